From an optimization exercise on the open Yosys and OpenROAD flow, aimed at small area and few clock cycles; shortcuts taken in it are not production practice.
Where RTL was checked, it was by simulation tests only, not by an equivalence proof against the original.
The runs stand in the order in which they began. Some may have run side by side, so a run need not build on the results above it, and the first need not be the original design.
Some runs may be left out. An edit can pass the tests and still lose a function that they never use.
Only the layout flow was run in runs 12, 13 and 16; the RTL was not checked for function there.
The clock cells of runs 9, 10, 12 and 14 to 19 come from the design's own scripts or RTL, not from TritonCTS.
The clock input has no modelled driver; a real chip could not lean on it and would need a root buffer or a full tree.
Power is estimated from default activity; no workload was simulated.

File: flow/run.sh
#!/bin/bash
# synth_recipe.tcl (not shown) runs the flow's synth.tcl, then flattens the netlist and writes it again
# the make line also repeats each setting of config.mk as NAME=value (left out here)
make -C /OpenROAD-flow-scripts/flow DESIGN_CONFIG=/design/flow/config.mk WORK_HOME=/design/flow/orfs CLKGATE_MAP_FILE= SYNTH_SCRIPT=/design/flow/synth_recipe.tcl finish
File: flow/config.mk
export PLATFORM = sky130hd
export DESIGN_NAME = data_pipe_1ton
export DESIGN_NICKNAME = data_pipe_1ton
export VERILOG_FILES = /design/flow/design.v
export SDC_FILE = /design/flow/constraint.sdc
export NUM_CORES = 4
export LEC_CHECK = 0
export CAP_MARGIN = 20
export CORE_MARGIN = 2
export CORE_UTILIZATION = 40
export PLACE_DENSITY = 0.6
export SLEW_MARGIN = 20
File: flow/constraint.sdc
create_clock -name core_clock -period 5.0 [get_ports {clock}]
set_input_delay 1.0000 -clock core_clock [delete_from_list [all_inputs] [get_ports {clock}]]
set_output_delay 1.0000 -clock core_clock [all_outputs]
set_load 0.01 [all_outputs]
File: flow/design.v
`timescale 1ns/1ps
module data_pipe_1ton #(
    parameter   DSIZE   = 8,
    parameter   NSIZE   = 8
)(
    input                           clock,
    input                           rst_n,
    input [DSIZE-1:0]               wr_data,
    input                           wr_vld,
    output logic                    wr_ready,
    input                           wr_align_last,
    output logic[DSIZE*NSIZE-1:0]   rd_data,
    output logic                    rd_vld,
    input                           rd_ready
);
localparam CW = (NSIZE <= 2) ? 1 : (NSIZE <= 4) ? 2 : (NSIZE <= 8) ? 3 : (NSIZE <= 16) ? 4 : (NSIZE <= 32) ? 5 : (NSIZE <= 64) ? 6 : (NSIZE <= 128) ? 7 : 8;
logic [CW-1:0]  cnt;
logic           word_vld;
logic           accept;
logic           last;
assign wr_ready = !word_vld || rd_ready;
assign accept   = wr_vld && wr_ready;
assign last     = (cnt == NSIZE-1);
assign rd_vld   = word_vld;
always @(posedge clock, negedge rst_n) begin
    if (!rst_n) begin
        cnt      <= '0;
        word_vld <= 1'b0;
    end else begin
        if (accept) begin
            if (last || wr_align_last) cnt <= '0;
            else                       cnt <= cnt + 1'b1;
        end
        if (accept && last)  word_vld <= 1'b1;
        else if (rd_ready)   word_vld <= 1'b0;
    end
end
genvar i;
generate
for (i = 0; i < NSIZE; i = i + 1) begin : g_lane
    always @(posedge clock) begin
        if (accept && cnt == i)
            rd_data[DSIZE*(NSIZE-i)-1 -: DSIZE] <= wr_data;
    end
end
endgenerate
endmodule
==> flow_summary.yaml, run 1 <==
power:
  peakVddDrop_v: 0.000236
  switching_share_pct: 19.8
  seq_power_share_pct: 54.2
  p_int_uw: 973
  total_power_mw: 1.21
  power.density_mw_per_mm2: 366
  cellLeakagePower_nw: 1.18
  power_frac_comb_pct: 7.2
  p_switching_uw: 240
  pwr-share-clk_pct: 38.6
global_routing:
  grt_max_degree: 12
  overflow: 0
  antenna_found_initial: 0
  grt_usage_pct: 14.9
  grt_pass1_wl_mm: 6.50
  grt_pass1_vias: 1192
setup_path:
  cp_max_fo: 8
  critPathArrivalTime_ps: 2140
  setup.worst_path.class: "in2out"
  worst_setup_path_start_kind: "primary input"
  critical_path.endpoint_type: "output port"
  crit_start: "rd_ready"
  required_ps: 4000
  rr_worst_depth: 3
  r2r_start: "word_vld"
detailed_routing:
  drt_wl_total_mm: 4.58
  routedWlPerCell_um: 17.5
  via_per_inst: 4.57
  vias: 1198
  drt-initial-drc-count: 48
  first_pass_iters: 4
  ant_nets: 0
  drc: 0
outcome:
  status: "no timing/DRC/antenna violations"
floorplan:
  die_w_um: 79.1
  die_y_um: 79.1
  initial_utilization_pct: 41.2
  core_area_mm2: 0.00547
  boundaryPins: 79
  fp.dieArea_mm2: 0.00625
  rows: 27
finish:
  layout_commonest_cell: "clkdlybuf4s50_1"
  drive_gt1_share_pct: 8.95
  diodes: 0
  area_growth_pct: 46.9
  utilization_pct: 60.5
  final_nets: 204
  final_cell_mix: "78 x clkdlybuf4s50_1, 64 x edfxtp_1, 9 x clkbuf_8, 6 x and3_1, 6 x ha_1"
timing:
  holdWs_ps: 570
  fin_crit_sh_pct: 62.9
  max_clock_freq_mhz: 318
  fin_crit_ps: 3140
  setup_violations: 0
  hold_viol: 0
  maxSlewViolCount: 0
  finClkSkew_ps: 5.69
  tns_ps: 0
  worst_pin_slew_ps: 497
  relSlewSlack_pct: 66.8
  rsz0062_at_grt: "no"
place:
  dp_hpwl_mm: 3.20
  place.port_buffers: 78
  gp_congestion: 0.792
min_path:
  min_from: "word_vld"
  hp-class: "reg2reg"
  hold_path_depth: 2
cts:
  cts_root_buf: "clkbuf_8"
  cts.clk_slew.worst_paths_ps: 60
  cts_tree: "built"
  cts.hold.buffers_added: 0
  clk_path_buf_depth: 2
  cts_inserted_buffers: 9
  post_cts_resized: 0
  h-tree-depth: 3
  post_cts_buffers: 0
  clk_latency_ps: 330
  cts.sinks: 68
logic_synthesis:
  synth_cells: 98
  synth_top_area_share_pct: 85.3
  yosysSeqAreaShare_pct: 89.7
  yosysWarnings: 1
  synthTopCellsByArea: "edfxtp_1 85%, dfrtp_1 4.4%, ha_1 3.3%"
  syn_nets: 117
  postSynthAreaPerCell_um2: 23.0
  netlist_area_mm2: 0.00225
  ys_ff_latch: 68
  yosysTopAreaCell: "edfxtp_1"
  synth_cell_types: 14
flow_run:
  cap_violations: 0
cell type report:
cell class | instances | area [um^2]
clock inverter | 4 | 73.8
inverter | 3 | 11.3
clock buffer | 12 | 135
tap | 72 | 90.1
multi-input combinational | 25 | 198
sequential | 68 | 2020
fill | 407 | 2160
timing repair buffer | 78 | 781
cells by family after synthesis:
logic type	Yosys count	synth area share, %
AO/OA/AOI/OAI	3	0.666
adder cells (fa/ha/maj)	6	3.33
buffers and inverters	5	1.50
flip-flops	68	89.7
AND/OR/NAND/NOR	16	4.77
routing by layer:
layer | share of wire (%) | up-vias | track usage (%)
li1 | - | 559 | -
met1 | 41 | 577 | 17.3
met2 | 53 | 54 | 25.6
met3 | 4.6 | 8 | 3.30
met4 | 1.7 | 0 | 8.62
met5 | 0 | - | 0
final timing paths:
kind                                to  slack [ps]
setup / recovery              wr_ready        1860
hold / removal                word_vld         570
setup reg to reg           rd_data[50]        3450
hold reg to reg               word_vld         570
max in group asynchronous       cnt[0]        3940
min in group asynchronous       cnt[1]         880
state kept, by name, indices dropped and copies added, names as in the netlist:
register  cells
rd_data      64
cnt           3
word_vld      1
power groups by stage:
stage	Combinational (mW)	Clock (mW)	Sequential (mW)
6_report	0.0873	0.468	0.658
3_5_place_dp	0.0885	0	0.670
4_1_cts	0.0887	0.477	0.658
2_1_floorplan	0.0217	0	0.678
5_1_grt	0.0940	0.500	0.659
3_3_place_gp	0.0857	0	0.669
through the flow:
step	std cells	instance area, um^2	worst slack, ps
after floorplan	98	2250	2760
after global placement	246	3100	1850
after detailed placement	246	3100	1860
after CTS	262	3310	1860
after global routing	262	3310	1830
final	262	3310	1860
synth_stat cells:
cell type / number
nor2_1: 1
and3_1: 6
nand4b_1: 1
ha_1: 6
nand2b_4: 1
nand2_1: 2
nand4_1: 2
buf_6: 2
and2_4: 1
o21ai_0: 3
dfrtp_1: 4
edfxtp_1: 64
inv_1: 3
and3_2: 2
critical path, cell delays in order:
cell and delay (ps):
clkdlybuf4s50_1 450, nand2b_4 150, clkdlybuf4s50_1 540
Testbench counts, summed over its fixed seeds: cycles 25,608.
==> run 2: changes to the inputs <==
==> flow/design.v (replaced) <==
`timescale 1ns/1ps
module data_pipe_1ton #(
    parameter   DSIZE   = 8,
    parameter   NSIZE   = 8
)(
    input                           clock,
    input                           rst_n,
    input [DSIZE-1:0]               wr_data,
    input                           wr_vld,
    output logic                    wr_ready,
    input                           wr_align_last,
    output logic[DSIZE*NSIZE-1:0]   rd_data,
    output logic                    rd_vld,
    input                           rd_ready
);
localparam CW = (NSIZE <= 2) ? 1 : (NSIZE <= 4) ? 2 : (NSIZE <= 8) ? 3 : (NSIZE <= 16) ? 4 : (NSIZE <= 32) ? 5 : (NSIZE <= 64) ? 6 : (NSIZE <= 128) ? 7 : 8;
logic [CW-1:0]                  cnt;
logic [DSIZE*(NSIZE-1)-1:0]     sr;
logic                           accept;
logic                           last;
assign last     = (cnt == NSIZE-1);
assign wr_ready = !last || rd_ready;
assign accept   = wr_vld && wr_ready;
assign rd_vld   = wr_vld && rd_ready && last;
assign rd_data  = {sr, wr_data};
always @(posedge clock, negedge rst_n) begin
    if (!rst_n)
        cnt <= '0;
    else if (accept) begin
        if (last || wr_align_last) cnt <= '0;
        else                       cnt <= cnt + 1'b1;
    end
end
always @(posedge clock) begin
    if (accept)
        sr <= {sr[DSIZE*(NSIZE-2)-1:0], wr_data};
end
endmodule
==> flow_summary.yaml, run 2 <==
outcome:
  status: "no timing/DRC/antenna violations"
logic_synthesis:
  yosysWarnings: 1
  synth_ff_type: "edfxtp_1"
  async_reset_ff_share_pct: 5.08
  yosysSeqAreaShare_pct: 91.8
  synth_cell_types: 11
  ys_ff_latch: 59
  synth_cells: 77
  yosysMostFrequentCell: "edfxtp_1"
  synthTopCellsByArea: "edfxtp_1 88%, dfrtp_1 3.9%, buf_4 3.1%"
  synth_top_area_share_pct: 87.9
  syn_nets: 92
  netlist_area_mm2: 0.00191
  synth_edf_count: 56
  yosysTopAreaCell: "edfxtp_1"
  synth_common_cells: "56 x edfxtp_1, 8 x buf_4, 3 x dfrtp_1"
  postSynthAreaPerCell_um2: 24.8
setup_path:
  critPathArrivalTime_ps: 2220
  setup.worst_path.class: "in2out"
  cp_max_fo: 3
  required_ps: 4000
  critical_path.endpoint_type: "output port"
  worst_setup_path_start_kind: "primary input"
  reg2reg_slack_ps: 2820
finish:
  largest_reg_flops: 56
  top_register: "sr"
  final_cell_mix: "78 x clkdlybuf4s50_1, 56 x edfxtp_1, 9 x clkbuf_8"
  layout_commonest_cell: "clkdlybuf4s50_1"
  drive_gt1_share_pct: 10.4
  final_nets: 173
  reg_top3: "sr (56), cnt (3)"
  nFillCells: 330
  final_cells: 217
  final_area_mm2: 0.00286
  diodes: 0
  area_growth_pct: 49.2
  utilization_pct: 61.3
timing:
  relSlewSlack_pct: 41.0
  fin_crit_sh_pct: 64.3
  worst_pin_slew_ps: 884
  setup_violations: 0
  maxSlewViolCount: 0
  holdWs_ps: 448
  rsz0062_at_grt: "no"
  finClkSkew_ps: 4.72
  tns_ps: 0
  hold_viol: 0
  fin_crit_ps: 3220
  max_clock_freq_mhz: 311
power:
  p_switching_uw: 217
  pwr-share-clk_pct: 32.5
  switching_share_pct: 21.0
  seq_power_share_pct: 57.5
  p_int_uw: 816
  power.density_mw_per_mm2: 362
  cellLeakagePower_nw: 1.03
  peakVddDrop_v: 0.000203
  power_frac_comb_pct: 10.0
detailed_routing:
  drt-initial-drc-count: 63
  first_pass_iters: 4
  via_per_inst: 4.59
  drc: 0
  routedWlPerCell_um: 14.6
  drt_wl_total_mm: 3.17
  vias: 995
  ant_nets: 0
global_routing:
  overflow: 0
  grt_pass1_vias: 1030
  grt_max_degree: 57
  grt_pass1_wl_mm: 4.86
  antenna_found_initial: 0
  grt_usage_pct: 13.1
floorplan:
  initial_utilization_pct: 41.0
  die_w_um: 73.2
  core_area_mm2: 0.00466
  fp.dieArea_mm2: 0.00535
  die_y_um: 73.2
  boundaryPins: 79
  rows: 25
place:
  dpl-instance-area_mm2: 0.00270
  dp_cells: 201
  dp_hpwl_mm: 2.17
  place.port_buffers: 78
  gp_congestion: 0.643
cts:
  cts.clk_slew.worst_paths_ps: 60
  cts_inserted_buffers: 9
  cts.sinks: 59
  cts_root_buf: "clkbuf_8"
  cts_tree: "built"
  post_cts_buffers: 0
  clk_path_buf_depth: 2
  post_cts_resized: 0
  clk_latency_ps: 320
  h-tree-depth: 3
  cts.hold.buffers_added: 0
min_path:
  hp-class: "reg2reg"
flow_run:
  cap_violations: 0
-- run 2: cell type report --
type / count / area [um^2] / area share, %
Clock buffer: 12 / 135 / 4.73
Sequential cell: 59 / 1760 / 61.5
Clock inverter: 4 / 17.5 / 0.613
Tap cell: 54 / 67.6 / 2.37
Inverter: 1 / 5.00 / 0.175
Multi-Input combinational cell: 9 / 92.6 / 3.24
Timing Repair Buffer: 78 / 781 / 27.3
-- run 2: final timing paths --
path | from | end | depth (start not counted)
max | wr_vld | rd_vld | 3
min | sr[25] | sr[33] | 0
max reg2reg | cnt[0] | sr[44] | 5
min reg2reg | sr[25] | sr[33] | 0
max in group asynchronous | rst_n | cnt[1] | 1
min in group asynchronous | rst_n | cnt[0] | 1
-- run 2: critical path, stage by stage --
cell and delay, ps:
clkdlybuf4s50_1 500, and3_2 180, clkdlybuf4s50_1 530
-- run 2: stage by stage --
stage | total power [mW] | setup WS [ps]
detailed placement | 0.708 | 1780
floorplan | 0.635 | 2270
finish | 1.03 | 1780
CTS | 1.05 | 1780
global route | 1.08 | 1740
global placement | 0.705 | 1810
-- run 2: cell families (layout without fill, tap and decap cells) --
group	after synthesis	count (layout)	share of synthesized area, %
buffers and inverters	9	95	3.34
flip-flops	59	59	91.8
AO/OA/AOI/OAI	2	2	0.916
AND/OR/NAND/NOR	4	4	1.83
adder cells (fa/ha/maj)	2	2	1.31
multiplexers	1	1	0.785
-- run 2: metal layers --
metal / wire length, um / part of all wire, % / vias to the layer above / GRT usage, %
li1: - / - / 461 / -
met1: 1250 / 39 / 462 / 14.4
met2: 1490 / 47 / 63 / 19.1
met3: 337 / 11 / 9 / 6.49
met4: 95 / 3.0 / 0 / 10.5
met5: 0 / 0 / - / 0
-- run 2: power groups by stage --
stage,registers [mW],logic [mW],clock network [mW]
after detailed placement,0.604,0.104,0
after global routing,0.598,0.109,0.372
after global placement,0.602,0.103,0
after CTS,0.594,0.105,0.349
final,0.594,0.103,0.336
after floorplan,0.616,0.0191,0
Testbench counts for the RTL of run 2, summed over its fixed seeds: cycles 25,600.
==> run 3: changes to the inputs <==
==> flow/flow/run.sh (new file) <==
#!/bin/bash
# Standard ORFS layout, with smaller port buffers and a lighter clock tree.
cp standard.sh standard_sh_copy.log 2>/dev/null
export BUFFER_PORTS_ARGS="-buffer_cell sky130_fd_sc_hd__buf_1"
export CTS_ARGS="-sink_clustering_enable -repair_clock_nets -dont_use_dummy_load -buf_list sky130_fd_sc_hd__clkbuf_4 -root_buf sky130_fd_sc_hd__clkbuf_4 -sink_clustering_size 20"
bash standard.sh finish > standard.log 2>&1
==> flow/standard.sh (new file) <==
#!/bin/bash
# synth_recipe.tcl (not shown) runs the flow's synth.tcl, then flattens the netlist and writes it again
# the make line also repeats each setting of config.mk as NAME=value (left out here)
make -C /OpenROAD-flow-scripts/flow DESIGN_CONFIG=/design/flow/config.mk WORK_HOME=/design/flow/orfs CLKGATE_MAP_FILE= SYNTH_SCRIPT=/design/flow/synth_recipe.tcl "${@:-finish}"
--- a/flow/config.mk
+++ b/flow/config.mk
@@ -7,6 +7,6 @@
 export LEC_CHECK = 0
 export CAP_MARGIN = 20
 export CORE_MARGIN = 2
-export CORE_UTILIZATION = 40
-export PLACE_DENSITY = 0.6
+export CORE_UTILIZATION = 70
+export PLACE_DENSITY = 0.8
 export SLEW_MARGIN = 20
removed: flow/run.sh
==> flow_summary.yaml, run 3 <==
timing:
  setup_violations: 0
  rsz0062_at_grt: "no"
  max_clock_freq_mhz: 392
  relSlewSlack_pct: 42.1
  worst_pin_slew_ps: 868
  hold_viol: 0
  fin_crit_ps: 2550
  maxSlewViolCount: 0
  finClkSkew_ps: 22.0
  fin_crit_sh_pct: 51.1
  tns_ps: 0
  holdWs_ps: 445
logic_synthesis:
  synth_edf_count: 56
  syn_nets: 92
  yosysTopAreaCell: "edfxtp_1"
  ys_ff_latch: 59
  synth_common_cells: "56 x edfxtp_1, 8 x buf_4, 3 x dfrtp_1"
  synth_ff_type: "edfxtp_1"
  yosysWarnings: 1
  postSynthAreaPerCell_um2: 24.8
  yosysMostFrequentCell: "edfxtp_1"
  synthTopCellsByArea: "edfxtp_1 88%, dfrtp_1 3.9%, buf_4 3.1%"
  netlist_area_mm2: 0.00191
  yosysSeqAreaShare_pct: 91.8
  synth_cell_types: 11
  async_reset_ff_share_pct: 5.08
  synth_top_area_share_pct: 87.9
  synth_cells: 77
cts:
  cts_inserted_buffers: 9
  cts_tree: "built"
  cts.hold.buffers_added: 0
  h-tree-depth: 3
  clk_path_buf_depth: 2
  cts.sinks: 59
  cts.clk_slew.worst_paths_ps: 70
  post_cts_buffers: 0
  cts_root_buf: "clkbuf_4"
  post_cts_resized: 0
  clk_latency_ps: 370
finish:
  final_nets: 173
  area_growth_pct: 17.7
  register_area_mm2: 0.00176
  final_cell_mix: "78 x buf_1, 56 x edfxtp_1, 9 x clkbuf_4, 3 x dfrtp_1"
  diodes: 0
  utilization_pct: 89.3
  top_register: "sr"
  largest_reg_flops: 56
  drive_gt1_share_pct: 9.62
  multi_input_area_um2: 92.6
  layout_commonest_cell: "buf_1"
  nFillCells: 86
  reg_top3: "sr (56), cnt (3)"
setup_path:
  required_ps: 4000
  critPathArrivalTime_ps: 1550
  setup.worst_path.class: "reg2out"
  r2r_start: "cnt[0]"
  critical_path.endpoint_type: "output port"
  max_stage_delay_ps: 410
  path_cells: "ha_1 -> ha_1 -> and3_2 -> buf_1"
  worst_setup_path_start_kind: "flop"
  cp_top_family: "adder cells"
  path_buf_inv: 1
  cpMaxStageDelayCell: "dfrtp_1"
  r2r-end: "sr[36]"
  rr_worst_depth: 5
  crit_path_frequent_cell: "ha_1"
  reg2reg_slack_ps: 2800
  cp_max_fo: 3
detailed_routing:
  drt-initial-drc-count: 37
  routedWlPerCell_um: 19.5
  drc: 0
  first_pass_iters: 4
  drt_wl_total_mm: 3.63
  vias: 1047
  via_per_inst: 5.63
  ant_nets: 0
floorplan:
  die_w_um: 56.3
  die_y_um: 56.3
  fp.dieArea_mm2: 0.00317
  rows: 18
  core_area_mm2: 0.00252
  boundaryPins: 79
  initial_utilization_pct: 75.8
power:
  cellLeakagePower_nw: 0.775
  peakVddDrop_v: 0.000304
  power.density_mw_per_mm2: 388
global_routing:
  grt_pass1_wl_mm: 5.42
  antenna_found_initial: 0
  overflow: 0
  grt_pass1_vias: 1048
  grt_usage_pct: 24.9
  grt_max_degree: 57
flow_run:
  cap_violations: 0
outcome:
  status: "no timing/DRC/antenna violations"
min_path:
  hp-class: "in2async"
place:
  place.port_buffers: 78
  dp_hpwl_mm: 2.09
  gp_congestion: 0.647
## run 3: per-stage QoR
step / worst slack, ps / cells / cell area [um^2] / power [mW]
after floorplan: 2270 / 77 / 1910 / 0.635
after global placement: 2570 / 177 / 2180 / 0.658
after detailed placement: 2500 / 177 / 2180 / 0.664
after CTS: 2420 / 186 / 2250 / 0.880
after global routing: 2370 / 186 / 2250 / 0.909
final: 2450 / 186 / 2250 / 0.874
## run 3: routing by layer
layer	track usage (%)	vias to the layer above	wire length, um
met5	0	-	0
met4	16.0	0	116
met3	7.83	12	376
met2	40.5	86	1830
met1	28.7	497	1300
li1	-	452	-
## run 3: how the worst max path moves through the flow
stage                   from      to  slack [ps]  cells past startpoint
floorplan           rd_ready   sr[0]        2270                      3
global placement    rd_ready   sr[3]        2570                      4
detailed placement  rd_ready   sr[5]        2500                      4
CTS                   cnt[0]  rd_vld        2420                      4
global route          cnt[0]  rd_vld        2370                      4
finish                cnt[0]  rd_vld        2450                      4
## run 3: logic make-up (layout without fill, tap and decap cells)
family                     count (synthesis)  after routing  synth area share, %
buffers and inverters                      9             88                 3.34
AOI/OAI and AO/OA                          2              2                0.916
and+or+nand+nor                            4              4                 1.83
muxes                                      1              1                0.785
DFF                                       59             59                 91.8
adders and majority gates                  2              2                 1.31
## run 3: final cells by class
type,count,share of cell area (%)
timing repair buffer,78,13.0
sequential,59,78.0
tap,30,1.67
clock buffer,9,3.00
inverter,1,0.222
multi-input combinational,9,4.11
## run 3: power by group
part	total (mW)	leakage (nW)	internal, mW	switching (mW)
Clock	0.217	0.0414	0.0836	0.134
Sequential	0.596	0.588	0.578	0.0174
Combinational	0.0611	0.146	0.0185	0.0426
==> run 4: changes to the inputs <==
==> flow/flow/run.sh (replaced) <==
#!/bin/bash
# Standard ORFS layout, with smaller port buffers and a lighter clock tree.
export BUFFER_PORTS_ARGS="-buffer_cell sky130_fd_sc_hd__buf_1"
export CTS_ARGS="-repair_clock_nets -dont_use_dummy_load -buf_list sky130_fd_sc_hd__clkbuf_8 -root_buf sky130_fd_sc_hd__clkbuf_8"
bash standard.sh finish > standard.log 2>&1
==> flow_summary.yaml, run 4 <==
place:
  gp_congestion: 0.647
  dp_cells: 177
  dp_hpwl_mm: 2.09
  place.port_buffers: 78
finish:
  final_nets: 173
  area_growth_pct: 20.7
  reg_top3: "sr (56), cnt (3)"
  diodes: 0
  utilization_pct: 91.5
  drive_gt1_share_pct: 9.62
  final_cells: 186
  layout_commonest_cell: "buf_1"
  largest_reg_flops: 56
  top_register: "sr"
  nFillCells: 80
  final_cell_mix: "78 x buf_1, 56 x edfxtp_1, 9 x clkbuf_8, 3 x dfrtp_1"
setup_path:
  rr_worst_depth: 5
  critical_path.endpoint_type: "output port"
  worst_setup_path_start_kind: "flop"
  reg2reg_slack_ps: 2830
  r2r_start: "cnt[0]"
  r2r-end: "sr[36]"
  required_ps: 4000
  cp_max_fo: 3
  critPathArrivalTime_ps: 1490
  endpoint: "rd_vld"
  crit_start: "cnt[0]"
  setup.worst_path.class: "reg2out"
floorplan:
  rows: 18
  fp.dieArea_mm2: 0.00317
  die_w_um: 56.3
  die_y_um: 56.3
  initial_utilization_pct: 75.8
  core_area_mm2: 0.00252
  boundaryPins: 79
detailed_routing:
  drc: 0
  met3_length_um: 317
  wl_met2_mm: 1.71
  drt_wl_total_mm: 3.52
  first_pass_iters: 4
  via_per_inst: 5.37
  ant_nets: 0
  vias: 998
  highest_layer: "met4"
  drt-met1-wl_mm: 1.39
  routedWlPerCell_um: 18.9
  drt-initial-drc-count: 48
logic_synthesis:
  yosysSeqAreaShare_pct: 91.8
  async_reset_ff_share_pct: 5.08
  syn_nets: 92
  synth_cell_types: 11
  netlist_area_mm2: 0.00191
  yosysMostFrequentCell: "edfxtp_1"
  postSynthAreaPerCell_um2: 24.8
  synth_ff_type: "edfxtp_1"
  synth_top_area_share_pct: 87.9
  synth_cells: 77
  ys_ff_latch: 59
  synth_edf_count: 56
  yosysWarnings: 1
  synthTopCellsByArea: "edfxtp_1 88%, dfrtp_1 3.9%, buf_4 3.1%"
  synth_common_cells: "56 x edfxtp_1, 8 x buf_4, 3 x dfrtp_1"
  yosysTopAreaCell: "edfxtp_1"
timing:
  fin_crit_ps: 2490
  finClkSkew_ps: 15.2
  setup_violations: 0
  hold_viol: 0
  worst_pin_slew_ps: 860
  rsz0062_at_grt: "no"
  fin_crit_sh_pct: 49.7
  max_clock_freq_mhz: 402
  maxSlewViolCount: 0
  relSlewSlack_pct: 42.6
  tns_ps: 0
global_routing:
  overflow: 0
  grt_pass1_vias: 1005
  grt_max_degree: 57
  grt_pass1_wl_mm: 5.26
  grt_usage_pct: 24.2
  antenna_found_initial: 0
cts:
  clk_latency_ps: 330
  clk_path_buf_depth: 2
  cts.clk_slew.worst_paths_ps: 50
  cts.hold.buffers_added: 0
  cts_inserted_buffers: 9
  cts.sinks: 59
  cts_tree: "built"
  post_cts_resized: 0
  cts_root_buf: "clkbuf_8"
  post_cts_buffers: 0
  h-tree-depth: 3
power:
  power.density_mw_per_mm2: 419
  total_power_uw: 968
  peakVddDrop_v: 0.000378
  cellLeakagePower_nw: 0.798
outcome:
  status: "no timing/DRC/antenna violations"
min_path:
  hp-class: "reg2reg"
  hold_path_depth: 0
flow_run:
  cap_violations: 0
==> run 4: critical path, cell delays in order (launching register included) <==
cell and delay, ps:
dfrtp_1 400, ha_1 210, ha_1 230, and3_2 220
buf_1 120
==> run 4: how the worst min path moves through the flow <==
stage / from / to
6_report: sr[41] / sr[49]
3_5_place_dp: sr[20] / sr[28]
5_1_grt: sr[42] / sr[50]
4_1_cts: sr[34] / sr[42]
3_3_place_gp: sr[11] / sr[19]
2_1_floorplan: cnt[1] / cnt[1]
==> run 4: area by class of cell <==
type                            instances  area, um^2  area share (%)
Tap cell                               30        37.5            1.63
Clock buffer                            9         124            5.37
Timing Repair Buffer                   78         293            12.7
Multi-Input combinational cell          9        92.6            4.01
Sequential cell                        59        1760            76.1
Inverter                                1        5.00           0.217
==> run 4: per-layer routing <==
metal	GRT usage (%)	up-vias
met2	35.0	64
met4	15.6	0
met3	10.1	10
li1	-	450
met5	0	-
met1	30.5	474
==> run 4: logic make-up (layout without fill, tap and decap cells) <==
kind of cell,count (synthesis),in the layout,share of synthesized area [%]
muxes,1,1,0.785
and+or+nand+nor,4,4,1.83
DFF,59,59,91.8
buffers and inverters,9,88,3.34
adders and majority gates,2,2,1.31
AOI/OAI and AO/OA,2,2,0.916
==> run 4: metrics by stage <==
step | cell area [um^2] | hold slack, ps | worst slack [ps]
3_3_place_gp | 2180 | 428 | 2570
5_1_grt | 2310 | 454 | 2450
6_report | 2310 | 441 | 2510
3_5_place_dp | 2180 | 433 | 2500
4_1_cts | 2310 | 450 | 2510
2_1_floorplan | 1910 | 477 | 2270
==> run 4: power breakdown <==
group	switching [mW]	total [mW]	leakage, nW	internal, mW
clock network	0.152	0.311	0.0647	0.160
registers	0.0171	0.597	0.588	0.580
logic	0.0418	0.0602	0.146	0.0184
==> run 5: changes to the inputs <==
==> flow/flow/run.sh (replaced) <==
#!/bin/bash
# Standard ORFS layout, with smaller port buffers and a lighter clock tree.
export BUFFER_PORTS_ARGS="-buffer_cell sky130_fd_sc_hd__buf_1"
export CTS_ARGS="-sink_clustering_enable -repair_clock_nets -dont_use_dummy_load -sink_clustering_size 30 -sink_clustering_max_diameter 200 -buf_list sky130_fd_sc_hd__clkbuf_4 -root_buf sky130_fd_sc_hd__clkbuf_4"
bash standard.sh finish > standard.log 2>&1
==> flow_summary.yaml, run 5 <==
outcome:
  status: "no timing/DRC/antenna violations"
logic_synthesis:
  postSynthAreaPerCell_um2: 24.8
  synth_common_cells: "56 x edfxtp_1, 8 x buf_4, 3 x dfrtp_1"
  syn_nets: 92
  ys_ff_latch: 59
  yosysTopAreaCell: "edfxtp_1"
  synth_cells: 77
  synth_edf_count: 56
  yosysWarnings: 1
  synthTopCellsByArea: "edfxtp_1 88%, dfrtp_1 3.9%, buf_4 3.1%"
  synth_top_area_share_pct: 87.9
  async_reset_ff_share_pct: 5.08
  synth_ff_type: "edfxtp_1"
  yosysMostFrequentCell: "edfxtp_1"
  synth_cell_types: 11
  yosysSeqAreaShare_pct: 91.8
  netlist_area_mm2: 0.00191
finish:
  layout_commonest_cell: "buf_1"
  final_nets: 173
  top_register: "sr"
  final_area_mm2: 0.00225
  final_cell_mix: "78 x buf_1, 56 x edfxtp_1, 9 x clkbuf_4, 3 x dfrtp_1"
  diodes: 0
  largest_reg_flops: 56
  reg_top3: "sr (56), cnt (3)"
  drive_gt1_share_pct: 9.62
  area_growth_pct: 17.7
  final_cells: 186
setup_path:
  cp_max_fo: 3
  path_buf_inv: 1
  setup.worst_path.class: "reg2out"
  worst_setup_path_start_kind: "flop"
  required_ps: 4000
  crit_path_frequent_cell: "ha_1"
  r2r_start: "cnt[0]"
  cp_top_family: "adder cells"
  max_stage_delay_ps: 410
  critical_path.endpoint_type: "output port"
  path_cells: "ha_1 -> ha_1 -> and3_2 -> buf_1"
  crit_start: "cnt[0]"
  critPathArrivalTime_ps: 1550
  cpMaxStageDelayCell: "dfrtp_1"
cts:
  h-tree-depth: 3
  clk_latency_ps: 370
  cts_tree: "built"
  post_cts_resized: 0
  cts_inserted_buffers: 9
  cts.clk_slew.worst_paths_ps: 70
  clk_path_buf_depth: 2
  post_cts_buffers: 0
  cts.hold.buffers_added: 0
  cts.sinks: 59
  cts_root_buf: "clkbuf_4"
floorplan:
  core_area_mm2: 0.00252
  rows: 18
  boundaryPins: 79
  initial_utilization_pct: 75.8
  die_w_um: 56.3
  fp.dieArea_mm2: 0.00317
  die_y_um: 56.3
timing:
  finClkSkew_ps: 22.0
  fin_crit_sh_pct: 51.1
  maxSlewViolCount: 0
  setup_slack_ps: 2450
  worst_pin_slew_ps: 868
  fin_crit_ps: 2550
  setup_violations: 0
  relSlewSlack_pct: 42.1
  max_clock_freq_mhz: 392
  hold_viol: 0
  holdWs_ps: 445
  rsz0062_at_grt: "no"
  tns_ps: 0
global_routing:
  grt_pass1_vias: 1048
  grt_max_degree: 57
  antenna_found_initial: 0
  overflow: 0
  grt_pass1_wl_mm: 5.42
  grt_usage_pct: 24.9
detailed_routing:
  drt_wl_total_mm: 3.63
  ant_nets: 0
  first_pass_iters: 4
  routedWlPerCell_um: 19.5
  drt-initial-drc-count: 37
  vias: 1047
  drc: 0
  via_per_inst: 5.63
power:
  peakVddDrop_v: 0.000304
  cellLeakagePower_nw: 0.775
  power.density_mw_per_mm2: 388
place:
  dpl-instance-area_mm2: 0.00218
  dp_hpwl_mm: 2.09
  place_ws_ps: 2500
  place.port_buffers: 78
  dp_cells: 177
  gp_congestion: 0.647
flow_run:
  cap_violations: 0
min_path:
  hp-class: "in2async"
==> run 5: cell counts after synthesis <==
No cell type changed its count.
==> run 5: worst paths after layout <==
kind	endpoint	slack [ps]	cells after the start
worst max register to register	sr[36]	2800	5
min in group core_clock	sr[10]	450	0
worst max-delay path	rd_vld	2450	4
worst min register to register	sr[10]	450	0
worst min-delay path	cnt[2]	440	1
max in group asynchronous	cnt[0]	4380	1
==> run 5: cell families (layout without fill, tap and decap cells) <==
logic type,count (synthesis),in the layout,share of synthesized area (%)
buffers and inverters,9,88,3.34
AND/OR/NAND/NOR,4,4,1.83
flip-flops,59,59,91.8
multiplexers,1,1,0.785
AO/OA/AOI/OAI,2,2,0.916
adder cells (fa/ha/maj),2,2,1.31
==> run 5: per-stage QoR <==
stage                     utilization (%)  total power [mW]
after floorplan                         -             0.635
after global routing                 89.3             0.909
after CTS                            89.2             0.880
after detailed placement             86.6             0.664
final                                89.3             0.874
after global placement               86.6             0.658
==> run 5: layer usage <==
metal	track usage [%]	routed length, um
met5	0	0
met4	16.0	116
met3	7.83	376
met2	40.5	1830
met1	28.7	1300
==> run 5: area by class of cell <==
cell class	count	area [um^2]
Multi-Input combinational cell	9	92.6
Clock buffer	9	67.6
Timing Repair Buffer	78	293
Sequential cell	59	1760
Fill cell	86	270
Inverter	1	5.00
Tap cell	30	37.5
==> run 5: where the power goes <==
part	internal, mW	switching (mW)	leakage, nW
registers	0.578	0.0174	0.588
clock network	0.0836	0.134	0.0414
logic	0.0185	0.0426	0.146
total	0.680	0.194	0.775
==> run 6: changes to the inputs <==
==> flow/flow/run.sh (replaced) <==
#!/bin/bash
# Standard ORFS layout, with smaller port buffers and a lighter clock tree.
export BUFFER_PORTS_ARGS="-buffer_cell sky130_fd_sc_hd__buf_1"
export CTS_ARGS="-sink_clustering_enable -repair_clock_nets -dont_use_dummy_load -sink_clustering_size 60 -sink_clustering_max_diameter 500 -buf_list sky130_fd_sc_hd__clkbuf_8 -root_buf sky130_fd_sc_hd__clkbuf_8"
bash standard.sh finish > standard.log 2>&1
==> flow_summary.yaml, run 6 <==
finish:
  reg_top3: "sr (56), cnt (3)"
  top_register: "sr"
  layout_commonest_cell: "buf_1"
  drive_gt1_share_pct: 9.62
  area_growth_pct: 20.7
  final_nets: 173
  final_cell_mix: "78 x buf_1, 56 x edfxtp_1, 9 x clkbuf_8, 3 x dfrtp_1"
  largest_reg_flops: 56
  diodes: 0
floorplan:
  rows: 18
  boundaryPins: 79
  fp.dieArea_mm2: 0.00317
  die_y_um: 56.3
  core_area_mm2: 0.00252
  initial_utilization_pct: 75.8
  die_w_um: 56.3
timing:
  worst_pin_slew_ps: 860
  hold_viol: 0
  fin_crit_ps: 2490
  maxSlewViolCount: 0
  setup_slack_ps: 2510
  fin_crit_sh_pct: 49.7
  max_clock_freq_mhz: 402
  tns_ps: 0
  relSlewSlack_pct: 42.6
  rsz0062_at_grt: "no"
  setup_violations: 0
  finClkSkew_ps: 15.2
  holdWs_ps: 441
cts:
  post_cts_resized: 0
  clk_latency_ps: 330
  clk_path_buf_depth: 2
  cts.clk_slew.worst_paths_ps: 50
  cts.hold.buffers_added: 0
  cts.sinks: 59
  h-tree-depth: 3
  cts_root_buf: "clkbuf_8"
  cts_inserted_buffers: 9
  post_cts_buffers: 0
  cts_tree: "built"
setup_path:
  rr_worst_depth: 5
  setup.worst_path.class: "reg2out"
  cpMaxStageDelayCell: "dfrtp_1"
  crit_path_frequent_cell: "ha_1"
  reg2reg_slack_ps: 2830
  cp_top_family: "adder cells"
  cp_num_cells: 4
  critical_path.endpoint_type: "output port"
  crit_start: "cnt[0]"
  r2r-end: "sr[36]"
  path_cells: "ha_1 -> ha_1 -> and3_2 -> buf_1"
  worst_setup_path_start_kind: "flop"
  required_ps: 4000
  critPathArrivalTime_ps: 1490
  cp_max_fo: 3
  endpoint: "rd_vld"
  r2r_start: "cnt[0]"
  path_buf_inv: 1
  max_stage_delay_ps: 400
detailed_routing:
  routedWlPerCell_um: 18.9
  vias: 998
  first_pass_iters: 4
  drt_wl_total_mm: 3.52
  via_per_inst: 5.37
  ant_nets: 0
  drt-initial-drc-count: 48
  drc: 0
global_routing:
  grt_usage_pct: 24.2
  grt_util_met3_pct: 10.1
  antenna_found_initial: 0
  grt_util_met1_pct: 30.5
  grt_pass1_vias: 1005
  overflow: 0
  top_usage_layer: "met2"
  grt_max_degree: 57
  grt_pass1_wl_mm: 5.26
  use_met2_pct: 35.0
logic_synthesis:
  yosysSeqAreaShare_pct: 91.8
  ys_ff_latch: 59
  synth_ff_type: "edfxtp_1"
  synth_top_area_share_pct: 87.9
  yosysTopAreaCell: "edfxtp_1"
  synth_common_cells: "56 x edfxtp_1, 8 x buf_4, 3 x dfrtp_1"
  synth_edf_count: 56
  netlist_area_mm2: 0.00191
  yosysWarnings: 1
  yosysMostFrequentCell: "edfxtp_1"
  synth_cell_types: 11
  syn_nets: 92
  async_reset_ff_share_pct: 5.08
  postSynthAreaPerCell_um2: 24.8
  synthTopCellsByArea: "edfxtp_1 88%, dfrtp_1 3.9%, buf_4 3.1%"
  synth_cells: 77
place:
  dp_hpwl_mm: 2.09
  place_ws_ps: 2500
  place.port_buffers: 78
  gp_congestion: 0.647
power:
  cellLeakagePower_nw: 0.798
  power.density_mw_per_mm2: 419
  peakVddDrop_v: 0.000378
  total_power_uw: 968
outcome:
  status: "no timing/DRC/antenna violations"
min_path:
  hp-class: "reg2reg"
flow_run:
  cap_violations: 0
==> run 6: cell counts after synthesis <==
No cell type changed its count.
==> run 6: layout make-up <==
cell class	instances	area, um^2
flip-flops and latches	59	1760
repair buffers	78	293
well taps	30	37.5
multi-input cells	9	92.6
fillers	80	214
inverters	1	5.00
clock buffers	9	124
==> run 6: worst reg2reg max path, delay by kind of cell, from the launching register on <==
family	cells	cell delay [ps]
simple gates	2	210
buf+inv	1	680
fa+ha+maj	2	380
flops	1	380
==> run 6: worst min path at each step <==
stage	from	endpoint	slack, ps	cells after the start
3_5_place_dp	sr[20]	sr[28]	430	0
2_1_floorplan	cnt[1]	cnt[1]	480	1
3_3_place_gp	sr[11]	sr[19]	430	0
5_1_grt	sr[42]	sr[50]	450	0
6_report	sr[41]	sr[49]	440	0
4_1_cts	sr[34]	sr[42]	450	0
==> run 6: cells by family (layout without fill, tap and decap cells) <==
family          after synthesis  count (layout)  synth area share (%)
flops                        59              59                  91.8
buf+inv                       9              88                  3.34
simple gates                  4               4                  1.83
fa+ha+maj                     2               2                  1.31
compound gates                2               2                 0.916
mux                           1               1                 0.785
==> run 6: report_power, final <==
group / internal, mW / switching (mW)
Sequential: 0.580 / 0.0171
Clock: 0.160 / 0.152
Combinational: 0.0184 / 0.0418
==> run 6: metrics by stage <==
step | utilization, % | cell area (um^2) | cells
after floorplan | - | 1910 | 77
final | 91.5 | 2310 | 186
after global routing | 91.5 | 2310 | 186
after detailed placement | 86.6 | 2180 | 177
after CTS | 91.5 | 2310 | 186
after global placement | 86.6 | 2180 | 177
==> run 6: layer usage <==
metal	routed length [um]	part of all wire, %	vias to the layer above
met5	0	0	-
met4	99	2.8	0
met3	317	9.0	10
met2	1710	49	64
met1	1390	40	474
li1	-	-	450
==> run 7: changes to the inputs <==
==> flow/design.v (replaced) <==
`timescale 1ns/1ps
module data_pipe_1ton #(
    parameter   DSIZE   = 8,
    parameter   NSIZE   = 8
)(
    input                           clock,
    input                           rst_n,
    input [DSIZE-1:0]               wr_data,
    input                           wr_vld,
    output logic                    wr_ready,
    input                           wr_align_last,
    output logic[DSIZE*NSIZE-1:0]   rd_data,
    output logic                    rd_vld,
    input                           rd_ready
);
localparam CW = (NSIZE <= 2) ? 1 : (NSIZE <= 4) ? 2 : (NSIZE <= 8) ? 3 : (NSIZE <= 16) ? 4 : (NSIZE <= 32) ? 5 : (NSIZE <= 64) ? 6 : (NSIZE <= 128) ? 7 : 8;
logic [CW-1:0]  cnt;
logic           word_vld;
logic           accept;
logic           last;
assign wr_ready = !word_vld || rd_ready;
assign accept   = wr_vld && wr_ready;
assign last     = (cnt == NSIZE-1);
assign rd_vld   = word_vld;
always @(posedge clock, negedge rst_n) begin
    if (!rst_n) begin
        cnt      <= '0;
        word_vld <= 1'b0;
    end else begin
        if (accept) begin
            if (last || wr_align_last) cnt <= '0;
            else                       cnt <= cnt + 1'b1;
        end
        if (accept && last)  word_vld <= 1'b1;
        else if (rd_ready)   word_vld <= 1'b0;
    end
end
genvar i;
generate
for (i = 0; i < NSIZE; i = i + 1) begin : g_lane
    always @(posedge clock) begin
        if (accept && cnt == i)
            rd_data[DSIZE*(NSIZE-i)-1 -: DSIZE] <= wr_data;
    end
end
endgenerate
endmodule
==> flow/flow/run.sh (replaced) <==
#!/bin/bash
# Standard ORFS layout, with smaller port buffers and a lighter clock tree.
export BUFFER_PORTS_ARGS="-buffer_cell sky130_fd_sc_hd__buf_1"
export CTS_ARGS="-sink_clustering_enable -repair_clock_nets -dont_use_dummy_load -buf_list sky130_fd_sc_hd__clkbuf_4 -root_buf sky130_fd_sc_hd__clkbuf_4 -sink_clustering_size 20"
bash standard.sh finish > standard.log 2>&1
==> flow_summary.yaml, run 7 <==
finish:
  area_growth_pct: 17.4
  final_nets: 204
  reg_top3: "rd_data (64), cnt (3), word_vld (1)"
  largest_reg_flops: 64
  final_cell_mix: "78 x buf_1, 64 x edfxtp_1, 9 x clkbuf_4, 6 x and3_1, 6 x ha_1"
  nFillCells: 148
  layout_commonest_cell: "buf_1"
  diodes: 0
  top_register: "rd_data"
  drive_gt1_share_pct: 7.10
  utilization_pct: 86.7
setup_path:
  critPathArrivalTime_ps: 1370
  critical_path.endpoint_type: "output port"
  r2r-end: "rd_data[45]"
  rr_worst_depth: 3
  reg2reg_slack_ps: 3490
  worst_setup_path_start_kind: "primary input"
  cp_max_fo: 8
  r2r_start: "cnt[0]"
  setup.worst_path.class: "in2out"
  required_ps: 4000
cts:
  cts_tree: "built"
  cts.clk_slew.worst_paths_ps: 70
  post_cts_buffers: 0
  h-tree-depth: 3
  clk_path_buf_depth: 2
  cts.hold.buffers_added: 0
  clk_latency_ps: 370
  post_cts_resized: 0
  cts_inserted_buffers: 9
  cts_root_buf: "clkbuf_4"
  cts.sinks: 68
power:
  cellLeakagePower_nw: 0.899
  power.density_mw_per_mm2: 355
  peakVddDrop_v: 0.000248
global_routing:
  grt_usage_pct: 22.7
  grt_pass1_vias: 1053
  overflow: 0
  grt_pass1_wl_mm: 5.31
  grt_max_degree: 11
  antenna_found_initial: 0
timing:
  max_clock_freq_mhz: 421
  rsz0062_at_grt: "no"
  fin_crit_ps: 2370
  maxSlewViolCount: 0
  holdWs_ps: 461
  setup_violations: 0
  hold_viol: 0
  fin_crit_sh_pct: 47.5
  relSlewSlack_pct: 70.5
  worst_pin_slew_ps: 443
  finClkSkew_ps: 23.2
  tns_ps: 0
logic_synthesis:
  syn_nets: 117
  synth_edf_count: 64
  yosysTopAreaCell: "edfxtp_1"
  synth_common_cells: "64 x edfxtp_1, 6 x and3_1, 6 x ha_1"
  synth_cell_types: 14
  async_reset_ff_share_pct: 5.88
  synth_cells: 98
  postSynthAreaPerCell_um2: 23.0
  yosysWarnings: 1
  ys_ff_latch: 68
  synth_ff_type: "edfxtp_1"
  netlist_area_mm2: 0.00225
  yosysSeqAreaShare_pct: 89.7
  synth_top_area_share_pct: 85.3
  synthTopCellsByArea: "edfxtp_1 85%, dfrtp_1 4.4%, ha_1 3.3%"
  yosysMostFrequentCell: "edfxtp_1"
detailed_routing:
  routedWlPerCell_um: 16.4
  ant_nets: 0
  drc: 0
  drt-initial-drc-count: 82
  via_per_inst: 5.22
  first_pass_iters: 4
  drt_wl_total_mm: 3.73
  vias: 1184
place:
  dp_hpwl_mm: 2.55
  gp_congestion: 0.759
  place.port_buffers: 78
floorplan:
  die_y_um: 60.7
  core_area_mm2: 0.00305
  boundaryPins: 79
  die_w_um: 60.7
  rows: 20
  initial_utilization_pct: 73.8
  fp.dieArea_mm2: 0.00369
outcome:
  status: "no timing/DRC/antenna violations"
min_path:
  hp-class: "in2async"
flow_run:
  cap_violations: 0
-- run 7: cell count changes after synthesis, sizes merged, moves of 3 or more --
| cell | before | now |
|---|---|---|
| edfxtp | 56 | 64 |
| o21ai | 0 | 3 |
| buf | 8 | 2 |
| and3 | 1 | 8 |
| ha | 2 | 6 |
-- run 7: where the power goes --
group	internal [mW]	switching, mW	leakage [nW]
Combinational	0.0164	0.0432	0.223
Clock	0.0836	0.141	0.0414
Sequential	0.649	0.00831	0.635
-- run 7: worst max path at each step --
stage	start	depth (start not counted)	slack (ps)	endpoint
2_1_floorplan	rd_ready	2	2760	wr_ready
3_3_place_gp	rd_ready	3	2630	wr_ready
3_5_place_dp	rd_ready	3	2630	wr_ready
4_1_cts	rd_ready	3	2630	wr_ready
5_1_grt	rd_ready	3	2580	wr_ready
6_report	rd_ready	3	2630	wr_ready
-- run 7: final cells by class --
| type | count | area, um^2 | area share [%] |
|---|---|---|---|
| Multi-Input combinational cell | 25 | 198 | 7.47 |
| Sequential cell | 68 | 2020 | 76.4 |
| Timing Repair Buffer | 78 | 293 | 11.1 |
| Inverter | 3 | 11.3 | 0.426 |
| Tap cell | 44 | 55.1 | 2.08 |
| Clock buffer | 9 | 67.6 | 2.55 |
-- run 7: routing by layer --
| metal | vias up | wire (um) | global-route usage [%] |
|---|---|---|---|
| met4 | 0 | 55 | 9.32 |
| li1 | 554 | - | - |
| met1 | 566 | 1560 | 29.3 |
| met2 | 57 | 1810 | 33.8 |
| met5 | - | 0 | 0 |
| met3 | 7 | 306 | 10.9 |
-- run 7: worst max-delay path: stages --
cell and delay (ps):
buf_1 60, nand2b_4 150, buf_1 160
-- run 7: cells by family (layout without fill, tap and decap cells) --
logic type	after synthesis	count (layout)	synth area share [%]
DFF	68	68	89.7
and+or+nand+nor	16	16	4.77
adders and majority gates	6	6	3.33
buffers and inverters	5	90	1.50
AOI/OAI and AO/OA	3	3	0.666
-- run 7: metrics by stage --
step                instance area [um^2]  instances  worst slack (ps)  power [mW]
floorplan                           2250         98              2760       0.699
global placement                    2580        218              2630       0.727
detailed placement                  2580        218              2630       0.729
CTS                                 2650        227              2630       0.947
global route                        2650        227              2580       0.982
finish                              2650        227              2630       0.941
Testbench counts for the RTL of run 7, summed over its fixed seeds: cycles 25,608.
==> run 8: changes to the inputs <==
==> flow/design.v (replaced) <==
`timescale 1ns/1ps
module data_pipe_1ton #(
    parameter   DSIZE   = 8,
    parameter   NSIZE   = 8
)(
    input                           clock,
    input                           rst_n,
    input [DSIZE-1:0]               wr_data,
    input                           wr_vld,
    output logic                    wr_ready,
    input                           wr_align_last,
    output logic[DSIZE*NSIZE-1:0]   rd_data,
    output logic                    rd_vld,
    input                           rd_ready
);
localparam CW = (NSIZE <= 2) ? 1 : (NSIZE <= 4) ? 2 : (NSIZE <= 8) ? 3 : (NSIZE <= 16) ? 4 : (NSIZE <= 32) ? 5 : (NSIZE <= 64) ? 6 : (NSIZE <= 128) ? 7 : 8;
logic [CW-1:0]                  cnt;
logic [DSIZE*(NSIZE-1)-1:0]     sr;
logic                           accept;
logic                           last;
assign last     = (cnt == NSIZE-1);
assign wr_ready = !last || rd_ready;
assign accept   = wr_vld && wr_ready;
assign rd_vld   = wr_vld && rd_ready && last;
assign rd_data  = {sr, wr_data};
always @(posedge clock, negedge rst_n) begin
    if (!rst_n)
        cnt <= '0;
    else if (accept) begin
        if (last || wr_align_last) cnt <= '0;
        else                       cnt <= cnt + 1'b1;
    end
end
always @(posedge clock) begin
    if (accept)
        sr <= {sr[DSIZE*(NSIZE-2)-1:0], wr_data};
end
endmodule
--- a/flow/config.mk
+++ b/flow/config.mk
@@ -6,7 +6,7 @@
 export NUM_CORES = 4
 export LEC_CHECK = 0
 export CAP_MARGIN = 20
-export CORE_MARGIN = 2
-export CORE_UTILIZATION = 70
+export CORE_AREA = 2 2 60 60
+export DIE_AREA = 0 0 62 62
 export PLACE_DENSITY = 0.8
 export SLEW_MARGIN = 20
==> flow_summary.yaml, run 8 <==
flow_run:
  cap_violations: 0
finish:
  area_growth_pct: 18.8
  reg_top3: "sr (56), cnt (3)"
  top_register: "sr"
  drive_gt1_share_pct: 9.62
  diodes: 0
  final_nets: 173
  multi_input_area_um2: 92.6
  final_cell_mix: "78 x buf_1, 56 x edfxtp_1, 9 x clkbuf_4, 3 x dfrtp_1"
  nFillCells: 237
  largest_reg_flops: 56
  final_cells: 202
  layout_commonest_cell: "buf_1"
  register_area_mm2: 0.00176
  utilization_pct: 69.2
setup_path:
  required_ps: 4000
  reg2reg_slack_ps: 2840
  critical_path.endpoint_type: "output port"
  cpMaxStageDelayCell: "dfrtp_1"
  critPathArrivalTime_ps: 1540
  cp_top_family: "adder cells"
  rr_worst_depth: 5
  r2r_start: "cnt[0]"
  crit_path_frequent_cell: "ha_1"
  r2r-end: "sr[44]"
  path_buf_inv: 1
  cp_max_fo: 3
  setup.worst_path.class: "reg2out"
  max_stage_delay_ps: 410
  path_cells: "ha_1 -> ha_1 -> and3_2 -> buf_1"
  worst_setup_path_start_kind: "flop"
timing:
  fin_crit_ps: 2540
  fin_crit_sh_pct: 50.8
  worst_pin_slew_ps: 857
  tns_ps: 0
  relSlewSlack_pct: 42.8
  maxSlewViolCount: 0
  finClkSkew_ps: 19.1
  hold_viol: 0
  max_clock_freq_mhz: 394
  setup_violations: 0
  rsz0062_at_grt: "no"
cts:
  post_cts_buffers: 0
  cts_tree: "built"
  cts_root_buf: "clkbuf_4"
  cts.sinks: 59
  clk_path_buf_depth: 2
  clk_latency_ps: 360
  cts.hold.buffers_added: 0
  cts.clk_slew.worst_paths_ps: 70
  cts_inserted_buffers: 9
  post_cts_resized: 0
  h-tree-depth: 3
logic_synthesis:
  yosysWarnings: 1
  netlist_area_mm2: 0.00191
  synth_top_area_share_pct: 87.9
  yosysSeqAreaShare_pct: 91.8
  postSynthAreaPerCell_um2: 24.8
  syn_nets: 92
  synthTopCellsByArea: "edfxtp_1 88%, dfrtp_1 3.9%, buf_4 3.1%"
  async_reset_ff_share_pct: 5.08
  yosysTopAreaCell: "edfxtp_1"
  synth_edf_count: 56
  yosysMostFrequentCell: "edfxtp_1"
  synth_common_cells: "56 x edfxtp_1, 8 x buf_4, 3 x dfrtp_1"
  ys_ff_latch: 59
  synth_cell_types: 11
  synth_cells: 77
  synth_ff_type: "edfxtp_1"
global_routing:
  grt_pass1_vias: 838
  grt_usage_pct: 14.9
  overflow: 0
  grt_max_degree: 57
  grt_pass1_wl_mm: 3.71
  antenna_found_initial: 0
detailed_routing:
  ant_nets: 0
  routedWlPerCell_um: 13.5
  drt-initial-drc-count: 38
  via_per_inst: 4.80
  first_pass_iters: 4
  drt_wl_total_mm: 2.72
  vias: 970
  drc: 0
floorplan:
  core_area_mm2: 0.00328
  die_w_um: 62
  rows: 21
  fp.dieArea_mm2: 0.00384
  die_y_um: 62
  boundaryPins: 79
  initial_utilization_pct: 58.2
place:
  place.port_buffers: 78
  dp_hpwl_mm: 1.92
  gp_congestion: 0.660
  dp_cells: 193
power:
  cellLeakagePower_nw: 0.775
  peakVddDrop_v: 0.000248
  power.density_mw_per_mm2: 379
outcome:
  status: "no timing/DRC/antenna violations"
min_path:
  hp-class: "in2async"
[run 8: changes by cell type in the layout (fill, tap and decap cells not counted), sizes merged, moves of 2 or more]
| cell | previous run | this run |
|---|---|---|
| and3 | 8 | 1 |
| edfxtp | 64 | 56 |
| o21ai | 3 | 0 |
| inv | 3 | 0 |
| nand4 | 2 | 0 |
| a22o | 0 | 2 |
| ha | 6 | 2 |
[run 8: logic make-up (layout without fill, tap and decap cells)]
group,count (synthesis),count (layout),synth area share (%)
flops,59,59,91.8
buf+inv,9,88,3.34
simple gates,4,4,1.83
fa+ha+maj,2,2,1.31
compound gates,2,2,0.916
mux,1,1,0.785
[run 8: power by group]
group	total, mW	switching [mW]	internal, mW	leakage, nW
combinational	0.0574	0.0390	0.0184	0.146
sequential	0.593	0.0148	0.578	0.588
clock	0.210	0.126	0.0836	0.0414
total	0.860	0.180	0.680	0.775
[run 8: final cells by class]
| cell class | instances | share of cell area, % |
|---|---|---|
| Inverter | 1 | 0.220 |
| Multi-Input combinational cell | 9 | 4.07 |
| Clock buffer | 9 | 2.97 |
| Tap cell | 46 | 2.53 |
| Sequential cell | 59 | 77.3 |
| Timing Repair Buffer | 78 | 12.9 |
[run 8: worst max-delay path by stage]
stage | cells past startpoint | from | slack [ps] | to
after floorplan | 3 | rd_ready | 2270 | sr[0]
after global placement | 4 | rd_ready | 2560 | sr[2]
after detailed placement | 4 | rd_ready | 2490 | sr[1]
after CTS | 4 | cnt[0] | 2430 | rd_vld
after global routing | 4 | cnt[0] | 2390 | rd_vld
final | 4 | cnt[0] | 2460 | rd_vld
[run 8: metal layers]
| layer | routed length, um | up-vias | track usage [%] |
|---|---|---|---|
| met3 | 282 | 2 | 7.45 |
| met1 | 1050 | 454 | 16.1 |
| met5 | 0 | - | 0 |
| li1 | - | 451 | - |
| met2 | 1370 | 63 | 22.5 |
| met4 | 20 | 0 | 10.9 |
[run 8: metrics by stage]
step,power (mW),hold WS [ps],area [um^2],setup WS [ps]
final,0.860,441,2270,2460
after global routing,0.904,418,2270,2390
after CTS,0.873,420,2270,2430
after detailed placement,0.663,432,2200,2490
after global placement,0.659,428,2200,2560
after floorplan,0.635,477,1910,2270
Testbench counts for the RTL of run 8, summed over its fixed seeds: cycles 25,600.
==> run 9: changes to the inputs <==
==> flow/flow/run.sh (replaced) <==
#!/bin/bash
# Standard ORFS layout, with the smallest buffer on the ports and a one-level
# clock tree built by flow/pre_cts.tcl in place of ORFS's CTS.
export BUFFER_PORTS_ARGS="-buffer_cell sky130_fd_sc_hd__buf_1"
export PRE_CTS_TCL="$PWD/flow/pre_cts.tcl"
bash standard.sh finish > standard.log 2>&1
==> flow/flow/ctsbuf.tcl (new file) <==
# Clock tree of a few buffers: the flip-flops are split into CTS_NBUF groups by
# position (k-means), and each group gets one clock buffer at its centroid,
# fed straight from the clock port.
proc my_clock_buffers { nbuf cell } {
  set block [ord::get_db_block]
  set dbu [$block getDbUnitsPerMicron]
  set sinks [get_pins -of_objects [get_nets clock] -filter "direction==input"]
  set pts {}
  foreach p $sinks {
    set inst [sta::sta_to_db_inst [$p instance]]
    set bb [$inst getBBox]
    lappend pts [list [get_full_name $p] [expr {([$bb xMin]+[$bb xMax])/2.0/$dbu}] [expr {([$bb yMin]+[$bb yMax])/2.0/$dbu}]]
  }
  # initial centres: spread along x
  set sorted [lsort -real -index 1 $pts]
  set n [llength $sorted]
  set cent {}
  for {set k 0} {$k < $nbuf} {incr k} {
    set e [lindex $sorted [expr {int(($k + 0.5) * $n / $nbuf)}]]
    lappend cent [list [lindex $e 1] [lindex $e 2]]
  }
  for {set it 0} {$it < 20} {incr it} {
    set groups {}
    for {set k 0} {$k < $nbuf} {incr k} { lappend groups {} }
    foreach e $pts {
      set best 0; set bd 1e30
      for {set k 0} {$k < $nbuf} {incr k} {
        set c [lindex $cent $k]
        set d [expr {abs([lindex $e 1]-[lindex $c 0]) + abs([lindex $e 2]-[lindex $c 1])}]
        if {$d < $bd} { set bd $d; set best $k }
      }
      lset groups $best [concat [lindex $groups $best] [list $e]]
    }
    set cent {}
    foreach g $groups {
      set sx 0; set sy 0
      foreach e $g { set sx [expr {$sx + [lindex $e 1]}]; set sy [expr {$sy + [lindex $e 2]}] }
      set m [expr {max(1,[llength $g])}]
      lappend cent [list [expr {$sx/$m}] [expr {$sy/$m}]]
    }
  }
  set k 0
  foreach g $groups c $cent {
    if {[llength $g] == 0} continue
    set pins {}
    foreach e $g { lappend pins [get_pins [lindex $e 0]] }
    puts "clock buffer $k: [llength $g] sinks at $c"
    insert_buffer -buffer_cell $cell -net clock -load_pins $pins -location $c -buffer_name clkbuf_bench_$k -net_name clknet_bench_$k
    incr k
  }
}
==> flow/flow/pre_cts.tcl (new file) <==
# Runs before ORFS's CTS step: builds the clock tree here (one level of
# clock buffers, see ctsbuf.tcl) and turns ORFS's clock_tree_synthesis call
# into a no-op.
source [file join [file dirname [info script]] ctsbuf.tcl]
my_clock_buffers 4 sky130_fd_sc_hd__clkbuf_8
set_propagated_clock [all_clocks]
rename clock_tree_synthesis orfs_clock_tree_synthesis
proc clock_tree_synthesis { args } { puts "clock tree built by pre_cts.tcl" }
==> flow_summary.yaml, run 9 <==
global_routing:
  overflow: 0
  grt_pass1_vias: 797
  grt_usage_pct: 12.3
  grt_pass1_wl_mm: 3.54
  grt_util_met1_pct: 14.5
  top_usage_layer: "met2"
  grt_util_met3_pct: 3.93
  antenna_found_initial: 0
  grt_max_degree: 57
  use_met2_pct: 22.6
logic_synthesis:
  netlist_area_mm2: 0.00191
  synth_common_cells: "56 x edfxtp_1, 8 x buf_4, 3 x dfrtp_1"
  yosysSeqAreaShare_pct: 91.8
  async_reset_ff_share_pct: 5.08
  synth_edf_count: 56
  postSynthAreaPerCell_um2: 24.8
  yosysTopAreaCell: "edfxtp_1"
  synth_ff_type: "edfxtp_1"
  synth_cells: 77
  synthTopCellsByArea: "edfxtp_1 88%, dfrtp_1 3.9%, buf_4 3.1%"
  syn_nets: 92
  ys_ff_latch: 59
  yosysMostFrequentCell: "edfxtp_1"
  synth_cell_types: 11
  yosysWarnings: 1
  synth_top_area_share_pct: 87.9
power:
  p_int_uw: 670
  switching_share_pct: 19.0
  seq_power_share_pct: 71.7
  p_switching_uw: 157
  pwr-share-clk_pct: 21.3
  power.density_mw_per_mm2: 366
  peakVddDrop_v: 0.000214
  power_frac_comb_pct: 7.0
  cellLeakagePower_nw: 0.763
finish:
  drive_gt1_share_pct: 6.62
  final_cell_mix: "78 x buf_1, 56 x edfxtp_1, 4 x clkbuf_8, 3 x dfrtp_1"
  final_nets: 168
  largest_reg_flops: 56
  reg_top3: "sr (56), cnt (3)"
  top_register: "sr"
  utilization_pct: 68.8
  area_growth_pct: 18.1
  layout_commonest_cell: "buf_1"
  diodes: 0
timing:
  setup_violations: 0
  fin_crit_sh_pct: 49.3
  relSlewSlack_pct: 42.7
  maxSlewViolCount: 0
  worst_pin_slew_ps: 858
  hold_viol: 0
  max_clock_freq_mhz: 406
  fin_crit_ps: 2470
  tns_ps: 0
  holdWs_ps: 429
  finClkSkew_ps: 28.3
  rsz0062_at_grt: "no"
outcome:
  status: "no timing/DRC/antenna violations"
setup_path:
  worst_setup_path_start_kind: "primary input"
  critPathArrivalTime_ps: 1470
  critical_path.endpoint_type: "output port"
  required_ps: 4000
  cp_max_fo: 3
  setup.worst_path.class: "in2out"
min_path:
  hp-class: "reg2reg"
floorplan:
  rows: 21
  die_w_um: 62
  initial_utilization_pct: 58.2
  boundaryPins: 79
  die_y_um: 62
  fp.dieArea_mm2: 0.00384
  core_area_mm2: 0.00328
cts:
  post_cts_resized: 0
  cts.clk_slew.worst_paths_ps: 100
  post_cts_buffers: 0
  clk_latency_ps: 160
  cts.hold.buffers_added: 0
flow_run:
  cap_violations: 0
place:
  place.port_buffers: 78
  gp_congestion: 0.660
  dp_hpwl_mm: 1.92
detailed_routing:
  via_per_inst: 4.83
  drt-initial-drc-count: 35
  routedWlPerCell_um: 13.5
  drc: 0
  vias: 952
  ant_nets: 0
  drt_wl_total_mm: 2.66
  first_pass_iters: 3
## run 9: power groups by stage
stage / Clock, mW / Combinational (mW) / Sequential, mW
2_1_floorplan: 0 / 0.0191 / 0.616
3_3_place_gp: 0 / 0.0570 / 0.602
3_5_place_dp: 0 / 0.0587 / 0.604
4_1_cts: 0.182 / 0.0586 / 0.594
5_1_grt: 0.197 / 0.0644 / 0.598
6_report: 0.177 / 0.0575 / 0.593
## run 9: cells by family (layout without fill, tap and decap cells)
family | count (synthesis) | count (layout) | share of synthesized area (%)
adder cells (fa/ha/maj) | 2 | 2 | 1.31
AO/OA/AOI/OAI | 2 | 2 | 0.916
multiplexers | 1 | 1 | 0.785
flip-flops | 59 | 59 | 91.8
AND/OR/NAND/NOR | 4 | 4 | 1.83
buffers and inverters | 9 | 83 | 3.34
## run 9: worst paths after layout
| path | startpoint | end | slack, ps | depth (start not counted) |
|---|---|---|---|---|
| setup / recovery | wr_vld | rd_vld | 2530 | 3 |
| hold / removal | sr[25] | sr[33] | 430 | 0 |
| setup reg to reg | cnt[0] | sr[48] | 2840 | 5 |
| hold reg to reg | sr[25] | sr[33] | 430 | 0 |
| max in group asynchronous | rst_n | cnt[2] | 4190 | 1 |
| min in group asynchronous | rst_n | cnt[0] | 660 | 1 |
## run 9: layout make-up, without the clock buffers
| cell class | instances | area, um^2 |
|---|---|---|
| sequential | 59 | 1760 |
| inverter | 1 | 5.00 |
| timing repair buffer | 78 | 293 |
| multi-input combinational | 9 | 92.6 |
| fill | 233 | 1020 |
| tap | 46 | 57.6 |
## run 9: critical path, stage by stage
cell    delay (ps)
buf_1          120
and3_2         200
buf_1          150
## run 9: per-stage QoR
| stage | cell area, um^2 | total power [mW] | worst slack, ps | cells |
|---|---|---|---|---|
| finish | 2260 | 0.827 | 2530 | 197 |
| global route | 2260 | 0.859 | 2390 | 197 |
| CTS | 2260 | 0.834 | 2540 | 197 |
| detailed placement | 2200 | 0.663 | 2490 | 193 |
| global placement | 2200 | 0.659 | 2560 | 193 |
| floorplan | 1910 | 0.635 | 2270 | 77 |
## run 9: metal layers
layer  part of all wire (%)  vias up
met5                      0        -
met4                    1.1        0
met3                     11        5
met2                     50       62
met1                     37      448
li1                       -      437
==> run 10: changes to the inputs <==
==> flow/flow/pre_cts.tcl (replaced) <==
# Runs before ORFS's CTS step: builds the clock tree here (one level of
# clock buffers, see ctsbuf.tcl) and turns ORFS's clock_tree_synthesis call
# into a no-op.
source [file join [file dirname [info script]] ctsbuf.tcl]
my_clock_buffers 3 sky130_fd_sc_hd__clkbuf_8
set_propagated_clock [all_clocks]
rename clock_tree_synthesis orfs_clock_tree_synthesis
proc clock_tree_synthesis { args } { puts "clock tree built by pre_cts.tcl" }
==> flow_summary.yaml, run 10 <==
outcome:
  status: "no timing/DRC/antenna violations"
setup_path:
  cp_num_cells: 3
  cp_max_fo: 3
  critical_path.endpoint_type: "output port"
  endpoint: "rd_vld"
  max_stage_delay_ps: 200
  r2r-end: "sr[22]"
  critPathArrivalTime_ps: 1470
  cp_top_family: "buffers and inverters"
  required_ps: 4000
  path_cells: "buf_1 -> and3_2 -> buf_1"
  path_buf_inv: 2
  setup.worst_path.class: "in2out"
  cpMaxStageDelayCell: "and3_2"
  worst_setup_path_start_kind: "primary input"
  crit_start: "wr_vld"
  reg2reg_slack_ps: 2810
  crit_path_frequent_cell: "buf_1"
  r2r_start: "cnt[0]"
  rr_worst_depth: 5
timing:
  setup_slack_ps: 2530
  max_clock_freq_mhz: 406
  hold_viol: 0
  fin_crit_ps: 2470
  relSlewSlack_pct: 43.2
  rsz0062_at_grt: "no"
  fin_crit_sh_pct: 49.3
  holdWs_ps: 427
  maxSlewViolCount: 0
  worst_pin_slew_ps: 851
  finClkSkew_ps: 24.2
  setup_violations: 0
  tns_ps: 0
place:
  dp_hpwl_mm: 1.92
  dp_cells: 193
  gp_congestion: 0.660
  place.port_buffers: 78
  place_ws_ps: 2490
cts:
  cts.hold.buffers_added: 0
  post_cts_resized: 0
  clk_latency_ps: 170
  cts.clk_slew.worst_paths_ps: 120
  post_cts_buffers: 0
logic_synthesis:
  synth_cells: 77
  syn_nets: 92
  yosysWarnings: 1
  synth_top_area_share_pct: 87.9
  async_reset_ff_share_pct: 5.08
  netlist_area_mm2: 0.00191
  ys_ff_latch: 59
  synth_cell_types: 11
  synth_ff_type: "edfxtp_1"
  synthTopCellsByArea: "edfxtp_1 88%, dfrtp_1 3.9%, buf_4 3.1%"
  synth_edf_count: 56
  yosysTopAreaCell: "edfxtp_1"
  yosysMostFrequentCell: "edfxtp_1"
  yosysSeqAreaShare_pct: 91.8
  synth_common_cells: "56 x edfxtp_1, 8 x buf_4, 3 x dfrtp_1"
  postSynthAreaPerCell_um2: 24.8
finish:
  final_cells: 196
  final_cell_mix: "78 x buf_1, 56 x edfxtp_1, 3 x clkbuf_8, 3 x dfrtp_1"
  multi_input_area_um2: 92.6
  drive_gt1_share_pct: 6.00
  final_nets: 167
  largest_reg_flops: 56
  area_growth_pct: 17.4
  register_area_mm2: 0.00176
  top_register: "sr"
  reg_top3: "sr (56), cnt (3)"
  layout_commonest_cell: "buf_1"
  nFillCells: 238
  diodes: 0
global_routing:
  grt_pass1_wl_mm: 3.50
  antenna_found_initial: 0
  grt_pass1_vias: 790
  grt_max_degree: 57
  overflow: 0
  grt_usage_pct: 12.1
floorplan:
  core_area_mm2: 0.00328
  rows: 21
  fp.dieArea_mm2: 0.00384
  initial_utilization_pct: 58.2
  boundaryPins: 79
  die_w_um: 62
  die_y_um: 62
detailed_routing:
  via_per_inst: 4.80
  vias: 940
  drc: 0
  routedWlPerCell_um: 13.4
  ant_nets: 0
  first_pass_iters: 3
  drt_wl_total_mm: 2.62
  drt-initial-drc-count: 40
power:
  cellLeakagePower_nw: 0.755
  peakVddDrop_v: 0.000265
  power.density_mw_per_mm2: 360
  total_power_uw: 808
min_path:
  hp-class: "reg2reg"
  min_from: "sr[39]"
flow_run:
  cap_violations: 0
-- run 10: cells by family after synthesis --
| kind of cell | Yosys count | share of synthesized area (%) |
|---|---|---|
| flops | 59 | 91.8 |
| buf+inv | 9 | 3.34 |
| simple gates | 4 | 1.83 |
| compound gates | 2 | 0.916 |
| fa+ha+maj | 2 | 1.31 |
| mux | 1 | 0.785 |
-- run 10: worst reg2reg max path: cells and delay by family (launching register included) --
family        cells  cell delay, ps
buf+inv           1             670
flops             1             400
simple gates      2             200
fa+ha+maj         2             380
-- run 10: worst min-delay path by stage --
stage	end	cells after the start
floorplan	cnt[1]	1
global placement	sr[18]	0
detailed placement	sr[20]	0
CTS	sr[47]	0
global route	sr[47]	0
finish	sr[47]	0
-- run 10: stage by stage --
stage               area, um^2  util (%)
floorplan                 1910         -
global placement          2200      67.1
detailed placement        2200      67.1
CTS                       2240      68.3
global route              2250      68.4
finish                    2250      68.4
-- run 10: power breakdown --
part	internal [mW]	leakage (nW)	switching, mW	total (mW)
sequential	0.578	0.588	0.0148	0.593
combinational	0.0184	0.146	0.0391	0.0575
clock	0.0559	0.0216	0.102	0.158
-- run 10: layer usage --
| layer | up-vias | GRT usage, % | share of wire [%] |
|---|---|---|---|
| met5 | - | 0 | 0 |
| met2 | 60 | 23.1 | 52 |
| met4 | 0 | 1.22 | 1.0 |
| met3 | 5 | 3.11 | 11 |
| li1 | 435 | - | - |
| met1 | 440 | 14.2 | 37 |
-- run 10: final cells by class, without the clock buffers --
type	count	share of cell area [%]
sequential	59	78.2
inverter	1	0.223
timing repair buffer	78	13.0
multi-input combinational	9	4.12
tap	46	2.56
==> run 11: changes to the inputs <==
--- a/flow/design.v
+++ b/flow/design.v
@@ -14,22 +14,32 @@
     input                           rd_ready
 );
 localparam CW = (NSIZE <= 2) ? 1 : (NSIZE <= 4) ? 2 : (NSIZE <= 8) ? 3 : (NSIZE <= 16) ? 4 : (NSIZE <= 32) ? 5 : (NSIZE <= 64) ? 6 : (NSIZE <= 128) ? 7 : 8;
-logic [CW-1:0]                  cnt;
+logic [CW-1:0]                  cnt;         
+logic [CW-1:0]                  cnt_next;    
 logic [DSIZE*(NSIZE-1)-1:0]     sr;
 logic                           accept;
 logic                           last;
-assign last     = (cnt == NSIZE-1);
+generate
+if (NSIZE == 8) begin : g_seq8
+    assign cnt_next = {cnt[1:0], (cnt[2] ~^ (cnt[0] & ~cnt[1]))};
+    assign last     = (cnt == 3'b100);
+end else begin : g_bin
+    assign cnt_next = (cnt == NSIZE-1) ? '0 : cnt + 1'b1;
+    assign last     = (cnt == NSIZE-1);
+end
+endgenerate
 assign wr_ready = !last || rd_ready;
 assign accept   = wr_vld && wr_ready;
 assign rd_vld   = wr_vld && rd_ready && last;
 assign rd_data  = {sr, wr_data};
+logic shift, hold;
+assign shift = accept && !wr_align_last;
+assign hold  = !accept;
 always @(posedge clock, negedge rst_n) begin
     if (!rst_n)
         cnt <= '0;
-    else if (accept) begin
-        if (last || wr_align_last) cnt <= '0;
-        else                       cnt <= cnt + 1'b1;
-    end
+    else
+        cnt <= ({CW{shift}} & cnt_next) | ({CW{hold}} & cnt);
 end
 always @(posedge clock) begin
     if (accept)
==> flow/flow/run.sh (replaced) <==
#!/bin/bash
# Standard ORFS layout, with smaller port buffers and a lighter clock tree.
export BUFFER_PORTS_ARGS="-buffer_cell sky130_fd_sc_hd__buf_1"
export CTS_ARGS="-sink_clustering_enable -repair_clock_nets -dont_use_dummy_load -buf_list sky130_fd_sc_hd__clkbuf_4 -root_buf sky130_fd_sc_hd__clkbuf_4 -sink_clustering_size 20"
bash standard.sh finish > standard.log 2>&1
removed: flow/flow/ctsbuf.tcl
removed: flow/flow/pre_cts.tcl
==> flow_summary.yaml, run 11 <==
setup_path:
  critical_path.endpoint_type: "output port"
  critPathArrivalTime_ps: 1790
  setup.worst_path.class: "in2out"
  rr_worst_depth: 2
  reg2reg_slack_ps: 3270
  r2r_start: "cnt[0]"
  required_ps: 4000
  worst_setup_path_start_kind: "primary input"
  cp_max_fo: 3
  r2r-end: "sr[17]"
detailed_routing:
  via_per_inst: 4.91
  drc: 0
  vias: 1016
  drt_wl_total_mm: 2.93
  routedWlPerCell_um: 14.1
  drt-initial-drc-count: 57
  ant_nets: 0
  first_pass_iters: 4
timing:
  hold_viol: 0
  fin_crit_ps: 2790
  setup_violations: 0
  finClkSkew_ps: 22.6
  fin_crit_sh_pct: 55.8
  rsz0062_at_grt: "no"
  relSlewSlack_pct: 54.1
  max_clock_freq_mhz: 359
  maxSlewViolCount: 0
  tns_ps: 0
  worst_pin_slew_ps: 689
finish:
  nFillCells: 232
  largest_reg_flops: 56
  layout_commonest_cell: "buf_1"
  reg_top3: "sr (56), cnt (3)"
  top_register: "sr"
  drive_gt1_share_pct: 6.83
  final_nets: 176
  final_area_mm2: 0.00227
  final_cell_mix: "78 x buf_1, 56 x edfxtp_1, 9 x clkbuf_4, 3 x nand2_1, 3 x dfrtp_1"
  final_cells: 207
  diodes: 0
  area_growth_pct: 18.7
floorplan:
  die_y_um: 62
  initial_utilization_pct: 58.1
  boundaryPins: 79
  fp.dieArea_mm2: 0.00384
  rows: 21
  core_area_mm2: 0.00328
  die_w_um: 62
global_routing:
  antenna_found_initial: 0
  overflow: 0
  grt_pass1_wl_mm: 3.71
  grt_pass1_vias: 872
  grt_max_degree: 57
  grt_usage_pct: 14.9
place:
  dp_hpwl_mm: 1.94
  dpl-instance-area_mm2: 0.00220
  gp_congestion: 0.882
  place.port_buffers: 78
  dp_cells: 198
power:
  total_power_uw: 946
  p_int_uw: 719
  peakVddDrop_v: 0.000217
  pwr-share-clk_pct: 22.7
  seq_power_share_pct: 66.9
  power_frac_comb_pct: 10.3
  p_switching_uw: 226
  cellLeakagePower_nw: 0.748
  power.density_mw_per_mm2: 417
  switching_share_pct: 23.9
flow_run:
  cap_violations: 0
cts:
  cts_inserted_buffers: 9
  post_cts_buffers: 0
  cts.hold.buffers_added: 0
  clk_latency_ps: 350
  cts_root_buf: "clkbuf_4"
  cts.clk_slew.worst_paths_ps: 80
  cts.sinks: 59
  cts_tree: "built"
  post_cts_resized: 0
  clk_path_buf_depth: 2
  h-tree-depth: 3
logic_synthesis:
  synthTopCellsByArea: "edfxtp_1 88%, dfrtp_1 3.9%, buf_4 3.1%"
  yosysTopAreaCell: "edfxtp_1"
  postSynthAreaPerCell_um2: 23.3
  syn_nets: 95
  synth_common_cells: "56 x edfxtp_1, 8 x buf_4, 3 x dfrtp_1, 3 x nand2_1"
  synth_top_area_share_pct: 88.1
  async_reset_ff_share_pct: 5.08
  synth_ff_type: "edfxtp_1"
  netlist_area_mm2: 0.00191
  ys_ff_latch: 59
  yosysWarnings: 1
  yosysSeqAreaShare_pct: 92.0
  synth_cell_types: 14
  yosysMostFrequentCell: "edfxtp_1"
  synth_cells: 82
  synth_edf_count: 56
min_path:
  hold_path_depth: 0
  min_from: "sr[26]"
  min_to: "sr[34]"
  hp-class: "reg2reg"
outcome:
  status: "no timing/DRC/antenna violations"
==> run 11: power by group through the flow <==
| stage | clock network [mW] | logic, mW | registers, mW |
|---|---|---|---|
| 6_report | 0.215 | 0.0978 | 0.633 |
| 5_1_grt | 0.245 | 0.109 | 0.639 |
| 4_1_cts | 0.223 | 0.0985 | 0.633 |
| 3_5_place_dp | 0 | 0.0985 | 0.644 |
| 3_3_place_gp | 0 | 0.0954 | 0.639 |
| 2_1_floorplan | 0 | 0.0350 | 0.661 |
==> run 11: how the worst max path moves through the flow <==
stage / from / end / slack (ps) / cells after the start
6_report: rd_ready / wr_ready / 2210 / 3
5_1_grt: rd_ready / wr_ready / 2200 / 3
4_1_cts: rd_ready / wr_ready / 2220 / 3
3_5_place_dp: rd_ready / wr_ready / 2220 / 3
3_3_place_gp: rd_ready / wr_ready / 2240 / 3
2_1_floorplan: rd_ready / wr_ready / 2450 / 1
==> run 11: cells by family after synthesis <==
group | Yosys count | share of synthesized area (%)
AO/OA/AOI/OAI | 3 | 1.11
AND/OR/NAND/NOR | 10 | 3.34
flip-flops | 59 | 92.0
buffers and inverters | 10 | 3.54
==> run 11: layer usage <==
metal  vias to the layer above  part of all wire (%)  track usage [%]
li1                        466                     -                -
met3                         4                   7.9             7.04
met2                        58                    49             23.1
met5                         -                     0                0
met4                         0                   1.0             11.9
met1                       488                    42             15.4
==> run 11: area by class of cell <==
type	count	area (um^2)	share of cell area, %
Clock buffer	9	67.6	2.98
Multi-Input combinational cell	13	85.1	3.75
Tap cell	46	57.6	2.54
Sequential cell	59	1760	77.5
Inverter	2	7.51	0.331
Timing Repair Buffer	78	293	12.9
==> run 11: per-stage QoR <==
step / util [%] / worst slack (ps) / hold WS [ps]
floorplan: - / 2450 / 499
global placement: 67.0 / 2240 / 426
detailed placement: 67.0 / 2220 / 433
CTS: 69.0 / 2220 / 425
global route: 69.0 / 2200 / 408
finish: 69.0 / 2210 / 425
==> run 11: worst max-delay path, cell delays in order <==
cell and delay [ps]:
buf_1 90, or4_4 550, buf_1 150
Testbench counts for the RTL of run 11, summed over its fixed seeds: cycles 25,600.
==> run 12: changes to the inputs <==
==> flow/design.v (replaced) <==
`timescale 1ns/1ps
module data_pipe_1ton #(
    parameter   DSIZE   = 8,
    parameter   NSIZE   = 8
)(
    input                           clock,
    input                           rst_n,
    input [DSIZE-1:0]               wr_data,
    input                           wr_vld,
    output logic                    wr_ready,
    input                           wr_align_last,
    output logic[DSIZE*NSIZE-1:0]   rd_data,
    output logic                    rd_vld,
    input                           rd_ready
);
localparam CW = (NSIZE <= 2) ? 1 : (NSIZE <= 4) ? 2 : (NSIZE <= 8) ? 3 : (NSIZE <= 16) ? 4 : (NSIZE <= 32) ? 5 : (NSIZE <= 64) ? 6 : (NSIZE <= 128) ? 7 : 8;
logic [CW-1:0]  cnt;         
logic           word_vld;
logic           accept;
logic           last;
assign last     = (cnt == NSIZE-1);
assign wr_ready = !word_vld || rd_ready;
assign accept   = wr_vld && wr_ready;
assign rd_vld   = word_vld;
always @(posedge clock, negedge rst_n) begin
    if (!rst_n) begin
        cnt      <= '0;
        word_vld <= 1'b0;
    end else begin
        if (accept) begin
            if (last || wr_align_last) cnt <= '0;
            else                       cnt <= cnt + 1'b1;
        end
        if (accept && last)  word_vld <= 1'b1;
        else if (rd_ready)   word_vld <= 1'b0;
    end
end
always @(posedge clock) begin
    if (accept)
        rd_data <= {rd_data[DSIZE*(NSIZE-1)-1:0], wr_data};
end
endmodule
==> flow/flow/run.sh (replaced) <==
#!/bin/bash
# Standard ORFS layout, with the smallest buffer on the ports and a one-level
# clock tree built by flow/pre_cts.tcl in place of ORFS's CTS.
export BUFFER_PORTS_ARGS="-buffer_cell sky130_fd_sc_hd__buf_1"
export PRE_CTS_TCL="$PWD/flow/pre_cts.tcl"
bash standard.sh finish > standard.log 2>&1
==> flow/flow/ctsbuf.tcl (new file) <==
# Clock tree of a few buffers: the flip-flops are split into CTS_NBUF groups by
# position (k-means), and each group gets one clock buffer at its centroid,
# fed straight from the clock port.
proc my_clock_buffers { nbuf cell } {
  set block [ord::get_db_block]
  set dbu [$block getDbUnitsPerMicron]
  set sinks [get_pins -of_objects [get_nets clock] -filter "direction==input"]
  set pts {}
  foreach p $sinks {
    set inst [sta::sta_to_db_inst [$p instance]]
    set bb [$inst getBBox]
    lappend pts [list [get_full_name $p] [expr {([$bb xMin]+[$bb xMax])/2.0/$dbu}] [expr {([$bb yMin]+[$bb yMax])/2.0/$dbu}]]
  }
  # initial centres: spread along x
  set sorted [lsort -real -index 1 $pts]
  set n [llength $sorted]
  set cent {}
  for {set k 0} {$k < $nbuf} {incr k} {
    set e [lindex $sorted [expr {int(($k + 0.5) * $n / $nbuf)}]]
    lappend cent [list [lindex $e 1] [lindex $e 2]]
  }
  for {set it 0} {$it < 20} {incr it} {
    set groups {}
    for {set k 0} {$k < $nbuf} {incr k} { lappend groups {} }
    foreach e $pts {
      set best 0; set bd 1e30
      for {set k 0} {$k < $nbuf} {incr k} {
        set c [lindex $cent $k]
        set d [expr {abs([lindex $e 1]-[lindex $c 0]) + abs([lindex $e 2]-[lindex $c 1])}]
        if {$d < $bd} { set bd $d; set best $k }
      }
      lset groups $best [concat [lindex $groups $best] [list $e]]
    }
    set cent {}
    foreach g $groups {
      set sx 0; set sy 0
      foreach e $g { set sx [expr {$sx + [lindex $e 1]}]; set sy [expr {$sy + [lindex $e 2]}] }
      set m [expr {max(1,[llength $g])}]
      lappend cent [list [expr {$sx/$m}] [expr {$sy/$m}]]
    }
  }
  set k 0
  foreach g $groups c $cent {
    if {[llength $g] == 0} continue
    set pins {}
    foreach e $g { lappend pins [get_pins [lindex $e 0]] }
    puts "clock buffer $k: [llength $g] sinks at $c"
    insert_buffer -buffer_cell $cell -net clock -load_pins $pins -location $c -buffer_name clkbuf_bench_$k -net_name clknet_bench_$k
    incr k
  }
}
==> flow/flow/pre_cts.tcl (new file) <==
# Runs before ORFS's CTS step: builds the clock tree here (one level of
# clock buffers, see ctsbuf.tcl) and turns ORFS's clock_tree_synthesis call
# into a no-op.
source [file join [file dirname [info script]] ctsbuf.tcl]
my_clock_buffers 4 sky130_fd_sc_hd__clkbuf_8
set_propagated_clock [all_clocks]
rename clock_tree_synthesis orfs_clock_tree_synthesis
proc clock_tree_synthesis { args } { puts "clock tree built by pre_cts.tcl" }
==> flow_summary.yaml, run 12 <==
logic_synthesis:
  yosysWarnings: 1
  async_reset_ff_share_pct: 5.88
  synthTopCellsByArea: "edfxtp_1 89%, dfrtp_1 4.7%, mux2_4 2.1%"
  yosysTopAreaCell: "edfxtp_1"
  synth_common_cells: "64 x edfxtp_1, 4 x dfrtp_1, 3 x mux2_4"
  synth_ff_type: "edfxtp_1"
  yosysSeqAreaShare_pct: 94.1
  synth_cells: 81
  netlist_area_mm2: 0.00215
  synth_edf_count: 64
  postSynthAreaPerCell_um2: 26.5
  synth_cell_types: 10
  synth_top_area_share_pct: 89.5
  syn_nets: 96
  yosysMostFrequentCell: "edfxtp_1"
  ys_ff_latch: 68
timing:
  tns_ps: 0
  setup_violations: 0
  fin_crit_ps: 2390
  rsz0062_at_grt: "no"
  relSlewSlack_pct: 51.8
  maxSlewViolCount: 0
  hold_viol: 0
  max_clock_freq_mhz: 418
  finClkSkew_ps: 13.1
  fin_crit_sh_pct: 47.9
  worst_pin_slew_ps: 723
cts:
  cts.clk_slew.worst_paths_ps: 80
  cts.hold.buffers_added: 0
  post_cts_resized: 0
  clk_latency_ps: 150
  post_cts_buffers: 0
setup_path:
  worst_setup_path_start_kind: "primary input"
  crit_start: "rd_ready"
  max_stage_delay_ps: 150
  r2r-end: "rd_data[52]"
  required_ps: 4000
  rr_worst_depth: 3
  cpMaxStageDelayCell: "nand2b_4"
  path_cells: "buf_1 -> nand2b_4 -> buf_1"
  reg2reg_slack_ps: 3480
  endpoint: "wr_ready"
  crit_path_frequent_cell: "buf_1"
  r2r_start: "word_vld"
  cp_max_fo: 3
  critPathArrivalTime_ps: 1390
  setup.worst_path.class: "in2out"
  critical_path.endpoint_type: "output port"
detailed_routing:
  drc: 0
  via_per_inst: 4.99
  routedWlPerCell_um: 14.1
  vias: 1042
  ant_nets: 0
  first_pass_iters: 4
  drt_wl_total_mm: 2.96
  drt-initial-drc-count: 64
finish:
  utilization_pct: 77.8
  register_area_mm2: 0.00202
  largest_reg_flops: 64
  final_nets: 180
  final_cell_mix: "78 x buf_1, 64 x edfxtp_1, 4 x clkbuf_8, 4 x dfrtp_1, 3 x mux2_4"
  top_register: "rd_data"
  drive_gt1_share_pct: 6.13
  nFillCells: 188
  final_cells: 209
  reg_top3: "rd_data (64), cnt (3), word_vld (1)"
  final_area_mm2: 0.00256
  multi_input_area_um2: 123
  area_growth_pct: 19.0
  layout_commonest_cell: "buf_1"
  diodes: 0
place:
  dp_cells: 205
  gp_congestion: 0.804
  place.port_buffers: 78
  dpl-instance-area_mm2: 0.00250
  dp_hpwl_mm: 2.21
global_routing:
  grt_pass1_vias: 895
  top_usage_layer: "met2"
  grt_util_met3_pct: 2.90
  grt_max_degree: 65
  use_met2_pct: 24.4
  grt_util_met1_pct: 17.5
  grt_pass1_wl_mm: 3.95
  antenna_found_initial: 0
  grt_usage_pct: 13.9
  overflow: 0
floorplan:
  boundaryPins: 79
  core_area_mm2: 0.00328
  die_y_um: 62
  fp.dieArea_mm2: 0.00384
  rows: 21
  initial_utilization_pct: 65.4
  die_w_um: 62
power:
  peakVddDrop_v: 0.000285
  cellLeakagePower_nw: 0.873
  total_power_uw: 941
  power.density_mw_per_mm2: 368
min_path:
  hp-class: "reg2reg"
outcome:
  status: "no timing/DRC/antenna violations"
flow_run:
  cap_violations: 0
run 12: through the flow:
stage          hold WS [ps]  setup slack [ps]
2_1_floorplan           486              2110
3_3_place_gp            427              2450
3_5_place_dp            433              2590
4_1_cts                 453              2580
5_1_grt                 459              2560
6_report                452              2610
run 12: where the power goes:
part | internal, mW | switching (mW)
clock | 0.0739 | 0.115
combinational | 0.0250 | 0.0427
sequential | 0.666 | 0.0184
total | 0.765 | 0.177
run 12: cell families after synthesis:
| group | count (synthesis) | synth area share, % |
|---|---|---|
| flip-flops | 68 | 94.1 |
| AND/OR/NAND/NOR | 7 | 2.45 |
| multiplexers | 3 | 2.10 |
| adder cells (fa/ha/maj) | 2 | 1.16 |
| buffers and inverters | 1 | 0.175 |
run 12: critical path: cells and delay by family:
| kind | cells | cell delay (ps) |
|---|---|---|
| AND/OR/NAND/NOR | 1 | 150 |
| buffers and inverters | 2 | 240 |
run 12: cell type report, without the clock buffers:
cell class              instances  share of cell area [%]
flip-flops and latches         68                    79.1
repair buffers                 78                    11.5
multi-input cells              12                    4.80
well taps                      46                    2.25
inverters                       1                   0.245
run 12: routing by layer:
metal / vias to the layer above / routed length (um)
met3: 10 / 259
met4: 0 / 81
met5: - / 0
met2: 61 / 1470
li1: 480 / -
met1: 491 / 1150
run 12: worst min-delay path by stage:
stage,endpoint,startpoint,slack (ps),depth (start not counted)
2_1_floorplan,cnt[1],cnt[1],490,1
6_report,rd_data[36],rd_data[28],450,0
3_3_place_gp,rd_data[48],rd_data[40],430,0
3_5_place_dp,rd_data[16],rd_data[8],430,0
5_1_grt,rd_data[37],rd_data[29],460,0
4_1_cts,rd_data[36],rd_data[28],450,0
==> run 13: changes to the inputs <==
==> flow/flow/run.sh (replaced) <==
#!/bin/bash
# Standard ORFS layout, with smaller port buffers and a lighter clock tree.
export BUFFER_PORTS_ARGS="-buffer_cell sky130_fd_sc_hd__buf_1"
export CTS_ARGS="-sink_clustering_enable -repair_clock_nets -dont_use_dummy_load -buf_list sky130_fd_sc_hd__clkbuf_4 -root_buf sky130_fd_sc_hd__clkbuf_4 -sink_clustering_size 20"
bash standard.sh finish > standard.log 2>&1
removed: flow/flow/ctsbuf.tcl
removed: flow/flow/pre_cts.tcl
==> flow_summary.yaml, run 13 <==
finish:
  largest_reg_flops: 64
  top_register: "rd_data"
  area_growth_pct: 19.6
  drive_gt1_share_pct: 8.93
  reg_top3: "rd_data (64), cnt (3), word_vld (1)"
  final_nets: 185
  diodes: 0
  nFillCells: 187
  final_cell_mix: "78 x buf_1, 64 x edfxtp_1, 9 x clkbuf_4, 4 x dfrtp_1, 3 x mux2_4"
  layout_commonest_cell: "buf_1"
timing:
  finClkSkew_ps: 27.8
  hold_viol: 0
  fin_crit_ps: 2410
  holdWs_ps: 423
  setup_violations: 0
  worst_pin_slew_ps: 715
  rsz0062_at_grt: "no"
  maxSlewViolCount: 0
  tns_ps: 0
  relSlewSlack_pct: 52.4
  fin_crit_sh_pct: 48.3
  max_clock_freq_mhz: 414
setup_path:
  critPathArrivalTime_ps: 1410
  critical_path.endpoint_type: "output port"
  required_ps: 4000
  cp_max_fo: 3
  setup.worst_path.class: "in2out"
  worst_setup_path_start_kind: "primary input"
logic_synthesis:
  synth_common_cells: "64 x edfxtp_1, 4 x dfrtp_1, 3 x mux2_4"
  yosysWarnings: 1
  yosysTopAreaCell: "edfxtp_1"
  synth_top_area_share_pct: 89.5
  synth_edf_count: 64
  synth_ff_type: "edfxtp_1"
  synth_cells: 81
  yosysSeqAreaShare_pct: 94.1
  postSynthAreaPerCell_um2: 26.5
  syn_nets: 96
  yosysMostFrequentCell: "edfxtp_1"
  synthTopCellsByArea: "edfxtp_1 89%, dfrtp_1 4.7%, mux2_4 2.1%"
  netlist_area_mm2: 0.00215
  synth_cell_types: 10
  async_reset_ff_share_pct: 5.88
  ys_ff_latch: 68
floorplan:
  initial_utilization_pct: 65.4
  rows: 21
  fp.dieArea_mm2: 0.00384
  die_y_um: 62
  boundaryPins: 79
  core_area_mm2: 0.00328
  die_w_um: 62
cts:
  clk_path_buf_depth: 2
  cts.sinks: 68
  post_cts_buffers: 0
  cts.hold.buffers_added: 0
  cts.clk_slew.worst_paths_ps: 90
  post_cts_resized: 0
  h-tree-depth: 3
  cts_inserted_buffers: 9
  clk_latency_ps: 370
  cts_tree: "built"
  cts_root_buf: "clkbuf_4"
detailed_routing:
  ant_nets: 0
  vias: 1061
  drt_wl_total_mm: 3.06
  first_pass_iters: 4
  routedWlPerCell_um: 14.3
  via_per_inst: 4.96
  drc: 0
  drt-initial-drc-count: 49
global_routing:
  grt_pass1_vias: 939
  grt_max_degree: 65
  grt_usage_pct: 16.7
  grt_pass1_wl_mm: 4.16
  overflow: 0
  antenna_found_initial: 0
place:
  gp_congestion: 0.804
  place.port_buffers: 78
  dp_hpwl_mm: 2.21
flow_run:
  cap_violations: 0
outcome:
  status: "no timing/DRC/antenna violations"
power:
  cellLeakagePower_nw: 0.886
  power.density_mw_per_mm2: 381
  peakVddDrop_v: 0.000252
  total_power_uw: 978
min_path:
  hp-class: "reg2reg"
run 13: path summary, 6_finish.rpt:
| check | startpoint | to | slack, ps | cells after the start |
|---|---|---|---|---|
| max | rd_ready | wr_ready | 2590 | 3 |
| min | rd_data[49] | rd_data[57] | 420 | 0 |
| max reg2reg | word_vld | rd_data[62] | 3460 | 3 |
| min reg2reg | rd_data[49] | rd_data[57] | 420 | 0 |
| max in group asynchronous | rst_n | word_vld | 4360 | 1 |
| min in group asynchronous | rst_n | cnt[1] | 440 | 1 |
run 13: per-stage QoR:
stage	cells	worst slack, ps	utilization [%]	instance area, um^2
3_5_place_dp	205	2590	76.2	2500
4_1_cts	214	2580	78.2	2570
3_3_place_gp	205	2450	76.1	2500
6_report	214	2590	78.2	2570
5_1_grt	214	2560	78.2	2570
2_1_floorplan	81	2110	-	2150
run 13: layout make-up:
type | instances | area [um^2] | area share, %
clock buffers | 9 | 67.6 | 2.63
multi-input cells | 12 | 123 | 4.77
well taps | 46 | 57.6 | 2.24
flip-flops and latches | 68 | 2020 | 78.7
repair buffers | 78 | 293 | 11.4
inverters | 1 | 6.26 | 0.244
run 13: critical path: stages:
cell,delay (ps)
buf_1,100
nand2b_4,150
buf_1,160
run 13: logic make-up after synthesis:
family / synth area share, %
multiplexers: 2.10
AND/OR/NAND/NOR: 2.45
buffers and inverters: 0.175
flip-flops: 94.1
adder cells (fa/ha/maj): 1.16
run 13: where the power goes:
group	switching, mW	total, mW	internal, mW
combinational	0.0427	0.0677	0.0251
clock	0.142	0.226	0.0836
sequential	0.0186	0.685	0.666
total	0.203	0.978	0.775
run 13: metal layers:
metal,share of wire (%),up-vias,track usage (%)
met5,0,-,0
met4,2.8,0,14.0
met3,8.6,9,7.45
met2,50,61,24.1
met1,39,497,19.0
li1,-,494,-
==> run 14: changes to the inputs <==
==> flow/design.v (replaced) <==
`timescale 1ns/1ps
module data_pipe_1ton #(
    parameter   DSIZE   = 8,
    parameter   NSIZE   = 8
)(
    input                           clock,
    input                           rst_n,
    input [DSIZE-1:0]               wr_data,
    input                           wr_vld,
    output logic                    wr_ready,
    input                           wr_align_last,
    output logic[DSIZE*NSIZE-1:0]   rd_data,
    output logic                    rd_vld,
    input                           rd_ready
);
localparam CW = (NSIZE <= 2) ? 1 : (NSIZE <= 4) ? 2 : (NSIZE <= 8) ? 3 : (NSIZE <= 16) ? 4 : (NSIZE <= 32) ? 5 : (NSIZE <= 64) ? 6 : (NSIZE <= 128) ? 7 : 8;
logic [CW-1:0]                  cnt;
logic [DSIZE*(NSIZE-1)-1:0]     sr;
logic                           accept;
logic                           last;
assign last     = (cnt == NSIZE-1);
assign wr_ready = !last || rd_ready;
assign accept   = wr_vld && wr_ready;
assign rd_vld   = wr_vld && rd_ready && last;
assign rd_data  = {sr, wr_data};
always @(posedge clock, negedge rst_n) begin
    if (!rst_n)
        cnt <= '0;
    else if (accept) begin
        if (last || wr_align_last) cnt <= '0;
        else                       cnt <= cnt + 1'b1;
    end
end
always @(posedge clock) begin
    if (accept)
        sr <= {sr[DSIZE*(NSIZE-2)-1:0], wr_data};
end
endmodule
==> flow/flow/run.sh (replaced) <==
#!/bin/bash
# Standard ORFS layout, with the smallest buffer on the ports and a one-level
# clock tree built by flow/pre_cts.tcl in place of ORFS's CTS.
export BUFFER_PORTS_ARGS="-buffer_cell sky130_fd_sc_hd__buf_1"
export PRE_CTS_TCL="$PWD/flow/pre_cts.tcl"
bash standard.sh finish > standard.log 2>&1
==> flow/flow/ctsbuf.tcl (new file) <==
# Clock tree of a few buffers: the flip-flops are split into CTS_NBUF groups by
# position (k-means), and each group gets one clock buffer at its centroid,
# fed straight from the clock port.
proc my_clock_buffers { nbuf cell } {
  set block [ord::get_db_block]
  set dbu [$block getDbUnitsPerMicron]
  set sinks [get_pins -of_objects [get_nets clock] -filter "direction==input"]
  set pts {}
  foreach p $sinks {
    set inst [sta::sta_to_db_inst [$p instance]]
    set bb [$inst getBBox]
    lappend pts [list [get_full_name $p] [expr {([$bb xMin]+[$bb xMax])/2.0/$dbu}] [expr {([$bb yMin]+[$bb yMax])/2.0/$dbu}]]
  }
  # initial centres: spread along x
  set sorted [lsort -real -index 1 $pts]
  set n [llength $sorted]
  set cent {}
  for {set k 0} {$k < $nbuf} {incr k} {
    set e [lindex $sorted [expr {int(($k + 0.5) * $n / $nbuf)}]]
    lappend cent [list [lindex $e 1] [lindex $e 2]]
  }
  for {set it 0} {$it < 20} {incr it} {
    set groups {}
    for {set k 0} {$k < $nbuf} {incr k} { lappend groups {} }
    foreach e $pts {
      set best 0; set bd 1e30
      for {set k 0} {$k < $nbuf} {incr k} {
        set c [lindex $cent $k]
        set d [expr {abs([lindex $e 1]-[lindex $c 0]) + abs([lindex $e 2]-[lindex $c 1])}]
        if {$d < $bd} { set bd $d; set best $k }
      }
      lset groups $best [concat [lindex $groups $best] [list $e]]
    }
    set cent {}
    foreach g $groups {
      set sx 0; set sy 0
      foreach e $g { set sx [expr {$sx + [lindex $e 1]}]; set sy [expr {$sy + [lindex $e 2]}] }
      set m [expr {max(1,[llength $g])}]
      lappend cent [list [expr {$sx/$m}] [expr {$sy/$m}]]
    }
  }
  set k 0
  foreach g $groups c $cent {
    if {[llength $g] == 0} continue
    set pins {}
    foreach e $g { lappend pins [get_pins [lindex $e 0]] }
    puts "clock buffer $k: [llength $g] sinks at $c"
    insert_buffer -buffer_cell $cell -net clock -load_pins $pins -location $c -buffer_name clkbuf_bench_$k -net_name clknet_bench_$k
    incr k
  }
}
==> flow/flow/pre_cts.tcl (new file) <==
# Runs before ORFS's CTS step: builds the clock tree here (one level of
# clock buffers, see ctsbuf.tcl) and turns ORFS's clock_tree_synthesis call
# into a no-op.
source [file join [file dirname [info script]] ctsbuf.tcl]
my_clock_buffers 4 sky130_fd_sc_hd__clkbuf_8
set_propagated_clock [all_clocks]
rename clock_tree_synthesis orfs_clock_tree_synthesis
proc clock_tree_synthesis { args } { puts "clock tree built by pre_cts.tcl" }
--- a/flow/config.mk
+++ b/flow/config.mk
@@ -5,6 +5,7 @@
 export SDC_FILE = /design/flow/constraint.sdc
 export NUM_CORES = 4
 export LEC_CHECK = 0
+export ABC_AREA = 1
 export CAP_MARGIN = 20
 export CORE_AREA = 2 2 60 60
 export DIE_AREA = 0 0 62 62
==> flow_summary.yaml, run 14 <==
timing:
  holdWs_ps: 440
  relSlewSlack_pct: 65.3
  maxSlewViolCount: 0
  tns_ps: 0
  rsz0062_at_grt: "no"
  finClkSkew_ps: 22.0
  fin_crit_ps: 2500
  max_clock_freq_mhz: 400
  hold_viol: 0
  fin_crit_sh_pct: 50.0
  setup_violations: 0
  worst_pin_slew_ps: 520
place:
  place.port_buffers: 78
  dpl-instance-area_mm2: 0.00224
  dp_hpwl_mm: 2.03
  gp_congestion: 0.794
finish:
  layout_commonest_cell: "buf_1"
  final_nets: 185
  final_area_mm2: 0.00233
  nFillCells: 232
  diodes: 0
  register_area_mm2: 0.00176
  area_growth_pct: 20.0
  multi_input_area_um2: 108
  top_register: "sr"
  final_cell_mix: "78 x buf_1, 56 x edfxtp_1, 10 x nand2_1, 4 x clkbuf_8"
  drive_gt1_share_pct: 7.14
  reg_top3: "sr (56), cnt (3)"
  largest_reg_flops: 56
  utilization_pct: 70.9
setup_path:
  cp_max_fo: 2
  path_buf_inv: 3
  critPathArrivalTime_ps: 1500
  crit_path_frequent_cell: "buf_1"
  setup.worst_path.class: "in2out"
  crit_start: "wr_vld"
  cpMaxStageDelayCell: "buf_1"
  r2r_start: "cnt[0]"
  worst_setup_path_start_kind: "primary input"
  cp_top_family: "buffers and inverters"
  required_ps: 4000
  critical_path.endpoint_type: "output port"
  max_stage_delay_ps: 180
  path_cells: "buf_1 -> inv_2 -> nor3_1 -> buf_1"
flow_run:
  cap_violations: 0
detailed_routing:
  vias: 1011
  wl_met2_mm: 1.32
  routedWlPerCell_um: 12.9
  met3_length_um: 269
  via_per_inst: 4.72
  drt-met1-wl_mm: 1.11
  drc: 0
  first_pass_iters: 4
  ant_nets: 0
  highest_layer: "met4"
  drt-initial-drc-count: 34
  drt_wl_total_mm: 2.77
logic_synthesis:
  synth_edf_count: 56
  ys_ff_latch: 59
  netlist_area_mm2: 0.00194
  yosysTopAreaCell: "edfxtp_1"
  async_reset_ff_share_pct: 5.08
  yosysMostFrequentCell: "edfxtp_1"
  synth_ff_type: "edfxtp_1"
  synth_common_cells: "56 x edfxtp_1, 10 x nand2_1, 8 x buf_4"
  synthTopCellsByArea: "edfxtp_1 87%, dfrtp_1 3.9%, buf_4 3.1%"
  synth_cells: 92
  yosysWarnings: 1
  synth_cell_types: 11
  yosysSeqAreaShare_pct: 90.6
  syn_nets: 107
  synth_top_area_share_pct: 86.7
  postSynthAreaPerCell_um2: 21.1
cts:
  post_cts_buffers: 0
  cts.hold.buffers_added: 0
  post_cts_resized: 0
  clk_latency_ps: 160
  cts.clk_slew.worst_paths_ps: 90
floorplan:
  die_y_um: 62
  boundaryPins: 79
  initial_utilization_pct: 59.0
  core_area_mm2: 0.00328
  fp.dieArea_mm2: 0.00384
  die_w_um: 62
  rows: 21
outcome:
  status: "no timing/DRC/antenna violations"
min_path:
  min_from: "sr[38]"
  hp-class: "reg2reg"
global_routing:
  grt_usage_pct: 13.5
  antenna_found_initial: 0
  grt_max_degree: 39
  overflow: 0
  grt_pass1_vias: 870
  grt_pass1_wl_mm: 3.84
power:
  peakVddDrop_v: 0.000290
  total_power_uw: 837
  cellLeakagePower_nw: 0.810
  power.density_mw_per_mm2: 360
==> run 14: path summary, 6_finish.rpt <==
check	cells past startpoint	to	slack, ps
worst max register to register	5	sr[47]	2790
worst min register to register	0	sr[46]	440
worst max-delay path	4	rd_vld	2500
worst min-delay path	0	sr[46]	440
min in group asynchronous	1	cnt[1]	640
max in group asynchronous	1	cnt[0]	4210
==> run 14: cells by family after synthesis <==
group	after synthesis	share of synthesized area, %
compound gates	1	0.452
fa+ha+maj	2	1.29
simple gates	16	3.42
buf+inv	14	4.26
flops	59	90.6
==> run 14: cell type report, without the clock buffers <==
| cell class | count | area share [%] |
|---|---|---|
| Inverter | 6 | 0.968 |
| Tap cell | 46 | 2.47 |
| Timing Repair Buffer | 80 | 14.1 |
| Sequential cell | 59 | 75.5 |
| Multi-Input combinational cell | 19 | 4.62 |
==> run 14: per-stage QoR <==
stage	worst slack, ps	std cells
2_1_floorplan	1830	92
3_3_place_gp	2260	209
3_5_place_dp	2220	209
4_1_cts	2380	213
5_1_grt	2430	214
6_report	2500	214
==> run 14: layer usage <==
layer,vias up,track usage (%)
li1,476,-
met1,464,18.3
met2,65,22.5
met3,6,2.69
met4,0,3.65
met5,-,0
==> run 14: where the power goes <==
group,internal [mW],switching (mW),total [mW]
combinational,0.0209,0.0440,0.0648
sequential,0.577,0.0146,0.592
clock,0.0736,0.106,0.180
total,0.672,0.165,0.837
Testbench counts for the RTL of run 14, summed over its fixed seeds: cycles 25,600.
==> run 15: changes to the inputs <==
--- a/flow/design.v
+++ b/flow/design.v
@@ -14,22 +14,32 @@
     input                           rd_ready
 );
 localparam CW = (NSIZE <= 2) ? 1 : (NSIZE <= 4) ? 2 : (NSIZE <= 8) ? 3 : (NSIZE <= 16) ? 4 : (NSIZE <= 32) ? 5 : (NSIZE <= 64) ? 6 : (NSIZE <= 128) ? 7 : 8;
-logic [CW-1:0]                  cnt;
+logic [CW-1:0]                  cnt;         
+logic [CW-1:0]                  cnt_next;    
 logic [DSIZE*(NSIZE-1)-1:0]     sr;
 logic                           accept;
 logic                           last;
-assign last     = (cnt == NSIZE-1);
+generate
+if (NSIZE == 8) begin : g_seq8
+    assign cnt_next = {cnt[1:0], (cnt[2] ~^ (cnt[0] & ~cnt[1]))};
+    assign last     = (cnt == 3'b100);
+end else begin : g_bin
+    assign cnt_next = (cnt == NSIZE-1) ? '0 : cnt + 1'b1;
+    assign last     = (cnt == NSIZE-1);
+end
+endgenerate
 assign wr_ready = !last || rd_ready;
 assign accept   = wr_vld && wr_ready;
 assign rd_vld   = wr_vld && rd_ready && last;
 assign rd_data  = {sr, wr_data};
+logic shift, hold;
+assign shift = accept && !wr_align_last;
+assign hold  = !accept;
 always @(posedge clock, negedge rst_n) begin
     if (!rst_n)
         cnt <= '0;
-    else if (accept) begin
-        if (last || wr_align_last) cnt <= '0;
-        else                       cnt <= cnt + 1'b1;
-    end
+    else
+        cnt <= ({CW{shift}} & cnt_next) | ({CW{hold}} & cnt);
 end
 always @(posedge clock) begin
     if (accept)
==> flow_summary.yaml, run 15 <==
timing:
  worst_pin_slew_ps: 852
  fin_crit_ps: 2550
  tns_ps: 0
  setup_slack_ps: 2450
  finClkSkew_ps: 18.9
  setup_violations: 0
  maxSlewViolCount: 0
  max_clock_freq_mhz: 392
  fin_crit_sh_pct: 51.0
  relSlewSlack_pct: 43.1
  rsz0062_at_grt: "no"
  hold_viol: 0
setup_path:
  setup.worst_path.class: "in2out"
  worst_setup_path_start_kind: "primary input"
  critPathArrivalTime_ps: 1550
  cp_max_fo: 5
  cpMaxStageDelayCell: "buf_1"
  path_cells: "buf_1 -> inv_1 -> nor2_1 -> buf_1"
  path_buf_inv: 3
  critical_path.endpoint_type: "output port"
  cp_top_family: "buffers and inverters"
  required_ps: 4000
  crit_path_frequent_cell: "buf_1"
  max_stage_delay_ps: 190
global_routing:
  grt_max_degree: 57
  grt_usage_pct: 12.8
  grt_pass1_wl_mm: 3.62
  overflow: 0
  grt_pass1_vias: 817
  antenna_found_initial: 0
logic_synthesis:
  syn_nets: 104
  yosysWarnings: 1
  synth_edf_count: 56
  yosysTopAreaCell: "edfxtp_1"
  async_reset_ff_share_pct: 5.08
  synth_cells: 91
  synth_top_area_share_pct: 87.2
  synth_common_cells: "56 x edfxtp_1, 9 x nand2_1, 8 x buf_4"
  synth_cell_types: 11
  yosysMostFrequentCell: "edfxtp_1"
  synthTopCellsByArea: "edfxtp_1 87%, dfrtp_1 3.9%, buf_4 3.1%"
  ys_ff_latch: 59
  synth_ff_type: "edfxtp_1"
  yosysSeqAreaShare_pct: 91.1
  postSynthAreaPerCell_um2: 21.2
  netlist_area_mm2: 0.00193
power:
  seq_power_share_pct: 71.4
  p_switching_uw: 165
  power_frac_comb_pct: 7.7
  p_int_uw: 673
  cellLeakagePower_nw: 0.774
  peakVddDrop_v: 0.000234
  pwr-share-clk_pct: 20.9
  switching_share_pct: 19.7
  power.density_mw_per_mm2: 369
finish:
  layout_commonest_cell: "buf_1"
  utilization_pct: 69.3
  final_nets: 180
  drive_gt1_share_pct: 4.85
  reg_top3: "sr (56), cnt (3)"
  area_growth_pct: 18.0
  diodes: 0
  final_cell_mix: "78 x buf_1, 56 x edfxtp_1, 9 x nand2_1, 5 x inv_1, 4 x clkbuf_8"
  largest_reg_flops: 56
  top_register: "sr"
  final_area_mm2: 0.00227
detailed_routing:
  vias: 1020
  drt-initial-drc-count: 27
  routedWlPerCell_um: 12.7
  drt_wl_total_mm: 2.67
  via_per_inst: 4.83
  drc: 0
  ant_nets: 0
  first_pass_iters: 4
floorplan:
  initial_utilization_pct: 58.7
  boundaryPins: 79
  die_w_um: 62
  core_area_mm2: 0.00328
  fp.dieArea_mm2: 0.00384
  die_y_um: 62
  rows: 21
min_path:
  hp-class: "reg2reg"
cts:
  post_cts_buffers: 0
  cts.hold.buffers_added: 0
  cts.clk_slew.worst_paths_ps: 100
  clk_latency_ps: 150
  post_cts_resized: 0
place:
  place_ws_ps: 2430
  place.port_buffers: 78
  dpl-instance-area_mm2: 0.00222
  gp_congestion: 0.720
  dp_hpwl_mm: 1.92
flow_run:
  cap_violations: 0
outcome:
  status: "no timing/DRC/antenna violations"
[run 15: cell count changes in the layout (fill, tap and decap cells not counted), sizes merged]
cell,delta
a21oi,-1
buf,-2
clkinv,+1
ha,-2
inv,-1
nand2,-2
nand3,+3
nand4,+3
nor2,-1
nor3,-1
[run 15: kinds of logic after synthesis]
group | share of synthesized area [%]
DFF | 91.1
buffers and inverters | 4.28
and+or+nand+nor | 4.61
[run 15: final timing paths]
| check | to | start | cells after the start | slack (ps) |
|---|---|---|---|---|
| setup / recovery | rd_vld | wr_vld | 4 | 2450 |
| hold / removal | sr[50] | sr[42] | 0 | 440 |
| setup reg to reg | sr[1] | cnt[0] | 4 | 2930 |
| hold reg to reg | sr[50] | sr[42] | 0 | 440 |
| max in group asynchronous | cnt[2] | rst_n | 1 | 4190 |
| min in group asynchronous | cnt[0] | rst_n | 1 | 660 |
[run 15: area by class of cell, without the clock buffers]
class,count,area (um^2)
Fill cell,240,1010
Inverter,6,23.8
Multi-Input combinational cell,18,88.8
Sequential cell,59,1760
Tap cell,46,57.6
Timing Repair Buffer,78,293
[run 15: worst reg2reg max path, cell delays in order, from the launching register on]
cell	delay (ps)
dfrtp_1	450
nor2_2	170
nand3_2	140
nand2_2	120
clkinv_2	640
[run 15: power by group through the flow]
stage	sequential [mW]	clock (mW)	combinational, mW
2_1_floorplan	0.623	0	0.0233
3_3_place_gp	0.607	0	0.0639
3_5_place_dp	0.610	0	0.0655
4_1_cts	0.599	0.180	0.0656
5_1_grt	0.604	0.197	0.0725
6_report	0.598	0.175	0.0646
[run 15: routing by layer]
layer,global-route usage (%),up-vias,share of wire (%)
li1,-,476,-
met1,15.9,482,39
met2,22.6,60,50
met3,3.52,2,10
met4,2.43,0,0.71
met5,0,-,0
[run 15: through the flow]
step                      hold slack [ps]  total power, mW  std cells
final                                 442            0.838        211
after CTS                             449            0.845        211
after floorplan                       499            0.646         91
after detailed placement              433            0.675        207
after global routing                  458            0.873        211
after global placement                428            0.671        207
Testbench counts for the RTL of run 15, summed over its fixed seeds: cycles 25,600.
==> run 16: changes to the inputs <==
==> flow/design.v (replaced) <==
`timescale 1ns/1ps
module data_pipe_1ton #(
    parameter   DSIZE   = 8,
    parameter   NSIZE   = 8
)(
    input                           clock,
    input                           rst_n,
    input [DSIZE-1:0]               wr_data,
    input                           wr_vld,
    output logic                    wr_ready,
    input                           wr_align_last,
    output logic[DSIZE*NSIZE-1:0]   rd_data,
    output logic                    rd_vld,
    input                           rd_ready
);
localparam CW = (NSIZE <= 2) ? 1 : (NSIZE <= 4) ? 2 : (NSIZE <= 8) ? 3 : (NSIZE <= 16) ? 4 : (NSIZE <= 32) ? 5 : (NSIZE <= 64) ? 6 : (NSIZE <= 128) ? 7 : 8;
logic [CW-1:0]  cnt;         
logic           word_vld;
logic           accept;
logic           last;
assign last     = (cnt == NSIZE-1);
assign wr_ready = !word_vld || rd_ready;
assign accept   = wr_vld && wr_ready;
assign rd_vld   = word_vld;
always @(posedge clock, negedge rst_n) begin
    if (!rst_n) begin
        cnt      <= '0;
        word_vld <= 1'b0;
    end else begin
        if (accept) begin
            if (last || wr_align_last) cnt <= '0;
            else                       cnt <= cnt + 1'b1;
        end
        if (accept && last)  word_vld <= 1'b1;
        else if (rd_ready)   word_vld <= 1'b0;
    end
end
always @(posedge clock) begin
    if (accept)
        rd_data <= {rd_data[DSIZE*(NSIZE-1)-1:0], wr_data};
end
endmodule
==> flow_summary.yaml, run 16 <==
power:
  power.density_mw_per_mm2: 360
  cellLeakagePower_nw: 0.904
  peakVddDrop_v: 0.000269
cts:
  cts.clk_slew.worst_paths_ps: 110
  post_cts_resized: 0
  cts.hold.buffers_added: 0
  post_cts_buffers: 0
  clk_latency_ps: 160
timing:
  relSlewSlack_pct: 72.6
  max_clock_freq_mhz: 415
  tns_ps: 0
  hold_viol: 0
  setup_slack_ps: 2590
  fin_crit_sh_pct: 48.1
  finClkSkew_ps: 27.5
  worst_pin_slew_ps: 410
  maxSlewViolCount: 0
  fin_crit_ps: 2410
  rsz0062_at_grt: "no"
  setup_violations: 0
place:
  dp_hpwl_mm: 2.34
  place_ws_ps: 2110
  gp_congestion: 0.750
  place.port_buffers: 78
setup_path:
  crit_path_frequent_cell: "buf_1"
  setup.worst_path.class: "in2out"
  r2r_start: "word_vld"
  crit_start: "rd_ready"
  max_stage_delay_ps: 140
  worst_setup_path_start_kind: "primary input"
  cp_max_fo: 3
  cpMaxStageDelayCell: "buf_1"
  required_ps: 4000
  critical_path.endpoint_type: "output port"
  path_cells: "buf_1 -> inv_1 -> nand2_2 -> buf_1"
  critPathArrivalTime_ps: 1410
detailed_routing:
  drt_wl_total_mm: 3.12
  drt-initial-drc-count: 38
  routedWlPerCell_um: 14.0
  first_pass_iters: 2
  drc: 0
  vias: 1080
  via_per_inst: 4.84
  ant_nets: 0
logic_synthesis:
  async_reset_ff_share_pct: 5.88
  synth_compound_area_share_pct: 0.988
  yosysWarnings: 1
  netlist_area_mm2: 0.00215
  ys_ff_latch: 68
  synth_top_area_share_pct: 89.3
  synth_edf_count: 64
  synth.area.mux_share_pct: 0
  synth_xor_area_share_pct: 0
  synth_top_family_by_area: "simple AND/OR/NAND/NOR gates"
  synth_ff_type: "edfxtp_1"
  synth_fa_ha_area_share_pct: 1.16
  synth_common_cells: "64 x edfxtp_1, 10 x nand2_1, 5 x inv_1"
  syn_nets: 108
  synthSimpleGateAreaFrac_pct: 2.85
  yosysSeqAreaShare_pct: 94.0
  yosysMostFrequentCell: "edfxtp_1"
  synth_cell_types: 10
  synth_cells: 93
  yosysTopAreaCell: "edfxtp_1"
  postSynthAreaPerCell_um2: 23.1
  synthTopCellsByArea: "edfxtp_1 89%, dfrtp_1 4.7%, nand2_1 1.7%"
floorplan:
  initial_utilization_pct: 65.5
  die_y_um: 62
  rows: 21
  boundaryPins: 79
  die_w_um: 62
  core_area_mm2: 0.00328
  fp.dieArea_mm2: 0.00384
flow_run:
  cap_violations: 0
finish:
  area_growth_pct: 20.5
  largest_reg_flops: 64
  layout_commonest_cell: "buf_1"
  diodes: 0
  final_cell_mix: "78 x buf_1, 64 x edfxtp_1, 10 x nand2_1, 5 x inv_1"
  top_register: "rd_data"
  final_nets: 194
  drive_gt1_share_pct: 5.65
  reg_top3: "rd_data (64), cnt (3), word_vld (1)"
min_path:
  min_from: "rd_data[29]"
  hp-class: "reg2reg"
global_routing:
  antenna_found_initial: 0
  overflow: 0
  grt_usage_pct: 15.6
  grt_max_degree: 38
  grt_pass1_wl_mm: 4.37
  grt_pass1_vias: 977
outcome:
  status: "no timing/DRC/antenna violations"
[run 16: through the flow]
step | power [mW] | util (%) | instance area (um^2) | hold WS (ps) | cells
after floorplan | 0.718 | - | 2150 | 453 | 93
after global placement | 0.745 | 76.4 | 2510 | 429 | 218
after detailed placement | 0.751 | 76.4 | 2510 | 433 | 218
after CTS | 0.936 | 78.1 | 2560 | 419 | 222
after global routing | 0.969 | 78.9 | 2590 | 434 | 223
final | 0.933 | 78.9 | 2590 | 420 | 223
[run 16: area by class of cell, without the clock buffers]
cell class,count,area [um^2]
well taps,46,57.6
multi-input cells,19,108
fillers,189,692
inverters,6,22.5
repair buffers,80,328
flip-flops and latches,68,2020
[run 16: critical path, delay by kind of cell]
kind	cells	cell delay (ps)
buf+inv	3	320
simple gates	1	80
[run 16: logic make-up (layout without fill, tap and decap cells)]
| logic type | after synthesis | after routing |
|---|---|---|
| compound gates | 2 | 2 |
| buf+inv | 6 | 90 |
| simple gates | 15 | 15 |
| flops | 68 | 68 |
| fa+ha+maj | 2 | 2 |
[run 16: power by group]
part / switching [mW] / internal [mW]
logic: 0.0424 / 0.0199
clock network: 0.121 / 0.0740
registers: 0.0158 / 0.660
[run 16: path summary, 6_finish.rpt]
check | end | slack, ps | depth (start not counted)
worst min register to register | rd_data[37] | 420 | 0
max in group asynchronous | cnt[0] | 4130 | 1
worst max-delay path | wr_ready | 2590 | 4
worst min-delay path | rd_data[37] | 420 | 0
worst max register to register | rd_data[21] | 3220 | 3
min in group asynchronous | cnt[2] | 650 | 1
[run 16: layer usage]
| metal | vias to the layer above | share of wire (%) | GRT usage [%] |
|---|---|---|---|
| met5 | - | 0 | 0 |
| met4 | 0 | 0.93 | 2.13 |
| met3 | 4 | 8.4 | 3.11 |
| met2 | 53 | 54 | 29.9 |
| met1 | 513 | 37 | 18.5 |
| li1 | 510 | - | - |
==> run 17: changes to the inputs <==
--- a/flow/design.v
+++ b/flow/design.v
@@ -15,22 +15,31 @@
 );
 localparam CW = (NSIZE <= 2) ? 1 : (NSIZE <= 4) ? 2 : (NSIZE <= 8) ? 3 : (NSIZE <= 16) ? 4 : (NSIZE <= 32) ? 5 : (NSIZE <= 64) ? 6 : (NSIZE <= 128) ? 7 : 8;
 logic [CW-1:0]  cnt;         
+logic [CW-1:0]  cnt_next;    
 logic           word_vld;
 logic           accept;
 logic           last;
-assign last     = (cnt == NSIZE-1);
+generate
+if (NSIZE == 8) begin : g_seq8
+    assign cnt_next = {cnt[1:0], (cnt[2] ~^ (cnt[0] & ~cnt[1]))};
+    assign last     = (cnt == 3'b100);
+end else begin : g_bin
+    assign cnt_next = (cnt == NSIZE-1) ? '0 : cnt + 1'b1;
+    assign last     = (cnt == NSIZE-1);
+end
+endgenerate
 assign wr_ready = !word_vld || rd_ready;
 assign accept   = wr_vld && wr_ready;
 assign rd_vld   = word_vld;
+logic shift, hold;
+assign shift = accept && !wr_align_last;
+assign hold  = !accept;
 always @(posedge clock, negedge rst_n) begin
     if (!rst_n) begin
         cnt      <= '0;
         word_vld <= 1'b0;
     end else begin
-        if (accept) begin
-            if (last || wr_align_last) cnt <= '0;
-            else                       cnt <= cnt + 1'b1;
-        end
+        cnt <= ({CW{shift}} & cnt_next) | ({CW{hold}} & cnt);
         if (accept && last)  word_vld <= 1'b1;
         else if (rd_ready)   word_vld <= 1'b0;
     end
--- a/flow/config.mk
+++ b/flow/config.mk
@@ -5,7 +5,6 @@
 export SDC_FILE = /design/flow/constraint.sdc
 export NUM_CORES = 4
 export LEC_CHECK = 0
-export ABC_AREA = 1
 export CAP_MARGIN = 20
 export CORE_AREA = 2 2 60 60
 export DIE_AREA = 0 0 62 62
==> flow_summary.yaml, run 17 <==
detailed_routing:
  drc: 0
  ant_nets: 0
  drt_wl_total_mm: 2.89
  first_pass_iters: 4
  vias: 1057
  drt-initial-drc-count: 47
  via_per_inst: 4.92
  routedWlPerCell_um: 13.4
finish:
  diodes: 0
  final_cell_mix: "78 x buf_1, 64 x edfxtp_1, 4 x clkbuf_8, 4 x dfrtp_1"
  drive_gt1_share_pct: 5.92
  largest_reg_flops: 64
  nFillCells: 189
  register_area_mm2: 0.00202
  reg_top3: "rd_data (64), cnt (3), word_vld (1)"
  area_growth_pct: 19.3
  top_register: "rd_data"
  utilization_pct: 77.8
  layout_commonest_cell: "buf_1"
  multi_input_area_um2: 106
  final_nets: 184
place:
  place.port_buffers: 78
  gp_congestion: 0.748
  dp_hpwl_mm: 2.13
  place_ws_ps: 2560
setup_path:
  path_buf_inv: 3
  critical_path.endpoint_type: "output port"
  required_ps: 4000
  path_cells: "buf_1 -> nor2b_4 -> inv_4 -> buf_1"
  cpMaxStageDelayCell: "nor2b_4"
  crit_path_frequent_cell: "buf_1"
  worst_setup_path_start_kind: "primary input"
  critPathArrivalTime_ps: 1440
  max_stage_delay_ps: 150
  cp_top_family: "buffers and inverters"
  reg2reg_slack_ps: 3330
  r2r_start: "word_vld"
  cp_max_fo: 4
  r2r-end: "rd_data[29]"
  rr_worst_depth: 5
  setup.worst_path.class: "in2out"
power:
  power.density_mw_per_mm2: 381
  p_switching_uw: 195
  power_frac_comb_pct: 8.4
  switching_share_pct: 20.0
  seq_power_share_pct: 72.2
  total_power_uw: 974
  cellLeakagePower_nw: 0.856
  p_int_uw: 780
  pwr-share-clk_pct: 19.4
  peakVddDrop_v: 0.000301
min_path:
  hold_path_depth: 0
  min_from: "rd_data[37]"
  hp-class: "reg2reg"
  min_to: "rd_data[45]"
timing:
  maxSlewViolCount: 0
  fin_crit_ps: 2440
  finClkSkew_ps: 48.2
  max_clock_freq_mhz: 410
  fin_crit_sh_pct: 48.8
  holdWs_ps: 444
  tns_ps: 0
  relSlewSlack_pct: 51.3
  setup_violations: 0
  worst_pin_slew_ps: 730
  hold_viol: 0
  rsz0062_at_grt: "no"
  setup_slack_ps: 2560
cts:
  cts.hold.buffers_added: 0
  post_cts_buffers: 0
  clk_latency_ps: 180
  cts.clk_slew.worst_paths_ps: 70
  post_cts_resized: 0
logic_synthesis:
  syn_nets: 99
  synth_edf_count: 64
  synthTopCellsByArea: "edfxtp_1 90%, dfrtp_1 4.7%, mux2_4 0.70%"
  yosysMostFrequentCell: "edfxtp_1"
  synth_cells: 86
  yosysTopAreaCell: "edfxtp_1"
  ys_ff_latch: 68
  yosysSeqAreaShare_pct: 94.4
  yosysWarnings: 1
  synth_top_area_share_pct: 89.7
  postSynthAreaPerCell_um2: 24.9
  netlist_area_mm2: 0.00214
  synth_cell_types: 16
  async_reset_ff_share_pct: 5.88
  synth_common_cells: "64 x edfxtp_1, 4 x dfrtp_1"
  synth_ff_type: "edfxtp_1"
global_routing:
  grt_max_degree: 65
  grt_pass1_vias: 925
  grt_pass1_wl_mm: 3.97
  antenna_found_initial: 0
  grt_usage_pct: 13.9
  overflow: 0
floorplan:
  boundaryPins: 79
  core_area_mm2: 0.00328
  fp.dieArea_mm2: 0.00384
  die_y_um: 62
  die_w_um: 62
  initial_utilization_pct: 65.2
  rows: 21
outcome:
  status: "no timing/DRC/antenna violations"
flow_run:
  cap_violations: 0
==> run 17: cell count changes after synthesis, sizes merged, moves of 2 or more <==
| cell | previous run | this run |
|---|---|---|
| nand2 | 12 | 3 |
| inv | 6 | 3 |
| nor2 | 3 | 0 |
| ha | 2 | 0 |
| nand3 | 0 | 2 |
| nor2b | 0 | 2 |
| o21ai | 1 | 3 |
==> run 17: cells by family (layout without fill, tap and decap cells) <==
| family | after synthesis | count (layout) | synth area share, % |
|---|---|---|---|
| AO/OA/AOI/OAI | 4 | 4 | 1.05 |
| XOR/XNOR | 1 | 1 | 0.409 |
| buffers and inverters | 3 | 86 | 0.643 |
| flip-flops | 68 | 68 | 94.4 |
| multiplexers | 1 | 1 | 0.701 |
| AND/OR/NAND/NOR | 9 | 9 | 2.80 |
==> run 17: how the worst max path moves through the flow <==
stage / from / endpoint / slack [ps] / cells after the start
4_1_cts: rd_ready / wr_ready / 2560 / 4
2_1_floorplan: rd_ready / rd_data[0] / 2170 / 4
3_3_place_gp: rd_ready / wr_ready / 2580 / 4
5_1_grt: rd_ready / wr_ready / 2530 / 4
3_5_place_dp: rd_ready / wr_ready / 2560 / 4
6_report: rd_ready / wr_ready / 2560 / 4
==> run 17: layer usage <==
layer	GRT usage, %	routed length, um
met5	0	0
met4	3.04	80
met3	3.11	250
met2	25.6	1490
met1	16.6	1070
==> run 17: final cells by class, without the clock buffers <==
class | count | area share, %
Timing Repair Buffer | 79 | 11.8
Sequential cell | 68 | 79.1
Multi-Input combinational cell | 15 | 4.16
Tap cell | 46 | 2.25
Inverter | 3 | 0.539
==> run 17: power by group through the flow <==
stage                     clock, mW  combinational, mW  sequential, mW
after detailed placement          0             0.0841           0.717
final                         0.189             0.0822           0.703
after floorplan                   0             0.0256           0.733
after global placement            0             0.0820           0.712
after CTS                     0.197             0.0838           0.704
after global routing          0.214             0.0922           0.710
==> run 17: stage by stage <==
step | std cells | area [um^2]
after global placement | 211 | 2500
after CTS | 215 | 2550
after detailed placement | 211 | 2500
final | 215 | 2550
after floorplan | 86 | 2140
after global routing | 215 | 2550
Testbench counts for the RTL of run 17, summed over its fixed seeds: cycles 25,608.
==> run 18: changes to the inputs <==
--- a/flow/design.v
+++ b/flow/design.v
@@ -14,11 +14,11 @@
     input                           rd_ready
 );
 localparam CW = (NSIZE <= 2) ? 1 : (NSIZE <= 4) ? 2 : (NSIZE <= 8) ? 3 : (NSIZE <= 16) ? 4 : (NSIZE <= 32) ? 5 : (NSIZE <= 64) ? 6 : (NSIZE <= 128) ? 7 : 8;
-logic [CW-1:0]  cnt;         
-logic [CW-1:0]  cnt_next;    
-logic           word_vld;
-logic           accept;
-logic           last;
+logic [CW-1:0]                  cnt;         
+logic [CW-1:0]                  cnt_next;    
+logic [DSIZE*(NSIZE-1)-1:0]     sr;
+logic                           accept;
+logic                           last;
 generate
 if (NSIZE == 8) begin : g_seq8
     assign cnt_next = {cnt[1:0], (cnt[2] ~^ (cnt[0] & ~cnt[1]))};
@@ -28,24 +28,21 @@
     assign last     = (cnt == NSIZE-1);
 end
 endgenerate
-assign wr_ready = !word_vld || rd_ready;
+assign wr_ready = !last || rd_ready;
 assign accept   = wr_vld && wr_ready;
-assign rd_vld   = word_vld;
+assign rd_vld   = wr_vld && rd_ready && last;
+assign rd_data  = {sr, wr_data};
 logic shift, hold;
 assign shift = accept && !wr_align_last;
 assign hold  = !accept;
 always @(posedge clock, negedge rst_n) begin
-    if (!rst_n) begin
-        cnt      <= '0;
-        word_vld <= 1'b0;
-    end else begin
+    if (!rst_n)
+        cnt <= '0;
+    else
         cnt <= ({CW{shift}} & cnt_next) | ({CW{hold}} & cnt);
-        if (accept && last)  word_vld <= 1'b1;
-        else if (rd_ready)   word_vld <= 1'b0;
-    end
 end
 always @(posedge clock) begin
     if (accept)
-        rd_data <= {rd_data[DSIZE*(NSIZE-1)-1:0], wr_data};
+        sr <= {sr[DSIZE*(NSIZE-2)-1:0], wr_data};
 end
 endmodule
==> flow_summary.yaml, run 18 <==
outcome:
  status: "no timing/DRC/antenna violations"
timing:
  setup_violations: 0
  rsz0062_at_grt: "no"
  relSlewSlack_pct: 54.3
  maxSlewViolCount: 0
  fin_crit_sh_pct: 55.9
  tns_ps: 0
  worst_pin_slew_ps: 686
  max_clock_freq_mhz: 358
  fin_crit_ps: 2790
  hold_viol: 0
  finClkSkew_ps: 25.3
detailed_routing:
  ant_nets: 0
  vias: 995
  drt_wl_total_mm: 2.84
  via_per_inst: 4.93
  drt-initial-drc-count: 41
  first_pass_iters: 4
  drc: 0
  routedWlPerCell_um: 14.1
global_routing:
  grt_usage_pct: 12.4
  antenna_found_initial: 0
  grt_max_degree: 57
  overflow: 0
  grt_pass1_wl_mm: 3.56
  grt_pass1_vias: 833
finish:
  drive_gt1_share_pct: 3.85
  reg_top3: "sr (56), cnt (3)"
  diodes: 0
  top_register: "sr"
  area_growth_pct: 18.1
  largest_reg_flops: 56
  final_area_mm2: 0.00225
  layout_commonest_cell: "buf_1"
  final_cells: 202
  nFillCells: 227
  final_nets: 171
  final_cell_mix: "78 x buf_1, 56 x edfxtp_1, 4 x clkbuf_8, 3 x nand2_1, 3 x dfrtp_1"
setup_path:
  crit_path_frequent_cell: "buf_1"
  reg2reg_slack_ps: 3290
  crit_start: "rd_ready"
  path_cells: "buf_1 -> or4_4 -> buf_1"
  r2r-end: "sr[28]"
  setup.worst_path.class: "in2out"
  r2r_start: "cnt[0]"
  cp_max_fo: 3
  rr_worst_depth: 2
  path_buf_inv: 2
  cpMaxStageDelayCell: "or4_4"
  cp_num_cells: 3
  required_ps: 4000
  critical_path.endpoint_type: "output port"
  cp_top_family: "simple AND/OR/NAND/NOR gates"
  worst_setup_path_start_kind: "primary input"
  max_stage_delay_ps: 550
  critPathArrivalTime_ps: 1790
min_path:
  hp-class: "reg2reg"
  min_from: "sr[21]"
  hold_path_depth: 0
  min_to: "sr[29]"
floorplan:
  rows: 21
  die_w_um: 62
  die_y_um: 62
  initial_utilization_pct: 58.1
  boundaryPins: 79
  core_area_mm2: 0.00328
  fp.dieArea_mm2: 0.00384
logic_synthesis:
  ys_ff_latch: 59
  postSynthAreaPerCell_um2: 23.3
  synth_top_area_share_pct: 88.1
  synth_common_cells: "56 x edfxtp_1, 8 x buf_4, 3 x dfrtp_1, 3 x nand2_1"
  yosysTopAreaCell: "edfxtp_1"
  yosysSeqAreaShare_pct: 92.0
  syn_nets: 95
  netlist_area_mm2: 0.00191
  synthTopCellsByArea: "edfxtp_1 88%, dfrtp_1 3.9%, buf_4 3.1%"
  synth_cells: 82
  synth_edf_count: 56
  yosysMostFrequentCell: "edfxtp_1"
  synth_cell_types: 14
  async_reset_ff_share_pct: 5.08
  yosysWarnings: 1
  synth_ff_type: "edfxtp_1"
cts:
  post_cts_resized: 0
  clk_latency_ps: 160
  post_cts_buffers: 0
  cts.clk_slew.worst_paths_ps: 100
  cts.hold.buffers_added: 0
power:
  p_int_uw: 709
  cellLeakagePower_nw: 0.735
  peakVddDrop_v: 0.000277
  power.density_mw_per_mm2: 404
  pwr-share-clk_pct: 19.8
  switching_share_pct: 22.2
  power_frac_comb_pct: 10.7
  seq_power_share_pct: 69.5
  p_switching_uw: 202
flow_run:
  cap_violations: 0
place:
  place.port_buffers: 78
  gp_congestion: 0.882
  dp_cells: 198
  dp_hpwl_mm: 1.94
  dpl-instance-area_mm2: 0.00220
run 18: changes by cell type after synthesis, sizes merged, moves of 2 or more:
cell,previous run,this run
or2b,0,2
buf,0,8
o21ai,3,1
edfxtp,64,56
run 18: power groups by stage:
stage | Clock [mW] | Sequential [mW] | Combinational, mW
3_3_place_gp | 0 | 0.639 | 0.0954
5_1_grt | 0.200 | 0.639 | 0.109
4_1_cts | 0.186 | 0.633 | 0.0985
2_1_floorplan | 0 | 0.661 | 0.0350
6_report | 0.180 | 0.633 | 0.0978
3_5_place_dp | 0 | 0.644 | 0.0985
run 18: metal layers:
| layer | track usage [%] | share of wire, % |
|---|---|---|
| met1 | 14.7 | 40 |
| met3 | 2.90 | 9.9 |
| met5 | 0 | 0 |
| met2 | 22.8 | 49 |
| met4 | 3.34 | 1.5 |
run 18: cells by family after synthesis:
kind of cell           synth area share (%)
buffers and inverters                  3.54
flip-flops                             92.0
AND/OR/NAND/NOR                        3.34
AO/OA/AOI/OAI                          1.11
run 18: area by class of cell, without the clock buffers:
class | instances | area, um^2 | share of cell area, %
inverter | 2 | 7.51 | 0.333
tap | 46 | 57.6 | 2.55
multi-input combinational | 13 | 85.1 | 3.77
timing repair buffer | 78 | 293 | 13.0
sequential | 59 | 1760 | 77.9
run 18: through the flow:
stage,setup slack (ps),hold WS [ps],power (mW),utilization [%]
6_report,2210,425,0.911,68.6
4_1_cts,2220,428,0.917,68.6
2_1_floorplan,2450,499,0.696,-
3_5_place_dp,2220,433,0.743,67.0
5_1_grt,2200,440,0.949,68.6
3_3_place_gp,2240,426,0.734,67.0
run 18: worst max path at each step:
stage / endpoint
after floorplan: wr_ready
after global placement: wr_ready
after CTS: wr_ready
after detailed placement: wr_ready
after global routing: wr_ready
final: wr_ready
Testbench counts for the RTL of run 18, summed over its fixed seeds: cycles 25,600.
==> run 19: changes to the inputs <==
--- a/flow/design.v
+++ b/flow/design.v
@@ -14,11 +14,11 @@
     input                           rd_ready
 );
 localparam CW = (NSIZE <= 2) ? 1 : (NSIZE <= 4) ? 2 : (NSIZE <= 8) ? 3 : (NSIZE <= 16) ? 4 : (NSIZE <= 32) ? 5 : (NSIZE <= 64) ? 6 : (NSIZE <= 128) ? 7 : 8;
-logic [CW-1:0]                  cnt;         
-logic [CW-1:0]                  cnt_next;    
-logic [DSIZE*(NSIZE-1)-1:0]     sr;
-logic                           accept;
-logic                           last;
+logic [CW-1:0]  cnt;         
+logic [CW-1:0]  cnt_next;    
+logic           word_vld;
+logic           accept;
+logic           last;
 generate
 if (NSIZE == 8) begin : g_seq8
     assign cnt_next = {cnt[1:0], (cnt[2] ~^ (cnt[0] & ~cnt[1]))};
@@ -28,21 +28,24 @@
     assign last     = (cnt == NSIZE-1);
 end
 endgenerate
-assign wr_ready = !last || rd_ready;
+assign wr_ready = !word_vld || rd_ready;
 assign accept   = wr_vld && wr_ready;
-assign rd_vld   = wr_vld && rd_ready && last;
-assign rd_data  = {sr, wr_data};
+assign rd_vld   = word_vld;
 logic shift, hold;
 assign shift = accept && !wr_align_last;
 assign hold  = !accept;
 always @(posedge clock, negedge rst_n) begin
-    if (!rst_n)
-        cnt <= '0;
-    else
+    if (!rst_n) begin
+        cnt      <= '0;
+        word_vld <= 1'b0;
+    end else begin
         cnt <= ({CW{shift}} & cnt_next) | ({CW{hold}} & cnt);
+        if (accept && last)  word_vld <= 1'b1;
+        else if (rd_ready)   word_vld <= 1'b0;
+    end
 end
 always @(posedge clock) begin
     if (accept)
-        sr <= {sr[DSIZE*(NSIZE-2)-1:0], wr_data};
+        rd_data <= {rd_data[DSIZE*(NSIZE-1)-1:0], wr_data};
 end
 endmodule
--- a/flow/config.mk
+++ b/flow/config.mk
@@ -5,6 +5,7 @@
 export SDC_FILE = /design/flow/constraint.sdc
 export NUM_CORES = 4
 export LEC_CHECK = 0
+export ABC_AREA = 1
 export CAP_MARGIN = 20
 export CORE_AREA = 2 2 60 60
 export DIE_AREA = 0 0 62 62
==> flow_summary.yaml, run 19 <==
outcome:
  status: "no timing/DRC/antenna violations"
finish:
  final_cell_mix: "78 x buf_1, 64 x edfxtp_1, 13 x nand2_1, 4 x clkbuf_8, 4 x dfrtp_1"
  utilization_pct: 77.2
  area_growth_pct: 19.5
  top_register: "rd_data"
  nFillCells: 207
  drive_gt1_share_pct: 5.20
  final_nets: 188
  diodes: 0
  reg_top3: "rd_data (64), cnt (3), word_vld (1)"
  largest_reg_flops: 64
  layout_commonest_cell: "buf_1"
logic_synthesis:
  yosysSeqAreaShare_pct: 95.3
  ys_ff_latch: 68
  synth_cells: 90
  synth_top_area_share_pct: 90.6
  synth_cell_types: 8
  syn_nets: 103
  async_reset_ff_share_pct: 5.88
  synth_common_cells: "64 x edfxtp_1, 13 x nand2_1, 4 x dfrtp_1, 4 x inv_1, 2 x nand2_2"
  yosysMostFrequentCell: "edfxtp_1"
  yosysTopAreaCell: "edfxtp_1"
  synthTopCellsByArea: "edfxtp_1 91%, dfrtp_1 4.7%, nand2_1 2.3%"
  netlist_area_mm2: 0.00212
  synth_ff_type: "edfxtp_1"
  yosysWarnings: 1
  postSynthAreaPerCell_um2: 23.6
  synth_edf_count: 64
power:
  p_int_uw: 763
  peakVddDrop_v: 0.000304
  power_frac_comb_pct: 7.2
  seq_power_share_pct: 72.4
  switching_share_pct: 19.8
  p_switching_uw: 189
  power.density_mw_per_mm2: 375
  cellLeakagePower_nw: 0.863
  total_power_uw: 951
  pwr-share-clk_pct: 20.4
timing:
  maxSlewViolCount: 0
  setup_slack_ps: 2660
  max_clock_freq_mhz: 428
  tns_ps: 0
  hold_viol: 0
  fin_crit_sh_pct: 46.7
  rsz0062_at_grt: "no"
  holdWs_ps: 444
  fin_crit_ps: 2340
  worst_pin_slew_ps: 745
  finClkSkew_ps: 8.17
  relSlewSlack_pct: 50.3
  setup_violations: 0
detailed_routing:
  drt_wl_total_mm: 3.03
  routedWlPerCell_um: 13.9
  ant_nets: 0
  drt-initial-drc-count: 37
  drc: 0
  via_per_inst: 4.89
  first_pass_iters: 4
  vias: 1070
min_path:
  hp-class: "reg2reg"
  hold_path_depth: 0
global_routing:
  grt_pass1_wl_mm: 4.04
  grt_max_degree: 65
  antenna_found_initial: 0
  grt_pass1_vias: 913
  grt_usage_pct: 14.6
  overflow: 0
floorplan:
  initial_utilization_pct: 64.6
  rows: 21
  core_area_mm2: 0.00328
  die_w_um: 62
  die_y_um: 62
  fp.dieArea_mm2: 0.00384
  boundaryPins: 79
cts:
  post_cts_resized: 0
  post_cts_buffers: 0
  cts.clk_slew.worst_paths_ps: 100
  clk_latency_ps: 150
  cts.hold.buffers_added: 0
place:
  gp_congestion: 0.877
  place.port_buffers: 78
  place_ws_ps: 2650
  dp_hpwl_mm: 2.19
flow_run:
  cap_violations: 0
setup_path:
  required_ps: 4000
  critPathArrivalTime_ps: 1340
  worst_setup_path_start_kind: "primary input"
  critical_path.endpoint_type: "output port"
  rr_worst_depth: 4
  cp_max_fo: 3
  setup.worst_path.class: "in2out"
==> run 19: cell types whose count changed after synthesis, sizes merged, moves of 2 or more <==
cell    before  now
edfxtp      56   64
nand2        3   15
inv          2    4
or2b         2    0
buf          8    0
==> run 19: final timing paths <==
path / from / slack (ps) / endpoint
max: rd_ready / 2660 / wr_ready
min: rd_data[26] / 440 / rd_data[34]
max reg2reg: word_vld / 3340 / rd_data[28]
min reg2reg: rd_data[26] / 440 / rd_data[34]
max in group asynchronous: rst_n / 4130 / cnt[2]
min in group asynchronous: rst_n / 670 / word_vld
==> run 19: metrics by stage <==
step | cell area (um^2) | instances
2_1_floorplan | 2120 | 90
3_3_place_gp | 2480 | 215
3_5_place_dp | 2480 | 215
4_1_cts | 2530 | 219
5_1_grt | 2530 | 219
6_report | 2530 | 219
==> run 19: layout make-up, without the clock buffers <==
class,instances,area (um^2),area share (%)
Timing Repair Buffer,79,300,11.8
Multi-Input combinational cell,18,85.1,3.36
Inverter,4,15.0,0.592
Sequential cell,68,2020,79.8
Tap cell,46,57.6,2.27
==> run 19: cell families after synthesis <==
| logic type | count (synthesis) | synth area share [%] |
|---|---|---|
| AO/OA/AOI/OAI | 1 | 0.354 |
| AND/OR/NAND/NOR | 17 | 3.66 |
| buffers and inverters | 4 | 0.707 |
| flip-flops | 68 | 95.3 |
==> run 19: routing by layer <==
| metal | wire length (um) | track usage, % | vias up |
|---|---|---|---|
| met5 | 0 | 0 | - |
| li1 | - | - | 499 |
| met4 | 58 | 4.26 | 0 |
| met2 | 1500 | 25.6 | 66 |
| met3 | 274 | 3.52 | 8 |
| met1 | 1210 | 18.3 | 497 |
==> run 19: critical path: stages <==
cell and delay [ps]:
buf_1 60, inv_1 40, nand2_2 80, buf_1 150
==> run 19: power groups by stage <==
stage               logic (mW)  clock network (mW)  registers, mW
floorplan               0.0169                   0          0.718
global placement        0.0670                   0          0.699
detailed placement      0.0693                   0          0.703
CTS                     0.0693               0.195          0.690
global route            0.0773               0.214          0.695
finish                  0.0687               0.194          0.689
Testbench counts for the RTL of run 19, summed over its fixed seeds: cycles 25,608.

==> separate check: timing with driven ports <==
The flow's constraints put no driver on any port. The routed layouts listed below were extracted and timed again, unchanged, in two steps.
Step 1: set_driving_cell puts a clkbuf_16 on clock and a buf_2 on each other input, an assumption about the parent block.
Step 2, shift: input delay + t, output delay - t, t = (earliest + latest rising clock arrival at the registers) / 2. This alone moves slack from input paths to output paths.
Three values: no drivers, after step 1, after step 2; two values: the first two.
run	t, ns	setup WS [ns]	clock arrival spread, ns	worst register clock-pin slew, ns	worst slew at a driven data input, ns
run 1	0.349	1.856 / 1.829 / 1.829	0.006 / 0.006	0.07 / 0.07	0.03
run 2	0.343	1.785 / 1.756 / 1.756	0.005 / 0.004	0.06 / 0.06	0.03
run 3	0.378	2.446 / 2.426 / 2.394	0.022 / 0.022	0.09 / 0.09	0.04
run 4	0.343	2.514 / 2.489 / 2.380	0.015 / 0.015	0.06 / 0.06	0.03
run 5	0.378	2.446 / 2.426 / 2.394	0.022 / 0.022	0.09 / 0.09	0.04
run 6	0.343	2.514 / 2.489 / 2.380	0.015 / 0.015	0.06 / 0.06	0.03
run 7	0.385	2.626 / 2.598 / 2.598	0.023 / 0.024	0.09 / 0.09	0.03
run 8	0.369	2.459 / 2.436 / 2.394	0.019 / 0.019	0.08 / 0.08	0.04
run 9	0.195	2.535 / 2.513 / 2.384	0.028 / 0.028	0.10 / 0.10	0.04
run 10	0.198	2.535 / 2.512 / 2.398	0.024 / 0.024	0.12 / 0.12	0.04
run 11	0.361	2.211 / 2.190 / 2.190	0.031 / 0.031	0.09 / 0.09	0.03
run 12	0.194	2.607 / 2.553 / 2.553	0.013 / 0.013	0.10 / 0.10	0.05
run 13	0.376	2.587 / 2.534 / 2.534	0.028 / 0.028	0.09 / 0.09	0.05
run 14	0.196	2.498 / 2.473 / 2.473	0.023 / 0.023	0.10 / 0.10	0.03
run 15	0.191	2.451 / 2.430 / 2.381	0.025 / 0.024	0.10 / 0.10	0.03
run 16	0.197	2.593 / 2.571 / 2.468	0.029 / 0.029	0.11 / 0.11	0.03
run 17	0.203	2.560 / 2.540 / 2.540	0.049 / 0.049	0.13 / 0.13	0.03
run 18	0.197	2.206 / 2.185 / 2.185	0.025 / 0.025	0.10 / 0.10	0.03
run 19	0.201	2.664 / 2.636 / 2.634	0.009 / 0.009	0.10 / 0.10	0.03
After both steps every run listed still meets setup and hold. The setup slack of run 9, which loses most, moves by -0.022 ns with the drivers and by -0.151 ns with both steps.
